This design comes from an exercise in tuning for small area, a short achievable clock period and few clock cycles on the open sky130 flow, not from production work.
In this exercise RTL edits were held to simulation tests only and were not proved equivalent to the original.
Runs are listed by start time; runs that overlapped did not see each other's results, and the first one shown may already differ from the original design.
Not every run is shown, and edits may drop behaviour that the tests do not exercise.
No activity file was given, so power comes from the tool's default toggle rates.

--- flow/design.v ---
module sel(in0, in1, sel, out);
	input wire [23:0] in0, in1;
	input wire sel;
	output wire [23:0] out;
	assign out = (sel) ? in1:in0;
endmodule
module zf(clk, rst_n, zf_in, zf_out);
	input wire clk, rst_n;
	input wire zf_in;
	output reg zf_out;
always @(posedge clk) begin
	if (!rst_n) begin
		zf_out <= 0;
	end else begin
		zf_out <= zf_in;
	end
end
endmodule
module pc(pc_in, pc_out, rst_n, clk, we, load);
	input rst_n, clk, we, load;  
	input[7:0] pc_in;
	output[7:0] pc_out;
	reg[7:0] pc_out;
	parameter [7:0] HALT_PC = 8'd75;
	always @(posedge clk) begin
		if (!rst_n) begin
			pc_out <= HALT_PC;
		end else if (load) begin
			pc_out <= 0;
		end else begin
			if (we) begin
				pc_out <= pc_in;
			end else begin
				pc_out <= pc_out + 1;
			end
		end
	end
endmodule
module alu(ina, inb, op, zf, out);
	input wire [23:0] ina, inb;
	input wire [3:0] op;
	output reg zf;
	output reg [23:0] out;
 parameter [3:0] RX90  = 4'b0000,
				RX180 = 4'b0001,
			   	RX270 = 4'b0010,
			    RY90  = 4'b0011,
			    RY180 = 4'b0100,
			    RY270 = 4'b0101,
			    RZ90  = 4'b0110,
			    RZ180 = 4'b0111,
			    CHECK = 4'b1000,
			    STORE = 4'b1001,
			    JNZ   = 4'b1010,
			    JMP   = 4'b1011,
			    REFERENCE = 4'b1100,
				ADD		  = 4'b1101,
				COPY	  = 4'b1110,
				COMP	  = 4'b1111;
 parameter [3:0]	FIRST  = 3'b000,
				SECOND = 3'b001,
				THIRD  = 3'b010,
				FOURTH = 3'b011,
				FIFTH  = 3'b100,
				SIXTH  = 3'b101,
				SEVENTH = 3'b110;
parameter ORDER_DIGIT_INC_FLAG = 1'b1,
		  INIT_ROTATION_FLAG = 1'b1;
always @(*) begin
	out <= 0;
	zf <= 0;
	case (op)
	RX90 : begin
		out <= {inb[23:19], inb[6:5], inb[16:15], inb[18:17], inb[12:11], inb[14:13], inb[8:7], inb[10:9], inb[4], inb[2:0], inb[3]};
		zf <= 0;
	end
	RX180 : begin
		out <= {inb[23:19], inb[10:9], inb[16:15], inb[6:5], inb[12:11], inb[18:17], inb[8:7], inb[14:13], inb[4], inb[1:0], inb[3:2]};
		zf <= 0;
	end
	RX270 : begin
		out <= {inb[23:19], inb[14:13], inb[16:15], inb[10:9], inb[12:11], inb[6:5], inb[8:7], inb[18:17], inb[4], inb[0], inb[3:1]};
		zf <= 0;
	end
	RY90 : begin
		out <= {inb[23:22], inb[13:12], inb[19:14], inb[1:0], inb[10:8], inb[11], inb[21:20], inb[5:2], inb[7:6]};
		zf <= 0;
	end
	RY180 : begin
		out <= {inb[23:22], inb[1:0], inb[19:14], inb[7:6], inb[9:8], inb[11:10], inb[13:12], inb[5:2], inb[21:20]};
		zf <= 0;
	end
	RY270 : begin
		out <= {inb[23:22], inb[7:6], inb[19:14], inb[21:20], inb[8], inb[11:9], inb[1:0], inb[5:2], inb[13:12]};
		zf <= 0;
	end
	RZ90 : begin
		out <= {inb[23], inb[11:10], inb[20:18], inb[22:21], inb[12], inb[15:13], inb[0], inb[3], inb[9:4], inb[16], inb[2:1], inb[17]};
		zf <= 0;
	end
	RZ180 : begin
		out <= {inb[23], inb[0], inb[3], inb[20:18], inb[11:10], inb[13:12], inb[15:14], inb[17:16], inb[9:4], inb[21], inb[2:1], inb[22]};
		zf <= 0;
	end
	REFERENCE : begin
		case (inb[23:21])
			FIRST: out <= {inb[2:0], 21'b000_000_000_000_000_000_000};
			SECOND: out <= {inb[5:3], 21'b000_000_000_000_000_000_000};
			THIRD: out <= {inb[8:6], 21'b000_000_000_000_000_000_000};
			FOURTH: out <= {inb[11:9], 21'b000_000_000_000_000_000_000};
			FIFTH: out <= {inb[14:12], 21'b000_000_000_000_000_000_000};
			SIXTH: out <= {inb[17:15], 21'b000_000_000_000_000_000_000};
			SEVENTH: out <= {inb[20:18], 21'b000_000_000_000_000_000_000};
			default: out <= 0;
		endcase
		zf <= 0;
	end
	ADD : begin
		if (ina[20] == ORDER_DIGIT_INC_FLAG) begin
			out <= {ina[23:21], 21'b000_000_000_000_000_000_000}  + inb;
		end else begin
			out <= {3'b000, inb[20:0]} + { 21'b000_000_000_000_000_000_000, ina[23:21]};
		end
		zf <= 0;
	end
	CHECK : begin
		zf <= (ina[23:21] == inb[23:21]) ? 1 : 0;
	end
	COMP : begin
		zf <= (ina == inb) ? 1 : 0;
	end
	COPY : begin
		if (ina[23] == INIT_ROTATION_FLAG) begin
			out <= {4'b0000, inb[20:0]};
		end else begin
			out <= inb;
		end
		zf <= 0;
	end
	STORE : begin
		out <= ina;
		zf <= 0;
	end
	endcase
end
endmodule
module decoder(op, zf, pc_in, pc_we, src0, src1, dst, reg_we, sel1, sel2, data, alu_op, mem_we);
	input wire [15:0] op;
	input wire zf;
	output reg [7:0] pc_in;
	output reg pc_we;
	output reg [3:0] src0, src1, dst;
	output reg reg_we;
	output reg sel1, sel2;
	output reg [23:0] data;
	output reg [3:0] alu_op;
	output reg mem_we;
 parameter [3:0] RX90  = 4'b0000,
				RX180 = 4'b0001,
			   	RX270 = 4'b0010,
			    RY90  = 4'b0011,
			    RY180 = 4'b0100,
			    RY270 = 4'b0101,
			    RZ90  = 4'b0110,
			    RZ180 = 4'b0111,
			    CHECK = 4'b1000,
			    STORE = 4'b1001,
			    JNZ   = 4'b1010,
			    JMP   = 4'b1011,
			    REFERENCE = 4'b1100,
				ADD		  = 4'b1101,
				COPY	  = 4'b1110,
				COMP	  = 4'b1111;
always @(*) begin
	alu_op <= 0; dst <= 0; src1 <= 0; src0 <= 0; pc_in <= 0; pc_we <= 0;
	reg_we <= 0; sel1 <= 0; sel2 <= 0; data <= 0; mem_we <= 0;
	case (op[15:12])
	RX90 : begin
		alu_op  <= op[15:12];
		dst	    <= op[11:8];
		src1	<= op[7:4];
		src0	<= 0;
		pc_in	<= 0;
		pc_we	<= 0;
		reg_we	<= 1;
		sel1	<= 1;
		sel2	<= 0;
		data	<= 0;
		mem_we	<= 0;
	end
	RX180 : begin
		alu_op  <= op[15:12];
		dst	    <= op[11:8];
		src1	<= op[7:4];
		src0	<= 0;
		pc_in	<= 0;
		pc_we	<= 0;
		reg_we	<= 1;
		sel1	<= 0;
		sel2	<= 0;
		data	<= 0;
		mem_we	<= 0;
	end
	RX270 : begin
		alu_op  <= op[15:12];
		dst	    <= op[11:8];
		src1	<= op[7:4];
		src0	<= 0;
		pc_in	<= 0;
		pc_we	<= 0;
		reg_we	<= 1;
		sel1	<= 0;
		sel2	<= 0;
		data	<= 0;
		mem_we	<= 0;
	end
	RY90 : begin
		alu_op  <= op[15:12];
		dst	    <= op[11:8];
		src1	<= op[7:4];
		src0	<= 0;
		pc_in	<= 0;
		pc_we	<= 0;
		reg_we	<= 1;
		sel1	<= 1;
		sel2	<= 0;
		data	<= 0;
		mem_we	<= 0;
	end
	RY180 : begin
		alu_op  <= op[15:12];
		dst	    <= op[11:8];
		src1	<= op[7:4];
		src0	<= 0;
		pc_in	<= 0;
		pc_we	<= 0;
		reg_we	<= 1;
		sel1	<= 1;
		sel2	<= 0;
		data	<= 0;
		mem_we	<= 0;
	end
	RY270 : begin
		alu_op  <= op[15:12];
		dst	    <= op[11:8];
		src1	<= op[7:4];
		src0	<= 0;
		pc_in	<= 0;
		pc_we	<= 0;
		reg_we	<= 1;
		sel1	<= 1;
		sel2	<= 0;
		data	<= 0;
		mem_we	<= 0;
	end
	RZ90 : begin
		alu_op  <= op[15:12];
		dst	    <= op[11:8];
		src1	<= op[7:4];
		src0	<= 0;
		pc_in	<= 0;
		pc_we	<= 0;
		reg_we	<= 1;
		sel1	<= 1;
		sel2	<= 0;
		data	<= 0;
		mem_we	<= 0;
	end
	RZ180 : begin
		alu_op  <= op[15:12];
		dst	    <= op[11:8];
		src1	<= op[7:4];
		src0	<= 0;
		pc_in	<= 0;
		pc_we	<= 0;
		reg_we	<= 1;
		sel1	<= 1;
		sel2	<= 0;
		data	<= 0;
		mem_we	<= 0;
	end
	REFERENCE : begin
		alu_op <= op[15:12];
		dst    <= op[11:8];
		src1   <= op[7:4];
		src0   <= 0;
		pc_in  <= 0;
		pc_we  <= 0;
		reg_we <= 1;
		sel1   <= 0;
		sel2   <= 0;
		data   <= 0;
		mem_we <= 0;
	end
	ADD: begin
		alu_op  <= op[15:12];
		dst		<= op[11:8];
		src1    <= op[7:4];
		src0    <= 0;
		pc_in   <= 0;
		pc_we   <= 0;
		reg_we  <= 1;
		sel1 	<= 0;
		sel2   	<= 0;
		data    <= {op[3:0], 20'b0000_0000_0000_0000_0000}; mem_we  <= 0;
	end
	CHECK : begin
		alu_op  <= op[15:12];
		dst		<= 0;
		src1    <= op[11:8];
		src0    <= 0;
		pc_in   <= 0;
		pc_we   <= zf;
		reg_we  <= 0;
		sel1 	<= 0;
		sel2   	<= 0;
		data    <= {op[7:0], 16'b0000_0000_0000_0000};
		mem_we  <= 0;
	end
	COMP : begin
		alu_op  <= op[15:12];
		dst		<= 0;
		src1    <= op[7:4];
		src0    <= op[3:0];
		pc_in   <= 0;
		pc_we   <= zf;
		reg_we  <= 0;
		sel1 	<= 1;
		sel2   	<= 0;
		data    <= 0;
		mem_we  <= 0;
	end
	COPY : begin
		alu_op	<= op[15:12];
		dst 	<= op[11:8];
		src1	<= op[7:4];
		src0	<= 0;
		pc_in	<= 0;
		pc_we	<= 0;
		reg_we	<= 1;
		sel1	<= 0;
		sel2	<= 0;
		data	<= op[3:0];
		mem_we	<= 0;
	end 
	JMP: begin
		alu_op  <= 0;
		dst		<= 0;
		src1    <= 0;
		src0    <= 0;
		pc_in   <= op[7:0];
		pc_we   <= 1;
		reg_we  <= 0;
		sel1 	<= 0;
		sel2   	<= 0;
		data    <= 0;
		mem_we  <= 0;
	end
	JNZ : begin
		alu_op  <= 0;
		dst		<= 0;
		src1    <= 0;
		src0    <= 0;
		pc_in   <= op[7:0];
		pc_we   <= zf;
		reg_we  <= 0;
		sel1 	<= 0;
		sel2   	<= 0;
		data    <= 0;
		mem_we 	<= 0;
	end
	 STORE : begin
		alu_op  <= op[15:12];
		dst		<= 0;
		src1    <= op[11:8];
		src0    <= op[7:4];
		pc_in   <= 0;
		pc_we   <= 0;
		reg_we  <= 0;
		sel1 	<= 1;
		sel2   	<= 0;
		data    <= 0;
		mem_we  <= 1;
	end
	default : begin
		pc_we <= 0;
	end
	endcase
end
endmodule
module imem(pc, op);
	input wire [7:0] pc;
	output reg [15:0] op;
 parameter [3:0] RX90  = 4'b0000,
				RX180 = 4'b0001,
			   	RX270 = 4'b0010,
			    RY90  = 4'b0011,
			    RY180 = 4'b0100,
			    RY270 = 4'b0101,
			    RZ90  = 4'b0110,
			    RZ180 = 4'b0111,
			    CHECK = 4'b1000,
			    STORE = 4'b1001,
			    JNZ   = 4'b1010,
			    JMP   = 4'b1011,
			    REFERENCE = 4'b1100,
				ADD		  = 4'b1101,
				COPY	  = 4'b1110,
				COMP	  = 4'b1111;
 parameter [2:0] X90  = 3'b000,
		  		X180 = 3'b001,
		  		X270 = 3'b010,
		  		Y90  = 3'b011,
	      		Y180 = 3'b100,
		  		Y270 = 3'b101,
		  		Z90  = 3'b110,
		  		Z180 = 3'b111;
 parameter [4:0]	BLUE_ADDR	 		= 4'b0000,
				WHITE_ADDR 			= 4'b0001,
				RED_ADDR	 		= 4'b0010,
				TMP_BLUE_ADDR 		= 4'b0011,
				TMP_WHITE_ADDR 		= 4'b0100,
				TMP_RED_ADDR 		= 4'b0101,
				ORDER1_ADDR 		= 4'b0110,
				ORDER2_ADDR 		= 4'b0111,
				TMP_ORDER_ADDR 		= 4'b1000,
				IDEAL_BLUE_ADDR		= 4'b1001,
				IDEAL_WHITE_ADDR	= 4'b1010,
				IDEAL_RED_ADDR		= 4'b1011;
 parameter [3:0]	FIRST  = 3'b000,
				SECOND = 3'b001,
				THIRD  = 3'b010,
				FOURTH = 3'b011,
				FIFTH  = 3'b100,
				SIXTH  = 3'b101,
				SEVENTH = 3'b110;
parameter INIT_ROTATION_FLAG = 1'b1,
		  ORDER_DIGIT_INC_FLAG	 = 1'b1,
		  SEQUENCE_INC_FLAG		 = 1'b0;
parameter [2:0]	INC_NUM = 3'b001;
parameter [3:0]	BLUE_MEM_ADDR	= 4'b0000,
				WHITE_MEM_ADDR	= 4'b0001,
				RED_MEM_ADDR	= 4'b0010;
parameter [7:0] TO_INIT 		  = 0,
				TO_READING_ORDER  = 4,
				TO_MAKE_SEQUENCE  = 9,
				TO_CHECK_ROTATION = 12,
				TO_RX90			  = 28,
				TO_RX180		  = 32,
				TO_RX270		  = 36,
				TO_RY90			  = 40,
				TO_RY180		  = 44,
				TO_RY270		  = 48,
				TO_RZ90			  = 52,
				TO_RZ180		  = 56,
				TO_BLUE_CHECK	  = 60,
				TO_WHITE_CHECK	  = 63,
				TO_RED_CHECK	  = 66,
				TO_OVERWRITE_STATE = 69,
				TO_FIN			   = 75;
always @(pc) begin
	op <= {JMP, 4'b0000, TO_FIN};
	case (pc)
	0: begin
		op[15:12]	<= COPY;
		op[11:8]	<= TMP_BLUE_ADDR;
		op[7:4]		<= BLUE_ADDR;
		op[3:0]		<= 4'b0000;
	end
	1: begin
		op[15:12]	<= COPY;
		op[11:8]	<= TMP_WHITE_ADDR;
		op[7:4]		<= WHITE_ADDR;
		op[3:0]		<= 4'b0000;
	end
	2: begin
		op[15:12]	<= COPY;
		op[11:8]	<= TMP_RED_ADDR;
		op[7:4]		<= RED_ADDR;
		op[3:0]		<= 4'b0000;
	end
	3: begin
		op[15:12]	<= JMP;
		op[11:8]	<= 4'b0000;
		op[7:0]		<= TO_BLUE_CHECK;
	end
	4: begin
		op[15:12]	<= CHECK;
		op[11:8]    <= ORDER1_ADDR;
		op[7:0]		<= {SEVENTH, 5'b00000};
	end
	5: begin
		op[15:12]	<= JNZ;
		op[11:8] 	<= 4'b0000;
		op[7:0]		<= TO_MAKE_SEQUENCE; 
	end
	6: begin
		op[15:12] <= REFERENCE;
		op[11:8]  <= TMP_ORDER_ADDR;
		op[7:4]   <= ORDER1_ADDR;
		op[3:0]   <= 4'b0000;
	end
	7: begin
		op[15:12] <= ADD;
		op[11:8]  <= ORDER1_ADDR;
		op[7:4]   <= ORDER1_ADDR;
		op[3:0]   <= {INC_NUM, ORDER_DIGIT_INC_FLAG};
	end
	8: begin
		op[15:12]	<= JMP;
		op[11:8]	<= 4'b0000;
		op[7:0]		<= TO_CHECK_ROTATION;
	end
	9: begin
		op[15:12]	<= ADD;
		op[11:8]	<= ORDER1_ADDR;
		op[7:4]		<= ORDER1_ADDR;
		op[3:0]		<= {INC_NUM, SEQUENCE_INC_FLAG};
	end
	10 : begin
		op[15:12]	<= COPY;
		op[11:8]	<= ORDER1_ADDR;
		op[7:4]		<= ORDER1_ADDR;
		op[3:0]		<= {INIT_ROTATION_FLAG, 3'b000};
	end
	11	: begin
		op[15:12]	<= JMP;
		op[11:8]	<= 4'b0000;
		op[7:0]		<= TO_INIT;
	end
	12: begin
		op[15:12]  <= CHECK;
		op[11:8]   <= TMP_ORDER_ADDR;
		op[7:0]    <= {X90, 5'b00000};
	end
	13: begin
		op[15:12]  <= JNZ;
		op[11:8]   <= 4'b0000;
		op[7:0]    <= TO_RX90;
	end
	14: begin
		op[15:12]  <= CHECK;
		op[11:8]   <= TMP_ORDER_ADDR;
		op[7:0]    <= {X180, 5'b00000};
	end
	15: begin
		op[15:12]  <= JNZ;
		op[11:8]   <= 4'b0000; 
		op[7:0]    <= TO_RX180;
	end
	16: begin
		op[15:12]  <= CHECK;
		op[11:8]   <= TMP_ORDER_ADDR;
		op[7:0]    <= {X270, 5'b00000};
	end
	17: begin
		op[15:12]  <= JNZ;
		op[11:8]   <= 4'b0000;
		op[7:0]    <= TO_RX270;
	end
	18: begin
		op[15:12]  <= CHECK;
		op[11:8]   <= TMP_ORDER_ADDR;
		op[7:0]    <= {Y90, 5'b00000};
	end
	19: begin
		op[15:12]  <= JNZ;
		op[11:8]   <= 4'b0000;
		op[7:0]    <= TO_RY90;
	end
	20: begin
		op[15:12]  <= CHECK;
		op[11:8]   <= TMP_ORDER_ADDR;
		op[7:0]    <= {Y180, 5'b00000};
	end
	21: begin
		op[15:12]  <= JNZ;
		op[11:8]   <= 4'b0000;
		op[7:0]    <= TO_RY180;
	end
	22: begin
		op[15:12]  <= CHECK;
		op[11:8]   <= TMP_ORDER_ADDR;
		op[7:0]    <= {Y270, 5'b00000};
	end
	23: begin
		op[15:12]  <= JNZ;
		op[11:8]   <= 4'b0000;
		op[7:0]    <= TO_RY270;
	end
	24: begin
		op[15:12]  <= CHECK;
		op[11:8]   <= TMP_ORDER_ADDR;
		op[7:0]    <= {Z90, 5'b00000};
	end
	25: begin
		op[15:12]  <= JNZ;
		op[11:8]   <= 4'b0000;
		op[7:0]    <= TO_RZ90;
	end
	26: begin
		op[15:12]  <= CHECK;
		op[11:8]   <= TMP_ORDER_ADDR;
		op[7:0]    <= {Z180, 5'b00000};
	end
	27: begin
		op[15:12]  <= JNZ;
		op[11:8]   <= 4'b0000;
		op[7:0]    <= TO_RZ180;
	end
	28: begin
		op[15:12] <= RX90;
		op[11:8]  <= TMP_BLUE_ADDR;
		op[7:4]   <= TMP_BLUE_ADDR;
		op[3:0]   <= 4'b0000;
	end
	29 : begin
		op[15:12] <= RX90;
		op[11:8]  <= TMP_WHITE_ADDR;
		op[7:4]   <= TMP_WHITE_ADDR;
		op[3:0]	  <= 4'b0000;
	end
	30 : begin
		op[15:12] <= RX90;
		op[11:8]  <= TMP_RED_ADDR;
		op[7:4]   <= TMP_RED_ADDR;
		op[3:0]	  <= 4'b0000;
	end
	31 : begin
		op[15:12] <= JMP;
		op[11:8]  <= 4'b0000;
		op[7:0]   <= TO_BLUE_CHECK;
	end
	32: begin
		op[15:12] <= RX180;
		op[11:8]  <= TMP_BLUE_ADDR;
		op[7:4]   <= TMP_BLUE_ADDR;
		op[3:0]   <= 4'b0000;
	end
	33 : begin
		op[15:12] <= RX180;
		op[11:8]  <= TMP_WHITE_ADDR;
		op[7:4]   <= TMP_WHITE_ADDR;
		op[3:0]	  <= 4'b0000;
	end
	34 : begin
		op[15:12] <= RX180;
		op[11:8]  <= TMP_RED_ADDR;
		op[7:4]   <= TMP_RED_ADDR;
		op[3:0]	  <= 4'b0000;
	end
	35 : begin
		op[15:12] <= JMP;
		op[11:8]  <= 4'b0000;
		op[7:0]   <= TO_BLUE_CHECK;
	end
	36: begin
		op[15:12] <= RX270;
		op[11:8]  <= TMP_BLUE_ADDR;
		op[7:4]   <= TMP_BLUE_ADDR;
		op[3:0]   <= 4'b0000;
	end
	37 : begin
		op[15:12] <= RX270;
		op[11:8]  <= TMP_WHITE_ADDR;
		op[7:4]   <= TMP_WHITE_ADDR;
		op[3:0]	  <= 4'b0000;
	end
	38 : begin
		op[15:12] <= RX270;
		op[11:8]  <= TMP_RED_ADDR;
		op[7:4]   <= TMP_RED_ADDR;
		op[3:0]	  <= 4'b0000;
	end
	39 : begin
		op[15:12] <= JMP;
		op[11:8]  <= 4'b0000;
		op[7:0]   <= TO_BLUE_CHECK;
	end
	40: begin
		op[15:12] <= RY90;
		op[11:8]  <= TMP_BLUE_ADDR;
		op[7:4]   <= TMP_BLUE_ADDR;
		op[3:0]   <= 4'b0000;
	end
	41 : begin
		op[15:12] <= RY90;
		op[11:8]  <= TMP_WHITE_ADDR;
		op[7:4]   <= TMP_WHITE_ADDR;
		op[3:0]	  <= 4'b0000;
	end
	42 : begin
		op[15:12] <= RY90;
		op[11:8]  <= TMP_RED_ADDR;
		op[7:4]   <= TMP_RED_ADDR;
		op[3:0]	  <= 4'b0000;
	end
	43 : begin
		op[15:12] <= JMP;
		op[11:8]  <= 4'b0000;
		op[7:0]   <= TO_BLUE_CHECK;
	end
	44: begin
		op[15:12] <= RY180;
		op[11:8]  <= TMP_BLUE_ADDR;
		op[7:4]   <= TMP_BLUE_ADDR;
		op[3:0]   <= 4'b0000;
	end
	45 : begin
		op[15:12] <= RY180;
		op[11:8]  <= TMP_WHITE_ADDR;
		op[7:4]   <= TMP_WHITE_ADDR;
		op[3:0]	  <= 4'b0000;
	end
	46 : begin
		op[15:12] <= RY180;
		op[11:8]  <= TMP_RED_ADDR;
		op[7:4]   <= TMP_RED_ADDR;
		op[3:0]	  <= 4'b0000;
	end
	47 : begin
		op[15:12] <= JMP;
		op[11:8]  <= 4'b0000;
		op[7:0]   <= TO_BLUE_CHECK;
	end
	48: begin
		op[15:12] <= RY270;
		op[11:8]  <= TMP_BLUE_ADDR;
		op[7:4]   <= TMP_BLUE_ADDR;
		op[3:0]   <= 4'b0000;
	end
	49 : begin
		op[15:12] <= RY270;
		op[11:8]  <= TMP_WHITE_ADDR;
		op[7:4]   <= TMP_WHITE_ADDR;
		op[3:0]	  <= 4'b0000;
	end
	50 : begin
		op[15:12] <= RY270;
		op[11:8]  <= TMP_RED_ADDR;
		op[7:4]   <= TMP_RED_ADDR;
		op[3:0]	  <= 4'b0000;
	end
	51 : begin
		op[15:12] <= JMP;
		op[11:8]  <= 4'b0000;
		op[7:0]   <= TO_BLUE_CHECK;
	end
	52: begin
		op[15:12] <= RZ90;
		op[11:8]  <= TMP_BLUE_ADDR;
		op[7:4]   <= TMP_BLUE_ADDR;
		op[3:0]   <= 4'b0000;
	end
	53 : begin
		op[15:12] <= RZ90;
		op[11:8]  <= TMP_WHITE_ADDR;
		op[7:4]   <= TMP_WHITE_ADDR;
		op[3:0]	  <= 4'b0000;
	end
	54 : begin
		op[15:12] <= RZ90;
		op[11:8]  <= TMP_RED_ADDR;
		op[7:4]   <= TMP_RED_ADDR;
		op[3:0]	  <= 4'b0000;
	end
	55: begin
		op[15:12] <= JMP;
		op[11:8]  <= 4'b0000;
		op[7:0]   <= TO_BLUE_CHECK;
	end
	56: begin
		op[15:12] <= RZ180;
		op[11:8]  <= TMP_BLUE_ADDR;
		op[7:4]   <= TMP_BLUE_ADDR;
		op[3:0]   <= 4'b0000;
	end
	57 : begin
		op[15:12] <= RZ180;
		op[11:8]  <= TMP_WHITE_ADDR;
		op[7:4]   <= TMP_WHITE_ADDR;
		op[3:0]	  <= 4'b0000;
	end
	58 : begin
		op[15:12] <= RZ180;
		op[11:8]  <= TMP_RED_ADDR;
		op[7:4]   <= TMP_RED_ADDR;
		op[3:0]	  <= 4'b0000;
	end
	59 : begin
		op[15:12] <= JMP;
		op[11:8]  <= 4'b0000;
		op[7:0]   <= TO_BLUE_CHECK;
	end
	60 : begin
		op[15:12]	<= COMP;
		op[11:8]	<= 4'b0000;
		op[7:4]		<= TMP_BLUE_ADDR;
		op[3:0]		<= IDEAL_BLUE_ADDR;
	end
	61 : begin
		op[15:12]	<= JNZ;
		op[11:8]	<= 4'b0000;
		op[7:0]		<= TO_WHITE_CHECK;
	end
	62: begin
		op[15:12]	<= JMP;
		op[11:8]	<= 4'b0000;
		op[7:0]		<= TO_READING_ORDER;
	end
	63 : begin
		op[15:12]	<= COMP;
		op[11:8]	<= 4'b0000;
		op[7:4]		<= TMP_WHITE_ADDR;
		op[3:0]		<= IDEAL_WHITE_ADDR;
	end
	64 : begin
		op[15:12]	<= JNZ;
		op[11:8]	<= 4'b0000;
		op[7:0]		<= TO_RED_CHECK;
	end
	65 : begin
		op[15:12]	<= JMP;
		op[11:8]	<= 4'b0000;
		op[7:0]		<= TO_READING_ORDER;
	end
	66 : begin
		op[15:12]	<= COMP;
		op[11:8]	<= 4'b0000;
		op[7:4]		<= TMP_RED_ADDR;
		op[3:0]		<= IDEAL_RED_ADDR;
	end
	67 : begin
		op[15:12]	<= JNZ;
		op[11:8]	<= 4'b0000;
		op[7:0]		<= TO_OVERWRITE_STATE;
	end
	68 : begin
		op[15:12]	<= JMP;
		op[11:8]	<= 4'b0000;
		op[7:0]		<= TO_READING_ORDER;
	end
	69 : begin
		op[15:12]	<= COPY;
		op[11:8]	<= BLUE_ADDR;
		op[7:4]		<= TMP_BLUE_ADDR;
		op[3:0]		<= 4'b0000;
	end
	70 : begin
		op[15:12]	<= COPY;
		op[11:8]	<= WHITE_ADDR;
		op[7:4]		<= TMP_WHITE_ADDR;
		op[3:0]		<= 4'b0000;
	end
	71 : begin
		op[15:12]	<= COPY;
		op[11:8]	<= RED_ADDR;
		op[7:4]		<= TMP_RED_ADDR;
		op[3:0]		<= 4'b0000;
	end
	72 : begin
		op[15:12]	<= STORE;
		op[11:8]	<= BLUE_ADDR;
		op[7:4]		<= BLUE_MEM_ADDR;
		op[3:0]		<= 4'b0000;
	end
	73 : begin
		op[15:12]	<= STORE;
		op[11:8]	<= WHITE_ADDR;
		op[7:4]		<= WHITE_MEM_ADDR;
		op[3:0]		<= 4'b0000;
	end
	74 : begin
		op[15:12]	<= STORE;
		op[11:8]	<= RED_ADDR;
		op[7:4]		<= RED_MEM_ADDR;
		op[3:0]		<= 4'b0000;
	end 
	75: begin
		op[15:12]	<= JMP;
		op[11:8]	<= 4'b0000;
		op[7:0]		<= TO_FIN;
	end
	endcase
end 
endmodule
module register(src0, src1, dst, we, data, clk, rst_n, data0, data1, load, init_blue, init_white, init_red, order1);
	input wire clk, rst_n, we;
	input wire [3:0] src0, src1;
	input wire [3:0] dst;
	input wire [23:0] data;
	output wire [23:0] data0, data1;
	input wire load;
	input wire [23:0] init_blue, init_white, init_red;
	output wire [23:0] order1;
	wire [23:0] reg0, reg1, reg2, reg3, reg4, reg5, reg6, reg7, reg8, reg9, reg10, reg11;
	reg [23:0] regis [15:0];  
	parameter [23:0] BLUE = 24'b1000_0000_0000_0000_1100_0001,
					WHITE = 24'b0000_1000_0001_0100_0000_1000,
					RED   = 24'b0001_0011_0010_0000_0000_0000,
					ORDER1 = 24'b0000_0000_0000_0000_0000_0000,
					ORDER2 = 24'b0000_0000_0000_0000_0000_0000,
					IDEAL_BLUE = 24'b1111_0000_0000_0000_0000_0000,
					IDEAL_WHITE = 24'b0000_1111_0000_0000_0000_0000,
					IDEAL_RED = 24'b0000_0000_1111_0000_0000_0000;
always @(posedge clk) begin
if (!rst_n) begin
		regis[0] <= BLUE;
		regis[1] <= WHITE;
		regis[2] <= RED;
		regis[3] <= 0;
		regis[4] <= 0;
		regis[5] <= 0;
		regis[6] <= ORDER1;
		regis[7] <= ORDER2;
		regis[8] <= 0;
		regis[9]  <= IDEAL_BLUE;
		regis[10] <= IDEAL_WHITE;
		regis[11] <= IDEAL_RED;
		regis[12] <= 0;
		regis[13] <= 0;
		regis[14] <= 0;
		regis[15] <= 0;
	end else if (load) begin
		regis[0] <= init_blue;
		regis[1] <= init_white;
		regis[2] <= init_red;
		regis[6] <= ORDER1;
	end else begin
		if (we) begin
			regis[dst] <= data;
		end else begin
			regis[dst] <= regis[dst];
		end
	end
end
assign data0 = regis[src0];
assign data1 = regis[src1];
assign order1 = regis[6];
assign reg0 = regis[0];
assign reg1 = regis[1];
assign reg2 = regis[2];
assign reg3 = regis[3]; assign reg4 = regis[4]; assign reg5 = regis[5]; assign reg6 = regis[6];
assign reg7 = regis[7];
assign reg8 = regis[8];
assign reg9 = regis[9];
assign reg10 = regis[10];
assign reg11 = regis[11];
endmodule
module rubik_top(clk, rst_n, start, init_blue, init_white, init_red, busy, done, result);
	input wire clk, rst_n;
	input wire start;
	input wire [23:0] init_blue, init_white, init_red;
	output wire busy, done;
	output wire [23:0] result;
	wire pc_we, reg_we, mem_we;
	wire [7:0] pc_in, pc_out;
	wire [15:0] op;
	wire [3:0] dst;
	wire [3:0] src0, src1;
	wire [23:0] dec_data;
	wire [3:0] alu_op;
	wire [23:0] alu_out;
	wire zf, zf_out;
	wire sel1, sel2;
	wire [23:0] sel1_out, sel2_out;
	wire [23:0] reg_data0, reg_data1, order1;
	wire [23:0] mem_data;
	wire halted, load;
	reg valid;
	parameter [7:0] HALT_PC = 8'd75;
assign halted = (pc_out == HALT_PC);
assign load = start & halted;
assign busy = ~halted;
assign done = halted & valid;
assign result = order1;
always @(posedge clk) begin
	if (!rst_n) begin
		valid <= 1'b0;
	end else if (load) begin
		valid <= 1'b1;
	end
end
assign mem_data = 24'd0;
sel s1(.in0(dec_data), .in1(reg_data0), .sel(sel1), .out(sel1_out));
sel s2(.in0(alu_out), .in1(mem_data), .sel(sel2), .out(sel2_out));
register r0(.src0(src0), .src1(src1), .dst(dst), .we(reg_we), .data(sel2_out), .clk(clk), .rst_n(rst_n), .data0(reg_data0), .data1(reg_data1),
	.load(load), .init_blue(init_blue), .init_white(init_white), .init_red(init_red), .order1(order1));
alu a0(.ina(sel1_out), .inb(reg_data1), .op(alu_op), .zf(zf), .out(alu_out));
pc pc0(.pc_in(pc_in), .pc_out(pc_out), .rst_n(rst_n), .clk(clk), .we(pc_we), .load(load));
imem imem0(.pc(pc_out), .op(op));
zf zf0(.clk(clk), .rst_n(rst_n), .zf_in(zf), .zf_out(zf_out));
decoder dec1(.op(op), .zf(zf_out), .pc_in(pc_in), .pc_we(pc_we), .src0(src0), .src1(src1), .dst(dst), .reg_we(reg_we), .sel1(sel1), .sel2(sel2), .data(dec_data), .alu_op(alu_op), .mem_we(mem_we));
endmodule
parameter [3:0] RX90  = 4'b0000,
				RX180 = 4'b0001,
			   	RX270 = 4'b0010,
			    RY90  = 4'b0011,
			    RY180 = 4'b0100,
			    RY270 = 4'b0101,
			    RZ90  = 4'b0110,
			    RZ180 = 4'b0111,
			    CHECK = 4'b1000,
			    STORE = 4'b1001,
			    JNZ   = 4'b1010,
			    JMP   = 4'b1011,
			    REFERENCE = 4'b1100,
				ADD		  = 4'b1101,
				COPY	  = 4'b1110,
				COMP	  = 4'b1111;
parameter [4:0]	BLUE_ADDR	 		= 4'b0000,
				WHITE_ADDR 			= 4'b0001,
				RED_ADDR	 		= 4'b0010,
				TMP_BLUE_ADDR 		= 4'b0011,
				TMP_WHITE_ADDR 		= 4'b0100,
				TMP_RED_ADDR 		= 4'b0101,
				ORDER1_ADDR 		= 4'b0110,
				ORDER2_ADDR 		= 4'b0111,
				TMP_ORDER_ADDR 		= 4'b1000,
				IDEAL_BLUE_ADDR		= 4'b1001,
				IDEAL_WHITE_ADDR	= 4'b1010,
				IDEAL_RED_ADDR		= 4'b1011;
parameter [3:0]	FIRST  = 3'b000,
				SECOND = 3'b001,
				THIRD  = 3'b010,
				FOURTH = 3'b011,
				FIFTH  = 3'b100,
				SIXTH  = 3'b101,
				SEVENTH = 3'b110;
parameter [2:0] X90  = 3'b000,
		  		X180 = 3'b001,
		  		X270 = 3'b010,
		  		Y90  = 3'b011,
	      		Y180 = 3'b100,
		  		Y270 = 3'b101,
		  		Z90  = 3'b110,
		  		Z180 = 3'b111;
--- flow/constraint.sdc ---
create_clock -name core_clock -period 10.0 [get_ports {clk}]
set_input_delay 2.0000 -clock core_clock [delete_from_list [all_inputs] [get_ports {clk}]]
set_output_delay 2.0000 -clock core_clock [all_outputs]
set_load 0.01 [all_outputs]
--- flow/run.sh ---
#!/bin/bash
# synth_recipe.tcl (not shown) runs the flow's synth.tcl, then flattens the netlist and writes it again
# the make line also repeats each setting of config.mk as NAME=value (left out here)
make -C /OpenROAD-flow-scripts/flow DESIGN_CONFIG=/design/flow/config.mk WORK_HOME=/design/flow/orfs CLKGATE_MAP_FILE= SYNTH_SCRIPT=/design/flow/synth_recipe.tcl finish
--- flow/config.mk ---
export PLATFORM = sky130hd
export DESIGN_NAME = rubik_top
export DESIGN_NICKNAME = rubik_top
export VERILOG_FILES = /design/flow/design.v
export SDC_FILE = /design/flow/constraint.sdc
export NUM_CORES = 4
export LEC_CHECK = 0
export CAP_MARGIN = 20
export CORE_MARGIN = 2
export CORE_UTILIZATION = 40
export SLEW_MARGIN = 20
==> flow_metrics.tcl, run 1 <==
set metrics [dict create \
    antenna_found_initial 3 \
    synth_cell_types 124 \
    synth-edff-count 384 \
    cts_buffer_depth 3 \
    hold_depth 2 \
    finalWirelength_mm 112 \
    path_class "register to register" \
    ant_nets 0 \
    grt-ovfl-total 0 \
    ys_warn_count 7 \
    cts_max_level 2 \
    final_cells 3447 \
    nNetsFinal 2706 \
    fin_crit_sh_pct 81.7 \
    critPathMaxStageDelay_ns 0.87 \
    crit_arrival_ns 8.45 \
    grt_pass1_vias 21900 \
    gr-usage-met1_pct 43.5 \
    yosysMostFrequentCell "nand2_1" \
    synthTopCellsByCount "nand2_1, edfxtp_1, nor2_1" \
    grt.busiest_layer "met2" \
    drive_above_1_share_pct 12.5 \
    rows 91 \
    hp-class "register to register" \
    critPathSlowestCell "a211oi_4" \
    layout.area.seq_sq_um 11700 \
    first_pass_iters 8 \
    netlist_top_cells_area "edfxtp_1, nand2_1, mux4_2, nor2_1, mux2i_1" \
    fin_crit_ns 8.17 \
    io_pins 101 \
    gp_congestion 1.04 \
    status "no timing/DRC/antenna violations" \
    core-area_sq_um 61400 \
    fmax_mhz 122 \
    grt_usage_pct 34.8 \
    grt_max_degree 102 \
    tightest_slew_ns 1.13 \
    drv_slew 0 \
    cts_hold_buf 0 \
    place_ws_ns 2.19 \
    hold_viol 0 \
    via_per_inst 6.61 \
    grt_pass1_wl_mm 159 \
    final.setup_skew_ns 0.0362 \
    drcViolationCount 0 \
    io_buffers 100 \
    synth-main-ff-cell "edfxtp_1" \
    grtUsageMet3_pct 7.25 \
    cp-start-kind "register" \
    clock_latency_ns 0.63 \
    cp_data_required_time_ns 10.28 \
    end_kind "register" \
    grtUsageMet2_pct 52.9 \
    clkSlewWorstSetupHoldPaths_ns 0.07 \
    synth_top_area_cell "edfxtp_1" \
    cts_setup_buffers 0 \
    final_area_sq_um 28600 \
    dpl_cell_area_sq_um 27000 \
    timing.setup.tns_ns 0 \
    ys_seq_area_share_pct 47.5 \
    via_count 22800 \
    drt_iter0_drc 3949 \
    die_x_microns 253 \
    clock_sinks 394 \
    syn_to_final_growth_pct 15.6 \
    cts_made_buffers 46 \
    slew_headroom_pct 24.8 \
    fin_ws_ns 1.83 \
    dpl.cell_count 3361 \
    hpwl_mm 76.7 \
    setup_violations 0 \
    initial_core_util_pct 40.3 \
    r2r.worst_path.cells 19 \
    netlist_area_sq_um 24700 \
    num-fill-cells 5725 \
    multi_input_area_sq_um 12500 \
    cp_common_cell "nor2_1" \
    synth_top_area_share_pct 46.7 \
    ctsResizeCount 0 \
    dieArea_sq_um 63800 \
    async_reset_ff_share_pct 0 \
    max-cap-violations 0 \
    ys_ff_latch 394 \
    die_y_microns 253 \
    rsz0062_at_grt "false" \
    synthCells 2445 \
    crit_chain "nand4bb_1 -> nor2_1 -> a22oi_1 -> and4_4 -> a211oi_4 -> nor2_1 -> nor2_4 -> buf_4 -> a211oi_1 -> o21ai_0 -> and3_1 -> xor2_1 -> ha_1 -> a41oi_1 -> nand2_1 -> nand4_1 -> mux2_2 -> a21oi_4 -> a21oi_1" \
    syn-mean-instance-area_sq_um 10.1 \
    path_max_fanout 52 \
    wl_per_cell_microns 32.6 \
    cts_tree "built" \
    cts_root_buffer "clkbuf_16" \
]
[state kept, by name (all words and copies together) (netlist names)]
register    count
r0.regis      384
pc0.pc_out      8
valid           1
zf0.zf_out      1
[cells by family after synthesis]
kind of cell / after synthesis / synth area share, %
XOR/XNOR: 46 / 1.63
other: 2 / 0.0304
multiplexers: 142 / 8.33
flip-flops: 394 / 47.5
buffers and inverters: 224 / 4.61
AO/OA/AOI/OAI: 558 / 17.1
AND/OR/NAND/NOR: 1068 / 20.3
adder cells (fa/ha/maj): 11 / 0.587
[per-layer routing]
layer,routed length (microns),share of wire (%),up-vias
li1,-,-,9444
met1,41000,36,11100
met2,49100,44,1712
met3,12100,11,471
met4,10300,9.1,4
met5,20,0.018,-
[placed cells by master (no fill, tap or decap), types with 11 or more instances in the layout]
| master | instances |
|---|---|
| o21ai_1 | 11 |
| nand4_1 | 32 |
| mux2i_1 | 68 |
| a211oi_1 | 37 |
| clkbuf_16 | 46 |
| mux2_2 | 24 |
| edfxtp_1 | 384 |
| a22oi_1 | 22 |
| clkdlybuf4s50_1 | 100 |
| o211ai_1 | 22 |
| conb_1 | 144 |
| nand2_2 | 12 |
| buf_4 | 76 |
| o21ai_0 | 100 |
| inv_1 | 26 |
| nor2b_1 | 46 |
| nand2_1 | 450 |
| xor2_1 | 14 |
| a21oi_1 | 62 |
| nor3_1 | 32 |
| a22o_1 | 29 |
| nand2b_1 | 12 |
| o21ai_2 | 11 |
| nor2_1 | 224 |
| xnor2_1 | 32 |
| nand3_1 | 117 |
| and3_1 | 48 |
| a222oi_1 | 24 |
| mux4_2 | 48 |
| a31oi_1 | 44 |
| a311oi_1 | 18 |
| a21oi_2 | 11 |
| clkinv_1 | 11 |
[area by class of cell]
cell class                 instances  share of cell area, %
tap                              790                   3.46
clock inverter                    31                   1.47
clock buffer                      53                   4.12
sequential                       394                   41.1
timing repair buffer             182                   5.89
inverter                          27                  0.355
multi-input combinational       1969                   43.6
antenna                            1                0.00876
[per-stage QoR]
step / hold slack [ns] / utilization [%]
6_report: 0.483 / 46.6
5_1_grt: 0.525 / 46.6
3_3_place_gp: 0.465 / 43.9
3_5_place_dp: 0.474 / 43.9
2_1_floorplan: 0.432 / -
4_1_cts: 0.492 / 46.5
[final timing paths]
kind	to	slack, ns	start
setup / recovery	r0.regis[2][20]	1.83	pc0.pc_out[7]
hold / removal	valid	0.48	valid
setup reg to reg	r0.regis[2][20]	1.83	pc0.pc_out[7]
hold reg to reg	valid	0.48	valid
[critical path: cells and delay by family (launching register included)]
family | cells | cell delay (ns)
mux | 1 | 0.39
fa+ha+maj | 1 | 0.18
buf+inv | 1 | 0.60
compound gates | 7 | 2.86
flops | 1 | 0.55
simple gates | 8 | 3.13
xor+xnor | 1 | 0.11
Testbench counts, summed over its fixed seeds: cycles 4,475,220.
Power of run 1 is not shown: the default activity estimate is doubtful for this run.
## Run 2: large edit since run 1, in outline
flow/design.v: 1037 -> 1175 lines; modules unchanged: 0
  rubik_top: edited, 45 -> 1175 lines, shown in part
  removed: sel, zf, pc, alu, decoder, imem, register
  code outside the modules changed too, not shown
==> module rubik_top, changes in run 2, first 48 of 1217 lines <==
@@ -1,45 +1,1175 @@
 module rubik_top(clk, rst_n, start, init_blue, init_white, init_red, busy, done, result);
-	input wire clk, rst_n;
-	input wire start;
-	input wire [23:0] init_blue, init_white, init_red;
-	output wire busy, done;
-	output wire [23:0] result;
-	wire pc_we, reg_we, mem_we;
-	wire [7:0] pc_in, pc_out;
-	wire [15:0] op;
-	wire [3:0] dst;
-	wire [3:0] src0, src1;
-	wire [23:0] dec_data;
-	wire [3:0] alu_op;
-	wire [23:0] alu_out;
-	wire zf, zf_out;
-	wire sel1, sel2;
-	wire [23:0] sel1_out, sel2_out;
-	wire [23:0] reg_data0, reg_data1, order1;
-	wire [23:0] mem_data;
-	wire halted, load;
-	reg valid;
-	parameter [7:0] HALT_PC = 8'd75;
-assign halted = (pc_out == HALT_PC);
-assign load = start & halted;
-assign busy = ~halted;
-assign done = halted & valid;
-assign result = order1;
+input wire clk, rst_n, start;
+input wire [23:0] init_blue, init_white, init_red;
+output wire busy, done;
+output wire [23:0] result;
+wire [23:0] ib = init_blue, iw = init_white, ir = init_red;
+wire m_0_0_0 = ir[13] & ~ib[0] & ~ib[10] & ~iw[0];
+wire m_0_0_1 = ir[0] & ~ib[10] & ~ib[13] & ~iw[10];
+wire m_0_0_2 = ir[10] & ~ib[0] & ~ib[13] & ~iw[13];
+wire m_0_1_0 = ir[9] & ~ib[1] & ~ib[6] & ~iw[1];
+wire m_0_1_1 = ir[1] & ~ib[6] & ~ib[9] & ~iw[6];
+wire m_0_1_2 = ir[6] & ~ib[1] & ~ib[9] & ~iw[9];
+wire m_0_2_0 = ir[5] & ~ib[2] & ~ib[18] & ~iw[2];
+wire m_0_2_1 = ir[2] & ~ib[18] & ~ib[5] & ~iw[18];
+wire m_0_2_2 = ir[18] & ~ib[2] & ~ib[5] & ~iw[5];
+wire m_0_3_0 = ir[17] & ~ib[3] & ~ib[14] & ~iw[3];
+wire m_0_3_1 = ir[3] & ~ib[14] & ~ib[17] & ~iw[14];
+wire m_0_3_2 = ir[14] & ~ib[3] & ~ib[17] & ~iw[17];
+wire m_0_4_0 = ir[7] & ~ib[20] & ~ib[8] & ~iw[20];
+wire m_0_4_1 = ir[20] & ~ib[8] & ~ib[7] & ~iw[8];
+wire m_0_4_2 = ir[8] & ~ib[20] & ~ib[7] & ~iw[7];
==> run 2 against run 1 <==
Net effect: the run now fails in global routing; synthesized cell count rose by 81%; synthesized area rose by 16%.
==> flow_metrics.tcl, run 2 <==
set metrics [dict create \
    initial_core_util_pct 40.6 \
    synthCells 4429 \
    cts_made_buffers 17 \
    ys_seq_area_share_pct 11.4 \
    ys_warn_count 3 \
    synth_cell_types 124 \
    netlist_top_cells_area "nor3_1, edfxtp_1, nor2_1, nor4_1, nand4_1" \
    rows 97 \
    synth-edff-count 83 \
    synthTopCellsByCount "nor3_1, nor2_1, nand2_1" \
    die_y_microns 271 \
    cts_setup_buffers 0 \
    synth_top_area_cell "nor3_1" \
    netlist_area_sq_um 28600 \
    hpwl_mm 292 \
    cts_root_buffer "clkbuf_16" \
    cts_max_level 4 \
    syn-mean-instance-area_sq_um 6.45 \
    ys_ff_latch 121 \
    yosysMostFrequentCell "nor3_1" \
    clock_sinks 121 \
    async_reset_ff_share_pct 0 \
    gp_congestion 1.88 \
    stop_stage "global routing" \
    place_ws_ns 0.223 \
    cts_buffer_depth 2 \
    die_x_microns 271 \
    ctsResizeCount 0 \
    grt_max_degree 59 \
    synth-main-ff-cell "edfxtp_1" \
    synth_top_area_share_pct 9.38 \
    cts_hold_buf 0 \
    io_buffers 88 \
    io_pins 101 \
    tool.error "[ERROR GRT-0116] Global routing finished with congestion. Check the congestion regions in the DRC Viewer." \
    status "did not finish" \
]
run 2: changes by cell type after synthesis, moves of 170 or more:
cell / delta
nor4_1: +266
nor2_1: +243
nand4_1: +220
edfxtp_1: -301
nand3_1: +170
nor3_1: +502
run 2: worst max-delay path by stage:
stage,start,to,depth (start not counted)
2_1_floorplan,init_blue[9],best_i[0],27
3_3_place_gp,init_red[22],best_l[6],29
3_5_place_dp,init_white[15],best_l[6],29
4_1_cts,step[1],best_i[0],29
run 2: cell families after synthesis:
kind of cell,after synthesis,synth area share (%)
buffers and inverters,378,5.97
other,1,0.0131
xor gates and xnor gates,19,0.688
and+or+nand+nor,2811,52.5
AOI/OAI and AO/OA,1014,25.9
muxes,67,2.69
adders and majority gates,18,0.815
DFF,121,11.4
run 2: metrics by stage:
| step | utilization (%) | cells | hold WS [ns] | instance area [sq um] |
|---|---|---|---|---|
| after floorplan | - | 4431 | 0.480 | 28600 |
| after global placement | 50.1 | 5892 | 0.507 | 35300 |
| after CTS | 51.1 | 5926 | 0.524 | 36000 |
| after detailed placement | 50.2 | 5894 | 0.517 | 35400 |
Testbench counts for the RTL of run 2, summed over its fixed seeds: cycles 311.
## Run 3: large edit since run 2, in outline
flow/design.v: 1175 -> 875 lines; modules unchanged: 0
  rubik_top: edited, 1175 -> 875 lines, shown in part
==> module rubik_top, changes in run 3, first 31 of 1583 lines <==
@@ -185,14 +185,173 @@
     default: add3 = 2'd0;
   endcase
 endfunction
-function [1:0] neg3(input [1:0] a);
-  neg3 = {a[0], a[1]};
-endfunction
 wire [1:0] tw_a = add3(s0c[4:3], s0c[14:13]);
 wire [1:0] tw_b = add3(s0c[19:18], s0c[24:23]);
 wire [1:0] tw_c = add3(s0c[29:28], s0c[34:33]);
 wire [1:0] tw_s = add3(add3(tw_a, tw_b), tw_c);
-wire [34:0] s0full = {s0c[34:10], neg3(tw_s), s0c[7:0]};
+wire [34:0] s0full = {s0c[34:10], tw_s[0], tw_s[1], s0c[7:0]};
+wire f_0 = m_0_0_0 & m_2_2_0 & m_3_3_0 & m_4_4_0 & m_5_5_0 & m_6_6_0;
+wire f_1 = m_0_0_0 & m_5_2_2 & m_2_3_1 & m_3_4_2 & m_4_5_1 & m_6_6_0;
+wire f_2 = m_0_0_0 & m_3_2_2 & m_4_3_1 & m_5_4_2 & m_2_5_1 & m_6_6_0;
+wire f_3 = m_0_0_0 & m_3_2_2 & m_5_3_1 & m_4_4_0 & m_6_5_2 & m_2_6_1;
+wire f_4 = m_0_0_0 & m_4_2_0 & m_5_3_0 & m_2_4_0 & m_3_5_0 & m_6_6_0;
+wire f_5 = m_0_0_0 & m_5_2_0 & m_6_3_0 & m_4_4_0 & m_2_5_0 & m_3_6_0;
+wire f_6 = m_0_0_0 & m_5_1_2 & m_3_3_0 & m_2_4_2 & m_4_5_1 & m_6_6_0;
+wire f_7 = m_0_0_0 & m_2_1_2 & m_4_2_1 & m_3_3_0 & m_5_4_2 & m_6_6_0;
+wire f_8 = m_0_0_0 & m_2_1_2 & m_5_2_1 & m_3_3_0 & m_4_4_0 & m_6_5_2;
+wire f_9 = m_0_0_0 & m_4_1_0 & m_5_2_0 & m_3_3_0 & m_2_5_0 & m_6_6_0;
+wire f_10 = m_0_0_0 & m_5_1_0 & m_6_2_0 & m_3_3_0 & m_4_4_0 & m_2_6_0;
+wire f_11 = m_2_1_0 & m_3_2_0 & m_0_3_0 & m_4_4_0 & m_5_5_0 & m_6_6_0;
+wire f_12 = m_2_1_0 & m_0_2_2 & m_4_3_1 & m_5_4_2 & m_3_5_1 & m_6_6_0;
+wire f_13 = m_2_1_0 & m_0_2_2 & m_5_3_1 & m_4_4_0 & m_6_5_2 & m_3_6_1;
+wire f_14 = m_2_1_0 & m_5_2_2 & m_3_3_1 & m_0_4_2 & m_4_5_1 & m_6_6_0;
+wire f_15 = m_2_1_0 & m_4_2_0 & m_5_3_0 & m_3_4_0 & m_0_5_0 & m_6_6_0;
+wire f_16 = m_2_1_0 & m_5_2_0 & m_6_3_0 & m_4_4_0 & m_3_5_0 & m_0_6_0;
+wire f_17 = m_5_1_2 & m_2_2_1 & m_0_3_0 & m_3_4_2 & m_4_5_1 & m_6_6_0;
--- a/flow/config.mk
+++ b/flow/config.mk
@@ -7,5 +7,5 @@
 export LEC_CHECK = 0
 export CAP_MARGIN = 20
 export CORE_MARGIN = 2
-export CORE_UTILIZATION = 40
+export CORE_UTILIZATION = 30
 export SLEW_MARGIN = 20
==> run 3 against run 2 <==
Net effect: the run now finishes clean; synthesized area down 33%; synthesized cell count down 37%.
==> flow_metrics.tcl, run 3 <==
set metrics [dict create \
    initial_core_util_pct 30.4 \
    nNetsFinal 2968 \
    drcViolationCount 0 \
    clkSlewWorstSetupHoldPaths_ns 0.07 \
    grt_usage_pct 55.2 \
    end_kind "register" \
    setup_violations 0 \
    cp_common_cell "ha_1" \
    cts_root_buffer "clkbuf_16" \
    crit_chain "and2_0 -> nand2_2 -> nor4_1 -> buf_4 -> a2111oi_0 -> o311ai_0 -> nor3_1 -> nand3_1 -> or4_1 -> ha_1 -> nor2b_1 -> o21ai_0 -> nand2b_1 -> a21oi_1 -> o21ai_0 -> nand2_1 -> nand3_2 -> mux2_2 -> inv_1 -> ha_1 -> inv_1 -> ha_1 -> xor2_1 -> o31ai_1" \
    final_common_cell "nand2_1" \
    first_pass_iters 14 \
    clock_sinks 138 \
    ys_ff_latch 138 \
    netlist_area_sq_um 19200 \
    clock_latency_ns 0.46 \
    via_per_inst 8.03 \
    cp_data_required_time_ns 10.29 \
    fin_crit_sh_pct 76.6 \
    finalWirelength_mm 184 \
    io_buffers 88 \
    cp-start-kind "register" \
    drt_iter0_drc 6929 \
    ys_seq_area_share_pct 19.7 \
    reg.largest.list "W x35, s0p x35, res x21" \
    async_reset_ff_share_pct 0 \
    yosysMostFrequentCell "nand2_1" \
    fmax_mhz 130 \
    netlist_top_cells_area "edfxtp_1, nand4_1, nor4_1, nand2_1, nor2_1" \
    hold_viol 0 \
    synth_top_area_share_pct 15.8 \
    cts_made_buffers 17 \
    drv_slew 0 \
    cts_hold_buf 0 \
    die_y_microns 257 \
    ctsResizeCount 0 \
    dieArea_sq_um 66000 \
    rsz0062_at_grt "false" \
    path_class "register to register" \
    cp_top_family "simple AND/OR/NAND/NOR gates" \
    critPathMaxStageDelay_ns 0.76 \
    syn_to_final_growth_pct 18.0 \
    synth_top_area_cell "edfxtp_1" \
    synthTopCellsByCount "nand2_1, nor2_1, nand4_1" \
    die_x_microns 257 \
    dpl.cell_count 3683 \
    final_cells 3760 \
    slew_headroom_pct 8.26 \
    crit_arrival_ns 7.95 \
    cts_buffer_depth 2 \
    ant_nets 0 \
    timing.setup.tns_ns 0 \
    synth-main-ff-cell "edfxtp_1" \
    core-area_sq_um 63200 \
    grt-ovfl-total 0 \
    max-cap-violations 0 \
    final.setup_skew_ns 0.0179 \
    hpwl_mm 133 \
    hp-class "register to register" \
    grt_max_degree 70 \
    power_mw 3.05 \
    place_ws_ns 2.73 \
    critPathBufInv 3 \
    rows 92 \
    cts_setup_buffers 0 \
    via_count 30200 \
    fin_crit_ns 7.66 \
    synthCells 2799 \
    final_cell_mix "nand2_1, nor2_1, nand4_1" \
    grt_pass1_vias 27600 \
    status "no timing/DRC/antenna violations" \
    syn-mean-instance-area_sq_um 6.85 \
    wl_per_cell_microns 49.0 \
    powerDensity_nw_per_um2 135 \
    cts_max_level 4 \
    p_leak_nw 7.62 \
    critPathSlowestCell "nand2_2" \
    grt_pass1_wl_mm 250 \
    cts_tree "built" \
    whs_ns 0.508 \
    path_max_fanout 15 \
    io_pins 101 \
    antenna_found_initial 30 \
    ys_warn_count 1 \
    peakVddDrop_mv 0.122 \
    drive_above_1_share_pct 12.2 \
    tightest_slew_ns 1.36 \
    synth_cell_types 96 \
    gp_congestion 1.18 \
    synth-edff-count 101 \
    fin_ws_ns 2.34 \
]
[run 3: cell count changes after synthesis, moves of 32 or more]
cell and change:
o31ai_1 -33, and2_1 +36, a21oi_1 -61, nor4_1 -55, nor3_1 -372, buf_2 -45
nand3_1 -160, a211oi_1 -40, nand2_1 -54, clkbuf_1 -50, o21ai_0 -32, o22ai_1 -47
nor2_1 -157, or3_1 -60
[run 3: where the power goes]
part	switching, mW	internal [mW]
Combinational	1.19	0.374
Sequential	0.158	0.696
Clock	0.280	0.351
[run 3: final cells by class]
class / count / area (sq um)
well taps: 846 / 1060
repair buffers: 251 / 2140
fillers: 6824 / 40600
diodes: 26 / 65.1
inverters: 44 / 165
clock inverters: 11 / 80.1
multi-input cells: 2423 / 14900
flip-flops and latches: 138 / 3770
clock buffers: 21 / 485
[run 3: worst paths after layout]
kind | slack [ns] | cells after the start | from | to
worst max-delay path | 2.34 | 24 | W[31] | res[23]
worst min-delay path | 0.51 | 2 | valid | valid
worst max register to register | 2.34 | 24 | W[31] | res[23]
worst min register to register | 0.51 | 2 | valid | valid
[run 3: cell families after synthesis]
group	share of synthesized area, %
other cells	0.0195
compound gates	16.5
xor+xnor	0.685
simple gates	52.9
buf+inv	5.71
mux	3.35
fa+ha+maj	1.17
flops	19.7
[run 3: per-stage QoR]
step	cell area (sq um)	util, %
CTS	22100	35.0
floorplan	19200	-
finish	22600	35.8
detailed placement	21600	34.1
global placement	21500	34.1
global route	22600	35.7
[run 3: metal layers]
layer | global-route usage (%) | up-vias | routed length (microns)
met5 | 13.2 | - | 556
met3 | 35.8 | 1510 | 29500
met4 | 53.6 | 30 | 25200
met2 | 74.7 | 3473 | 70400
met1 | 55.6 | 14000 | 58500
li1 | - | 11200 | -
[run 3: worst register-to-register path, cell delays in order, from the launching register on]
cell	delay [ns]
dfxtp_1	0.41
and2_0	0.67
nand2_2	0.77
nor4_1	0.17
buf_4	0.21
a2111oi_0	0.74
o311ai_0	0.65
nor3_1	0.74
nand3_1	0.12
or4_1	0.51
ha_1	0.34
nor2b_1	0.13
o21ai_0	0.14
nand2b_1	0.07
a21oi_1	0.15
o21ai_0	0.10
nand2_1	0.14
nand3_2	0.24
mux2_2	0.32
inv_1	0.04
ha_1	0.26
inv_1	0.04
ha_1	0.18
xor2_1	0.16
o31ai_1	0.20
Testbench counts for the RTL of run 3, summed over its fixed seeds: cycles 475.
## Run 4: large edit since run 3, in outline
flow/design.v: 875 -> 841 lines; modules unchanged: 0
  rubik_top: edited, 875 -> 841 lines, shown in part
==> module rubik_top as of run 4, first 37 of 841 lines <==
module rubik_top(clk, rst_n, start, init_blue, init_white, init_red, busy, done, result);
input wire clk, rst_n, start;
input wire [23:0] init_blue, init_white, init_red;
output wire busy, done;
output wire [23:0] result;
wire [23:0] ib = init_blue, iw = init_white, ir = init_red;
wire m_0_0_0 = ir[13] & ~ib[0] & ~ib[10] & ~iw[0];
wire m_0_0_1 = ir[0] & ~ib[10] & ~ib[13] & ~iw[10];
wire m_0_0_2 = ir[10] & ~ib[0] & ~ib[13] & ~iw[13];
wire m_0_1_0 = ir[9] & ~ib[1] & ~ib[6] & ~iw[1];
wire m_0_1_1 = ir[1] & ~ib[6] & ~ib[9] & ~iw[6];
wire m_0_1_2 = ir[6] & ~ib[1] & ~ib[9] & ~iw[9];
wire m_0_2_0 = ir[5] & ~ib[2] & ~ib[18] & ~iw[2];
wire m_0_2_1 = ir[2] & ~ib[18] & ~ib[5] & ~iw[18];
wire m_0_2_2 = ir[18] & ~ib[2] & ~ib[5] & ~iw[5];
wire m_0_3_0 = ir[17] & ~ib[3] & ~ib[14] & ~iw[3];
wire m_0_3_1 = ir[3] & ~ib[14] & ~ib[17] & ~iw[14];
wire m_0_3_2 = ir[14] & ~ib[3] & ~ib[17] & ~iw[17];
wire m_0_4_0 = ir[7] & ~ib[20] & ~ib[8] & ~iw[20];
wire m_0_4_1 = ir[20] & ~ib[8] & ~ib[7] & ~iw[8];
wire m_0_4_2 = ir[8] & ~ib[20] & ~ib[7] & ~iw[7];
wire m_0_5_0 = ir[11] & ~ib[21] & ~ib[12] & ~iw[21];
wire m_0_5_1 = ir[21] & ~ib[12] & ~ib[11] & ~iw[12];
wire m_0_5_2 = ir[12] & ~ib[21] & ~ib[11] & ~iw[11];
wire m_0_6_0 = ir[15] & ~ib[22] & ~ib[16] & ~iw[22];
wire m_0_6_1 = ir[22] & ~ib[16] & ~ib[15] & ~iw[16];
wire m_0_6_2 = ir[16] & ~ib[22] & ~ib[15] & ~iw[15];
wire m_2_0_0 = iw[10] & ~ib[0] & ~ir[0];
wire m_2_0_1 = iw[13] & ~ib[10] & ~ir[10];
wire m_2_0_2 = iw[0] & ~ib[13] & ~ir[13];
wire m_2_1_0 = iw[6] & ~ib[1] & ~ir[1];
wire m_2_1_1 = iw[9] & ~ib[6] & ~ir[6];
wire m_2_1_2 = iw[1] & ~ib[9] & ~ir[9];
wire m_2_2_0 = iw[18] & ~ib[2] & ~ir[2];
wire m_2_2_1 = iw[5] & ~ib[18] & ~ir[18];
wire m_2_2_2 = iw[2] & ~ib[5] & ~ir[5];
wire m_2_3_0 = iw[14] & ~ib[3] & ~ir[3];
--- a/flow/config.mk
+++ b/flow/config.mk
@@ -8,4 +8,5 @@
 export CAP_MARGIN = 20
 export CORE_MARGIN = 2
 export CORE_UTILIZATION = 30
+export SETUP_SLACK_MARGIN = 5
 export SLEW_MARGIN = 20
==> run 4 against run 3 <==
Net effect: hold slack got worse by 0.092 ns; synthesized cell count fell by 2.6%; routed wire length fell by 15%; sequential share of layout area rose by 4.0 points; global-route usage fell by 8.3 points; final cell count fell by 3.7%; via count fell by 11%; non-clock buffer count fell by 49; clock skew rose by 0.0015 ns; clock power barely moved; critical path type unchanged; critical endpoint is now h1r; largest power group unchanged.
==> flow_metrics.tcl, run 4 <==
set metrics [dict create \
    status "no timing/DRC/antenna violations" \
    syn-mean-instance-area_sq_um 7.04 \
    async_reset_ff_share_pct 0 \
    fin_util_pct 35.2 \
    synth_cell_types 97 \
    final_area_sq_um 22200 \
    hpwl_mm 116 \
    cp_data_required_time_ns 10.26 \
    r2r.worst_path.cells 8 \
    gp_congestion 1.14 \
    netlist_area_sq_um 19200 \
    final.setup_skew_ns 0.0194 \
    io_pins 101 \
    power_mw 2.45 \
    cts_tree "built" \
    synthCells 2725 \
    ys_ff_latch 156 \
    yosysMostFrequentCell "nand2_1" \
    grt-ovfl-total 0 \
    synth_top_area_share_pct 23.2 \
    timing.setup.tns_ns 0 \
    drive_above_1_share_pct 10.2 \
    grt_pass1_wl_mm 215 \
    antenna_found_initial 13 \
    rrSetupSlack_ns 4.78 \
    via_per_inst 7.41 \
    synth_mux_area_share_pct 4.75 \
    syn_to_final_growth_pct 15.9 \
    cts_root_buffer "clkbuf_16" \
    grt_max_degree 66 \
    powerDensity_nw_per_um2 110 \
    path_max_fanout 13 \
    io_buffers 91 \
    initial_core_util_pct 30.4 \
    synthTopCellsByCount "nand2_1, nor2_1, nand4_1" \
    grt_usage_pct 46.9 \
    via_count 26800 \
    hp-start "chk_H[1]" \
    synthAdderAreaFrac_pct 1.23 \
    hold_viol 0 \
    synth_top_family_by_area "simple AND/OR/NAND/NOR gates" \
    r2r-end "h1r" \
    drcViolationCount 0 \
    cts_made_buffers 17 \
    synth-edff-count 148 \
    die_y_microns 257 \
    multi_input_area_sq_um 14000 \
    drv_slew 0 \
    fin_crit_sh_pct 52.2 \
    dieArea_sq_um 65900 \
    wl_per_cell_microns 43.4 \
    reg.largest.list "W x35, s0p x33, res x24" \
    path_class "register to register" \
    max-cap-violations 0 \
    hp-class "register to register" \
    final_common_cell "nand2_1" \
    fmax_mhz 192 \
    ys_seq_area_share_pct 24.0 \
    tightest_slew_ns 1.38 \
    crit_arrival_ns 5.48 \
    end_kind "register" \
    grt_pass1_vias 25300 \
    rows 92 \
    place_ws_ns 4.23 \
    core-area_sq_um 63100 \
    synth_xor_area_share_pct 0.640 \
    layout.area.seq_sq_um 4600 \
    clock_latency_ns 0.47 \
    ys_warn_count 1 \
    synth-main-ff-cell "edfxtp_1" \
    peakVddDrop_mv 0.143 \
    synth-compound-area-share_pct 18.2 \
    nNetsFinal 2847 \
    synth_top_area_cell "edfxtp_1" \
    synthSimpleGateAreaFrac_pct 45.9 \
    num-fill-cells 7001 \
    die_x_microns 257 \
    setup_violations 0 \
    final_cell_mix "nand2_1, nor2_1, nand4_1" \
    netlist_top_cells_area "edfxtp_1, nand2_1, nor2_1, nand4_1, nor4_1" \
    cp-start-kind "register" \
    largest_reg_flops 35 \
    fin_ws_ns 4.78 \
    cts_max_level 4 \
    clkSlewWorstSetupHoldPaths_ns 0.07 \
    holdPathEnd "Hr[1]" \
    cts_buffer_depth 2 \
    fin_crit_ns 5.22 \
    p_leak_nw 7.47 \
    first_pass_iters 12 \
    hold_depth 0 \
    clock_sinks 156 \
    rr_startpoint "W[31]" \
    drt_iter0_drc 5364 \
    regMostFlops "W" \
    rsz0062_at_grt "true" \
    ant_nets 0 \
    dpl_cell_area_sq_um 21300 \
    finalWirelength_mm 157 \
    slew_headroom_pct 6.95 \
    critical_path.startpoint "W[31]" \
]
## run 4: changes by cell type after synthesis, moves of 15 or more
cell and delta:
clkbuf_1 +26, or4_1 -26, buf_2 -17, and2_1 -20, o21ai_0 +33, dfxtp_1 -29
nand4_1 -70, and3_1 +23, edfxtp_1 +47, nor2_1 +19, a31oi_1 +16, nor3b_1 -15
nor4_1 -58
## run 4: repair_timing
item                                    in CTS  in global routing
setup buffers                                0                  0
gates resized for setup                      8                 13
endpoints found under the setup margin      10                 11
hold buffers                                 0                  0
## run 4: final cells by class
class	instances	share of cell area [%]
clock buffer	19	2.04
clock inverter	13	0.462
multi-input combinational	2320	63.0
tap	846	4.76
antenna	8	0.0901
sequential	156	20.7
timing repair buffer	202	7.95
inverter	57	0.974
## run 4: worst max-delay path by stage
stage / depth (start not counted) / end / slack [ns]
3_3_place_gp: 10 / res[5] / 4.06
3_5_place_dp: 10 / res[5] / 4.23
2_1_floorplan: 2 / H[0] / 5.65
4_1_cts: 9 / res[21] / 5.04
6_report: 8 / h1r / 4.78
5_1_grt: 9 / res[21] / 4.92
## run 4: worst max-delay path, cell delays in order (launching register included)
cell      delay (ns)
edfxtp_1        0.68
nor3b_2         0.71
and2_0          0.93
nand3_1         0.89
nor4_1          1.00
or3_1           0.27
or4_1           0.12
nor4bb_1        0.07
a41oi_1         0.34
## run 4: routing by layer
| layer | vias up | global-route usage (%) | share of wire, % |
|---|---|---|---|
| li1 | 10700 | - | - |
| met1 | 12700 | 52.3 | 34 |
| met2 | 2605 | 68.4 | 41 |
| met3 | 929 | 19.0 | 13 |
| met4 | 8 | 42.0 | 12 |
| met5 | - | 0.512 | 0.040 |
## run 4: through the flow
step | hold WS [ns] | instances
finish | 0.416 | 3621
CTS | 0.416 | 3603
detailed placement | 0.405 | 3571
global route | 0.424 | 3614
floorplan | 0.400 | 2725
global placement | 0.402 | 3571
## run 4: cell families (layout without fill, tap and decap cells)
group	count (synthesis)	in the layout
buf+inv	249	291
fa+ha+maj	19	19
other cells	0	8
xor+xnor	14	14
flops	156	156
mux	83	83
compound gates	527	527
simple gates	1677	1677
## run 4: where the power goes
group          leakage [nW]  internal (mW)  switching [mW]  total [mW]
combinational          5.74          0.285           0.675       0.961
sequential             1.46          0.794          0.0658       0.859
clock                 0.272          0.337           0.297       0.634
total                  7.47           1.42            1.04        2.45
Testbench counts for the RTL of run 4, summed over its fixed seeds: cycles 475.
==> run 5: changes to the inputs <==
--- a/flow/design.v
+++ b/flow/design.v
@@ -819,19 +819,20 @@
 wire [1:0] ndidx = nLc - 2'd1 - nstep;
 wire [2:0] nx = (ndidx==2'd0) ? nH[2:0] : (ndidx==2'd1) ? nH[5:3] : nH[8:6];
 always @(posedge clk) begin
+  W <= load ? s0c : VE;
+  H <= load ? 9'd0 : nH; Lc <= load ? 2'd0 : nLc; i <= load ? 2'd1 : ni; step <= load ? 2'd0 : nstep; x <= load ? 3'd0 : nx;
+  chk <= load | last; chk_end <= ~load & hend; chk_k <= load ? 3'd3 : 3'd3 + {1'b0,Lc} + {1'b0,i}; chk_H <= load ? 9'd0 : H;
+  h1r <= ~load & chk & hit1; l1r <= l1; endr <= ~load & chk & chk_end; kr <= chk_k; Hr <= chk_H;
+  found <= ~load & (found | better);
+  if (load) s0p <= s0c;
+end
+always @(posedge clk) begin
   if (!rst_n) begin
     busy_r <= 1'b0; valid <= 1'b0;
   end else if (load) begin
-    s0p <= s0c; W <= s0c;
-    H <= 9'd0; Lc <= 2'd0; i <= 2'd1; step <= 2'd0; x <= 3'd0; found <= 1'b0;
-    chk <= 1'b1; chk_end <= 1'b0; chk_k <= 3'd3; chk_H <= 9'd0;
-    h1r <= 1'b0; endr <= 1'b0;
     res <= t0v; valid <= hit0; busy_r <= ~hit0;
   end else if (busy_r) begin
-    W <= VE; H <= nH; Lc <= nLc; i <= ni; step <= nstep; x <= nx;
-    chk <= last; chk_end <= hend; chk_k <= 3'd3 + {1'b0,Lc} + {1'b0,i}; chk_H <= H;
-    h1r <= chk & hit1; l1r <= l1; endr <= chk & chk_end; kr <= chk_k; Hr <= chk_H;
-    if (better) begin res <= {kr, 3'd0, Hr, l1r}; found <= 1'b1; end
+    if (better) res <= {kr, 3'd0, Hr, l1r};
     if (endr) begin
       if (better | found) begin valid <= 1'b1; busy_r <= 1'b0; end
       else if (Hr == 9'd511) begin res <= 24'd0; valid <= 1'b1; busy_r <= 1'b0; end
==> flow/flow/run.sh (new file) <==
#!/bin/bash
set -o pipefail
export SETUP_SLACK_MARGIN=5.9
bash standard.sh > standard.log 2>&1
status=$?
# keep ORFS's per-step logs beside this flow's own log
cp -r orfs/logs orfs_logs 2>/dev/null || true
exit $status
==> flow/standard.sh (new file) <==
#!/bin/bash
# synth_recipe.tcl (not shown) runs the flow's synth.tcl, then flattens the netlist and writes it again
# the make line also repeats each setting of config.mk as NAME=value (left out here)
make -C /OpenROAD-flow-scripts/flow DESIGN_CONFIG=/design/flow/config.mk WORK_HOME=/design/flow/orfs CLKGATE_MAP_FILE= SYNTH_SCRIPT=/design/flow/synth_recipe.tcl "${@:-finish}"
--- a/flow/config.mk
+++ b/flow/config.mk
@@ -8,5 +8,4 @@
 export CAP_MARGIN = 20
 export CORE_MARGIN = 2
 export CORE_UTILIZATION = 30
-export SETUP_SLACK_MARGIN = 5
 export SLEW_MARGIN = 20
removed: flow/run.sh
==> run 5 against run 4 <==
Net effect: synthesized cell count increased by 1.7%; count of clock-buffer cells in the layout up 4; cell area grew 7.0%; sequential share of layout area is 5.2 points lower; setup slack better by 0.85 ns; critical path type unchanged; critical endpoint is now l1r[2]; via count rose by 5.4%.
==> flow_metrics.tcl, run 5 <==
set metrics [dict create \
    final_cell_mix "nor2_1, nand2_1, nand4_1" \
    cp_top_family "simple AND/OR/NAND/NOR gates" \
    p_comb_share_pct 54.4 \
    io_pins 101 \
    fin_ws_ns 5.63 \
    final_cells 3710 \
    holdPathEnd "Hr[7]" \
    rr_startpoint "W[10]" \
    cts_made_buffers 17 \
    cts_hold_buf 0 \
    crit_chain "nor3b_2 -> buf_4 -> nand4_1 -> nor4_4 -> or4_1 -> nand4b_1 -> nor4_1 -> nand3_1 -> or4_1" \
    grt_max_degree 56 \
    cp-start-kind "register" \
    clock_sinks 156 \
    drt_iter0_drc 5351 \
    rsz0062_at_grt "true" \
    largest_reg_flops 35 \
    cp_common_cell "or4_1" \
    fin_crit_ns 4.37 \
    final_common_cell "nor2_1" \
    ys_ff_latch 156 \
    setup_violations 0 \
    final_area_sq_um 23800 \
    status "no timing/DRC/antenna violations" \
    peakVddDrop_mv 0.125 \
    hold_viol 0 \
    critPathMaxStageDelay_ns 0.87 \
    switchingPower_mw 1.79 \
    critPathSlowestCell "nor4_4" \
    synth_top_area_cell "dfxtp_1" \
    dpl_cell_area_sq_um 20900 \
    dieArea_sq_um 64900 \
    cts_root_buffer "clkbuf_16" \
    nNetsFinal 2945 \
    clkSlewWorstSetupHoldPaths_ns 0.07 \
    hpwl_mm 116 \
    crit_arrival_ns 4.78 \
    wl_per_cell_microns 43.6 \
    fmax_mhz 229 \
    via_count 28300 \
    grt_pass1_wl_mm 219 \
    syn-mean-instance-area_sq_um 6.81 \
    grt-ovfl-total 0 \
    drive_above_1_share_pct 19.3 \
    rows 91 \
    dpl.cell_count 3579 \
    max-cap-violations 0 \
    p_clk_share_pct 19.2 \
    core-area_sq_um 61900 \
    end_kind "register" \
    drcViolationCount 0 \
    cts_buffer_depth 2 \
    timing.setup.tns_ns 0 \
    r2r-end "l1r[2]" \
    cts_tree "built" \
    hp-start "chk_H[7]" \
    initial_core_util_pct 30.4 \
    hold_depth 0 \
    path_class "register to register" \
    critPathBufInv 1 \
    synthTopCellsByCount "nor2_1, nand2_1, nor4_1" \
    slew_headroom_pct 4.97 \
    netlist_area_sq_um 18900 \
    synth-edff-count 57 \
    p_leak_nw 8.28 \
    reg.largest.list "W x35, s0p x33, res x24" \
    syn_to_final_growth_pct 26.1 \
    swShare_pct 51.5 \
    rrSetupSlack_ns 5.63 \
    regMostFlops "W" \
    r2r.worst_path.cells 9 \
    hp-class "register to register" \
    yosysMostFrequentCell "nor2_1" \
    internal_power_mw 1.68 \
    final.setup_skew_ns 0.0236 \
    whs_ns 0.316 \
    via_per_inst 7.63 \
    seqPwrFrac_pct 26.4 \
    die_y_microns 255 \
    grt_pass1_vias 26000 \
    cp_data_required_time_ns 10.41 \
    power_mw 3.47 \
    finalWirelength_mm 162 \
    netlist_top_cells_area "dfxtp_1, edfxtp_1, nor4_1, nand4_1, nor2_1" \
    ys_seq_area_share_pct 19.6 \
    first_pass_iters 14 \
    place_ws_ns 4.03 \
    drv_slew 0 \
    fin_crit_sh_pct 43.7 \
    ys_warn_count 1 \
    synth_cell_types 95 \
    tightest_slew_ns 1.41 \
    ant_nets 0 \
    grt_usage_pct 48.9 \
    powerDensity_nw_per_um2 146 \
    path_max_fanout 9 \
    die_x_microns 255 \
    antenna_found_initial 14 \
    num-fill-cells 6743 \
    synth_top_area_share_pct 10.5 \
    synth-main-ff-cell "dfxtp_1" \
    io_buffers 91 \
    cts_max_level 4 \
    gp_congestion 1.15 \
    fin_util_pct 38.4 \
    async_reset_ff_share_pct 0 \
    synthCells 2771 \
    clock_latency_ns 0.48 \
]
[run 5: cell count changes in the layout (fill, tap and decap cells not counted), moves of 33 or more]
cell	change
edfxtp_1	-91
dfxtp_1	+89
nand2_1	-74
clkdlybuf4s50_1	-53
buf_4	+50
nand4_1	+39
nor4_1	+38
o21ai_0	-35
nand3_1	-33
[run 5: worst max-delay path by stage]
stage	cells after the start	from	slack, ns	endpoint
after floorplan	9	init_red[15]	5.90	res[5]
after global placement	8	init_white[22]	3.90	res[5]
after detailed placement	9	init_white[15]	4.03	res[5]
after CTS	10	init_red[13]	5.65	res[5]
after global routing	9	init_blue[9]	5.82	res[5]
final	9	W[10]	5.63	l1r[2]
[run 5: logic make-up after synthesis]
kind of cell             synth area share (%)
adder cells (fa/ha/maj)                  1.25
XOR/XNOR                                0.743
multiplexers                             3.76
AO/OA/AOI/OAI                            19.5
AND/OR/NAND/NOR                          49.2
flip-flops                               19.6
buffers and inverters                    6.00
[run 5: final cells by class]
cell class	count	area, sq um	share of cell area (%)
clock inverters	9	72.6	0.305
multi-input cells	2337	15400	64.8
diodes	8	20.0	0.0842
well taps	837	1050	4.41
clock buffers	23	510	2.15
flip-flops and latches	156	3700	15.5
inverters	52	200	0.842
repair buffers	288	2820	11.9
[run 5: metal layers]
metal  vias up  global-route usage (%)  wire (microns)
met5         -                    1.05             234
met4        16                    43.1           19400
met3      1049                    23.1           23600
met2      2897                    68.6           63300
met1     13300                    55.0           55200
li1      11000                       -               -
[run 5: worst register-to-register path: cells and delay by family (launching register included)]
kind / cells / cell delay, ns
buffers and inverters: 1 / 0.29
flip-flops: 1 / 0.49
AND/OR/NAND/NOR: 8 / 3.53
[run 5: power by group through the flow]
stage                     clock network, mW  logic, mW  registers, mW
after floorplan                           0       1.10          0.829
after global placement                    0       1.71          0.916
after detailed placement                  0       1.68          0.922
after CTS                             0.672       1.73          0.909
after global routing                  0.695       1.93          0.929
final                                 0.667       1.89          0.917
[run 5: timing repair]
action | 4_1_cts | 5_1_grt
cloned | 7 | 5
buffers inserted | 30 | 39
resized for setup | 254 | 208
pin swaps | 21 | 47
endpoints found under the setup margin | 26 | 29
Testbench counts for the RTL of run 5, summed over its fixed seeds: cycles 475.
==> run 6: changes to the inputs <==
--- a/flow/design.v
+++ b/flow/design.v
@@ -186,142 +186,142 @@
     default: add3 = 2'd0;
   endcase
 endfunction
-wire f_0 = ib[20] & ib[21] & iw[16] & iw[17] & iw[18] & ir[12] & ir[13] & ir[14] & ir[15];
-wire f_1 = ib[5] & ib[12] & iw[8] & iw[16] & iw[17] & ir[2] & ir[13] & ir[15] & ir[20];
-wire f_2 = ib[7] & ib[14] & iw[11] & iw[16] & iw[18] & ir[2] & ir[13] & ir[15] & ir[20];
-wire f_3 = ib[14] & ib[20] & iw[15] & iw[18] & iw[21] & ir[2] & ir[12] & ir[13] & ir[17];
-wire f_4 = ib[2] & ib[3] & iw[8] & iw[11] & iw[16] & ir[12] & ir[13] & ir[14] & ir[15];
-wire f_5 = ib[2] & ib[20] & iw[12] & iw[14] & iw[15] & ir[13] & ir[16] & ir[17] & ir[18];
-wire f_6 = ib[9] & ib[12] & iw[16] & iw[17] & iw[20] & ir[1] & ir[13] & ir[14] & ir[15];
-wire f_7 = ib[7] & ib[18] & iw[1] & iw[16] & iw[17] & ir[13] & ir[14] & ir[15] & ir[20];
-wire f_8 = ib[18] & ib[20] & iw[1] & iw[17] & iw[21] & ir[5] & ir[12] & ir[13] & ir[14];
-wire f_9 = ib[1] & ib[2] & iw[12] & iw[16] & iw[17] & ir[13] & ir[14] & ir[15] & ir[18];
-wire f_10 = ib[1] & ib[20] & iw[16] & iw[17] & iw[18] & ir[5] & ir[6] & ir[13] & ir[14];
-wire f_11 = ib[20] & ib[21] & iw[5] & iw[6] & iw[16] & ir[12] & ir[15] & ir[17] & ir[18];
-wire f_12 = ib[7] & ib[14] & iw[6] & iw[16] & iw[21] & ir[11] & ir[15] & ir[18] & ir[20];
-wire f_13 = ib[14] & ib[20] & iw[6] & iw[21] & iw[22] & ir[12] & ir[15] & ir[17] & ir[18];
-wire f_14 = ib[5] & ib[12] & iw[3] & iw[6] & iw[16] & ir[2] & ir[8] & ir[15] & ir[17];
-wire f_15 = ib[2] & ib[3] & iw[6] & iw[7] & iw[16] & ir[8] & ir[11] & ir[14] & ir[15];
-wire f_16 = ib[2] & ib[20] & iw[6] & iw[11] & iw[14] & ir[12] & ir[15] & ir[17] & ir[18];
-wire f_17 = ib[9] & ib[12] & iw[5] & iw[8] & iw[16] & ir[1] & ir[15] & ir[17] & ir[20];
-wire f_18 = ib[7] & ib[18] & iw[6] & iw[11] & iw[16] & ir[1] & ir[15] & ir[17] & ir[20];
-wire f_19 = ib[18] & ib[20] & iw[6] & iw[15] & iw[21] & ir[1] & ir[5] & ir[12] & ir[17];
-wire f_20 = ib[1] & ib[2] & iw[8] & iw[11] & iw[16] & ir[12] & ir[15] & ir[17] & ir[18];
-wire f_21 = ib[1] & ib[20] & iw[12] & iw[15] & iw[18] & ir[5] & ir[6] & ir[16] & ir[17];
-wire f_22 = ib[20] & ib[21] & iw[9] & iw[10] & iw[16] & ir[5] & ir[6] & ir[12] & ir[15];
-wire f_23 = ib[7] & ib[14] & iw[9] & iw[10] & iw[16] & ir[6] & ir[15] & ir[20] & ir[21];
-wire f_24 = ib[14] & ib[20] & iw[9] & iw[10] & iw[21] & ir[6] & ir[12] & ir[17] & ir[22];
-wire f_25 = ib[5] & ib[12] & iw[9] & iw[10] & iw[16] & ir[2] & ir[3] & ir[6] & ir[15];
-wire f_26 = ib[2] & ib[3] & iw[9] & iw[10] & iw[16] & ir[6] & ir[7] & ir[14] & ir[15];
-wire f_27 = ib[2] & ib[20] & iw[9] & iw[10] & iw[14] & ir[6] & ir[11] & ir[17] & ir[18];
-wire f_28 = ib[7] & ib[18] & iw[10] & iw[16] & iw[21] & ir[6] & ir[11] & ir[15] & ir[20];
-wire f_29 = ib[18] & ib[20] & iw[10] & iw[21] & iw[22] & ir[5] & ir[6] & ir[12] & ir[15];
-wire f_30 = ib[9] & ib[12] & iw[2] & iw[10] & iw[16] & ir[1] & ir[5] & ir[8] & ir[15];
-wire f_31 = ib[1] & ib[2] & iw[7] & iw[10] & iw[16] & ir[8] & ir[11] & ir[15] & ir[18];
-wire f_32 = ib[1] & ib[20] & iw[10] & iw[11] & iw[18] & ir[5] & ir[6] & ir[12] & ir[15];
-wire f_33 = ib[20] & ib[21] & iw[13] & iw[14] & iw[16] & ir[9] & ir[10] & ir[12] & ir[15];
-wire f_34 = ib[5] & ib[12] & iw[13] & iw[16] & iw[20] & ir[2] & ir[9] & ir[10] & ir[15];
-wire f_35 = ib[7] & ib[14] & iw[2] & iw[13] & iw[16] & ir[9] & ir[10] & ir[15] & ir[20];
-wire f_36 = ib[14] & ib[20] & iw[2] & iw[13] & iw[21] & ir[9] & ir[10] & ir[12] & ir[17];
-wire f_37 = ib[2] & ib[3] & iw[12] & iw[13] & iw[16] & ir[9] & ir[10] & ir[14] & ir[15];
-wire f_38 = ib[2] & ib[20] & iw[13] & iw[14] & iw[16] & ir[9] & ir[10] & ir[17] & ir[18];
-wire f_39 = ib[7] & ib[18] & iw[13] & iw[14] & iw[16] & ir[10] & ir[15] & ir[20] & ir[21];
-wire f_40 = ib[18] & ib[20] & iw[13] & iw[14] & iw[21] & ir[5] & ir[10] & ir[12] & ir[22];
-wire f_41 = ib[9] & ib[12] & iw[13] & iw[14] & iw[16] & ir[1] & ir[2] & ir[10] & ir[15];
-wire f_42 = ib[1] & ib[2] & iw[13] & iw[14] & iw[16] & ir[7] & ir[10] & ir[15] & ir[18];
-wire f_43 = ib[1] & ib[20] & iw[13] & iw[14] & iw[18] & ir[5] & ir[6] & ir[10] & ir[11];
-wire f_44 = ib[12] & ib[17] & iw[8] & iw[13] & iw[16] & ir[3] & ir[9] & ir[15] & ir[20];
-wire f_45 = ib[16] & ib[20] & iw[3] & iw[12] & iw[13] & ir[9] & ir[14] & ir[15] & ir[21];
-wire f_46 = ib[1] & ib[17] & iw[5] & iw[13] & iw[21] & ir[6] & ir[12] & ir[18] & ir[22];
-wire f_47 = ib[6] & ib[7] & iw[16] & iw[17] & iw[18] & ir[14] & ir[15] & ir[20] & ir[21];
-wire f_48 = ib[6] & ib[11] & iw[7] & iw[18] & iw[22] & ir[14] & ir[15] & ir[20] & ir[21];
-wire f_49 = ib[3] & ib[6] & iw[8] & iw[11] & iw[18] & ir[14] & ir[15] & ir[20] & ir[21];
-wire f_50 = ib[6] & ib[7] & iw[5] & iw[17] & iw[21] & ir[12] & ir[18] & ir[20] & ir[22];
-wire f_51 = ib[6] & ib[20] & iw[17] & iw[18] & iw[21] & ir[9] & ir[12] & ir[14] & ir[22];
-wire f_52 = ib[3] & ib[12] & iw[8] & iw[9] & iw[16] & ir[1] & ir[5] & ir[14] & ir[20];
-wire f_53 = ib[7] & ib[10] & iw[11] & iw[14] & iw[16] & ir[3] & ir[9] & ir[15] & ir[20];
-wire f_54 = ib[7] & ib[10] & iw[16] & iw[18] & iw[21] & ir[11] & ir[14] & ir[15] & ir[20];
-wire f_55 = ib[7] & ib[10] & iw[5] & iw[6] & iw[16] & ir[15] & ir[18] & ir[20] & ir[21];
-wire f_56 = ib[7] & ib[10] & iw[3] & iw[9] & iw[16] & ir[5] & ir[6] & ir[15] & ir[20];
-wire f_57 = ib[13] & ib[14] & iw[8] & iw[9] & iw[21] & ir[5] & ir[12] & ir[17] & ir[20];
-wire f_58 = ib[13] & ib[14] & iw[5] & iw[20] & iw[21] & ir[12] & ir[17] & ir[18] & ir[22];
-wire f_59 = ib[13] & ib[14] & iw[18] & iw[21] & iw[22] & ir[1] & ir[12] & ir[15] & ir[17];
-wire f_60 = ib[13] & ib[14] & iw[1] & iw[15] & iw[21] & ir[8] & ir[9] & ir[12] & ir[17];
-wire f_61 = ib[12] & ib[17] & iw[9] & iw[16] & iw[20] & ir[3] & ir[5] & ir[6] & ir[15];
-wire f_62 = ib[16] & ib[20] & iw[3] & iw[9] & iw[21] & ir[5] & ir[6] & ir[14] & ir[15];
-wire f_63 = ib[1] & ib[17] & iw[18] & iw[21] & iw[22] & ir[6] & ir[7] & ir[12] & ir[15];
-wire f_64 = ib[6] & ib[7] & iw[14] & iw[16] & iw[21] & ir[10] & ir[11] & ir[15] & ir[20];
-wire f_65 = ib[6] & ib[11] & iw[7] & iw[14] & iw[15] & ir[3] & ir[10] & ir[20] & ir[21];
-wire f_66 = ib[3] & ib[6] & iw[11] & iw[15] & iw[20] & ir[10] & ir[14] & ir[16] & ir[21];
-wire f_67 = ib[6] & ib[7] & iw[18] & iw[21] & iw[22] & ir[10] & ir[12] & ir[15] & ir[20];
-wire f_68 = ib[6] & ib[20] & iw[14] & iw[21] & iw[22] & ir[9] & ir[10] & ir[12] & ir[15];
-wire f_69 = ib[3] & ib[12] & iw[5] & iw[9] & iw[20] & ir[1] & ir[10] & ir[14] & ir[18];
-wire f_70 = ib[10] & ib[20] & iw[14] & iw[15] & iw[21] & ir[3] & ir[9] & ir[12] & ir[13];
-wire f_71 = ib[10] & ib[20] & iw[18] & iw[21] & iw[22] & ir[12] & ir[13] & ir[14] & ir[15];
-wire f_72 = ib[10] & ib[20] & iw[5] & iw[6] & iw[21] & ir[12] & ir[13] & ir[18] & ir[22];
-wire f_73 = ib[10] & ib[20] & iw[3] & iw[9] & iw[21] & ir[5] & ir[6] & ir[12] & ir[13];
-wire f_74 = ib[12] & ib[13] & iw[8] & iw[9] & iw[16] & ir[0] & ir[5] & ir[15] & ir[20];
-wire f_75 = ib[12] & ib[13] & iw[5] & iw[16] & iw[20] & ir[0] & ir[15] & ir[17] & ir[18];
-wire f_76 = ib[12] & ib[13] & iw[16] & iw[17] & iw[18] & ir[0] & ir[1] & ir[14] & ir[15];
-wire f_77 = ib[12] & ib[13] & iw[1] & iw[14] & iw[16] & ir[0] & ir[8] & ir[9] & ir[15];
-wire f_78 = ib[12] & ib[17] & iw[5] & iw[6] & iw[16] & ir[0] & ir[3] & ir[15] & ir[18];
-wire f_79 = ib[16] & ib[20] & iw[3] & iw[5] & iw[6] & ir[0] & ir[14] & ir[15] & ir[18];
-wire f_80 = ib[1] & ib[17] & iw[7] & iw[15] & iw[21] & ir[0] & ir[6] & ir[8] & ir[12];
-wire f_81 = ib[6] & ib[7] & iw[10] & iw[11] & iw[16] & ir[0] & ir[5] & ir[15] & ir[20];
-wire f_82 = ib[6] & ib[11] & iw[3] & iw[7] & iw[10] & ir[0] & ir[5] & ir[20] & ir[21];
-wire f_83 = ib[3] & ib[6] & iw[10] & iw[11] & iw[16] & ir[0] & ir[5] & ir[14] & ir[21];
-wire f_84 = ib[6] & ib[7] & iw[10] & iw[15] & iw[21] & ir[0] & ir[3] & ir[12] & ir[20];
-wire f_85 = ib[6] & ib[20] & iw[10] & iw[15] & iw[21] & ir[0] & ir[5] & ir[9] & ir[12];
-wire f_86 = ib[3] & ib[12] & iw[9] & iw[10] & iw[18] & ir[0] & ir[1] & ir[14] & ir[15];
-wire f_87 = ib[9] & ib[12] & iw[3] & iw[8] & iw[13] & ir[0] & ir[1] & ir[5] & ir[20];
-wire f_88 = ib[9] & ib[12] & iw[13] & iw[14] & iw[15] & ir[0] & ir[1] & ir[3] & ir[8];
-wire f_89 = ib[9] & ib[12] & iw[13] & iw[18] & iw[22] & ir[0] & ir[1] & ir[14] & ir[15];
-wire f_90 = ib[9] & ib[12] & iw[5] & iw[13] & iw[20] & ir[0] & ir[1] & ir[18] & ir[22];
-wire f_91 = ib[12] & ib[17] & iw[0] & iw[16] & iw[18] & ir[3] & ir[8] & ir[13] & ir[15];
-wire f_92 = ib[16] & ib[20] & iw[0] & iw[3] & iw[18] & ir[12] & ir[13] & ir[14] & ir[15];
-wire f_93 = ib[1] & ib[17] & iw[0] & iw[8] & iw[21] & ir[5] & ir[6] & ir[12] & ir[13];
-wire f_94 = ib[6] & ib[7] & iw[0] & iw[3] & iw[21] & ir[5] & ir[12] & ir[17] & ir[20];
-wire f_95 = ib[6] & ib[7] & iw[0] & iw[5] & iw[16] & ir[15] & ir[17] & ir[18] & ir[20];
-wire f_96 = ib[6] & ib[11] & iw[0] & iw[5] & iw[7] & ir[18] & ir[20] & ir[21] & ir[22];
-wire f_97 = ib[3] & ib[6] & iw[0] & iw[5] & iw[11] & ir[8] & ir[14] & ir[18] & ir[21];
-wire f_98 = ib[6] & ib[20] & iw[0] & iw[5] & iw[21] & ir[9] & ir[12] & ir[17] & ir[18];
-wire f_99 = ib[3] & ib[12] & iw[0] & iw[9] & iw[15] & ir[1] & ir[8] & ir[14] & ir[16];
-wire f_100 = ib[0] & ib[3] & iw[5] & iw[8] & iw[12] & ir[7] & ir[9] & ir[14] & ir[18];
-wire f_101 = ib[0] & ib[3] & iw[8] & iw[11] & iw[16] & ir[5] & ir[7] & ir[12] & ir[14];
-wire f_102 = ib[0] & ib[3] & iw[6] & iw[8] & iw[15] & ir[7] & ir[11] & ir[14] & ir[16];
-wire f_103 = ib[0] & ib[3] & iw[8] & iw[9] & iw[18] & ir[6] & ir[7] & ir[14] & ir[15];
-wire f_104 = ib[0] & ib[8] & iw[1] & iw[3] & iw[11] & ir[5] & ir[6] & ir[7] & ir[12];
-wire f_105 = ib[0] & ib[8] & iw[1] & iw[14] & iw[15] & ir[3] & ir[6] & ir[7] & ir[11];
-wire f_106 = ib[0] & ib[8] & iw[1] & iw[18] & iw[22] & ir[6] & ir[7] & ir[14] & ir[15];
-wire f_107 = ib[0] & ib[8] & iw[1] & iw[5] & iw[12] & ir[6] & ir[7] & ir[18] & ir[22];
-wire f_108 = ib[0] & ib[1] & iw[8] & iw[11] & iw[16] & ir[5] & ir[6] & ir[12] & ir[15];
-wire f_109 = ib[0] & ib[1] & iw[7] & iw[14] & iw[16] & ir[6] & ir[8] & ir[11] & ir[15];
-wire f_110 = ib[0] & ib[1] & iw[16] & iw[17] & iw[18] & ir[6] & ir[7] & ir[14] & ir[15];
-wire f_111 = ib[0] & ib[1] & iw[5] & iw[12] & iw[16] & ir[6] & ir[15] & ir[17] & ir[18];
-wire f_112 = ib[0] & ib[3] & iw[8] & iw[11] & iw[16] & ir[9] & ir[10] & ir[12] & ir[15];
-wire f_113 = ib[0] & ib[3] & iw[7] & iw[16] & iw[18] & ir[8] & ir[10] & ir[11] & ir[15];
-wire f_114 = ib[0] & ib[3] & iw[5] & iw[6] & iw[16] & ir[7] & ir[10] & ir[15] & ir[18];
-wire f_115 = ib[0] & ib[3] & iw[9] & iw[12] & iw[16] & ir[5] & ir[6] & ir[10] & ir[15];
-wire f_116 = ib[0] & ib[20] & iw[6] & iw[12] & iw[15] & ir[5] & ir[9] & ir[10] & ir[16];
-wire f_117 = ib[0] & ib[20] & iw[6] & iw[11] & iw[14] & ir[9] & ir[10] & ir[12] & ir[15];
-wire f_118 = ib[0] & ib[20] & iw[6] & iw[17] & iw[18] & ir[9] & ir[10] & ir[11] & ir[14];
-wire f_119 = ib[0] & ib[20] & iw[5] & iw[6] & iw[16] & ir[9] & ir[10] & ir[17] & ir[18];
-wire f_120 = ib[3] & ib[20] & iw[10] & iw[12] & iw[15] & ir[9] & ir[13] & ir[14] & ir[16];
-wire f_121 = ib[3] & ib[20] & iw[10] & iw[11] & iw[18] & ir[12] & ir[13] & ir[14] & ir[15];
-wire f_122 = ib[3] & ib[20] & iw[5] & iw[6] & iw[10] & ir[11] & ir[13] & ir[14] & ir[18];
-wire f_123 = ib[3] & ib[20] & iw[9] & iw[10] & iw[16] & ir[5] & ir[6] & ir[13] & ir[14];
-wire f_124 = ib[14] & ib[15] & iw[8] & iw[9] & iw[10] & ir[5] & ir[13] & ir[20] & ir[22];
-wire f_125 = ib[6] & ib[7] & iw[10] & iw[16] & iw[17] & ir[5] & ir[13] & ir[20] & ir[22];
-wire f_126 = ib[6] & ib[7] & iw[3] & iw[10] & iw[12] & ir[13] & ir[16] & ir[17] & ir[20];
-wire f_127 = ib[6] & ib[7] & iw[10] & iw[11] & iw[18] & ir[3] & ir[12] & ir[13] & ir[20];
-wire f_128 = ib[6] & ib[7] & iw[5] & iw[10] & iw[22] & ir[11] & ir[13] & ir[18] & ir[20];
-wire f_129 = ib[14] & ib[15] & iw[5] & iw[10] & iw[20] & ir[11] & ir[13] & ir[18] & ir[22];
-wire f_130 = ib[14] & ib[15] & iw[10] & iw[11] & iw[18] & ir[1] & ir[12] & ir[13] & ir[22];
-wire f_131 = ib[14] & ib[15] & iw[1] & iw[10] & iw[12] & ir[8] & ir[9] & ir[13] & ir[22];
-wire f_132 = ib[1] & ib[22] & iw[8] & iw[10] & iw[17] & ir[5] & ir[6] & ir[13] & ir[14];
-wire f_133 = ib[1] & ib[22] & iw[7] & iw[10] & iw[12] & ir[6] & ir[8] & ir[13] & ir[17];
-wire f_134 = ib[1] & ib[22] & iw[10] & iw[11] & iw[18] & ir[6] & ir[7] & ir[12] & ir[13];
-wire f_135 = ib[1] & ib[22] & iw[5] & iw[10] & iw[14] & ir[6] & ir[11] & ir[13] & ir[18];
+wire f_0 = m_0_0_0 & m_2_2_0 & m_3_3_0 & m_4_4_0 & m_5_5_0 & m_6_6_0;
+wire f_1 = m_0_0_0 & m_5_2_2 & m_2_3_1 & m_3_4_2 & m_4_5_1 & m_6_6_0;
+wire f_2 = m_0_0_0 & m_3_2_2 & m_4_3_1 & m_5_4_2 & m_2_5_1 & m_6_6_0;
+wire f_3 = m_0_0_0 & m_3_2_2 & m_5_3_1 & m_4_4_0 & m_6_5_2 & m_2_6_1;
+wire f_4 = m_0_0_0 & m_4_2_0 & m_5_3_0 & m_2_4_0 & m_3_5_0 & m_6_6_0;
+wire f_5 = m_0_0_0 & m_5_2_0 & m_6_3_0 & m_4_4_0 & m_2_5_0 & m_3_6_0;
+wire f_6 = m_0_0_0 & m_5_1_2 & m_3_3_0 & m_2_4_2 & m_4_5_1 & m_6_6_0;
+wire f_7 = m_0_0_0 & m_2_1_2 & m_4_2_1 & m_3_3_0 & m_5_4_2 & m_6_6_0;
+wire f_8 = m_0_0_0 & m_2_1_2 & m_5_2_1 & m_3_3_0 & m_4_4_0 & m_6_5_2;
+wire f_9 = m_0_0_0 & m_4_1_0 & m_5_2_0 & m_3_3_0 & m_2_5_0 & m_6_6_0;
+wire f_10 = m_0_0_0 & m_5_1_0 & m_6_2_0 & m_3_3_0 & m_4_4_0 & m_2_6_0;
+wire f_11 = m_2_1_0 & m_3_2_0 & m_0_3_0 & m_4_4_0 & m_5_5_0 & m_6_6_0;
+wire f_12 = m_2_1_0 & m_0_2_2 & m_4_3_1 & m_5_4_2 & m_3_5_1 & m_6_6_0;
+wire f_13 = m_2_1_0 & m_0_2_2 & m_5_3_1 & m_4_4_0 & m_6_5_2 & m_3_6_1;
+wire f_14 = m_2_1_0 & m_5_2_2 & m_3_3_1 & m_0_4_2 & m_4_5_1 & m_6_6_0;
+wire f_15 = m_2_1_0 & m_4_2_0 & m_5_3_0 & m_3_4_0 & m_0_5_0 & m_6_6_0;
+wire f_16 = m_2_1_0 & m_5_2_0 & m_6_3_0 & m_4_4_0 & m_3_5_0 & m_0_6_0;
+wire f_17 = m_5_1_2 & m_2_2_1 & m_0_3_0 & m_3_4_2 & m_4_5_1 & m_6_6_0;
+wire f_18 = m_3_1_2 & m_4_2_1 & m_0_3_0 & m_5_4_2 & m_2_5_1 & m_6_6_0;
+wire f_19 = m_3_1_2 & m_5_2_1 & m_0_3_0 & m_4_4_0 & m_6_5_2 & m_2_6_1;
+wire f_20 = m_4_1_0 & m_5_2_0 & m_0_3_0 & m_2_4_0 & m_3_5_0 & m_6_6_0;
+wire f_21 = m_5_1_0 & m_6_2_0 & m_0_3_0 & m_4_4_0 & m_2_5_0 & m_3_6_0;
+wire f_22 = m_2_0_0 & m_3_1_0 & m_0_2_0 & m_4_4_0 & m_5_5_0 & m_6_6_0;
+wire f_23 = m_2_0_0 & m_3_1_0 & m_4_3_1 & m_5_4_2 & m_0_5_1 & m_6_6_0;
+wire f_24 = m_2_0_0 & m_3_1_0 & m_5_3_1 & m_4_4_0 & m_6_5_2 & m_0_6_1;
+wire f_25 = m_2_0_0 & m_3_1_0 & m_5_2_2 & m_0_3_1 & m_4_5_1 & m_6_6_0;
+wire f_26 = m_2_0_0 & m_3_1_0 & m_4_2_0 & m_5_3_0 & m_0_4_0 & m_6_6_0;
+wire f_27 = m_2_0_0 & m_3_1_0 & m_5_2_0 & m_6_3_0 & m_4_4_0 & m_0_5_0;
+wire f_28 = m_2_0_0 & m_0_1_2 & m_4_2_1 & m_5_4_2 & m_3_5_1 & m_6_6_0;
+wire f_29 = m_2_0_0 & m_0_1_2 & m_5_2_1 & m_4_4_0 & m_6_5_2 & m_3_6_1;
+wire f_30 = m_2_0_0 & m_5_1_2 & m_3_2_1 & m_0_4_2 & m_4_5_1 & m_6_6_0;
+wire f_31 = m_2_0_0 & m_4_1_0 & m_5_2_0 & m_3_4_0 & m_0_5_0 & m_6_6_0;
+wire f_32 = m_2_0_0 & m_5_1_0 & m_6_2_0 & m_4_4_0 & m_3_5_0 & m_0_6_0;
+wire f_33 = m_3_0_0 & m_0_1_0 & m_2_3_0 & m_4_4_0 & m_5_5_0 & m_6_6_0;
+wire f_34 = m_3_0_0 & m_0_1_0 & m_5_2_2 & m_2_4_2 & m_4_5_1 & m_6_6_0;
+wire f_35 = m_3_0_0 & m_0_1_0 & m_2_2_2 & m_4_3_1 & m_5_4_2 & m_6_6_0;
+wire f_36 = m_3_0_0 & m_0_1_0 & m_2_2_2 & m_5_3_1 & m_4_4_0 & m_6_5_2;
+wire f_37 = m_3_0_0 & m_0_1_0 & m_4_2_0 & m_5_3_0 & m_2_5_0 & m_6_6_0;
+wire f_38 = m_3_0_0 & m_0_1_0 & m_5_2_0 & m_6_3_0 & m_4_4_0 & m_2_6_0;
+wire f_39 = m_3_0_0 & m_4_2_1 & m_2_3_0 & m_5_4_2 & m_0_5_1 & m_6_6_0;
+wire f_40 = m_3_0_0 & m_5_2_1 & m_2_3_0 & m_4_4_0 & m_6_5_2 & m_0_6_1;
+wire f_41 = m_3_0_0 & m_5_1_2 & m_0_2_1 & m_2_3_0 & m_4_5_1 & m_6_6_0;
+wire f_42 = m_3_0_0 & m_4_1_0 & m_5_2_0 & m_2_3_0 & m_0_4_0 & m_6_6_0;
+wire f_43 = m_3_0_0 & m_5_1_0 & m_6_2_0 & m_2_3_0 & m_4_4_0 & m_0_5_0;
+wire f_44 = m_2_0_1 & m_0_1_0 & m_5_3_2 & m_3_4_2 & m_4_5_1 & m_6_6_0;
+wire f_45 = m_2_0_1 & m_0_1_0 & m_6_3_2 & m_4_4_0 & m_3_5_2 & m_5_6_1;
+wire f_46 = m_2_0_1 & m_5_1_0 & m_3_2_0 & m_4_3_2 & m_6_5_2 & m_0_6_1;
+wire f_47 = m_4_1_1 & m_2_2_0 & m_3_3_0 & m_5_4_2 & m_0_5_1 & m_6_6_0;
+wire f_48 = m_4_1_1 & m_2_2_0 & m_0_3_2 & m_6_4_1 & m_5_5_2 & m_3_6_1;
+wire f_49 = m_4_1_1 & m_2_2_0 & m_5_3_0 & m_3_4_2 & m_6_5_1 & m_0_6_0;
+wire f_50 = m_4_1_1 & m_3_2_0 & m_2_3_1 & m_5_4_2 & m_6_5_2 & m_0_6_1;
+wire f_51 = m_5_1_1 & m_2_2_0 & m_3_3_0 & m_4_4_0 & m_6_5_2 & m_0_6_1;
+wire f_52 = m_6_1_1 & m_0_2_0 & m_5_3_0 & m_3_4_2 & m_4_5_1 & m_2_6_0;
+wire f_53 = m_4_0_1 & m_0_1_0 & m_3_3_2 & m_5_4_2 & m_2_5_1 & m_6_6_0;
+wire f_54 = m_4_0_1 & m_2_2_0 & m_0_3_2 & m_5_4_2 & m_3_5_1 & m_6_6_0;
+wire f_55 = m_4_0_1 & m_2_1_0 & m_3_2_0 & m_5_4_2 & m_0_5_1 & m_6_6_0;
+wire f_56 = m_4_0_1 & m_3_1_0 & m_0_2_0 & m_2_3_2 & m_5_4_2 & m_6_6_0;
+wire f_57 = m_4_0_2 & m_2_1_1 & m_0_2_0 & m_5_3_1 & m_3_4_2 & m_6_5_2;
+wire f_58 = m_4_0_2 & m_3_2_0 & m_5_3_1 & m_2_4_2 & m_6_5_2 & m_0_6_1;
+wire f_59 = m_4_0_2 & m_0_1_1 & m_2_2_0 & m_5_3_1 & m_6_5_2 & m_3_6_1;
+wire f_60 = m_4_0_2 & m_3_1_1 & m_5_3_1 & m_0_4_2 & m_6_5_2 & m_2_6_1;
+wire f_61 = m_3_1_0 & m_0_2_0 & m_5_3_2 & m_2_4_2 & m_4_5_1 & m_6_6_0;
+wire f_62 = m_3_1_0 & m_0_2_0 & m_6_3_2 & m_4_4_0 & m_2_5_2 & m_5_6_1;
+wire f_63 = m_5_1_0 & m_2_2_0 & m_4_3_2 & m_0_4_0 & m_6_5_2 & m_3_6_1;
+wire f_64 = m_0_0_2 & m_4_1_1 & m_2_3_0 & m_5_4_2 & m_3_5_1 & m_6_6_0;
+wire f_65 = m_0_0_2 & m_4_1_1 & m_3_3_2 & m_6_4_1 & m_5_5_2 & m_2_6_1;
+wire f_66 = m_0_0_2 & m_4_1_1 & m_5_3_0 & m_2_4_2 & m_6_5_1 & m_3_6_0;
+wire f_67 = m_0_0_2 & m_4_1_1 & m_2_2_0 & m_5_4_2 & m_6_5_2 & m_3_6_1;
+wire f_68 = m_0_0_2 & m_5_1_1 & m_2_3_0 & m_4_4_0 & m_6_5_2 & m_3_6_1;
+wire f_69 = m_0_0_2 & m_6_1_1 & m_3_2_0 & m_5_3_0 & m_2_4_2 & m_4_5_1;
+wire f_70 = m_5_0_1 & m_0_1_0 & m_3_3_2 & m_4_4_0 & m_6_5_2 & m_2_6_1;
+wire f_71 = m_5_0_1 & m_2_2_0 & m_0_3_2 & m_4_4_0 & m_6_5_2 & m_3_6_1;
+wire f_72 = m_5_0_1 & m_2_1_0 & m_3_2_0 & m_4_4_0 & m_6_5_2 & m_0_6_1;
+wire f_73 = m_5_0_1 & m_3_1_0 & m_0_2_0 & m_2_3_2 & m_4_4_0 & m_6_5_2;
+wire f_74 = m_5_0_2 & m_2_1_1 & m_0_2_0 & m_3_4_2 & m_4_5_1 & m_6_6_0;
+wire f_75 = m_5_0_2 & m_3_2_0 & m_0_3_0 & m_2_4_2 & m_4_5_1 & m_6_6_0;
+wire f_76 = m_5_0_2 & m_0_1_1 & m_2_2_0 & m_3_3_0 & m_4_5_1 & m_6_6_0;
+wire f_77 = m_5_0_2 & m_3_1_1 & m_2_3_0 & m_0_4_2 & m_4_5_1 & m_6_6_0;
+wire f_78 = m_0_0_1 & m_2_1_0 & m_3_2_0 & m_5_3_2 & m_4_5_1 & m_6_6_0;
+wire f_79 = m_0_0_1 & m_2_1_0 & m_3_2_0 & m_6_3_2 & m_4_4_0 & m_5_6_1;
+wire f_80 = m_0_0_1 & m_5_1_0 & m_4_3_2 & m_3_4_0 & m_6_5_2 & m_2_6_1;
+wire f_81 = m_3_0_2 & m_4_1_1 & m_0_2_0 & m_5_4_2 & m_2_5_1 & m_6_6_0;
+wire f_82 = m_3_0_2 & m_4_1_1 & m_0_2_0 & m_2_3_2 & m_6_4_1 & m_5_5_2;
+wire f_83 = m_3_0_2 & m_4_1_1 & m_0_2_0 & m_5_3_0 & m_6_5_1 & m_2_6_0;
+wire f_84 = m_3_0_2 & m_4_1_1 & m_0_3_1 & m_5_4_2 & m_6_5_2 & m_2_6_1;
+wire f_85 = m_3_0_2 & m_5_1_1 & m_0_2_0 & m_4_4_0 & m_6_5_2 & m_2_6_1;
+wire f_86 = m_3_0_2 & m_6_1_1 & m_2_2_0 & m_5_3_0 & m_4_5_1 & m_0_6_0;
+wire f_87 = m_6_0_1 & m_5_1_2 & m_0_2_0 & m_2_3_2 & m_3_4_2 & m_4_5_1;
+wire f_88 = m_6_0_1 & m_5_1_2 & m_3_3_2 & m_0_4_2 & m_4_5_1 & m_2_6_1;
+wire f_89 = m_6_0_1 & m_5_1_2 & m_2_2_0 & m_0_3_2 & m_4_5_1 & m_3_6_1;
+wire f_90 = m_6_0_1 & m_5_1_2 & m_3_2_0 & m_2_4_2 & m_4_5_1 & m_0_6_1;
+wire f_91 = m_3_0_1 & m_2_2_0 & m_5_3_2 & m_0_4_2 & m_4_5_1 & m_6_6_0;
+wire f_92 = m_3_0_1 & m_2_2_0 & m_6_3_2 & m_4_4_0 & m_0_5_2 & m_5_6_1;
+wire f_93 = m_3_0_1 & m_5_1_0 & m_0_2_0 & m_4_3_2 & m_2_4_0 & m_6_5_2;
+wire f_94 = m_2_0_2 & m_4_1_1 & m_0_2_0 & m_3_3_1 & m_5_4_2 & m_6_5_2;
+wire f_95 = m_2_0_2 & m_4_1_1 & m_3_2_0 & m_0_3_0 & m_5_4_2 & m_6_6_0;
+wire f_96 = m_2_0_2 & m_4_1_1 & m_3_2_0 & m_6_4_1 & m_5_5_2 & m_0_6_1;
+wire f_97 = m_2_0_2 & m_4_1_1 & m_3_2_0 & m_5_3_0 & m_0_4_2 & m_6_5_1;
+wire f_98 = m_2_0_2 & m_5_1_1 & m_3_2_0 & m_0_3_0 & m_4_4_0 & m_6_5_2;
+wire f_99 = m_2_0_2 & m_6_1_1 & m_5_3_0 & m_0_4_2 & m_4_5_1 & m_3_6_0;
+wire f_100 = m_4_0_0 & m_0_1_0 & m_3_2_0 & m_5_3_0 & m_6_4_0 & m_2_5_0;
+wire f_101 = m_4_0_0 & m_0_2_0 & m_5_3_0 & m_6_4_0 & m_3_5_0 & m_2_6_0;
+wire f_102 = m_4_0_0 & m_2_1_0 & m_5_3_0 & m_6_4_0 & m_0_5_0 & m_3_6_0;
+wire f_103 = m_4_0_0 & m_3_1_0 & m_2_2_0 & m_5_3_0 & m_6_4_0 & m_0_6_0;
+wire f_104 = m_4_0_0 & m_6_1_2 & m_0_2_0 & m_2_3_2 & m_5_4_1 & m_3_5_0;
+wire f_105 = m_4_0_0 & m_6_1_2 & m_3_3_2 & m_5_4_1 & m_0_5_0 & m_2_6_1;
+wire f_106 = m_4_0_0 & m_6_1_2 & m_2_2_0 & m_0_3_2 & m_5_4_1 & m_3_6_1;
+wire f_107 = m_4_0_0 & m_6_1_2 & m_3_2_0 & m_5_4_1 & m_2_5_0 & m_0_6_1;
+wire f_108 = m_4_0_0 & m_5_1_0 & m_0_2_0 & m_2_4_0 & m_3_5_0 & m_6_6_0;
+wire f_109 = m_4_0_0 & m_5_1_0 & m_2_3_0 & m_3_4_0 & m_0_5_0 & m_6_6_0;
+wire f_110 = m_4_0_0 & m_5_1_0 & m_2_2_0 & m_3_3_0 & m_0_4_0 & m_6_6_0;
+wire f_111 = m_4_0_0 & m_5_1_0 & m_3_2_0 & m_0_3_0 & m_2_5_0 & m_6_6_0;
+wire f_112 = m_5_0_0 & m_0_1_0 & m_4_3_0 & m_2_4_0 & m_3_5_0 & m_6_6_0;
+wire f_113 = m_5_0_0 & m_2_2_0 & m_4_3_0 & m_3_4_0 & m_0_5_0 & m_6_6_0;
+wire f_114 = m_5_0_0 & m_2_1_0 & m_3_2_0 & m_4_3_0 & m_0_4_0 & m_6_6_0;
+wire f_115 = m_5_0_0 & m_3_1_0 & m_0_2_0 & m_4_3_0 & m_2_5_0 & m_6_6_0;
+wire f_116 = m_5_0_0 & m_6_1_0 & m_0_2_0 & m_4_4_0 & m_2_5_0 & m_3_6_0;
+wire f_117 = m_5_0_0 & m_6_1_0 & m_2_3_0 & m_4_4_0 & m_3_5_0 & m_0_6_0;
+wire f_118 = m_5_0_0 & m_6_1_0 & m_2_2_0 & m_3_3_0 & m_4_4_0 & m_0_5_0;
+wire f_119 = m_5_0_0 & m_6_1_0 & m_3_2_0 & m_0_3_0 & m_4_4_0 & m_2_6_0;
+wire f_120 = m_6_0_0 & m_0_1_0 & m_5_3_0 & m_4_4_0 & m_2_5_0 & m_3_6_0;
+wire f_121 = m_6_0_0 & m_2_2_0 & m_5_3_0 & m_4_4_0 & m_3_5_0 & m_0_6_0;
+wire f_122 = m_6_0_0 & m_2_1_0 & m_3_2_0 & m_5_3_0 & m_4_4_0 & m_0_5_0;
+wire f_123 = m_6_0_0 & m_3_1_0 & m_0_2_0 & m_5_3_0 & m_4_4_0 & m_2_6_0;
+wire f_124 = m_6_0_0 & m_2_1_1 & m_0_2_0 & m_4_3_1 & m_3_4_2 & m_5_6_2;
+wire f_125 = m_6_0_0 & m_4_1_1 & m_0_2_0 & m_2_3_1 & m_5_4_2 & m_3_6_2;
+wire f_126 = m_6_0_0 & m_4_1_1 & m_3_3_1 & m_5_4_2 & m_2_5_0 & m_0_6_2;
+wire f_127 = m_6_0_0 & m_4_1_1 & m_2_2_0 & m_0_3_1 & m_5_4_2 & m_3_5_0;
+wire f_128 = m_6_0_0 & m_4_1_1 & m_3_2_0 & m_5_4_2 & m_0_5_0 & m_2_6_2;
+wire f_129 = m_6_0_0 & m_3_2_0 & m_4_3_1 & m_2_4_2 & m_0_5_0 & m_5_6_2;
+wire f_130 = m_6_0_0 & m_0_1_1 & m_2_2_0 & m_4_3_1 & m_3_5_0 & m_5_6_2;
+wire f_131 = m_6_0_0 & m_3_1_1 & m_4_3_1 & m_0_4_2 & m_2_5_0 & m_5_6_2;
+wire f_132 = m_6_0_0 & m_5_1_0 & m_0_2_0 & m_3_3_0 & m_2_4_0 & m_4_6_0;
+wire f_133 = m_6_0_0 & m_5_1_0 & m_0_3_0 & m_3_4_0 & m_2_5_0 & m_4_6_0;
+wire f_134 = m_6_0_0 & m_5_1_0 & m_2_2_0 & m_0_4_0 & m_3_5_0 & m_4_6_0;
+wire f_135 = m_6_0_0 & m_5_1_0 & m_3_2_0 & m_2_3_0 & m_0_5_0 & m_4_6_0;
 wire hit0 = f_0 | f_1 | f_2 | f_3 | f_4 | f_5 | f_6 | f_7 | f_8 | f_9 | f_10 | f_11 | f_12 | f_13 | f_14 | f_15 | f_16 | f_17 | f_18 | f_19 | f_20 | f_21 | f_22 | f_23 | f_24 | f_25 | f_26 | f_27 | f_28 | f_29 | f_30 | f_31 | f_32 | f_33 | f_34 | f_35 | f_36 | f_37 | f_38 | f_39 | f_40 | f_41 | f_42 | f_43 | f_44 | f_45 | f_46 | f_47 | f_48 | f_49 | f_50 | f_51 | f_52 | f_53 | f_54 | f_55 | f_56 | f_57 | f_58 | f_59 | f_60 | f_61 | f_62 | f_63 | f_64 | f_65 | f_66 | f_67 | f_68 | f_69 | f_70 | f_71 | f_72 | f_73 | f_74 | f_75 | f_76 | f_77 | f_78 | f_79 | f_80 | f_81 | f_82 | f_83 | f_84 | f_85 | f_86 | f_87 | f_88 | f_89 | f_90 | f_91 | f_92 | f_93 | f_94 | f_95 | f_96 | f_97 | f_98 | f_99 | f_100 | f_101 | f_102 | f_103 | f_104 | f_105 | f_106 | f_107 | f_108 | f_109 | f_110 | f_111 | f_112 | f_113 | f_114 | f_115 | f_116 | f_117 | f_118 | f_119 | f_120 | f_121 | f_122 | f_123 | f_124 | f_125 | f_126 | f_127 | f_128 | f_129 | f_130 | f_131 | f_132 | f_133 | f_134 | f_135;
 wire [23:0] t0v;
 assign t0v[0] = f_1 | f_2 | f_4 | f_8 | f_10 | f_12 | f_14 | f_15 | f_19 | f_21 | f_23 | f_25 | f_26 | f_29 | f_32 | f_34 | f_35 | f_37 | f_40 | f_43 | f_45 | f_47 | f_48 | f_49 | f_52 | f_62 | f_64 | f_65 | f_66 | f_69 | f_74 | f_75 | f_76 | f_77 | f_79 | f_81 | f_82 | f_83 | f_86 | f_87 | f_88 | f_89 | f_90 | f_92 | f_95 | f_96 | f_97 | f_99 | f_120 | f_121 | f_122 | f_123 | f_124 | f_125 | f_126 | f_127 | f_128 | f_129 | f_130 | f_131 | f_132 | f_133 | f_134 | f_135;
--- a/flow/config.mk
+++ b/flow/config.mk
@@ -7,5 +7,5 @@
 export LEC_CHECK = 0
 export CAP_MARGIN = 20
 export CORE_MARGIN = 2
-export CORE_UTILIZATION = 30
+export CORE_UTILIZATION = 35
 export SLEW_MARGIN = 20
==> run 6 against run 5 <==
Net effect: the run now fails in global routing; synthesized cell count shrank 2.7%; synthesized area shrank 2.6%.
==> flow_metrics.tcl, run 6 <==
set metrics [dict create \
    synthTopCellsByCount "nand2_1, nor2_1, nor4_1" \
    clock_sinks 156 \
    cts_max_level 4 \
    synth_top_area_share_pct 10.8 \
    cts_root_buffer "clkbuf_16" \
    synthAdderAreaFrac_pct 1.28 \
    dpl.cell_count 3361 \
    synthSimpleGateAreaFrac_pct 51.2 \
    ys_warn_count 1 \
    rows 83 \
    synth_cell_types 84 \
    synthCells 2697 \
    synth_mux_area_share_pct 4.47 \
    grt_max_degree 71 \
    ys_ff_latch 156 \
    die_x_microns 233 \
    synth-edff-count 57 \
    yosysMostFrequentCell "nand2_1" \
    cts_made_buffers 17 \
    stop_stage "global routing" \
    synth-main-ff-cell "dfxtp_1" \
    synth-compound-area-share_pct 17.3 \
    initial_core_util_pct 35.6 \
    ys_seq_area_share_pct 20.1 \
    io_pins 101 \
    die_y_microns 233 \
    tool.error "[ERROR GRT-0232] Routing congestion too high. Check the congestion heatmap in the GUI." \
    synth_top_area_cell "dfxtp_1" \
    gp_congestion 1.28 \
    async_reset_ff_share_pct 0 \
    cts_buffer_depth 2 \
    synth_xor_area_share_pct 0.763 \
    status "did not finish" \
    synth_top_family_by_area "simple AND/OR/NAND/NOR gates" \
    netlist_area_sq_um 18400 \
    syn-mean-instance-area_sq_um 6.81 \
    netlist_top_cells_area "dfxtp_1, edfxtp_1, nor4_1, nand4_1, nand2_1" \
    hpwl_mm 106 \
    grt_usage_pct 53.7 \
    io_buffers 91 \
    grt-ovfl-total 1 \
]
-- run 6: cell count changes after synthesis, moves of 12 or more --
cell      delta
a31oi_1     -28
buf_2       -35
inv_1       -12
mux2i_1     +18
nand4b_1    +12
nor2_1      -22
nor3_1      +19
o21ai_0     +19
or3b_2      +25
or4_1       -16
or4b_2      +14
-- run 6: logic make-up after synthesis --
| family | after synthesis |
|---|---|
| muxes | 75 |
| buffers and inverters | 232 |
| AOI/OAI and AO/OA | 470 |
| adders and majority gates | 19 |
| and+or+nand+nor | 1729 |
| xor gates and xnor gates | 16 |
| DFF | 156 |
-- run 6: timing repair --
action,4_1_cts
gates resized for setup,280
hold buffers,0
gates cloned,1
setup endpoints to repair,22
setup buffers,41
endpoints found under the hold margin,0
pin swaps,34
-- run 6: per-layer routing --
layer	global-route usage, %	overflow
met5	15.2	0
met2	72.1	0
met1	57.6	0
met3	31.5	1
met4	48.6	0
-- run 6: through the flow --
stage          cell area, sq um  setup slack [ns]
2_1_floorplan             18400              5.90
3_5_place_dp              20200              3.61
4_1_cts                   21900              5.79
3_3_place_gp              20200              3.54
-- run 6: how the worst max path moves through the flow --
stage / slack [ns] / endpoint / depth (start not counted) / start
floorplan: 5.90 / res[2] / 8 / init_red[18]
global placement: 3.54 / res[3] / 9 / init_blue[7]
CTS: 5.79 / res[3] / 9 / init_blue[15]
detailed placement: 3.61 / res[3] / 9 / init_blue[7]
Testbench counts for the RTL of run 6, summed over its fixed seeds: cycles 475.
==> run 7: changes to the inputs <==
--- a/flow/config.mk
+++ b/flow/config.mk
@@ -6,6 +6,7 @@
 export NUM_CORES = 4
 export LEC_CHECK = 0
 export CAP_MARGIN = 20
+export CELL_PAD_IN_SITES_DETAIL_PLACEMENT = 1
 export CORE_MARGIN = 2
-export CORE_UTILIZATION = 35
+export CORE_UTILIZATION = 30
 export SLEW_MARGIN = 20
==> run 7 against run 6 <==
Net effect: the run now finishes clean; synthesized cell count is the same; synthesized area is the same.
==> flow_metrics.tcl, run 7 <==
set metrics [dict create \
    status "no timing/DRC/antenna violations" \
    fin_ws_ns 5.68 \
    ys_warn_count 1 \
    netlist_top_cells_area "dfxtp_1, edfxtp_1, nor4_1, nand4_1, nand2_1" \
    max-cap-violations 0 \
    largest_reg_flops 35 \
    dpl.cell_count 3488 \
    fin_crit_ns 4.32 \
    syn_to_final_growth_pct 24.0 \
    synth_top_area_cell "dfxtp_1" \
    grt_pass1_vias 27400 \
    final_cells 3606 \
    die_x_microns 251 \
    synthCells 2697 \
    core-area_sq_um 60500 \
    num-fill-cells 7453 \
    hp-start "chk_k[1]" \
    yosysMostFrequentCell "nand2_1" \
    cts_buffer_depth 2 \
    crit_arrival_ns 4.66 \
    ant_nets 0 \
    netlist_area_sq_um 18400 \
    die_y_microns 251 \
    rr_startpoint "W[17]" \
    clock_latency_ns 0.48 \
    antenna_found_initial 9 \
    cts_max_level 4 \
    regMostFlops "W" \
    powerDensity_nw_per_um2 141 \
    rows 90 \
    hold_viol 0 \
    critical_path.startpoint "W[17]" \
    cts_root_buffer "clkbuf_16" \
    clock_sinks 156 \
    whs_ns 0.322 \
    finalWirelength_mm 164 \
    hp-class "register to register" \
    ys_seq_area_share_pct 20.1 \
    hpwl_mm 121 \
    synth-main-ff-cell "dfxtp_1" \
    via_count 28100 \
    peakVddDrop_mv 0.129 \
    rsz0062_at_grt "true" \
    dieArea_sq_um 63200 \
    drv_slew 0 \
    synth-edff-count 57 \
    via_per_inst 7.79 \
    nNetsFinal 2898 \
    cts_hold_buf 0 \
    wl_per_cell_microns 45.5 \
    synth_cell_types 84 \
    timing.setup.tns_ns 0 \
    power_mw 3.22 \
    cp_data_required_time_ns 10.34 \
    multi_input_area_sq_um 15200 \
    grt-ovfl-total 0 \
    place_ws_ns 3.66 \
    p_leak_nw 7.86 \
    syn-mean-instance-area_sq_um 6.81 \
    clkSlewWorstSetupHoldPaths_ns 0.07 \
    async_reset_ff_share_pct 0 \
    end_kind "register" \
    ys_ff_latch 156 \
    initial_core_util_pct 30.4 \
    fin_crit_sh_pct 43.2 \
    io_buffers 91 \
    first_pass_iters 7 \
    io_pins 101 \
    slew_headroom_pct 4.44 \
    synthTopCellsByCount "nand2_1, nor2_1, nor4_1" \
    synth_top_area_share_pct 10.8 \
    grt_pass1_wl_mm 224 \
    final.setup_skew_ns 0.0238 \
    grt_max_degree 73 \
    final_cell_mix "nand2_1, nor2_1, nand4_1" \
    path_class "register to register" \
    cp-start-kind "register" \
    grt_usage_pct 50.5 \
    drt_iter0_drc 5152 \
    setup_violations 0 \
    fmax_mhz 232 \
    reg.largest.list "W x35, s0p x33, res x24" \
    gp_congestion 1.16 \
    drive_above_1_share_pct 20.1 \
    layout.area.seq_sq_um 3700 \
    cts_tree "built" \
    path_max_fanout 8 \
    final_common_cell "nand2_1" \
    cts_made_buffers 17 \
    tightest_slew_ns 1.42 \
    drcViolationCount 0 \
]
==> run 7: cell counts after synthesis <==
Identical to the previous run, type by type.
==> run 7: logic make-up (layout without fill, tap and decap cells) <==
kind of cell,count (synthesis),after routing,synth area share [%]
other cells,0,6,0
mux,75,75,4.47
flops,156,156,20.1
buf+inv,232,348,4.89
compound gates,470,470,17.3
simple gates,1729,1734,51.2
xor+xnor,16,16,0.763
fa+ha+maj,19,19,1.28
==> run 7: path summary, 6_finish.rpt <==
path	endpoint	slack [ns]	cells after the start
setup / recovery	l1r[5]	5.68	8
hold / removal	kr[1]	0.32	0
setup reg to reg	l1r[5]	5.68	8
hold reg to reg	kr[1]	0.32	0
==> run 7: metal layers <==
metal / global-route usage (%) / up-vias / wire length [microns]
met5: 2.24 / - / 160
met2: 74.6 / 2750 / 66800
li1: - / 10800 / -
met1: 55.8 / 13500 / 56000
met3: 20.9 / 1056 / 21600
met4: 44.4 / 8 / 19400
==> run 7: power by group <==
part	internal (mW)	total, mW	switching (mW)
clock network	0.346	0.671	0.325
registers	0.760	0.913	0.153
logic	0.452	1.64	1.18
total	1.56	3.22	1.66
==> run 7: critical path, stage by stage (launching register included) <==
cell and delay, ns:
dfxtp_1 0.49, and3b_1 0.44, nand4_1 0.60, nor3_1 0.31, nor4_1 1.13, nand4_1 0.18
nor4_1 0.53, nand2_1 0.08, or4_1 0.40
==> run 7: metrics by stage <==
stage / utilization (%) / cell area [sq um]
3_5_place_dp: 34.1 / 20600
3_3_place_gp: 34.0 / 20600
2_1_floorplan: - / 18400
5_1_grt: 37.6 / 22800
6_report: 37.7 / 22800
4_1_cts: 36.8 / 22300
==> run 7: layout make-up <==
class | instances | area share (%)
Clock inverter | 14 | 0.610
Inverter | 39 | 0.648
Timing Repair Buffer | 277 | 9.51
Sequential cell | 156 | 16.2
Multi-Input combinational cell | 2314 | 66.7
Tap cell | 782 | 4.30
Antenna cell | 6 | 0.0659
Clock buffer | 18 | 1.98
==> run 7: what timing repair did <==
action,4_1_cts,5_1_grt
pin swaps,39,37
cloned,4,1
setup buffers,46,23
gates resized for setup,335,174
endpoints found under the setup margin,57,27
==> run 8: changes to the inputs <==
==> flow/flow/run.sh (replaced) <==
#!/bin/bash
set -o pipefail
export SETUP_SLACK_MARGIN=6.2
bash standard.sh > standard.log 2>&1
status=$?
# keep ORFS's per-step logs beside this flow's own log
cp -r orfs/logs orfs_logs 2>/dev/null || true
exit $status
==> run 8 against run 7 <==
Net effect: still clean; total power increased by 2.9%; fmax up 5.3%; non-clock buffer count grew 121; setup slack improved by 0.22 ns; clock skew up 0.00075 ns; register-to-register slack better by 0.28 ns; largest power group unchanged.
==> flow_metrics.tcl, run 8 <==
set metrics [dict create \
    status "no timing/DRC/antenna violations" \
    syn_to_final_growth_pct 36.2 \
    synth_top_area_cell "dfxtp_1" \
    crit_cells 10 \
    critPathSlowestCell "or4b_4" \
    timing.setup.tns_ns 0 \
    grt-ovfl-total 0 \
    synth-main-ff-cell "dfxtp_1" \
    synth_top_area_share_pct 10.8 \
    io_pins 101 \
    wl_per_cell_microns 45.8 \
    largest_reg_flops 35 \
    cts_root_buffer "clkbuf_16" \
    critical_path.startpoint "init_blue[15]" \
    die_x_microns 251 \
    fmax_mhz 244 \
    cts_tree "built" \
    ys_warn_count 1 \
    cts_hold_buf 0 \
    async_reset_ff_share_pct 0 \
    final_cell_mix "buf_4, nand2_1, nor2_1" \
    drt_iter0_drc 5172 \
    via_per_inst 7.90 \
    cp_data_required_time_ns 10.29 \
    ys_seq_area_share_pct 20.1 \
    final_area_sq_um 25000 \
    path_max_fanout 10 \
    critPathMaxStageDelay_ns 0.64 \
    hold_depth 0 \
    reg.largest.list "W x35, s0p x33, res x24" \
    crit_arrival_ns 4.39 \
    grt_usage_pct 51.7 \
    grt_pass1_wl_mm 229 \
    clock_latency_ns 0.49 \
    drive_above_1_share_pct 27.6 \
    dpl_cell_area_sq_um 20800 \
    holdPathEnd "kr[0]" \
    finalWirelength_mm 171 \
    via_count 29400 \
    cp-start-kind "input port" \
    critPathBufInv 2 \
    ant_nets 0 \
    cts_max_level 4 \
    drv_slew 0 \
    dieArea_sq_um 63200 \
    r2r-end "l1r[5]" \
    powerDensity_nw_per_um2 132 \
    cts_buffer_depth 2 \
    netlist_area_sq_um 18400 \
    yosysMostFrequentCell "nand2_1" \
    p_leak_nw 8.94 \
    synth_cell_types 84 \
    grt_pass1_vias 28100 \
    die_y_microns 251 \
    core-area_sq_um 60500 \
    setup_violations 0 \
    hpwl_mm 123 \
    nNetsFinal 3017 \
    tightest_slew_ns 1.39 \
    path_class "input port to register" \
    slew_headroom_pct 6.16 \
    r2r.worst_path.cells 9 \
    regMostFlops "W" \
    gp_congestion 1.16 \
    initial_core_util_pct 30.4 \
    rsz0062_at_grt "true" \
    fin_crit_ns 4.10 \
    cp_top_family "simple AND/OR/NAND/NOR gates" \
    grt_max_degree 54 \
    synthTopCellsByCount "nand2_1, nor2_1, nor4_1" \
    rr_startpoint "W[21]" \
    final_common_cell "buf_4" \
    peakVddDrop_mv 0.151 \
    rows 90 \
    fin_util_pct 41.4 \
    clock_sinks 156 \
    end_kind "register" \
    ys_ff_latch 156 \
    antenna_found_initial 11 \
    hp-class "register to register" \
    rrSetupSlack_ns 5.96 \
    syn-mean-instance-area_sq_um 6.81 \
    num-fill-cells 7287 \
    synth-edff-count 57 \
    cts_made_buffers 17 \
    hp-start "chk_k[0]" \
    max-cap-violations 0 \
    clkSlewWorstSetupHoldPaths_ns 0.07 \
    netlist_top_cells_area "dfxtp_1, edfxtp_1, nor4_1, nand4_1, nand2_1" \
    synthCells 2697 \
    hold_viol 0 \
    crit_chain "buf_4 -> or4b_4 -> buf_4 -> nor2_4 -> nand3_1 -> nand4_1 -> a21oi_1 -> nand4_1 -> nor4_4 -> o22ai_1" \
    first_pass_iters 11 \
    io_buffers 91 \
    drcViolationCount 0 \
    final.setup_skew_ns 0.0246 \
    fin_crit_sh_pct 41.0 \
]
## run 8: cell counts after synthesis
Identical to the previous run, type by type.
## run 8: stage by stage
step           instances  hold slack (ns)  power [mW]  setup slack [ns]
4_1_cts             3647            0.326        3.13              5.98
5_1_grt             3721            0.324        3.35              5.82
3_3_place_gp        3483            0.311        2.36              3.53
3_5_place_dp        3483            0.315        2.40              3.59
2_1_floorplan       2697            0.310        1.77              6.07
6_report            3729            0.328        3.31              5.90
## run 8: how the worst max path moves through the flow
stage	end	slack (ns)
after global placement	res[3]	3.53
after floorplan	valid	6.07
after detailed placement	res[3]	3.59
after CTS	res[2]	5.98
final	res[2]	5.90
after global routing	res[2]	5.82
## run 8: metal layers
metal / vias to the layer above / GRT usage (%) / part of all wire (%)
met5: - / 2.78 / 0.083
met4: 7 / 49.8 / 13
met3: 1263 / 21.8 / 14
met2: 3044 / 73.9 / 40
met1: 14100 / 56.9 / 34
li1: 11100 / - / -
## run 8: power by group
group          total, mW  internal [mW]  switching, mW  leakage (nW)
Sequential         0.910          0.762          0.148          1.34
Clock              0.674          0.355          0.318         0.278
Combinational       1.73          0.491           1.24          7.33
Total               3.31           1.61           1.70          8.94
## run 8: logic make-up (layout without fill, tap and decap cells)
family | after synthesis | count (layout) | share of synthesized area [%]
adders and majority gates | 19 | 19 | 1.28
buffers and inverters | 232 | 469 | 4.89
xor gates and xnor gates | 16 | 16 | 0.763
DFF | 156 | 156 | 20.1
muxes | 75 | 75 | 4.47
other | 0 | 10 | 0
and+or+nand+nor | 1729 | 1732 | 51.2
AOI/OAI and AO/OA | 470 | 470 | 17.3
## run 8: cell type report
cell class	count	area, sq um	area share [%]
Antenna cell	10	25.0	0.100
Timing Repair Buffer	398	3410	13.6
Multi-Input combinational cell	2312	16200	64.7
Clock buffer	19	443	1.77
Clock inverter	13	128	0.510
Inverter	39	150	0.600
Sequential cell	156	3700	14.8
Tap cell	782	978	3.91
## run 8: repair_timing
item | 4_1_cts | 5_1_grt
pin swaps | 86 | 82
gates resized for setup | 616 | 187
setup buffers | 126 | 64
setup endpoints to repair | 67 | 26
cloned | 6 | 1
==> run 9: changes to the inputs <==
==> flow/flow/run.sh (replaced) <==
#!/bin/bash
set -o pipefail
export SETUP_SLACK_MARGIN=5.9
bash standard.sh > standard.log 2>&1
status=$?
# keep ORFS's per-step logs beside this flow's own log
cp -r orfs/logs orfs_logs 2>/dev/null || true
exit $status
--- a/flow/config.mk
+++ b/flow/config.mk
@@ -9,4 +9,6 @@
 export CELL_PAD_IN_SITES_DETAIL_PLACEMENT = 1
 export CORE_MARGIN = 2
 export CORE_UTILIZATION = 30
+export CTS_BUF_LIST = sky130_fd_sc_hd__clkbuf_4 sky130_fd_sc_hd__clkbuf_8
+export CTS_CLUSTER_SIZE = 40
 export SLEW_MARGIN = 20
==> run 9 against run 8 <==
Net effect: combinational power shrank 6%; critical path depth is 1 lower; first-iteration DRC count is 6.0% lower; clock skew is 0.0069 ns higher; via count fell by 5.1%; synthesized cell count stayed put; final cell count is 3.4% lower; hold slack better by 0.0023 ns; still clean on timing, DRC and antenna; sequential power increased by 0.7%; non-clock buffer count shrank 129.
==> flow_metrics.tcl, run 9 <==
set metrics [dict create \
    status "no timing/DRC/antenna violations" \
    syn-mean-instance-area_sq_um 6.81 \
    setup_violations 0 \
    cp_data_required_time_ns 10.41 \
    rrSetupSlack_ns 5.71 \
    synthTopCellsByCount "nand2_1, nor2_1, nor4_1" \
    grt_pass1_vias 27100 \
    synth-compound-area-share_pct 17.3 \
    antenna_found_initial 13 \
    rr_startpoint "W[13]" \
    hold_depth 0 \
    yosysMostFrequentCell "nand2_1" \
    final_common_cell "nand2_1" \
    dieArea_sq_um 63200 \
    holdPathEnd "kr[1]" \
    synth_top_family_by_area "simple AND/OR/NAND/NOR gates" \
    peakVddDrop_mv 0.132 \
    cts_hold_buf 0 \
    final.setup_skew_ns 0.0314 \
    nNetsFinal 2889 \
    clkSlewWorstSetupHoldPaths_ns 0.11 \
    drt_iter0_drc 4863 \
    rsz0062_at_grt "true" \
    synth-main-ff-cell "dfxtp_1" \
    gp_congestion 1.16 \
    ys_warn_count 1 \
    path_max_fanout 40 \
    r2r.worst_path.cells 9 \
    initial_core_util_pct 30.4 \
    core-area_sq_um 60500 \
    synth_top_area_cell "dfxtp_1" \
    final_cell_mix "nand2_1, nor2_1, nand4_1" \
    regMostFlops "W" \
    cts_root_buffer "clkbuf_8" \
    drv_slew 0 \
    synth_cell_types 84 \
    synth_mux_area_share_pct 4.47 \
    via_per_inst 7.76 \
    power_mw 3.05 \
    cp-start-kind "register" \
    hp-class "register to register" \
    synthCells 2697 \
    reg.largest.list "W x35, s0p x33, res x24" \
    critical_path.startpoint "W[13]" \
    drcViolationCount 0 \
    hp-start "chk_k[1]" \
    die_y_microns 251 \
    synth_xor_area_share_pct 0.763 \
    cp_top_family "simple AND/OR/NAND/NOR gates" \
    synthAdderAreaFrac_pct 1.28 \
    fin_util_pct 37.1 \
    hpwl_mm 121 \
    synth-edff-count 57 \
    cts_buffer_depth 2 \
    clock_latency_ns 0.54 \
    wl_per_cell_microns 45.3 \
    ys_seq_area_share_pct 20.1 \
    grt_usage_pct 50.3 \
    tightest_slew_ns 1.27 \
    p_leak_nw 7.70 \
    fin_crit_sh_pct 42.9 \
    ant_nets 0 \
    die_x_microns 251 \
    hold_viol 0 \
    path_class "register to register" \
    critPathMaxStageDelay_ns 0.65 \
    critPathSlowestCell "or4_1" \
    rows 90 \
    syn_to_final_growth_pct 22.2 \
    r2r-end "l1r[5]" \
    slew_headroom_pct 14.3 \
    num-fill-cells 7471 \
    timing.setup.tns_ns 0 \
    async_reset_ff_share_pct 0 \
    grt_max_degree 73 \
    max-cap-violations 0 \
    crit_chain "nor2_2 -> buf_4 -> nand4_1 -> or4_1 -> nor4b_1 -> nand3_1 -> or3_1 -> or3_1 -> or4_1" \
    ys_ff_latch 156 \
    via_count 28000 \
    powerDensity_nw_per_um2 136 \
    io_buffers 91 \
    end_kind "register" \
    netlist_area_sq_um 18400 \
    first_pass_iters 9 \
    cts_tree "built" \
    synth_top_area_share_pct 10.8 \
    cts_max_level 4 \
    finalWirelength_mm 163 \
    synthSimpleGateAreaFrac_pct 51.2 \
    critPathBufInv 1 \
    io_pins 101 \
    grt-ovfl-total 0 \
    largest_reg_flops 35 \
    clock_sinks 156 \
    cts_made_buffers 17 \
    fin_crit_ns 4.29 \
    fmax_mhz 233 \
    drive_above_1_share_pct 19.7 \
    netlist_top_cells_area "dfxtp_1, edfxtp_1, nor4_1, nand4_1, nand2_1" \
    grt_pass1_wl_mm 222 \
    crit_arrival_ns 4.70 \
]
## run 9: cells by family after synthesis
logic type,count (synthesis)
AO/OA/AOI/OAI,470
XOR/XNOR,16
buffers and inverters,232
AND/OR/NAND/NOR,1729
multiplexers,75
adder cells (fa/ha/maj),19
flip-flops,156
## run 9: timing repair
item / 4_1_cts / 5_1_grt
endpoints found under the setup margin: 31 / 29
pin swaps: 34 / 32
buffers inserted: 38 / 23
cloned: 2 / 2
resized for setup: 295 / 165
## run 9: worst reg2reg max path, cell delays in order, from the launching register on
cell and delay, ns:
dfxtp_1 0.56, nor2_2 0.05, buf_4 0.30, nand4_1 0.43
or4_1 0.65, nor4b_1 0.61, nand3_1 0.30, or3_1 0.39
or3_1 0.39, or4_1 0.47
## run 9: cell type report
type / count / area (sq um) / area share (%)
well taps: 782 / 978 / 4.36
repair buffers: 269 / 2060 / 9.16
clock buffers: 17 / 234 / 1.04
flip-flops and latches: 156 / 3700 / 16.5
inverters: 39 / 148 / 0.658
clock inverters: 15 / 169 / 0.753
diodes: 10 / 25.0 / 0.111
multi-input cells: 2313 / 15100 / 67.4
## run 9: stage by stage
step / area, sq um / std cells / setup slack [ns] / hold WS [ns]
after floorplan: 18400 / 2697 / 5.90 / 0.310
after global placement: 20600 / 3488 / 3.59 / 0.310
after detailed placement: 20600 / 3488 / 3.66 / 0.313
after CTS: 21900 / 3560 / 5.87 / 0.333
after global routing: 22400 / 3593 / 5.83 / 0.334
final: 22400 / 3601 / 5.71 / 0.330
## run 9: worst max-delay path by stage
stage	to	slack, ns	cells after the start
floorplan	res[2]	5.90	8
global placement	res[3]	3.59	10
detailed placement	res[3]	3.66	10
CTS	res[3]	5.87	10
global route	h1r	5.83	8
finish	l1r[5]	5.71	9
## run 9: power breakdown
group | switching, mW | internal (mW)
clock network | 0.304 | 0.209
logic | 1.18 | 0.451
registers | 0.156 | 0.760
## run 9: metal layers
layer  track usage (%)  share of wire [%]
met2              73.7                 41
met1              55.3                 34
met4              45.0                 12
met5              2.93               0.16
met3              21.3                 13
==> run 10: changes to the inputs <==
==> flow/flow/run.sh (replaced) <==
#!/bin/bash
set -o pipefail
export SETUP_SLACK_MARGIN=5.7
bash standard.sh > standard.log 2>&1
status=$?
# keep ORFS's per-step logs beside this flow's own log
cp -r orfs/logs orfs_logs 2>/dev/null || true
exit $status
--- a/flow/config.mk
+++ b/flow/config.mk
@@ -9,6 +9,4 @@
 export CELL_PAD_IN_SITES_DETAIL_PLACEMENT = 1
 export CORE_MARGIN = 2
 export CORE_UTILIZATION = 30
-export CTS_BUF_LIST = sky130_fd_sc_hd__clkbuf_4 sky130_fd_sc_hd__clkbuf_8
-export CTS_CLUSTER_SIZE = 40
 export SLEW_MARGIN = 20
==> run 10 against run 9 <==
Net effect: hold slack worse by 0.0025 ns; global-route usage decreased by 0.98 points; synthesized cell count is the same; sequential share of layout area grew 0.083 points; setup slack lost 0.40 ns; combinational power about the same; still clean; count of clock-buffer cells in the layout increased by 4; critical endpoint is now h1r; clock skew shrank 0.011 ns; sequential power down 2%; register-to-register slack got worse by 0.40 ns.
==> flow_metrics.tcl, run 10 <==
set metrics [dict create \
    rrSetupSlack_ns 5.31 \
    reg.largest.list "W x35, s0p x33, res x24" \
    fmax_mhz 213 \
    via_count 27700 \
    clock_sinks 156 \
    hold_viol 0 \
    final_cells 3571 \
    yosysMostFrequentCell "nand2_1" \
    peakVddDrop_mv 0.132 \
    status "no timing/DRC/antenna violations" \
    rsz0062_at_grt "true" \
    io_pins 101 \
    finalWirelength_mm 159 \
    dpl.cell_count 3477 \
    die_x_microns 251 \
    nNetsFinal 2859 \
    netlist_area_sq_um 18400 \
    drt_iter0_drc 4909 \
    cp-start-kind "register" \
    syn_to_final_growth_pct 21.4 \
    wl_per_cell_microns 44.5 \
    ys_warn_count 1 \
    timing.setup.tns_ns 0 \
    crit_arrival_ns 5.11 \
    async_reset_ff_share_pct 0 \
    drcViolationCount 0 \
    ys_seq_area_share_pct 20.1 \
    cts_tree "built" \
    cts_max_level 4 \
    core-area_sq_um 60500 \
    cts_root_buffer "clkbuf_16" \
    critical_path.startpoint "W[18]" \
    synthTopCellsByCount "nand2_1, nor2_1, nor4_1" \
    synth_top_area_cell "dfxtp_1" \
    netlist_top_cells_area "dfxtp_1, edfxtp_1, nor4_1, nand4_1, nand2_1" \
    r2r-end "h1r" \
    r2r.worst_path.cells 8 \
    rr_startpoint "W[18]" \
    final.setup_skew_ns 0.0209 \
    powerDensity_nw_per_um2 145 \
    path_max_fanout 14 \
    die_y_microns 251 \
    tightest_slew_ns 1.37 \
    synth_cell_types 84 \
    regMostFlops "W" \
    fin_crit_sh_pct 46.9 \
    synth-main-ff-cell "dfxtp_1" \
    ant_nets 0 \
    fin_crit_ns 4.69 \
    grt_pass1_wl_mm 218 \
    num-fill-cells 7523 \
    largest_reg_flops 35 \
    cts_buffer_depth 2 \
    final_common_cell "nand2_1" \
    drv_slew 0 \
    path_class "register to register" \
    grt_max_degree 55 \
    slew_headroom_pct 7.70 \
    io_buffers 91 \
    cts_made_buffers 17 \
    ys_ff_latch 156 \
    initial_core_util_pct 30.4 \
    syn-mean-instance-area_sq_um 6.81 \
    multi_input_area_sq_um 14900 \
    clkSlewWorstSetupHoldPaths_ns 0.08 \
    max-cap-violations 0 \
    hp-class "register to register" \
    gp_congestion 1.18 \
    final_cell_mix "nand2_1, nor2_1, nand4_1" \
    hpwl_mm 118 \
    cp-endpoint "h1r" \
    end_kind "register" \
    clock_latency_ns 0.49 \
    synth-edff-count 57 \
    layout.area.seq_sq_um 3690 \
    drive_above_1_share_pct 16.8 \
    via_per_inst 7.77 \
    grt_usage_pct 49.3 \
    synth_top_area_share_pct 10.8 \
    p_leak_nw 7.59 \
    grt_pass1_vias 26700 \
    dieArea_sq_um 63200 \
    grt-ovfl-total 0 \
    setup_violations 0 \
    cp_data_required_time_ns 10.42 \
    synthCells 2697 \
    first_pass_iters 12 \
    antenna_found_initial 15 \
    cts_hold_buf 0 \
    rows 90 \
]
==> run 10: cell counts after synthesis <==
No cell type changed its count.
==> run 10: final cells by class <==
cell class | count | area share [%]
antenna | 10 | 0.112
clock buffer | 21 | 2.16
clock inverter | 11 | 0.527
inverter | 39 | 0.679
multi-input combinational | 2309 | 66.9
sequential | 156 | 16.6
tap | 782 | 4.39
timing repair buffer | 243 | 8.70
==> run 10: layer usage <==
layer | GRT usage, % | vias up | share of wire, %
li1 | - | 10700 | -
met3 | 22.2 | 1000 | 13
met4 | 42.1 | 10 | 11
met5 | 3.24 | - | 0.042
met1 | 56.0 | 13400 | 35
met2 | 70.0 | 2634 | 40
==> run 10: how the worst min path moves through the flow <==
stage                        start     to  slack (ns)  depth (start not counted)
final                     chk_k[2]  kr[2]        0.33                          0
after global routing      chk_H[3]  Hr[3]        0.33                          0
after detailed placement  chk_H[3]  Hr[3]        0.31                          0
after CTS                 chk_H[6]  Hr[6]        0.33                          0
after floorplan           chk_H[0]  Hr[0]        0.31                          0
after global placement    chk_H[7]  Hr[7]        0.31                          0
==> run 10: timing repair <==
item                                    CTS  global route
gates resized for setup                 220           117
endpoints found under the setup margin   15            21
pin swaps                                21            13
setup buffers                            28            18
==> run 10: where the power goes <==
group          switching, mW  internal (mW)  total [mW]
sequential             0.141          0.759       0.900
clock                  0.311          0.378       0.690
combinational           1.19          0.450        1.64
==> run 10: worst max-delay path, cell delays in order (launching register included) <==
cell and delay, ns:
dfxtp_1 0.50, nor2b_2 0.89, nand4_1 0.69, nor4_1 1.05
a41oi_1 0.52, nand3_1 0.50, nor4_1 0.16, nand3_1 0.15
o311a_1 0.15
==> run 10: stage by stage <==
step                instance area, sq um  power, mW  utilization, %  setup slack (ns)  hold WS, ns
floorplan                          18400       1.76               -              5.71        0.310
finish                             22300       3.23            36.9              5.31        0.328
global placement                   20500       2.41            33.9              3.51        0.311
detailed placement                 20500       2.41            33.9              3.50        0.313
CTS                                21900       3.12            36.2              5.67        0.329
global route                       22300       3.31            36.9              5.65        0.332
==> run 10: cells by family after synthesis <==
| logic type | synth area share, % |
|---|---|
| multiplexers | 4.47 |
| buffers and inverters | 4.89 |
| XOR/XNOR | 0.763 |
| AND/OR/NAND/NOR | 51.2 |
| AO/OA/AOI/OAI | 17.3 |
| adder cells (fa/ha/maj) | 1.28 |
| flip-flops | 20.1 |

separate check: timing with driven ports:
The results above use ideal ports. As a check the final layouts listed here were re-extracted and re-timed, cells and wires unchanged.
Step 1: set_driving_cell puts a clkbuf_16 on clk and a buf_2 on each other input, an assumption about the parent block.
Step 2 times the ports against the registers' clock, not the clock port: input delays grow and output delays shrink by t, the midpoint of the rising clock arrivals with the driver on.
Slacks: ideal / step 1 / step 2; pairs: ideal / step 1.
run | t (ns) | setup WS [ns] | cell pins on the clock port's net
run 1 | 0.673 | 1.826 / 1.826 / 1.826 | 1
run 3 | 0.522 | 2.337 / 2.337 / 2.337 | 1
run 4 | 0.516 | 4.781 / 4.781 / 4.312 | 1
run 5 | 0.535 | 5.628 / 5.628 / 5.298 | 1
run 7 | 0.526 | 5.685 / 5.685 / 5.189 | 1
run 8 | 0.535 | 5.903 / 5.932 / 5.397 | 1
run 9 | 0.582 | 5.711 / 5.711 / 5.257 | 1
run 10 | 0.532 | 5.314 / 5.314 / 5.103 | 1
After both steps every run listed still meets setup and hold. For run 8, which loses most, drivers alone change the setup slack by +0.029 ns; drivers and shift together by -0.506 ns.
